What follows belongs to an exercise in optimizing a design on an open flow for small area; a production flow would make more cautious choices.
RTL that was checked went through simulation tests only; none was proved equivalent to the original.
Runs are listed by start time; runs that overlapped did not see each other's results, and the first one shown may already differ from the original design.
The series may have gaps, and a smaller design here may also do less where the tests do not look.
No functional check of the RTL was part of runs 3 and 4.
Power is estimated from default activity; no workload was simulated.

`flow/design.v`:
```
module adder (
    input wire clk,
    input wire reset,
    input wire plus1,
    input wire plus2,
    input wire plus3,
    input wire minus1,
    input wire minus2,
    input wire minus3,
    output reg [10:0] score
);
    wire reset_n = ~reset;
    localparam DEBOUNCE_TIME = 500;   
    reg [8:0] debounce_counter_plus1;
    reg debounce_plus1;
    reg plus1_stable;
    always @(posedge clk or negedge reset) begin
        if (!reset) begin
            debounce_counter_plus1 <= 0;
            debounce_plus1 <= 0;
            plus1_stable <= 0;
        end else begin
            if (plus1 == 1'b0) begin
                if (debounce_counter_plus1 < DEBOUNCE_TIME) begin
                    debounce_counter_plus1 <= debounce_counter_plus1 + 1;
                end else begin
                    debounce_plus1 <= 1;
                    plus1_stable <= 1;
                end
            end else begin
                debounce_counter_plus1 <= 0;
                debounce_plus1 <= 0;
                plus1_stable <= 0;
            end
        end
    end
    reg [8:0] debounce_counter_plus2;
    reg debounce_plus2;
    reg plus2_stable;
    always @(posedge clk or negedge reset) begin
        if (!reset) begin
            debounce_counter_plus2 <= 0;
            debounce_plus2 <= 0;
            plus2_stable <= 0;
        end else begin
            if (plus2 == 1'b0) begin
                if (debounce_counter_plus2 < DEBOUNCE_TIME) begin
                    debounce_counter_plus2 <= debounce_counter_plus2 + 1;
                end else begin
                    debounce_plus2 <= 1;
                    plus2_stable <= 1;
                end
            end else begin
                debounce_counter_plus2 <= 0;
                debounce_plus2 <= 0;
                plus2_stable <= 0;
            end
        end
    end
    reg [8:0] debounce_counter_plus3;
    reg debounce_plus3;
    reg plus3_stable;
    always @(posedge clk or negedge reset) begin
        if (!reset) begin
            debounce_counter_plus3 <= 0;
            debounce_plus3 <= 0;
            plus3_stable <= 0;
        end else begin
            if (plus3 == 1'b0) begin
                if (debounce_counter_plus3 < DEBOUNCE_TIME) begin
                    debounce_counter_plus3 <= debounce_counter_plus3 + 1;
                end else begin
                    debounce_plus3 <= 1;
                    plus3_stable <= 1;
                end
            end else begin
                debounce_counter_plus3 <= 0;
                debounce_plus3 <= 0;
                plus3_stable <= 0;
            end
        end
    end
    reg [8:0] debounce_counter_minus1;
    reg debounce_minus1;
    reg minus1_stable;
    always @(posedge clk or negedge reset) begin
        if (!reset) begin
            debounce_counter_minus1 <= 0;
            debounce_minus1 <= 0;
            minus1_stable <= 0;
        end else begin
            if (minus1 == 1'b0) begin
                if (debounce_counter_minus1 < DEBOUNCE_TIME) begin
                    debounce_counter_minus1 <= debounce_counter_minus1 + 1;
                end else begin
                    debounce_minus1 <= 1;
                    minus1_stable <= 1;
                end
            end else begin
                debounce_counter_minus1 <= 0;
                debounce_minus1 <= 0;
                minus1_stable <= 0;
            end
        end
    end
    reg [8:0] debounce_counter_minus2;
    reg debounce_minus2;
    reg minus2_stable;
    always @(posedge clk or negedge reset) begin
        if (!reset) begin
            debounce_counter_minus2 <= 0;
            debounce_minus2 <= 0;
            minus2_stable <= 0;
        end else begin
            if (minus2 == 1'b0) begin
                if (debounce_counter_minus2 < DEBOUNCE_TIME) begin
                    debounce_counter_minus2 <= debounce_counter_minus2 + 1;
                end else begin
                    debounce_minus2 <= 1;
                    minus2_stable <= 1;
                end
            end else begin
                debounce_counter_minus2 <= 0;
                debounce_minus2 <= 0;
                minus2_stable <= 0;
            end
        end
    end
    reg [8:0] debounce_counter_minus3;
    reg debounce_minus3;
    reg minus3_stable;
    always @(posedge clk or negedge reset) begin
        if (!reset) begin
            debounce_counter_minus3 <= 0;
            debounce_minus3 <= 0;
            minus3_stable <= 0;
        end else begin
            if (minus3 == 1'b0) begin
                if (debounce_counter_minus3 < DEBOUNCE_TIME) begin
                    debounce_counter_minus3 <= debounce_counter_minus3 + 1;
                end else begin
                    debounce_minus3 <= 1;
                    minus3_stable <= 1;
                end
            end else begin
                debounce_counter_minus3 <= 0;
                debounce_minus3 <= 0;
                minus3_stable <= 0;
            end
        end
    end
    reg plus1_reg, plus2_reg, plus3_reg, minus1_reg, minus2_reg, minus3_reg;
    reg plus1_last, plus2_last, plus3_last, minus1_last, minus2_last, minus3_last;
    always @(posedge clk or negedge reset) begin
        if (!reset) begin
            plus1_reg <= 0;
            plus2_reg <= 0;
            plus3_reg <= 0;
            minus1_reg <= 0;
            minus2_reg <= 0;
            minus3_reg <= 0;
            plus1_last <= 0;
            plus2_last <= 0;
            plus3_last <= 0;
            minus1_last <= 0;
            minus2_last <= 0;
            minus3_last <= 0;
        end else begin
            plus1_last <= plus1_stable;
            plus2_last <= plus2_stable;
            plus3_last <= plus3_stable;
            minus1_last <= minus1_stable;
            minus2_last <= minus2_stable;
            minus3_last <= minus3_stable;
            plus1_reg <= (plus1_stable & ~plus1_last);   
            plus2_reg <= (plus2_stable & ~plus2_last);   
            plus3_reg <= (plus3_stable & ~plus3_last);   
            minus1_reg <= (minus1_stable & ~minus1_last);   
            minus2_reg <= (minus2_stable & ~minus2_last);   
            minus3_reg <= (minus3_stable & ~minus3_last);   
        end
    end
    always @(posedge clk or negedge reset) begin
        if (!reset) begin
            score <= 0;   
        end else begin
            if (plus1_reg) begin
                score <= score + 1;
            end
            if (plus2_reg) begin
                score <= score + 2;
            end
            if (plus3_reg) begin
                score <= score + 3;
            end
            if (minus1_reg) begin
                score <= score - 1;
            end
            if (minus2_reg) begin
                score <= score - 2;
            end
            if (minus3_reg) begin
                score <= score - 3;
            end
        end
    end
endmodule
module DecimalToASCII(
    input [10:0] decimal,
    output reg [7:0] ascii_0, ascii_1, ascii_2
);
always @* begin
		  ascii_0 = decimal % 10 + 48;
		  ascii_1 = (decimal / 10) % 10 + 48;
		  ascii_2 = (decimal / 100) % 10 + 48;
end
endmodule
module timer(clk,pause,min,sec,reset,period);
input clk,pause,reset;
output reg [10:0] min,sec;
output reg [10:0] period;
localparam TICK_MAX = 99;
reg [6:0] tick;
reg clkt,p,stop;
reg pause_last;
wire reset_n=~reset;
wire clkt_rise = (tick == TICK_MAX) && !clkt;
wire pause_rise = pause && !pause_last;
always @(posedge clk or posedge reset_n)
begin
	 if (reset_n) begin
        tick <= 0;
        clkt <= 0;
    end else begin
        tick <= tick + 1;
        if (tick == TICK_MAX) begin	 
            clkt <= ~clkt;
            tick <= 0;
        end
    end
end
always @(posedge clk or posedge reset_n) begin
    if (reset_n) begin
        pause_last <= 1'b1;
        p <= 1'b0;
    end else begin
        pause_last <= pause;
        if (pause_rise) p <= ~p;
    end
end
always @(posedge clk or posedge reset_n) begin
    if (reset_n) begin
        min <= 10;
        sec <= 0;
        period <= 1;
        stop <= 0;
    end else if (clkt_rise) begin
        if (!p^!stop) begin
            stop <= 0;
            if (min > 0 || sec > 0) begin
                if (sec == 0) begin
                    if (min > 0) begin
                        min <= min - 1;
                        sec <= 59;
                    end
                end else begin
                    sec <= sec - 1;
                end
            end else if (period<4) begin period<=period + 1; min<=10; sec<=0; stop<=1;  end
        end
    end
end
endmodule
module datapath(plus1_H,plus2_H,plus3_H,minus1_H,minus2_H,minus3_H,plus1_G,plus2_G,plus3_G,minus1_G,minus2_G,minus3_G,reset,pause,clk,ascii_0_H, ascii_1_H, ascii_2_H,ascii_0_G, ascii_1_G, ascii_2_G,ascii_0_min, ascii_1_min,ascii_0_sec, ascii_1_sec,ascii_0_period);
    input clk,reset,plus1_H,plus2_H,plus3_H,minus1_H,minus2_H,minus3_H,plus1_G,plus2_G,plus3_G,minus1_G,minus2_G,minus3_G;
    input pause;
	 output  [7:0] ascii_0_G, ascii_1_G, ascii_2_G;
    output  [7:0] ascii_0_H, ascii_1_H, ascii_2_H;
	 output  [7:0] ascii_0_min, ascii_1_min;
	 output  [7:0] ascii_0_sec, ascii_1_sec;
	 output  [7:0] ascii_0_period;
    wire [10:0] score_H,score_G;
	 wire [10:0] min,sec,period;
    adder HOME(clk,reset,plus1_H,plus2_H,plus3_H,minus1_H,minus2_H,minus3_H,score_H);
    adder GUEST(clk,reset,plus1_G,plus2_G,plus3_G,minus1_G,minus2_G,minus3_G,score_G);
    timer timer(.clk(clk),.pause(pause),.reset(reset),.min(min),.sec(sec),.period(period));
    DecimalToASCII dectoAsc_H (.decimal(score_H),.ascii_0(ascii_0_H),.ascii_1(ascii_1_H),.ascii_2(ascii_2_H));
    DecimalToASCII dectoAsc_G (.decimal(score_G),.ascii_0(ascii_0_G),.ascii_1(ascii_1_G),.ascii_2(ascii_2_G));
	 DecimalToASCII dectoAsc_min (.decimal(min),.ascii_0(ascii_0_min),.ascii_1(ascii_1_min),.ascii_2());
	 DecimalToASCII dectoAsc_sec (.decimal(sec),.ascii_0(ascii_0_sec),.ascii_1(ascii_1_sec),.ascii_2());
	 DecimalToASCII dectoAsc_period (.decimal(period),.ascii_0(ascii_0_period),.ascii_1(),.ascii_2());
endmodule
module ps2scan(
	input clk,
	input reset,
	input ps2k_clk,
	input ps2k_data,
	output[7:0] ps2_byte,
	output ps2_state
);
reg[7:0] ps2_byte_r;
reg[7:0] temp_data;
reg[3:0] num;
wire parity_check;
reg parity_good;
reg start_good;
reg stop_good;
reg ps2k_clk_s1, ps2k_clk_s2, ps2k_clk_s3;
reg ps2k_data_s1, ps2k_data_s2;
always @ (posedge clk or negedge reset) begin
	if(!reset) begin
			ps2k_clk_s1 <= 1'b1;
			ps2k_clk_s2 <= 1'b1;
			ps2k_clk_s3 <= 1'b1;
			ps2k_data_s1 <= 1'b1;
			ps2k_data_s2 <= 1'b1;
		end
	else begin
			ps2k_clk_s1 <= ps2k_clk;
			ps2k_clk_s2 <= ps2k_clk_s1;
			ps2k_clk_s3 <= ps2k_clk_s2;
			ps2k_data_s1 <= ps2k_data;
			ps2k_data_s2 <= ps2k_data_s1;
		end
end
wire ps2k_fall = ps2k_clk_s3 & ~ps2k_clk_s2;
wire ps2d = ps2k_data_s2;
assign parity_check = ~^temp_data;
wire newcode_rise = ps2k_fall && (num == 4'd10) && ps2d;
always @ (posedge clk or negedge reset) begin
	if(!reset) begin
			num <= 4'd0;
			temp_data <= 8'd0;
			parity_good <= 1'b0;
			start_good <= 1'b0;
			stop_good <= 1'b0;
		end
		else if (ps2k_fall) begin
				case (num)
					4'd0:	begin
								start_good <= ~ps2d;
								if (~ps2d) begin
									num <= num+1'b1;
								end
							end
					4'd1:	begin
								num <= num+1'b1;
								temp_data[0] <= ps2d;	 
							end
					4'd2:	begin
								num <= num+1'b1;
								temp_data[1] <= ps2d;	 
							end
					4'd3:	begin
								num <= num+1'b1;
								temp_data[2] <= ps2d;	 
							end
					4'd4:	begin
								num <= num+1'b1;
								temp_data[3] <= ps2d;	 
							end
					4'd5:	begin
								num <= num+1'b1;
								temp_data[4] <= ps2d;	 
							end
					4'd6:	begin
								num <= num+1'b1;
								temp_data[5] <= ps2d;	 
							end
					4'd7:	begin
								num <= num+1'b1;
								temp_data[6] <= ps2d;	 
							end
					4'd8:	begin
								num <= num+1'b1;
								temp_data[7] <= ps2d;	 
							end
					4'd9:	begin
								num <= num+1'b1;
								parity_good <= parity_check == ps2d;
							end
					4'd10: begin
								stop_good <= ps2d;
								if (ps2d) begin
									num <= 4'd0;
								end
							end
					default: ;
					endcase
				end
end
reg key_f0;
reg key_e0;
reg ps2_state_r;
always @ (posedge clk or negedge reset) begin
	if(!reset) begin
			key_f0 <= 1'b0;
			key_e0 <= 1'b0;
			ps2_state_r <= 1'b0;
			ps2_byte_r <= 8'h00;
		end
	else if (newcode_rise) begin
			if(temp_data == 8'hf0) key_f0 <= 1'b1;
			else if (temp_data == 8'he0) key_e0 <= 1'b1;
			else begin
					if(!key_f0 && !key_e0) begin
							ps2_byte_r <= temp_data;
							ps2_state_r <= 1'b1;
						end
					else begin
							ps2_state_r <= 1'b0;
							key_f0 <= 1'b0;
							key_e0 <= 1'b0;
							ps2_byte_r<=8'hf0;
						end
				end
		end
end
assign ps2_byte=ps2_byte_r;  
assign ps2_state = ps2_state_r;
endmodule
module receive(
	input state,
	input [7:0] code,
	output reg pause,
	output reg plus1_G,
	output reg plus2_G,
	output reg plus3_G,
	output reg plus1_H,
	output reg plus2_H,
	output reg plus3_H,
	output reg minus1_G,
	output reg minus2_G,
	output reg minus3_G,
	output reg minus1_H,
	output reg minus2_H,
	output reg minus3_H
	);
	parameter space=8'h29,
				 A=8'h1c, 
				 S=8'h1b, 
				 D=8'h23, 
				 J=8'h3b, 
				 K=8'h42, 
				 L=8'h4b, 
				 X=8'h22, 
				 C=8'h21, 
				 V=8'h2a,  
				 B=8'h32,  
				 N=8'h31,  
				 M=8'h3a;  
	always@(*) begin
		case(code) 
			A: begin
						pause=0;
						plus1_G=1;
						plus2_G=1;
						plus3_G=1;
						plus1_H=0;
						plus2_H=1;
						plus3_H=1;
						minus1_G=1;
						minus2_G=1;
						minus3_G=1;
						minus1_H=1;
						minus2_H=1;
						minus3_H=1;
					end
			S: begin
						pause=0;
						plus1_G=1;
						plus2_G=1;
						plus3_G=1;
						plus1_H=1;
						plus2_H=0;
						plus3_H=1;
						minus1_G=1;
						minus2_G=1;
						minus3_G=1;
						minus1_H=1;
						minus2_H=1;
						minus3_H=1;
					end
			D: begin
						pause=0;
						plus1_G=1;
						plus2_G=1;
						plus3_G=1;
						plus1_H=1;
						plus2_H=1;
						plus3_H=0;
						minus1_G=1;
						minus2_G=1;
						minus3_G=1;
						minus1_H=1;
						minus2_H=1;
						minus3_H=1;
					end
			J: begin
						pause=1;
						plus1_G=0;
						plus2_G=1;
						plus3_G=1;
						plus1_H=1;
						plus2_H=1;
						plus3_H=1;
						minus1_G=1;
						minus2_G=1;
						minus3_G=1;
						minus1_H=1;
						minus2_H=1;
						minus3_H=1;
					end
			K: begin
						pause=0;
						plus1_G=1;
						plus2_G=0;
						plus3_G=1;
						plus1_H=1;
						plus2_H=1;
						plus3_H=1;
						minus1_G=1;
						minus2_G=1;
						minus3_G=1;
						minus1_H=1;
						minus2_H=1;
						minus3_H=1;
					end
			L: begin
						pause=0;
						plus1_G=1;
						plus2_G=1;
						plus3_G=0;
						plus1_H=1;
						plus2_H=1;
						plus3_H=1;
						minus1_G=1;
						minus2_G=1;
						minus3_G=1;
						minus1_H=1;
						minus2_H=1;
						minus3_H=1;
					end
				X: begin
						pause=0;
						plus1_G=1;
						plus2_G=1;
						plus3_G=1;
						plus1_H=1;
						plus2_H=1;
						plus3_H=1;
						minus1_G=1;
						minus2_G=1;
						minus3_G=1;
						minus1_H=0;
						minus2_H=1;
						minus3_H=1;
					end
			C: begin
						pause=0;
						plus1_G=1;
						plus2_G=1;
						plus3_G=1;
						plus1_H=1;
						plus2_H=1;
						plus3_H=1;
						minus1_G=1;
						minus2_G=1;
						minus3_G=1;
						minus1_H=1;
						minus2_H=0;
						minus3_H=1;
					end
			V: begin
						pause=0;
						plus1_G=1;
						plus2_G=1;
						plus3_G=1;
						plus1_H=1;
						plus2_H=1;
						plus3_H=1;
						minus1_G=1;
						minus2_G=1;
						minus3_G=1;
						minus1_H=1;
						minus2_H=1;
						minus3_H=0;
					end
			B: begin
						pause=0;
						plus1_G=1;
						plus2_G=1;
						plus3_G=1;
						plus1_H=1;
						plus2_H=1;
						plus3_H=1;
						minus1_G=0;
						minus2_G=1;
						minus3_G=1;
						minus1_H=1;
						minus2_H=1;
						minus3_H=1;
					end
			N: begin
						pause=0;
						plus1_G=1;
						plus2_G=1;
						plus3_G=1;
						plus1_H=1;
						plus2_H=1;
						plus3_H=1;
						minus1_G=1;
						minus2_G=0;
						minus3_G=1;
						minus1_H=1;
						minus2_H=1;
						minus3_H=1;
					end
			M :begin
						pause=0;
						plus1_G=1;
						plus2_G=1;
						plus3_G=1;
						plus1_H=1;
						plus2_H=1;
						plus3_H=1;
						minus1_G=1;
						minus2_G=1;
						minus3_G=0;
						minus1_H=1;
						minus2_H=1;
						minus3_H=1;
					end	
			space: begin
						pause=0;
						plus1_G=1;
						plus2_G=1;
						plus3_G=1;
						plus1_H=1;
						plus2_H=1;
						plus3_H=1;
						minus1_G=1;
						minus2_G=1;
						minus3_G=1;
						minus1_H=1;
						minus2_H=1;
						minus3_H=1;
					end
			default:  begin
						pause=1;
						plus1_G=1;
						plus2_G=1;
						plus3_G=1;
						plus1_H=1;
						plus2_H=1;
						plus3_H=1;
						minus1_G=1;
						minus2_G=1;
						minus3_G=1;
						minus1_H=1;
						minus2_H=1;
						minus3_H=1;
					end
			endcase
	end
endmodule
module ps2_key(
	input clk,
	input reset,
	input ps2k_clk,
	input ps2k_data,
	output  pause,
	output plus1_G,
	output  plus2_G,
	output  plus3_G,
	output plus1_H,
	output  plus2_H,
	output  plus3_H,
	output minus1_G,
	output  minus2_G,
	output  minus3_G,
	output minus1_H,
	output  minus2_H,
	output  minus3_H	);
wire[7:0] ps2_byte;	 
wire ps2_state;		 
ps2scan			ps2scan(	.clk(clk),
								.reset(reset),
								.ps2k_clk(ps2k_clk),
								.ps2k_data(ps2k_data),
								.ps2_byte(ps2_byte),
								.ps2_state(ps2_state)
								);
receive			digits(	 
								.state(ps2_state),
								.code(ps2_byte),
								.plus1_G(plus1_G),
								.plus2_G(plus2_G),
								.plus3_G(plus3_G),
								.plus1_H(plus1_H),
								.plus2_H(plus2_H),
								.plus3_H(plus3_H),
								.minus1_G(minus1_G),
								.minus2_G(minus2_G),
								.minus3_G(minus3_G),
								.minus1_H(minus1_H),
								.minus2_H(minus2_H),
								.minus3_H(minus3_H),
								.pause(pause)
								);
endmodule
module lcd(clk, reset, rs, rw, en,dat,ascii_0_G,ascii_1_G,ascii_2_G,ascii_0_H,ascii_1_H,ascii_2_H,ascii_0_min,ascii_1_min,ascii_0_sec,ascii_1_sec,ascii_0_period);
 input clk;
 input reset;
 input  [7:0] ascii_0_G, ascii_1_G, ascii_2_G;
 input  [7:0] ascii_0_H, ascii_1_H, ascii_2_H;
 input  [7:0] ascii_0_min, ascii_1_min;
 input  [7:0] ascii_0_sec, ascii_1_sec;
 input  [7:0] ascii_0_period;
 output [7:0] dat;
 output  rs,rw,en;
 reg [7:0] g0,g1,g2,h0,h1,h2,m0,m1,s0,s1,p;
 reg [7:0] dat;
 reg rs;
 localparam LCD_DIV = 4'd8;
 reg  [3:0] counter;
 reg [4:0] next;
 wire [4:0] current = next;
 reg clkr;
 parameter  set0=4'h0; 
 parameter  set1=4'h1; 
 parameter  set2=4'h2; 
 parameter  set3=4'h3; 
 parameter  dat0=4'h4; 
 parameter  dat1=4'h5; 
 parameter  dat2=4'h6; 
 parameter  dat3=4'h7; 
 parameter  set4=4'h8; 
 parameter  dat4=4'h9; 
 parameter  dat5=4'hA; 
 parameter  dat6=4'hB; 
 parameter  dat7=4'hC; 
 parameter  dat8=4'hD; 
 parameter  set5=4'hE; 
 parameter  dat9=5'hF; 
 parameter  dat10=5'h10; 
 parameter  dat11=5'h11;
 parameter  dat12=5'h12;
 parameter  dat13=5'h13; 
 parameter  dat14=5'h14;  
 parameter  dat15=5'h15;
 parameter  dat16=5'h16;
 parameter  dat17=5'h17; 
 parameter  dat18=5'h18; 
 parameter  dat19=5'h19;
 parameter  dat20=5'h1A; 
 parameter  dat21=5'h1B; 
 parameter  dat22=5'h1C;
 parameter  dat23=5'h1D;
 parameter  dat24=5'h1F;
 parameter  nul=4'hE;   
wire clkr_tog = (counter == LCD_DIV - 4'd1);
wire clkr_rise = clkr_tog && !clkr;
wire clkr_fall = clkr_tog && clkr;
always @(posedge clk or negedge reset)
 begin
  if (!reset) begin
   counter <= 0;
   clkr <= 0;
  end else if (clkr_tog) begin
   clkr <= ~clkr;
   counter <= 0;
  end else begin
   counter <= counter + 4'd1;
  end
end
always @(posedge clk)
begin
 if (clkr_rise) begin
 g0 <= ascii_0_G;
 g1 <= ascii_1_G;
 g2 <= ascii_2_G;
 h0 <= ascii_0_H;
 h1 <= ascii_1_H;
 h2 <= ascii_2_H;
 s0 <= ascii_0_sec;
 s1 <= ascii_1_sec;
 m0 <= ascii_0_min;
 m1 <= ascii_1_min;
 p  <= ascii_0_period;
 end
end
always @(posedge clk or negedge reset)
begin
 if (!reset) begin
  next <= set0;
  rs <= 0;
  dat <= 8'h00;
 end else if (clkr_fall) begin
  case(current) 
    set0:   begin  rs<=0; dat<=8'h38; next<=set1; end 
    set1:   begin  rs<=0; dat<=8'h0c; next<=set2; end 
    set2:   begin  rs<=0; dat<=8'h6; next<=set3; end 
    set3:   begin  rs<=0; dat<=8'h1; next<=dat0; end 
    dat0:   begin  rs<=1; dat<="H"; next<=dat1; end 
    dat1:   begin  rs<=1; dat<="O"; next<=dat2; end 
    dat2:   begin  rs<=1; dat<="M"; next<=dat3; end 
    dat3:   begin  rs<=1; dat<="E"; next<=set4; end
    set4:   begin  rs<=0; dat<=8'h8b; next<=dat4; end 
    dat4:   begin  rs<=1; dat<="G"; next<=dat5; end 
    dat5:   begin  rs<=1; dat<="U"; next<=dat6; end 
    dat6:   begin  rs<=1; dat<="E"; next<=dat7; end 
    dat7:   begin  rs<=1; dat<="S"; next<=dat8; end 
    dat8:   begin  rs<=1; dat<="T"; next<=set5; end 
	 set5:   begin  rs<=0; dat<=8'hc0; next<=dat9; end 
    dat9:   begin  rs<=1; dat<=h2; next<=dat10; end 
	 dat10:   begin  rs<=1; dat<=h1; next<=dat11; end
	 dat11:   begin  rs<=1; dat<=h0; next<=dat12; end
	 dat12:   begin  rs<=1; dat<=" "; next<=dat13; end
	 dat13:   begin  rs<=1; dat<=p; next<=dat14; end 
	 dat14:   begin  rs<=1; dat<="-"; next<=dat15; end
	 dat15:   begin  rs<=1; dat<=m1; next<=dat16; end
	 dat16:   begin  rs<=1; dat<=m0; next<=dat17; end
	 dat17:   begin  rs<=1; dat<=":"; next<=dat18; end
	 dat18:   begin  rs<=1; dat<=s1; next<=dat19; end
	 dat19:   begin  rs<=1; dat<=s0; next<=dat20; end
	 dat20:   begin  rs<=1; dat<=" "; next<=dat21; end
	 dat21:   begin  rs<=1; dat<=" "; next<=dat22; end
	 dat22:   begin  rs<=1; dat<=g2; next<=dat23; end
	 dat23:   begin  rs<=1; dat<=g1; next<=dat24; end
	 dat24:   begin  rs<=1; dat<=g0; next<=nul;  end
   default:   next<=set0;
    endcase
 end
end
assign en=clkr;
assign rw=0;
endmodule
module top(clk, rs, rw, en,dat,ps2k_clk,ps2k_data,reset);
 input clk,reset; 
 input ps2k_clk,ps2k_data; 
 output [7:0] dat; 
 output  rs,rw,en; 
	 wire plus1_H,plus2_H,plus3_H,minus1_H,minus2_H,minus3_H,plus1_G,plus2_G,plus3_G,minus1_G,minus2_G,minus3_G;
    wire pause;
    wire [9:0] decimal;
	 wire  [7:0] ascii_0_G, ascii_1_G, ascii_2_G;
    wire  [7:0] ascii_0_H, ascii_1_H, ascii_2_H;
	 wire  [7:0] ascii_0_min, ascii_1_min;
	 wire  [7:0] ascii_0_sec, ascii_1_sec;
	 wire [7:0] ascii_0_period;
	 datapath d(plus1_H,plus2_H,plus3_H,minus1_H,minus2_H,minus3_H,
	 plus1_G,plus2_G,plus3_G,minus1_G,minus2_G,minus3_G,reset,pause,
	 clk,ascii_0_H, ascii_1_H, ascii_2_H,ascii_0_G, ascii_1_G, 
	 ascii_2_G,ascii_0_min, ascii_1_min,ascii_0_sec, ascii_1_sec,ascii_0_period);
	 ps2_key p(clk,reset,ps2k_clk,ps2k_data,pause,plus1_G,plus2_G,plus3_G,plus1_H,plus2_H,plus3_H,minus1_G,
	minus2_G,minus3_G,minus1_H,minus2_H,minus3_H	);
	lcd l(clk, reset, rs, rw, en,dat,
	ascii_0_G,ascii_1_G,ascii_2_G,ascii_0_H,
	ascii_1_H,ascii_2_H,ascii_0_min,ascii_1_min,
	ascii_0_sec,ascii_1_sec,ascii_0_period);
endmodule
```
`flow/run.sh`:
```
#!/bin/bash
# synth_recipe.tcl (not shown) runs the flow's synth.tcl, then flattens the netlist and writes it again
# the make line also repeats each setting of config.mk as NAME=value (left out here)
make -C /OpenROAD-flow-scripts/flow DESIGN_CONFIG=/design/flow/config.mk WORK_HOME=/design/flow/orfs CLKGATE_MAP_FILE= SYNTH_SCRIPT=/design/flow/synth_recipe.tcl finish
```
`flow/config.mk`:
```
export PLATFORM = sky130hd
export DESIGN_NAME = top
export DESIGN_NICKNAME = top
export VERILOG_FILES = /design/flow/design.v
export SDC_FILE = /design/flow/constraint.sdc
export NUM_CORES = 4
export LEC_CHECK = 0
export CAP_MARGIN = 20
export CORE_MARGIN = 2
export CORE_UTILIZATION = 40
export SLEW_MARGIN = 20
```
`flow/constraint.sdc`:
```
create_clock -name core_clock -period 10.0 [get_ports {clk}]
set_input_delay 2.0000 -clock core_clock [delete_from_list [all_inputs] [get_ports {clk}]]
set_output_delay 2.0000 -clock core_clock [all_outputs]
set_load 0.01 [all_outputs]
```
==> impl_metrics.py, run 1 <==
metrics = {
    "layout": {
        "filler_cell_count": 7691,
        "regArea_sq_um": 9060,
        "syn2layout_area_growth_pct": 6.703,
        "nets": 3800,
        "final_area_sq_um": 33080,
        "multi_input_area_sq_um": 20430,
        "drive_gt1_share_pct": 7.585,
        "insertedDiodeCount": 0,
    },
    "logic_synthesis": {
        "synth-edff-count": 88,
        "netlist_instances": 3831,
        "async_reset_ff_share_pct": 74.42,
        "synth_cell_type_count": 145,
        "synth.most_common_cell": "nor2_1",
        "synth.ff_latch_count": 344,
        "synth_area_per_cell_sq_um": 8.093,
        "ys_top_cells_by_area": "dfrtp_1, edfxtp_1, nor2_1, a21oi_1, xnor2_1",
        "synth_top_area_share_pct": 19.93,
        "yosysSeqAreaShare_pct": 29.22,
        "synthTopCellsByCount": "nor2_1, nand2_1, a21oi_1",
        "synth.net_count": 3932,
        "yosysWarnings": 6,
        "synth_flop_cell": "dfrtp_1",
        "synth_largest_area_cell": "dfrtp_1",
        "syn_area_sq_um": 31010,
    },
    "route": {
        "vias": 28511,
        "wl_per_cell_um": 16.97,
        "wl_um": 80970,
        "drc_errors": 0,
        "vias_per_cell": 5.976,
        "drt.antenna.violating_nets": 0,
        "first_pass_iters": 6,
        "first_iter_violations": 2593,
    },
    "grt": {
        "grt_use_met3_pct": 2.428,
        "grt_pass1_wl_um": 134300,
        "grt_max_degree": 144,
        "grtUsageMet1_pct": 28.55,
        "gr-total-overflow": 0,
        "grt.met2_usage_pct": 31.82,
        "antenna_found_initial": 0,
        "top_usage_layer": "met2",
        "grt_usage_pct": 19.94,
        "grt_pass1_vias": 25909,
    },
    "timing": {
        "slew_violations": 0,
        "setup_tns_ns": 0,
        "skew_ns": 0.02564,
        "setup-violations-final": 0,
        "post-route-min-period_ns": 8.243,
        "worst_pin_slew_ns": 1.064,
        "slew_headroom_pct": 29.04,
        "max_freq_mhz": 121.3,
        "post-route-period-util_pct": 82.43,
        "fin_ws_ns": 1.757,
        "rsz0062_at_grt": "false",
        "hold_viol": 0,
    },
    "placement": {
        "place.gp.congestion": 0.9213,
        "numPortBuffers": 13,
        "dpl_worst_slack_ns": 1.938,
        "placed_cell_area_sq_um": 31630,
        "dp.final_hpwl_um": 57600,
    },
    "floorplan": {
        "boundaryPins": 15,
        "core_sq_um": 77080,
        "rows": 102,
        "die-height_um": 282.4,
        "dieArea_sq_um": 79760,
        "initial_core_util_pct": 40.22,
        "die_w_um": 282.4,
    },
    "cts": {
        "cts.sinks": 344,
        "cts_root_buf": "clkbuf_16",
        "hold_buffers": 0,
        "clock_latency_ns": 0.61,
        "cts_buffers": 43,
        "cts_max_level": 2,
        "post_cts_resize_count": 0,
        "ctsLongestPathBuffers": 3,
        "post_cts_buffers": 0,
        "path_clk_slew_ns": 0.06,
        "cts_tree": "built",
    },
    "worst_setup_path": {
        "criticalPathCategory": "reg -> reg",
        "end_kind": "flop",
        "crit_required_ns": 10.33,
        "crit_arrival_ns": 8.58,
        "start_kind": "flop",
        "cp_max_fo": 25,
    },
    "min_path": {
        "min_path_type": "reg -> reg",
    },
    "flow_run": {
        "max_cap_viol_count": 0,
    },
    "outcome": {
        "outcome": "complete, no violations",
    },
}
==> worst max-delay path, cell delays in order, from the launching register on <==
cell	delay, ns
dfrtp_1	0.65
nor2_1	0.44
inv_1	0.15
ha_1	0.51
nand3b_1	0.20
o22ai_1	0.10
or2_2	0.34
a21oi_1	0.44
inv_1	0.21
ha_1	0.22
nand2b_1	0.17
ha_1	0.28
o21ai_0	0.34
nor2b_1	0.58
o21ai_0	0.24
a2111oi_0	0.80
and3_1	0.31
o221ai_4	0.14
o21bai_4	0.30
xnor2_2	0.20
ha_1	0.23
nor2_1	0.05
mux2_1	0.30
a31o_2	0.26
nor4_2	0.25
o221ai_2	0.14
xnor2_1	0.13
==> cell type report <==
class / instances / area share [%]
timing repair buffer: 30 / 0.8320
clock inverter: 26 / 0.8850
sequential: 344 / 27.38
tap: 1040 / 3.933
clock buffer: 51 / 3.494
multi-input combinational: 3130 / 61.75
inverter: 150 / 1.721
==> cells in the final DEF, fill, tap and decap left out, drive strengths merged, types with 36 or more instances in the layout <==
master,instances
a211oi,64
a21o,47
a21oi,280
a31oi,69
and2,36
and3,59
clkbuf,51
dfrtp,247
edfxtp,88
ha,97
inv,149
mux2i,53
nand2,316
nand2b,72
nand3,141
nand4,62
nor2,414
nor2b,50
nor3,140
o211ai,48
o21ai,238
or3,43
xnor2,148
xor2,83
==> metrics by stage <==
step,std cells,hold WS (ns),utilization [%]
4_1_cts,4771,0.3570,42.91
2_1_floorplan,3831,0.3452,-
5_1_grt,4771,0.3622,42.92
3_5_place_dp,4694,0.3489,41.04
3_3_place_gp,4694,0.3456,41.04
6_report,4771,0.3555,42.92
==> layer usage <==
| layer | vias to the layer above | routed length (um) |
|---|---|---|
| li1 | 14032 | - |
| met1 | 13551 | 38240 |
| met2 | 827 | 37080 |
| met3 | 101 | 4140 |
| met4 | 0 | 1508 |
| met5 | - | 0 |
==> kinds of logic (layout without fill, tap and decap cells) <==
group           Yosys count  after routing  share of synthesized area [%]
other cells               1              1                        0.01209
buf+inv                 357            257                          4.963
compound gates         1172           1172                          26.48
xor+xnor                231            231                          6.598
fa+ha+maj               129            129                          4.955
simple gates           1510           1510                          24.74
flops                   344            344                          29.22
mux                      87             87                          3.022
==> worst paths after layout <==
path	start	slack (ns)	depth (start not counted)	end
setup / recovery	d.timer.min[9]$_DFFE_PN0P_	1.76	26	l.m1[7]$_DFFE_PP_
hold / removal	p.ps2scan.ps2k_data_s1$_DFF_PN1_	0.36	0	p.ps2scan.ps2k_data_s2$_DFF_PN1_
setup reg to reg	d.timer.min[9]$_DFFE_PN0P_	1.76	26	l.m1[7]$_DFFE_PP_
hold reg to reg	p.ps2scan.ps2k_data_s1$_DFF_PN1_	0.36	0	p.ps2scan.ps2k_data_s2$_DFF_PN1_
max in group asynchronous	reset	7.17	2	d.timer.period[5]$_DFFE_PN0P_
min in group asynchronous	reset	1.47	1	d.HOME.debounce_counter_plus3[3]$_DFFE_PN0P_
Power of run 1 is not shown: the default activity estimate is doubtful for this run.
==> run 2, diff against run 1 <==
==> flow/design.v (replaced) <==
module adder(
	input clk,
	input reset,
	input upd,
	input [2:0] delta,
	output reg [3:0] d0, d1, d2,
	output reg [1:0] d3
);
wire [3:0] n0, n1, n2;
wire [1:0] n3;
bcd_step step(.d0(d0), .d1(d1), .d2(d2), .d3(d3), .delta(delta),
	.n0(n0), .n1(n1), .n2(n2), .n3(n3));
always @(posedge clk or negedge reset)
	if (!reset) begin
		d0 <= 4'd0; d1 <= 4'd0; d2 <= 4'd0; d3 <= 2'd0;
	end else if (upd) begin
		d0 <= n0; d1 <= n1; d2 <= n2; d3 <= n3;
	end
endmodule
module bcd_step(
	input [3:0] d0, d1, d2,
	input [1:0] d3,
	input [2:0] delta,
	output reg [3:0] n0, n1, n2,
	output reg [1:0] n3
);
	reg [4:0] t;
	reg up, dn;
	reg [3:0] r0, r1, r2;
	reg [2:0] r3;
	always @(*) begin
		t = {1'b0, d0} + {{2{delta[2]}}, delta};
		dn = t[4];
		up = !t[4] && t[3] && (t[2] || t[1]);
		if (up) r0 = t[3:0] - 4'd10;
		else if (dn) r0 = t[3:0] + 4'd10;
		else r0 = t[3:0];
		r1 = d1;
		if (up) begin
			if (d1 == 4'd9) r1 = 4'd0; else begin r1 = d1 + 4'd1; up = 1'b0; end
		end else if (dn) begin
			if (d1 == 4'd0) r1 = 4'd9; else begin r1 = d1 - 4'd1; dn = 1'b0; end
		end
		r2 = d2;
		if (up) begin
			if (d2 == 4'd9) r2 = 4'd0; else begin r2 = d2 + 4'd1; up = 1'b0; end
		end else if (dn) begin
			if (d2 == 4'd0) r2 = 4'd9; else begin r2 = d2 - 4'd1; dn = 1'b0; end
		end
		r3 = {1'b0, d3};
		if (up) r3 = r3 + 3'd1;
		else if (dn) r3 = r3 - 3'd1;
		if (dn && d3 == 2'd0) begin
			n3 = 2'd2; n2 = 4'd0; n1 = 4'd4; n0 = r0 - 4'd2;
		end else if (r3 == 3'd2 && r2 == 4'd0 && ((r1 == 4'd4 && r0 >= 4'd8) || r1 == 4'd5)) begin
			n3 = 2'd0; n2 = 4'd0; n1 = 4'd0; n0 = (r0 >= 4'd8) ? r0 - 4'd8 : r0 + 4'd2;
		end else begin
			n3 = r3[1:0]; n2 = r2; n1 = r1; n0 = r0;
		end
	end
endmodule
module timer(
	input clk,
	input reset,
	input tick,
	input p,
	output reg [3:0] s0,
	output reg [2:0] s1,
	output reg [3:0] m0,
	output reg m1,
	output reg [2:0] period
);
reg stop;
wire zero = !m1 && m0 == 4'd0 && s1 == 3'd0 && s0 == 4'd0;
always @(posedge clk or negedge reset)
	if (!reset) begin
		s0 <= 4'd0; s1 <= 3'd0; m0 <= 4'd0; m1 <= 1'b1;
		period <= 3'd1;
		stop <= 1'b0;
	end else if (tick && (p ^ stop)) begin
		stop <= 1'b0;
		if (!zero) begin
			if (s0 != 4'd0) s0 <= s0 - 4'd1;
			else begin
				s0 <= 4'd9;
				if (s1 != 3'd0) s1 <= s1 - 3'd1;
				else begin
					s1 <= 3'd5;
					if (m0 != 4'd0) m0 <= m0 - 4'd1;
					else begin
						m0 <= 4'd9;
						m1 <= 1'b0;
					end
				end
			end
		end else if (period != 3'd4) begin
			period <= period + 3'd1;
			m1 <= 1'b1; m0 <= 4'd0; s1 <= 3'd0; s0 <= 4'd0;
			stop <= 1'b1;
		end
	end
endmodule
module datapath(
	input clk,
	input reset,
	input fire,
	input [3:0] key,
	input p,
	input tick,
	output [3:0] h0, h1, h2, g0, g1, g2,
	output [3:0] s0,
	output [2:0] s1,
	output [3:0] m0,
	output m1,
	output [2:0] period
);
	wire [1:0] h3, g3;
	adder HOME(.clk(clk), .reset(reset), .upd(fire && !key[3]), .delta(key[2:0]),
		.d0(h0), .d1(h1), .d2(h2), .d3(h3));
	adder GUEST(.clk(clk), .reset(reset), .upd(fire && key[3]), .delta(key[2:0]),
		.d0(g0), .d1(g1), .d2(g2), .d3(g3));
	timer timer(.clk(clk), .reset(reset), .tick(tick), .p(p),
		.s0(s0), .s1(s1), .m0(m0), .m1(m1), .period(period));
endmodule
module ps2scan(
	input clk,
	input reset,
	input ps2k_clk,
	input ps2k_data,
	output newcode,
	output [7:0] code
);
reg cs1, cs2, cs3;
reg ds1, ds2;
always @(posedge clk or negedge reset)
	if (!reset) {cs1, cs2, cs3} <= 3'b111;
	else        {cs1, cs2, cs3} <= {ps2k_clk, cs1, cs2};
always @(posedge clk) begin
	ds1 <= ps2k_data;
	ds2 <= ds1;
end
wire fall = cs3 & ~cs2;
wire d = ds2;
reg [3:0] num;
reg [7:0] sr;
always @(posedge clk or negedge reset)
	if (!reset) num <= 4'd0;
	else if (fall) begin
		if (num == 4'd0) begin
			if (!d) num <= 4'd1;
		end else if (num == 4'd10) begin
			if (d) num <= 4'd0;
		end else
			num <= num + 4'd1;
	end
always @(posedge clk)
	if (fall && num != 4'd0 && num <= 4'd8) sr <= {d, sr[7:1]};
assign newcode = fall && (num == 4'd10) && d;
assign code = sr;
endmodule
module receive(
	input [7:0] code,
	output reg [3:0] cls
);
	always @(*) begin
		case (code)
			8'h1c: cls = 4'b0001;  
			8'h1b: cls = 4'b0010;  
			8'h23: cls = 4'b0011;  
			8'h22: cls = 4'b0111;  
			8'h21: cls = 4'b0110;  
			8'h2a: cls = 4'b0101;  
			8'h3b: cls = 4'b1001;  
			8'h42: cls = 4'b1010;  
			8'h4b: cls = 4'b1011;  
			8'h32: cls = 4'b1111;  
			8'h31: cls = 4'b1110;  
			8'h3a: cls = 4'b1101;  
			8'h29: cls = 4'b1000;  
			default: cls = 4'b0000;
		endcase
	end
endmodule
module ps2_key(
	input clk,
	input reset,
	input ps2k_clk,
	input ps2k_data,
	output reg p,
	output reg fire,
	output reg [3:0] key
);
wire newcode;
wire [7:0] code;
ps2scan ps2scan(.clk(clk), .reset(reset), .ps2k_clk(ps2k_clk),
	.ps2k_data(ps2k_data), .newcode(newcode), .code(code));
wire [3:0] enc;
receive digits(.code(code), .cls(enc));
reg flag;
reg [3:0] cls;
wire prefix = (code == 8'hf0) || (code == 8'he0);
wire [3:0] ncls = flag ? 4'b0000 : enc;
wire wr = newcode && !prefix;
wire chg = wr && (ncls != cls);
always @(posedge clk or negedge reset)
	if (!reset) begin
		flag <= 1'b0;
		cls <= 4'b0000;
	end else if (newcode) begin
		if (prefix) flag <= 1'b1;
		else begin
			flag <= 1'b0;
			cls <= ncls;
		end
	end
wire active = cls[2:0] != 3'b000;
wire pause = active ? (cls == 4'b1001) : !cls[3];
reg pause_last;
always @(posedge clk or negedge reset)
	if (!reset) begin
		pause_last <= 1'b1;
		p <= 1'b0;
	end else begin
		pause_last <= pause;
		if (pause && !pause_last) p <= ~p;
	end
reg [8:0] cnt;
wire hit = (cnt == 9'd500);
always @(posedge clk)
	if (chg || !active) cnt <= 9'd0;
	else if (cnt != 9'd501) cnt <= cnt + 9'd1;
reg f1;
always @(posedge clk or negedge reset)
	if (!reset) begin
		f1 <= 1'b0;
		fire <= 1'b0;
	end else begin
		f1 <= active && hit;
		fire <= f1;
	end
always @(posedge clk)
	if (active && hit) key <= cls;
endmodule
module lcd(
	input clk,
	input reset,
	input rise,
	input fall,
	input [3:0] h2, h1, h0, g2, g1, g0,
	input [3:0] s0,
	input [2:0] s1,
	input [3:0] m0,
	input m1,
	input [2:0] period,
	output rs,
	output [7:0] dat
);
reg [4:0] state;
reg [3:0] snap, dig;
always @(posedge clk or negedge reset)
	if (!reset) state <= 5'd0;
	else if (fall) state <= (state == 5'd31) ? 5'd15 : state + 5'd1;
reg [3:0] sel;
always @(*) begin
	case (state)
		5'd15: sel = h2;
		5'd16: sel = h1;
		5'd17: sel = h0;
		5'd19: sel = {1'b0, period};
		5'd21: sel = {3'b000, m1};
		5'd22: sel = m0;
		5'd24: sel = {1'b0, s1};
		5'd25: sel = s0;
		5'd28: sel = g2;
		5'd29: sel = g1;
		5'd30: sel = g0;
		default: sel = g0;
	endcase
end
always @(posedge clk) begin
	if (rise) snap <= sel;
	if (fall) dig <= snap;
end
reg [8:0] b;
always @(*) begin
	case (state)
		5'd0:  b = 9'h000;
		5'd1:  b = 9'h038;
		5'd2:  b = 9'h00c;
		5'd3:  b = 9'h006;
		5'd4:  b = 9'h001;
		5'd5:  b = {1'b1, "H"};
		5'd6:  b = {1'b1, "O"};
		5'd7:  b = {1'b1, "M"};
		5'd8:  b = {1'b1, "E"};
		5'd9:  b = 9'h08b;
		5'd10: b = {1'b1, "G"};
		5'd11: b = {1'b1, "U"};
		5'd12: b = {1'b1, "E"};
		5'd13: b = {1'b1, "S"};
		5'd14: b = {1'b1, "T"};
		5'd15: b = 9'h0c0;
		5'd19: b = {1'b1, " "};
		5'd21: b = {1'b1, "-"};
		5'd24: b = {1'b1, ":"};
		5'd27: b = {1'b1, " "};
		5'd28: b = {1'b1, " "};
		default: b = {1'b1, 4'h3, dig};
	endcase
end
assign rs = b[8];
assign dat = b[7:0];
endmodule
module top(clk, rs, rw, en, dat, ps2k_clk, ps2k_data, reset);
 input clk, reset;
 input ps2k_clk, ps2k_data;
 output [7:0] dat;
 output rs, rw, en;
 reg [2:0] ph;
 reg clkr;
 reg [4:0] u;
 always @(posedge clk or negedge reset)
  if (!reset) begin
   ph <= 3'd0; clkr <= 1'b0; u <= 5'd0;
  end else begin
   ph <= ph + 3'd1;
   if (ph == 3'd7) begin
    clkr <= ~clkr;
    u <= (u == 5'd24) ? 5'd0 : u + 5'd1;
   end
  end
 wire tick = (u == 5'd12) && (ph == 3'd3);
 wire rise = (ph == 3'd7) && !clkr;
 wire fall = (ph == 3'd7) && clkr;
 wire p, fire;
 wire [3:0] key;
 ps2_key k(.clk(clk), .reset(reset), .ps2k_clk(ps2k_clk), .ps2k_data(ps2k_data),
  .p(p), .fire(fire), .key(key));
 wire [3:0] h0, h1, h2, g0, g1, g2, s0, m0;
 wire [2:0] s1, period;
 wire m1;
 datapath d(.clk(clk), .reset(reset), .fire(fire), .key(key), .p(p), .tick(tick),
  .h0(h0), .h1(h1), .h2(h2), .g0(g0), .g1(g1), .g2(g2),
  .s0(s0), .s1(s1), .m0(m0), .m1(m1), .period(period));
 lcd l(.clk(clk), .reset(reset), .rise(rise), .fall(fall),
  .h2(h2), .h1(h1), .h0(h0), .g2(g2), .g1(g1), .g0(g0),
  .s0(s0), .s1(s1), .m0(m0), .m1(m1), .period(period),
  .rs(rs), .dat(dat));
 assign en = clkr;
 assign rw = 1'b0;
endmodule
==> impl_metrics.py, run 2 <==
metrics = {
    "logic_synthesis": {
        "synthAdderAreaFrac_pct": 7.256,
        "synth_largest_area_cell": "dfrtp_1",
        "yosysWarnings": 8,
        "synth.most_common_cell": "nand2_1",
        "async_reset_ff_share_pct": 70.48,
        "synth_flop_cell": "dfrtp_1",
        "synth_top_area_share_pct": 23.38,
        "synth.ff_latch_count": 105,
        "synth_area_per_cell_sq_um": 8.511,
        "ys_top_cells_by_area": "dfrtp_1, edfxtp_1, ha_1, nand2_1, o21ai_0",
        "yosysSeqAreaShare_pct": 36.83,
        "synth_top_family_by_area": "simple AND/OR/NAND/NOR gates",
        "yosys.area_share.simple_pct": 23.23,
        "synth-edff-count": 20,
        "synthTopCellsByCount": "nand2_1, nor2_1, dfrtp_1",
        "synth.mux.area_fraction_pct": 3.422,
        "synth_xor_area_share_pct": 5.089,
        "synth.net_count": 900,
        "synth_compound_area_share_pct": 19.50,
        "netlist_instances": 855,
        "syn_area_sq_um": 7277,
        "synth_cell_type_count": 84,
    },
    "route": {
        "first_iter_violations": 335,
        "vias": 6012,
        "first_pass_iters": 5,
        "wl_per_cell_um": 15.48,
        "drc_errors": 0,
        "wl_um": 16650,
        "drt.antenna.violating_nets": 0,
        "vias_per_cell": 5.593,
    },
    "layout": {
        "drive_gt1_share_pct": 6.383,
        "nets": 886,
        "final_area_sq_um": 7854,
        "largest_reg_flops": 9,
        "filler_cell_count": 1774,
        "syn2layout_area_growth_pct": 7.926,
        "reg_top3": "k.cnt: 9 flops, k.ps2scan.sr: 8 flops",
        "regMostFlops": "k.cnt",
        "insertedDiodeCount": 0,
        "final_common_cell": "nand2_1",
        "finalNonFillerCells": 1075,
        "final_core_util_pct": 43.87,
        "layout_common_cells": "nand2_1, nor2_1, dfrtp_1, o21ai_0, inv_1",
        "multi_input_area_sq_um": 4260,
        "regArea_sq_um": 2680,
    },
    "power": {
        "p_leak_nw": 3.188,
        "ir_drop_uv": 70.65,
        "power.density_nw_per_um2": 114.6,
    },
    "placement": {
        "dp.final_hpwl_um": 12140,
        "numPortBuffers": 13,
        "place.gp.congestion": 0.8842,
        "placedCellCount": 1059,
        "placed_cell_area_sq_um": 7550,
    },
    "floorplan": {
        "boundaryPins": 15,
        "initial_core_util_pct": 40.65,
        "die-height_um": 138.9,
        "dieArea_sq_um": 19290,
        "rows": 49,
        "die_w_um": 138.9,
        "core_sq_um": 17900,
    },
    "cts": {
        "path_clk_slew_ns": 0.08,
        "ctsLongestPathBuffers": 2,
        "cts_tree": "built",
        "post_cts_resize_count": 0,
        "cts.sinks": 105,
        "cts_max_level": 3,
        "post_cts_buffers": 0,
        "cts_buffers": 9,
        "cts_root_buf": "clkbuf_16",
        "clock_latency_ns": 0.36,
        "hold_buffers": 0,
    },
    "worst_setup_path": {
        "cp_max_fo": 21,
        "crit_required_ns": 8.00,
        "criticalPathCategory": "reg -> out",
        "critPathMaxStageDelay_ns": 0.79,
        "start_kind": "flop",
        "end_kind": "output port",
        "critPathSlowestCell": "dfrtp_1",
        "crit_chain": "clkinv_1 > o21ai_0 > a21oi_1 > nor4_1 > mux2_2 > clkdlybuf4s50_1",
        "crit_arrival_ns": 3.44,
    },
    "timing": {
        "holdWs_ns": 0.3359,
        "setup_tns_ns": 0,
        "slew_violations": 0,
        "post-route-period-util_pct": 54.43,
        "worst_pin_slew_ns": 0.9049,
        "slew_headroom_pct": 39.68,
        "setup-violations-final": 0,
        "rsz0062_at_grt": "false",
        "skew_ns": 0.008904,
        "hold_viol": 0,
        "max_freq_mhz": 183.7,
        "post-route-min-period_ns": 5.443,
    },
    "grt": {
        "grt_max_degree": 68,
        "grt_pass1_vias": 5692,
        "grt_usage_pct": 17.92,
        "gr-total-overflow": 0,
        "antenna_found_initial": 0,
        "grt_pass1_wl_um": 28460,
    },
    "flow_run": {
        "max_cap_viol_count": 0,
    },
    "min_path": {
        "min_path_type": "reg -> reg",
    },
    "outcome": {
        "outcome": "complete, no violations",
    },
}
run 2: changes by cell type after synthesis, moves of 93 or more:
cell	before	now
xnor2_1	145	24
a21oi_1	269	33
nand2_1	313	109
clkbuf_1	126	33
o21ai_0	202	67
nor2_1	407	77
dfrtp_1	247	68
nor3_1	134	23
nand3_1	140	28
run 2: worst max-delay path: cells and delay by family (launching register included):
family	cells	cell delay, ns
and+or+nand+nor	1	0.69
AOI/OAI and AO/OA	2	0.27
DFF	1	0.79
buffers and inverters	2	0.92
muxes	1	0.41
run 2: power by group:
part | switching [mW] | total, mW | internal (mW)
logic | 0.0270 | 0.0530 | 0.0260
registers | 0.0292 | 0.484 | 0.454
clock network | 0.167 | 0.363 | 0.196
run 2: cell type report:
type | instances | share of cell area (%)
multi-input cells | 662 | 54.25
flip-flops and latches | 105 | 34.12
well taps | 229 | 3.648
clock buffers | 9 | 2.868
inverters | 48 | 2.294
repair buffers | 15 | 1.816
clock inverters | 7 | 1.004
run 2: kinds of logic after synthesis:
logic type	after synthesis
AND/OR/NAND/NOR	342
AO/OA/AOI/OAI	216
flip-flops	105
buffers and inverters	88
adder cells (fa/ha/maj)	41
XOR/XNOR	39
multiplexers	23
other	1
run 2: metrics by stage:
| stage | setup slack [ns] | power (mW) |
|---|---|---|
| 5_1_grt | 4.296 | 0.9471 |
| 3_5_place_dp | 4.964 | 0.5459 |
| 3_3_place_gp | 4.996 | 0.5447 |
| 2_1_floorplan | 5.736 | 0.5258 |
| 6_report | 4.557 | 0.9000 |
| 4_1_cts | 4.578 | 0.9173 |
run 2: final timing paths:
kind / from / end / slack [ns] / depth (start not counted)
worst max-delay path: l.state[3]$_DFFE_PN0P_ / dat[0] / 4.56 / 6
worst min-delay path: k.ps2scan.ds1$_DFF_P_ / k.ps2scan.ds2$_DFF_P_ / 0.34 / 0
worst max register to register: d.HOME.d0[0]$_DFFE_PN0P_ / d.HOME.d0[2]$_DFFE_PN0P_ / 6.02 / 13
worst min register to register: k.ps2scan.ds1$_DFF_P_ / k.ps2scan.ds2$_DFF_P_ / 0.34 / 0
max in group asynchronous: reset / d.timer.s0[0]$_DFFE_PN0P_ / 7.47 / 2
min in group asynchronous: reset / l.state[4]$_DFFE_PN0P_ / 1.45 / 1
run 2: routing by layer:
layer / up-vias / wire length (um) / GRT usage [%]
met1: 2834 / 8135 / 24.58
met5: - / 0 / 0
met3: 26 / 477 / 3.246
met4: 0 / 387 / 6.539
li1: 3040 / - / -
met2: 112 / 7646 / 28.44
==> run 3, diff against run 2 <==
--- a/flow/design.v
+++ b/flow/design.v
@@ -3,17 +3,26 @@
 	input reset,
 	input upd,
+	input team,
 	input [2:0] delta,
-	output reg [3:0] d0, d1, d2,
-	output reg [1:0] d3
+	output reg [3:0] h0, h1, h2,
+	output reg [3:0] g0, g1, g2
 );
+reg [1:0] h3, g3;
 wire [3:0] n0, n1, n2;
 wire [1:0] n3;
-bcd_step step(.d0(d0), .d1(d1), .d2(d2), .d3(d3), .delta(delta),
+bcd_step step(.d0(team ? g0 : h0), .d1(team ? g1 : h1), .d2(team ? g2 : h2),
+	.d3(team ? g3 : h3), .delta(delta),
 	.n0(n0), .n1(n1), .n2(n2), .n3(n3));
 always @(posedge clk or negedge reset)
 	if (!reset) begin
-		d0 <= 4'd0; d1 <= 4'd0; d2 <= 4'd0; d3 <= 2'd0;
-	end else if (upd) begin
-		d0 <= n0; d1 <= n1; d2 <= n2; d3 <= n3;
+		h0 <= 4'd0; h1 <= 4'd0; h2 <= 4'd0; h3 <= 2'd0;
+	end else if (upd && !team) begin
+		h0 <= n0; h1 <= n1; h2 <= n2; h3 <= n3;
+	end
+always @(posedge clk or negedge reset)
+	if (!reset) begin
+		g0 <= 4'd0; g1 <= 4'd0; g2 <= 4'd0; g3 <= 2'd0;
+	end else if (upd && team) begin
+		g0 <= n0; g1 <= n1; g2 <= n2; g3 <= n3;
 	end
 endmodule
@@ -115,9 +124,6 @@
 	output [2:0] period
 );
-	wire [1:0] h3, g3;
-	adder HOME(.clk(clk), .reset(reset), .upd(fire && !key[3]), .delta(key[2:0]),
-		.d0(h0), .d1(h1), .d2(h2), .d3(h3));
-	adder GUEST(.clk(clk), .reset(reset), .upd(fire && key[3]), .delta(key[2:0]),
-		.d0(g0), .d1(g1), .d2(g2), .d3(g3));
+	adder scores(.clk(clk), .reset(reset), .upd(fire), .team(key[3]), .delta(key[2:0]),
+		.h0(h0), .h1(h1), .h2(h2), .g0(g0), .g1(g1), .g2(g2));
 	timer timer(.clk(clk), .reset(reset), .tick(tick), .p(p),
 		.s0(s0), .s1(s1), .m0(m0), .m1(m1), .period(period));
@@ -188,6 +194,6 @@
 	input ps2k_data,
 	output reg p,
-	output reg fire,
-	output reg [3:0] key
+	output fire,
+	output [3:0] key
 );
 wire newcode;
@@ -225,25 +231,17 @@
 		if (pause && !pause_last) p <= ~p;
 	end
+localparam [8:0] CNT0 = 9'h1DC;
 reg [8:0] cnt;
-wire hit = (cnt == 9'd500);
-always @(posedge clk)
-	if (chg || !active) cnt <= 9'd0;
-	else if (cnt != 9'd501) cnt <= cnt + 9'd1;
-reg f1;
-always @(posedge clk or negedge reset)
-	if (!reset) begin
-		f1 <= 1'b0;
-		fire <= 1'b0;
-	end else begin
-		f1 <= active && hit;
-		fire <= f1;
-	end
+wire hit = (cnt == 9'h0FF);
 always @(posedge clk)
-	if (active && hit) key <= cls;
+	if (chg || !active) cnt <= CNT0;
+	else cnt <= {cnt[7:0], ~(cnt[8] ^ cnt[4]) | hit};
+assign fire = active && hit;
+assign key = cls;
 endmodule
 module lcd(
 	input clk,
 	input reset,
-	input rise,
+	input sample,
 	input fall,
 	input [3:0] h2, h1, h0, g2, g1, g0,
@@ -279,5 +277,5 @@
 end
 always @(posedge clk) begin
-	if (rise) snap <= sel;
+	if (sample) snap <= sel;
 	if (fall) dig <= snap;
 end
@@ -331,5 +329,5 @@
   end
  wire tick = (u == 5'd12) && (ph == 3'd3);
- wire rise = (ph == 3'd7) && !clkr;
+ wire sample = (ph == 3'd5) && !clkr;
  wire fall = (ph == 3'd7) && clkr;
  wire p, fire;
@@ -343,5 +341,5 @@
   .h0(h0), .h1(h1), .h2(h2), .g0(g0), .g1(g1), .g2(g2),
   .s0(s0), .s1(s1), .m0(m0), .m1(m1), .period(period));
- lcd l(.clk(clk), .reset(reset), .rise(rise), .fall(fall),
+ lcd l(.clk(clk), .reset(reset), .sample(sample), .fall(fall),
   .h2(h2), .h1(h1), .h0(h0), .g2(g2), .g1(g1), .g0(g0),
   .s0(s0), .s1(s1), .m0(m0), .m1(m1), .period(period),
--- a/flow/config.mk
+++ b/flow/config.mk
@@ -6,6 +6,8 @@
 export NUM_CORES = 4
 export LEC_CHECK = 0
+export ABC_AREA = 1
 export CAP_MARGIN = 20
 export CORE_MARGIN = 2
 export CORE_UTILIZATION = 40
+export CTS_BUF_LIST = sky130_fd_sc_hd__clkbuf_8
 export SLEW_MARGIN = 20
==> impl_metrics.py, run 3 <==
metrics = {
    "placement": {
        "dp.final_hpwl_um": 10720,
        "place.gp.congestion": 0.8590,
        "numPortBuffers": 13,
        "dpl_worst_slack_ns": 5.576,
    },
    "grt": {
        "grt_usage_pct": 18.23,
        "grt_max_degree": 73,
        "grtUsageMet1_pct": 24.53,
        "grt_pass1_vias": 5141,
        "grt_pass1_wl_um": 24340,
        "gr-total-overflow": 0,
        "grt_use_met3_pct": 3.813,
        "grt.met2_usage_pct": 29.75,
        "top_usage_layer": "met2",
        "antenna_found_initial": 0,
    },
    "cts": {
        "post_cts_buffers": 0,
        "cts_tree": "built",
        "hold_buffers": 0,
        "cts_root_buf": "clkbuf_8",
        "cts_buffers": 9,
        "cts_max_level": 3,
        "path_clk_slew_ns": 0.10,
        "cts.sinks": 99,
        "ctsLongestPathBuffers": 2,
        "clock_latency_ns": 0.39,
        "post_cts_resize_count": 0,
    },
    "floorplan": {
        "initial_core_util_pct": 41.32,
        "core_sq_um": 15310,
        "die-height_um": 129.8,
        "boundaryPins": 15,
        "rows": 45,
        "die_w_um": 129.8,
        "dieArea_sq_um": 16840,
    },
    "layout": {
        "regMostFlops": "k.cnt",
        "syn2layout_area_growth_pct": 7.968,
        "reg_top3": "k.cnt: 9 flops, k.ps2scan.sr: 8 flops",
        "final_core_util_pct": 44.62,
        "largest_reg_flops": 9,
        "nets": 926,
        "multi_input_area_sq_um": 3218,
        "regArea_sq_um": 2510,
        "filler_cell_count": 1602,
        "layout_common_cells": "nand2_1, inv_1, nor2_1, dfrtp_1, nand3_1",
        "insertedDiodeCount": 0,
        "final_common_cell": "nand2_1",
        "drive_gt1_share_pct": 5.593,
    },
    "timing": {
        "rsz0062_at_grt": "false",
        "post-route-period-util_pct": 48.98,
        "skew_ns": 0.01523,
        "setup-violations-final": 0,
        "setup_tns_ns": 0,
        "slew_headroom_pct": 39.13,
        "post-route-min-period_ns": 4.898,
        "slew_violations": 0,
        "max_freq_mhz": 204.2,
        "worst_pin_slew_ns": 0.9131,
        "hold_viol": 0,
        "fin_ws_ns": 5.102,
    },
    "route": {
        "drt.antenna.violating_nets": 0,
        "vias": 5435,
        "drc_errors": 0,
        "first_iter_violations": 312,
        "wl_um": 14190,
        "vias_per_cell": 4.919,
        "wl_per_cell_um": 12.84,
        "first_pass_iters": 5,
    },
    "worst_setup_path": {
        "cp_num_buf_inv": 5,
        "cp_max_fo": 5,
        "crit_arrival_ns": 2.90,
        "crit_chain": "inv_1 > ha_1 > inv_1 > nor2_1 > inv_1 > nor2_1 > nor2_1 > o311ai_0 > nor3_1 > nand3_1 > inv_1 > nand2_1 > nand4_1 > clkdlybuf4s50_1",
        "path_common_cell": "inv_1",
        "critPathTopFamily": "buffers and inverters",
        "critPathSlowestCell": "clkdlybuf4s50_1",
        "critPathMaxStageDelay_ns": 0.54,
        "criticalPathCategory": "reg -> out",
        "end_kind": "output port",
        "start_kind": "flop",
        "crit_required_ns": 8.00,
    },
    "logic_synthesis": {
        "synth.most_common_cell": "nand2_1",
        "synth-edff-count": 16,
        "synth_area_per_cell_sq_um": 7.216,
        "synth_cell_type_count": 48,
        "ys_top_cells_by_area": "dfrtp_1, nand2_1, inv_1, edfxtp_1, ha_1",
        "async_reset_ff_share_pct": 72.73,
        "synth_flop_cell": "dfrtp_1",
        "syn_area_sq_um": 6329,
        "synth_largest_area_cell": "dfrtp_1",
        "synthTopCellsByCount": "nand2_1, inv_1, nor2_1",
        "synth_top_area_share_pct": 26.10,
        "yosysWarnings": 8,
        "yosysSeqAreaShare_pct": 39.66,
        "netlist_instances": 877,
        "synth.ff_latch_count": 99,
        "synth.net_count": 914,
    },
    "flow_run": {
        "max_cap_viol_count": 0,
    },
    "power": {
        "power_mw": 0.7602,
        "p_leak_nw": 3.311,
        "ir_drop_uv": 71.82,
        "power.density_nw_per_um2": 111.3,
    },
    "outcome": {
        "outcome": "complete, no violations",
    },
    "min_path": {
        "min_path_type": "reg -> reg",
    },
}
[run 3: cell type report]
class / instances / share of cell area [%]
Timing Repair Buffer: 16 / 2.197
Multi-Input combinational cell: 627 / 47.10
Clock inverter: 7 / 0.8240
Sequential cell: 99 / 36.73
Inverter: 136 / 7.471
Tap cell: 211 / 3.864
Clock buffer: 9 / 1.813
[run 3: path summary, 6_finish.rpt]
| check | start | cells past startpoint | end | slack [ns] |
|---|---|---|---|---|
| hold / removal | k.ps2scan.ds1$_DFF_P_ | 0 | k.ps2scan.ds2$_DFF_P_ | 0.33 |
| max in group asynchronous | reset | 1 | d.scores.h1[2]$_DFFE_PN0P_ | 7.67 |
| hold reg to reg | k.ps2scan.ds1$_DFF_P_ | 0 | k.ps2scan.ds2$_DFF_P_ | 0.33 |
| setup / recovery | l.state[0]$_DFFE_PN0P_ | 14 | dat[3] | 5.10 |
| setup reg to reg | k.cls[3]$_DFFE_PN0P_ | 22 | d.scores.h0[3]$_DFFE_PN0P_ | 5.78 |
| min in group asynchronous | reset | 1 | u[3]$_DFFE_PN0N_ | 1.73 |
[run 3: worst reg2reg max path, delay by kind of cell (launching register included)]
family	cells	cell delay, ns
buf+inv	4	0.90
fa+ha+maj	2	0.70
simple gates	14	1.77
flops	1	0.37
compound gates	1	0.13
xor+xnor	1	0.25
[run 3: logic make-up (layout without fill, tap and decap cells)]
logic type / after synthesis / count (layout) / synth area share, %
other: 1 / 1 / 0.05926
AO/OA/AOI/OAI: 111 / 111 / 10.06
buffers and inverters: 151 / 168 / 9.490
XOR/XNOR: 14 / 14 / 1.937
AND/OR/NAND/NOR: 468 / 468 / 32.15
flip-flops: 99 / 99 / 39.66
adder cells (fa/ha/maj): 33 / 33 / 6.643
[run 3: per-layer routing]
metal  part of all wire [%]  vias to the layer above
met1                     49                     2463
met5                      0                        -
met3                    3.4                       19
met2                     46                       92
met4                    1.8                        0
li1                       -                     2861
[run 3: report_power, final]
part | switching (mW) | internal [mW] | leakage [nW]
sequential | 0.0137 | 0.429 | 1.16
clock | 0.154 | 0.0945 | 0.0963
combinational | 0.0475 | 0.0212 | 2.05
total | 0.215 | 0.545 | 3.31
[run 3: metrics by stage]
stage | instance area (sq um) | std cells | hold WS (ns)
3_3_place_gp | 6653 | 1089 | 0.3152
3_5_place_dp | 6653 | 1089 | 0.3171
2_1_floorplan | 6329 | 877 | 0.3096
5_1_grt | 6833 | 1105 | 0.3531
4_1_cts | 6833 | 1105 | 0.3401
6_report | 6833 | 1105 | 0.3346
==> run 4, diff against run 3 <==
==> flow/flow/run.sh (new file) <==
#!/bin/bash
# Layout flow: the standard ORFS flow (standard.sh) with
#  - an area-oriented ABC script for the standard synthesis's logic mapping
#    (registers are mapped before ABC runs, so they are the standard ones),
#  - small port buffers, and a clock tree without dummy loads.
# Each tool's output goes to a log file of its own in this folder.
set -euo pipefail
S=$PWD/scripts
rm -rf "$S"
cp -r "$FLOW_HOME/scripts" "$S"
cp flow/abc_area.script "$S/abc_area.script"
CTS="-sink_clustering_enable -repair_clock_nets -dont_use_dummy_load -buf_list sky130_fd_sc_hd__clkbuf_8"
bash standard.sh SCRIPTS_DIR="$S" ABC_AREA=1 synth > synth.log 2>&1
bash standard.sh SCRIPTS_DIR="$S" ABC_AREA=1 \
  BUFFER_PORTS_ARGS="-buffer_cell sky130_fd_sc_hd__buf_1" \
  CTS_ARGS="$CTS" finish > layout.log 2>&1
==> flow/flow/abc_area.script (new file) <==
strash
&get -n
&deepsyn -T 60
&put
dch -f
amap
topo
==> flow/standard.sh (new file) <==
#!/bin/bash
# synth_recipe.tcl (not shown) runs the flow's synth.tcl, then flattens the netlist and writes it again
# the make line also repeats each setting of config.mk as NAME=value (left out here)
make -C /OpenROAD-flow-scripts/flow DESIGN_CONFIG=/design/flow/config.mk WORK_HOME=/design/flow/orfs CLKGATE_MAP_FILE= SYNTH_SCRIPT=/design/flow/synth_recipe.tcl "${@:-finish}"
--- a/flow/config.mk
+++ b/flow/config.mk
@@ -6,8 +6,6 @@
 export NUM_CORES = 4
 export LEC_CHECK = 0
-export ABC_AREA = 1
 export CAP_MARGIN = 20
 export CORE_MARGIN = 2
 export CORE_UTILIZATION = 40
-export CTS_BUF_LIST = sky130_fd_sc_hd__clkbuf_8
 export SLEW_MARGIN = 20
removed: flow/run.sh
==> impl_metrics.py, run 4 <==
metrics = {
    "grt": {
        "grt_pass1_wl_um": 20420,
        "grt_pass1_vias": 4334,
        "grt_max_degree": 73,
        "gr-total-overflow": 0,
        "grt_usage_pct": 17.93,
        "antenna_found_initial": 0,
    },
    "worst_setup_path": {
        "path_common_cell": "clkinv_1",
        "critPathTopFamily": "compound AO/OA/AOI/OAI gates",
        "crit_chain": "clkinv_1 > o22a_1 > ha_1 > clkinv_1 > fa_1 > nor2_1 > o21a_1 > nor2_1 > o21ai_0 > nor3_1 > clkinv_1 > nor2_1 > clkinv_1 > nor2_1 > a221oi_1 > or2_0 > a2111oi_0 > nand2_1 > clkinv_1 > a21oi_1 > a21oi_1 > a31oi_1 > o21ai_0",
        "cp_num_buf_inv": 5,
        "crit_arrival_ns": 6.14,
        "cp_max_fo": 20,
        "critPathMaxStageDelay_ns": 0.66,
        "crit_required_ns": 10.27,
        "end_kind": "flop",
        "critPathSlowestCell": "dfrtp_1",
        "criticalPathCategory": "reg -> reg",
        "start_kind": "flop",
    },
    "route": {
        "wl_per_cell_um": 15.20,
        "wl_um": 12240,
        "drt.antenna.violating_nets": 0,
        "first_iter_violations": 338,
        "first_pass_iters": 5,
        "vias_per_cell": 5.569,
        "drc_errors": 0,
        "vias": 4483,
    },
    "layout": {
        "layout_common_cells": "nor2_1, clkinv_1, dfrtp_1, o21ai_0, o22ai_1",
        "nets": 667,
        "insertedDiodeCount": 0,
        "regMostFlops": "k.cnt",
        "largest_reg_flops": 9,
        "finalNonFillerCells": 805,
        "final_common_cell": "nor2_1",
        "drive_gt1_share_pct": 2.703,
        "syn2layout_area_growth_pct": 7.417,
        "regArea_sq_um": 2510,
        "reg_top3": "k.cnt: 9 flops, k.ps2scan.sr: 8 flops",
        "multi_input_area_sq_um": 2489,
        "filler_cell_count": 1295,
    },
    "cts": {
        "post_cts_buffers": 0,
        "path_clk_slew_ns": 0.10,
        "ctsLongestPathBuffers": 2,
        "cts_tree": "built",
        "cts_max_level": 3,
        "cts_buffers": 9,
        "clock_latency_ns": 0.38,
        "cts.sinks": 99,
        "cts_root_buf": "clkbuf_8",
        "post_cts_resize_count": 0,
        "hold_buffers": 0,
    },
    "logic_synthesis": {
        "synth-edff-count": 16,
        "synthTopCellsByCount": "nor2_1, clkinv_1, dfrtp_1",
        "synth_xor_area_share_pct": 0,
        "synth.net_count": 643,
        "synth_area_per_cell_sq_um": 8.810,
        "async_reset_ff_share_pct": 72.73,
        "synthAdderAreaFrac_pct": 7.628,
        "netlist_instances": 607,
        "synth_top_family_by_area": "compound AO/OA/AOI/OAI gates",
        "synth_cell_type_count": 44,
        "ys_top_cells_by_area": "dfrtp_1, edfxtp_1, ha_1, nor2_1, clkinv_1",
        "yosys.area_share.simple_pct": 16.07,
        "synth.ff_latch_count": 99,
        "synth.mux.area_fraction_pct": 0,
        "synth_largest_area_cell": "dfrtp_1",
        "synth_top_area_share_pct": 30.88,
        "syn_area_sq_um": 5348,
        "yosysSeqAreaShare_pct": 46.93,
        "synth.most_common_cell": "nor2_1",
        "synth_compound_area_share_pct": 22.77,
        "yosysWarnings": 8,
        "synth_flop_cell": "dfrtp_1",
    },
    "power": {
        "power_mw": 0.8804,
        "p_leak_nw": 2.271,
        "ir_drop_uv": 121.3,
        "power.density_nw_per_um2": 153.3,
    },
    "timing": {
        "post-route-min-period_ns": 5.869,
        "post-route-period-util_pct": 58.69,
        "setup-violations-final": 0,
        "hold_viol": 0,
        "rsz0062_at_grt": "false",
        "worst_pin_slew_ns": 0.9395,
        "setup_tns_ns": 0,
        "slew_headroom_pct": 37.36,
        "skew_ns": 0.02984,
        "max_freq_mhz": 170.4,
        "slew_violations": 0,
    },
    "placement": {
        "dp.final_hpwl_um": 9032,
        "numPortBuffers": 13,
        "place.gp.congestion": 0.8983,
        "placedCellCount": 796,
    },
    "outcome": {
        "outcome": "complete, no violations",
    },
    "floorplan": {
        "rows": 42,
        "core_sq_um": 13140,
        "dieArea_sq_um": 14310,
        "boundaryPins": 15,
        "initial_core_util_pct": 40.70,
        "die-height_um": 119.6,
        "die_w_um": 119.6,
    },
    "flow_run": {
        "max_cap_viol_count": 0,
    },
    "min_path": {
        "min_path_type": "reg -> reg",
    },
}
[run 4: power by group]
part / internal, mW / switching (mW) / total [mW]
clock network: 0.0809 / 0.124 / 0.205
logic: 0.0783 / 0.139 / 0.217
registers: 0.435 / 0.0236 / 0.458
[run 4: layout make-up]
class,count,area share [%]
repair buffers,14,1.046
well taps,176,3.834
clock buffers,9,2.156
inverters,91,5.946
multi-input cells,416,43.32
flip-flops and latches,99,43.69
[run 4: kinds of logic after synthesis]
family                   Yosys count
AND/OR/NAND/NOR                  195
other                              1
flip-flops                        99
buffers and inverters             92
adder cells (fa/ha/maj)           32
AO/OA/AOI/OAI                    188
[run 4: metrics by stage]
| step | area (sq um) | util [%] | setup WS (ns) | hold slack [ns] |
|---|---|---|---|---|
| 2_1_floorplan | 5348 | - | 5.146 | 0.3096 |
| 3_3_place_gp | 5620 | 42.78 | 4.441 | 0.3169 |
| 6_report | 5744 | 43.72 | 4.131 | 0.3356 |
| 5_1_grt | 5744 | 43.72 | 3.606 | 0.3535 |
| 4_1_cts | 5744 | 43.72 | 4.236 | 0.3399 |
| 3_5_place_dp | 5620 | 42.78 | 4.296 | 0.3150 |
[run 4: final timing paths]
| path | start | endpoint | slack [ns] | depth (start not counted) |
|---|---|---|---|---|
| setup / recovery | k.cls[3]$_DFFE_PN0P_ | d.scores.g0[3]$_DFFE_PN0P_ | 4.13 | 23 |
| min in group asynchronous | reset | d.scores.g3[0]$_DFFE_PN0P_ | 1.75 | 1 |
| max in group asynchronous | reset | d.scores.h0[0]$_DFFE_PN0P_ | 7.62 | 1 |
| hold / removal | k.ps2scan.ds1$_DFF_P_ | k.ps2scan.ds2$_DFF_P_ | 0.34 | 0 |
| setup reg to reg | k.cls[3]$_DFFE_PN0P_ | d.scores.g0[3]$_DFFE_PN0P_ | 4.13 | 23 |
| hold reg to reg | k.ps2scan.ds1$_DFF_P_ | k.ps2scan.ds2$_DFF_P_ | 0.34 | 0 |
[run 4: routing by layer]
layer / vias to the layer above / routed length (um) / global-route usage [%]
li1: 2213 / - / -
met4: 0 / 266 / 6.838
met3: 22 / 647 / 5.228
met1: 2141 / 5639 / 23.67
met2: 107 / 5683 / 27.89
met5: - / 0 / 0
[run 4: worst register-to-register path: cells and delay by family, from the launching register on]
| family | cells | cell delay, ns |
|---|---|---|
| buf+inv | 5 | 1.13 |
| simple gates | 7 | 1.57 |
| flops | 1 | 0.66 |
| compound gates | 9 | 2.01 |
| fa+ha+maj | 2 | 0.38 |
==> run 5, diff against run 4 <==
--- a/flow/design.v
+++ b/flow/design.v
@@ -8,62 +8,61 @@
 	output reg [3:0] g0, g1, g2
 );
-reg [1:0] h3, g3;
+reg ht, gt;
 wire [3:0] n0, n1, n2;
-wire [1:0] n3;
-bcd_step step(.d0(team ? g0 : h0), .d1(team ? g1 : h1), .d2(team ? g2 : h2),
-	.d3(team ? g3 : h3), .delta(delta),
-	.n0(n0), .n1(n1), .n2(n2), .n3(n3));
+wire nt;
+bcd_step step(.d0(team ? g0 : h0), .d1(team ? g1 : h1), .h(team ? g2 : h2),
+	.t(team ? gt : ht), .delta(delta),
+	.n0(n0), .n1(n1), .nh(n2), .nt(nt));
 always @(posedge clk or negedge reset)
 	if (!reset) begin
-		h0 <= 4'd0; h1 <= 4'd0; h2 <= 4'd0; h3 <= 2'd0;
+		h0 <= 4'd0; h1 <= 4'd0; h2 <= 4'd0; ht <= 1'b0;
 	end else if (upd && !team) begin
-		h0 <= n0; h1 <= n1; h2 <= n2; h3 <= n3;
+		h0 <= n0; h1 <= n1; h2 <= n2; ht <= nt;
 	end
 always @(posedge clk or negedge reset)
 	if (!reset) begin
-		g0 <= 4'd0; g1 <= 4'd0; g2 <= 4'd0; g3 <= 2'd0;
+		g0 <= 4'd0; g1 <= 4'd0; g2 <= 4'd0; gt <= 1'b0;
 	end else if (upd && team) begin
-		g0 <= n0; g1 <= n1; g2 <= n2; g3 <= n3;
+		g0 <= n0; g1 <= n1; g2 <= n2; gt <= nt;
 	end
 endmodule
 module bcd_step(
-	input [3:0] d0, d1, d2,
-	input [1:0] d3,
+	input [3:0] d0, d1, h,
+	input t,
 	input [2:0] delta,
-	output reg [3:0] n0, n1, n2,
-	output reg [1:0] n3
+	output reg [3:0] n0, n1, nh,
+	output reg nt
 );
-	reg [4:0] t;
-	reg up, dn;
-	reg [3:0] r0, r1, r2;
-	reg [2:0] r3;
+	reg [4:0] t5;
+	reg up, dn, c1;
+	reg [3:0] r0;
 	always @(*) begin
-		t = {1'b0, d0} + {{2{delta[2]}}, delta};
-		dn = t[4];
-		up = !t[4] && t[3] && (t[2] || t[1]);
-		if (up) r0 = t[3:0] - 4'd10;
-		else if (dn) r0 = t[3:0] + 4'd10;
-		else r0 = t[3:0];
-		r1 = d1;
+		t5 = {1'b0, d0} + {{2{delta[2]}}, delta};
+		dn = t5[4];
+		up = !t5[4] && t5[3] && (t5[2] || t5[1]);
+		if (up) r0 = t5[3:0] - 4'd10;
+		else if (dn) r0 = t5[3:0] + 4'd10;
+		else r0 = t5[3:0];
+		n0 = r0;
+		n1 = d1; c1 = 1'b0;
 		if (up) begin
-			if (d1 == 4'd9) r1 = 4'd0; else begin r1 = d1 + 4'd1; up = 1'b0; end
+			if (d1 == 4'd9) begin n1 = 4'd0; c1 = 1'b1; end else n1 = d1 + 4'd1;
 		end else if (dn) begin
-			if (d1 == 4'd0) r1 = 4'd9; else begin r1 = d1 - 4'd1; dn = 1'b0; end
+			if (d1 == 4'd0) begin n1 = 4'd9; c1 = 1'b1; end else n1 = d1 - 4'd1;
 		end
-		r2 = d2;
-		if (up) begin
-			if (d2 == 4'd9) r2 = 4'd0; else begin r2 = d2 + 4'd1; up = 1'b0; end
-		end else if (dn) begin
-			if (d2 == 4'd0) r2 = 4'd9; else begin r2 = d2 - 4'd1; dn = 1'b0; end
+		nh = h; nt = t;
+		if (c1 && !delta[2]) begin
+			if (h == 4'd9) begin
+				if (t) nh = 4'd10; else begin nh = 4'd0; nt = 1'b1; end
+			end else nh = h + 4'd1;
+		end else if (c1 && delta[2]) begin
+			if (h == 4'd0) begin nh = 4'd9; nt = 1'b0; end
+			else if (h == 4'd10) nh = 4'd9;
+			else nh = h - 4'd1;
 		end
-		r3 = {1'b0, d3};
-		if (up) r3 = r3 + 3'd1;
-		else if (dn) r3 = r3 - 3'd1;
-		if (dn && d3 == 2'd0) begin
-			n3 = 2'd2; n2 = 4'd0; n1 = 4'd4; n0 = r0 - 4'd2;
-		end else if (r3 == 3'd2 && r2 == 4'd0 && ((r1 == 4'd4 && r0 >= 4'd8) || r1 == 4'd5)) begin
-			n3 = 2'd0; n2 = 4'd0; n1 = 4'd0; n0 = (r0 >= 4'd8) ? r0 - 4'd8 : r0 + 4'd2;
-		end else begin
-			n3 = r3[1:0]; n2 = r2; n1 = r1; n0 = r0;
+		if (dn && c1 && h == 4'd0 && !t) begin
+			nt = 1'b1; nh = 4'd10; n1 = 4'd4; n0 = r0 - 4'd2;
+		end else if (h == 4'd10 && ((n1 == 4'd4 && r0 >= 4'd8) || n1 == 4'd5)) begin
+			nt = 1'b0; nh = 4'd0; n1 = 4'd0; n0 = (r0 >= 4'd8) ? r0 - 4'd8 : r0 + 4'd2;
 		end
 	end
@@ -76,14 +75,13 @@
 	output reg [3:0] s0,
 	output reg [2:0] s1,
-	output reg [3:0] m0,
-	output reg m1,
-	output reg [2:0] period
+	output reg [3:0] min,
+	output reg pa, pb
 );
 reg stop;
-wire zero = !m1 && m0 == 4'd0 && s1 == 3'd0 && s0 == 4'd0;
+wire zero = min == 4'd0 && s1 == 3'd0 && s0 == 4'd0;
 always @(posedge clk or negedge reset)
 	if (!reset) begin
-		s0 <= 4'd0; s1 <= 3'd0; m0 <= 4'd0; m1 <= 1'b1;
-		period <= 3'd1;
+		s0 <= 4'd0; s1 <= 3'd0; min <= 4'd10;
+		pa <= 1'b1; pb <= 1'b0;
 		stop <= 1'b0;
 	end else if (tick && (p ^ stop)) begin
@@ -96,14 +94,11 @@
 				else begin
 					s1 <= 3'd5;
-					if (m0 != 4'd0) m0 <= m0 - 4'd1;
-					else begin
-						m0 <= 4'd9;
-						m1 <= 1'b0;
-					end
+					min <= min - 4'd1;
 				end
 			end
-		end else if (period != 3'd4) begin
-			period <= period + 3'd1;
-			m1 <= 1'b1; m0 <= 4'd0; s1 <= 3'd0; s0 <= 4'd0;
+		end else if (pa || pb) begin
+			pa <= !pa && pb;
+			pb <= pa ^ pb;
+			min <= 4'd10;
 			stop <= 1'b1;
 		end
@@ -120,12 +115,11 @@
 	output [3:0] s0,
 	output [2:0] s1,
-	output [3:0] m0,
-	output m1,
-	output [2:0] period
+	output [3:0] min,
+	output pa, pb
 );
 	adder scores(.clk(clk), .reset(reset), .upd(fire), .team(key[3]), .delta(key[2:0]),
 		.h0(h0), .h1(h1), .h2(h2), .g0(g0), .g1(g1), .g2(g2));
 	timer timer(.clk(clk), .reset(reset), .tick(tick), .p(p),
-		.s0(s0), .s1(s1), .m0(m0), .m1(m1), .period(period));
+		.s0(s0), .s1(s1), .min(min), .pa(pa), .pb(pb));
 endmodule
 module ps2scan(
@@ -248,7 +242,6 @@
 	input [3:0] s0,
 	input [2:0] s1,
-	input [3:0] m0,
-	input m1,
-	input [2:0] period,
+	input [3:0] min,
+	input pa, pb,
 	output rs,
 	output [7:0] dat
@@ -265,7 +258,7 @@
 		5'd16: sel = h1;
 		5'd17: sel = h0;
-		5'd19: sel = {1'b0, period};
-		5'd21: sel = {3'b000, m1};
-		5'd22: sel = m0;
+		5'd19: sel = {1'b0, !(pa || pb), pb, pa};
+		5'd21: sel = {3'b000, min[3] && min[1]};
+		5'd22: sel = min;
 		5'd24: sel = {1'b0, s1};
 		5'd25: sel = s0;
@@ -304,5 +297,5 @@
 		5'd27: b = {1'b1, " "};
 		5'd28: b = {1'b1, " "};
-		default: b = {1'b1, 4'h3, dig};
+		default: b = {1'b1, 4'h3, dig[3] && !dig[1], dig[2], dig[1] && !dig[3], dig[0]};
 	endcase
 end
@@ -335,13 +328,13 @@
  ps2_key k(.clk(clk), .reset(reset), .ps2k_clk(ps2k_clk), .ps2k_data(ps2k_data),
   .p(p), .fire(fire), .key(key));
- wire [3:0] h0, h1, h2, g0, g1, g2, s0, m0;
- wire [2:0] s1, period;
- wire m1;
+ wire [3:0] h0, h1, h2, g0, g1, g2, s0, min;
+ wire [2:0] s1;
+ wire pa, pb;
  datapath d(.clk(clk), .reset(reset), .fire(fire), .key(key), .p(p), .tick(tick),
   .h0(h0), .h1(h1), .h2(h2), .g0(g0), .g1(g1), .g2(g2),
-  .s0(s0), .s1(s1), .m0(m0), .m1(m1), .period(period));
+  .s0(s0), .s1(s1), .min(min), .pa(pa), .pb(pb));
  lcd l(.clk(clk), .reset(reset), .sample(sample), .fall(fall),
   .h2(h2), .h1(h1), .h0(h0), .g2(g2), .g1(g1), .g0(g0),
-  .s0(s0), .s1(s1), .m0(m0), .m1(m1), .period(period),
+  .s0(s0), .s1(s1), .min(min), .pa(pa), .pb(pb),
   .rs(rs), .dat(dat));
  assign en = clkr;
==> impl_metrics.py, run 5 <==
metrics = {
    "placement": {
        "placedCellCount": 795,
        "placed_cell_area_sq_um": 5470,
        "place.gp.congestion": 0.9001,
        "dpl_worst_slack_ns": 4.135,
        "dp.final_hpwl_um": 8906,
        "numPortBuffers": 13,
    },
    "timing": {
        "worst_pin_slew_ns": 0.8947,
        "rsz0062_at_grt": "false",
        "slew_violations": 0,
        "fin_ws_ns": 3.985,
        "slew_headroom_pct": 39.90,
        "post-route-period-util_pct": 60.15,
        "skew_ns": 0.02902,
        "max_freq_mhz": 166.3,
        "post-route-min-period_ns": 6.015,
        "holdWs_ns": 0.3358,
        "hold_viol": 0,
        "setup-violations-final": 0,
        "setup_tns_ns": 0,
    },
    "layout": {
        "filler_cell_count": 1272,
        "syn2layout_area_growth_pct": 7.943,
        "reg_top3": "k.cnt: 9 flops, k.ps2scan.sr: 8 flops",
        "regMostFlops": "k.cnt",
        "layout_common_cells": "clkinv_1, nor2_1, dfrtp_1, o22ai_1, nand2_1",
        "largest_reg_flops": 9,
        "final_core_util_pct": 44.33,
        "insertedDiodeCount": 0,
        "final_common_cell": "clkinv_1",
        "drive_gt1_share_pct": 3.323,
        "finalNonFillerCells": 804,
        "final_area_sq_um": 5594,
        "nets": 669,
    },
    "cts": {
        "cts_root_buf": "clkbuf_8",
        "cts.sinks": 95,
        "cts_tree": "built",
        "hold_buffers": 0,
        "cts_max_level": 3,
        "post_cts_resize_count": 0,
        "clock_latency_ns": 0.38,
        "ctsLongestPathBuffers": 2,
        "path_clk_slew_ns": 0.08,
        "cts_buffers": 9,
        "post_cts_buffers": 0,
    },
    "worst_setup_path": {
        "crit_required_ns": 10.23,
        "reg2reg_from": "k.cls[3]$_DFFE_PN0P_",
        "critPathSlowestCell": "dfrtp_1",
        "cp_max_fo": 19,
        "critPathTopFamily": "simple AND/OR/NAND/NOR gates",
        "r2r_end": "d.scores.h0[2]$_DFFE_PN0P_",
        "criticalPathCategory": "reg -> reg",
        "critPathMaxStageDelay_ns": 0.65,
        "path_common_cell": "nand2_1",
        "end_kind": "flop",
        "reg2reg_slack_ns": 3.99,
        "cp_num_buf_inv": 4,
        "rr_worst_depth": 26,
        "start_kind": "flop",
        "crit_arrival_ns": 6.24,
    },
    "route": {
        "wl_per_cell_um": 14.53,
        "first_pass_iters": 7,
        "vias": 4304,
        "first_iter_violations": 351,
        "wl_um": 11680,
        "drt.antenna.violating_nets": 0,
        "vias_per_cell": 5.353,
        "drc_errors": 0,
    },
    "grt": {
        "gr-total-overflow": 0,
        "grt_pass1_vias": 4086,
        "antenna_found_initial": 0,
        "grt_usage_pct": 17.80,
        "grt_pass1_wl_um": 19870,
        "grt_max_degree": 69,
    },
    "floorplan": {
        "initial_core_util_pct": 41.07,
        "die_w_um": 117.8,
        "core_sq_um": 12620,
        "dieArea_sq_um": 13880,
        "rows": 41,
        "die-height_um": 117.8,
        "boundaryPins": 15,
    },
    "power": {
        "power.density_nw_per_um2": 168.4,
        "ir_drop_uv": 107.0,
        "p_leak_nw": 2.201,
        "power_mw": 0.9421,
    },
    "logic_synthesis": {
        "netlist_instances": 607,
        "ys_top_cells_by_area": "dfrtp_1, edfxtp_1, clkinv_1, nor2_1, ha_1",
        "synth_flop_cell": "dfrtp_1",
        "yosysWarnings": 8,
        "synth.ff_latch_count": 95,
        "synth-edff-count": 16,
        "async_reset_ff_share_pct": 71.58,
        "synth_cell_type_count": 47,
        "synth_area_per_cell_sq_um": 8.538,
        "syn_area_sq_um": 5182,
        "synth_largest_area_cell": "dfrtp_1",
        "synthTopCellsByCount": "clkinv_1, nor2_1, dfrtp_1",
        "synth.net_count": 642,
        "synth.most_common_cell": "clkinv_1",
        "synth_top_area_share_pct": 29.45,
        "yosysSeqAreaShare_pct": 46.52,
    },
    "flow_run": {
        "max_cap_viol_count": 0,
    },
    "min_path": {
        "min_path_type": "reg -> reg",
        "whs_path_depth": 0,
        "min_to": "k.ps2scan.ds2$_DFF_P_",
        "hp-start": "k.ps2scan.ds1$_DFF_P_",
    },
    "outcome": {
        "outcome": "complete, no violations",
    },
}
## run 5: cell type report
type | count | area [sq um] | area share [%]
timing repair buffer | 17 | 80.08 | 1.431
inverter | 114 | 427.9 | 7.649
sequential | 95 | 2411 | 43.10
clock buffer | 9 | 123.9 | 2.214
multi-input combinational | 397 | 2336 | 41.76
tap | 172 | 215.2 | 3.847
## run 5: power breakdown
| group | switching [mW] | internal (mW) |
|---|---|---|
| sequential | 0.0377 | 0.439 |
| clock | 0.116 | 0.0807 |
| combinational | 0.175 | 0.0936 |
## run 5: routing by layer
metal | global-route usage [%] | part of all wire [%]
met4 | 5.873 | 1.7
met2 | 28.85 | 47
met3 | 3.924 | 4.9
met5 | 0 | 0
met1 | 23.69 | 47
## run 5: how the worst max path moves through the flow
stage	start	to	slack [ns]	cells after the start
floorplan	k.cls[3]$_DFFE_PN0P_	d.scores.h0[2]$_DFFE_PN0P_	4.97	26
global placement	k.cls[3]$_DFFE_PN0P_	d.scores.h0[2]$_DFFE_PN0P_	4.45	26
detailed placement	k.cls[3]$_DFFE_PN0P_	d.scores.h0[2]$_DFFE_PN0P_	4.13	26
CTS	k.cls[3]$_DFFE_PN0P_	d.scores.h0[2]$_DFFE_PN0P_	4.07	26
global route	k.cls[3]$_DFFE_PN0P_	d.scores.h0[2]$_DFFE_PN0P_	3.17	26
finish	k.cls[3]$_DFFE_PN0P_	d.scores.h0[2]$_DFFE_PN0P_	3.99	26
## run 5: cell families after synthesis
group | count (synthesis) | synth area share (%)
AOI/OAI and AO/OA | 163 | 19.97
DFF | 95 | 46.52
and+or+nand+nor | 202 | 17.41
buffers and inverters | 115 | 8.402
other | 1 | 0.07236
adders and majority gates | 31 | 7.629
==> run 6, diff against run 5 <==
--- a/flow/flow/run.sh
+++ b/flow/flow/run.sh
@@ -10,5 +10,5 @@
 cp -r "$FLOW_HOME/scripts" "$S"
 cp flow/abc_area.script "$S/abc_area.script"
-CTS="-sink_clustering_enable -repair_clock_nets -dont_use_dummy_load -buf_list sky130_fd_sc_hd__clkbuf_8"
+CTS="-sink_clustering_enable -repair_clock_nets -dont_use_dummy_load -buf_list sky130_fd_sc_hd__clkbuf_4 -root_buf sky130_fd_sc_hd__clkbuf_8"
 bash standard.sh SCRIPTS_DIR="$S" ABC_AREA=1 synth > synth.log 2>&1
 bash standard.sh SCRIPTS_DIR="$S" ABC_AREA=1 \
==> flow/flow/abc_area.script (replaced) <==
strash
&get -n
&deepsyn -T 20
&put
dch -f
amap
topo
==> impl_metrics.py, run 6 <==
metrics = {
    "placement": {
        "place.gp.congestion": 0.9311,
        "numPortBuffers": 13,
        "dp.final_hpwl_um": 8928,
        "placedCellCount": 785,
        "dpl_worst_slack_ns": 4.252,
    },
    "logic_synthesis": {
        "synth_cell_type_count": 47,
        "synth.most_common_cell": "clkinv_1",
        "syn_area_sq_um": 5172,
        "ys_top_cells_by_area": "dfrtp_1, edfxtp_1, clkinv_1, ha_1, nor2_1",
        "netlist_instances": 598,
        "synth_flop_cell": "dfrtp_1",
        "synth_top_area_share_pct": 29.51,
        "synth_area_per_cell_sq_um": 8.650,
        "synth_largest_area_cell": "dfrtp_1",
        "synthTopCellsByCount": "clkinv_1, nor2_1, dfrtp_1",
        "synth.net_count": 633,
        "yosysWarnings": 8,
        "yosysSeqAreaShare_pct": 46.61,
        "synth-edff-count": 16,
        "async_reset_ff_share_pct": 71.58,
        "synth.ff_latch_count": 95,
    },
    "layout": {
        "reg_top3": "k.cnt: 9 flops, k.ps2scan.sr: 8 flops",
        "final_common_cell": "clkinv_1",
        "largest_reg_flops": 9,
        "insertedDiodeCount": 0,
        "filler_cell_count": 1274,
        "regMostFlops": "k.cnt",
        "syn2layout_area_growth_pct": 7.813,
        "layout_common_cells": "clkinv_1, nor2_1, dfrtp_1, o22ai_1, a21oi_1",
        "nets": 659,
        "drive_gt1_share_pct": 3.215,
        "finalNonFillerCells": 794,
    },
    "power": {
        "p_clk_share_pct": 26.3,
        "power.switching_mw": 0.2224,
        "power.density_nw_per_um2": 138.4,
        "internal_power_mw": 0.5492,
        "switching_share_pct": 28.82,
        "power_frac_comb_pct": 14.9,
        "p_leak_nw": 2.226,
        "ir_drop_uv": 77.33,
        "power_frac_seq_pct": 58.8,
    },
    "cts": {
        "post_cts_resize_count": 0,
        "post_cts_buffers": 0,
        "ctsLongestPathBuffers": 2,
        "cts_root_buf": "clkbuf_8",
        "cts.sinks": 95,
        "hold_buffers": 0,
        "path_clk_slew_ns": 0.09,
        "cts_tree": "built",
        "clock_latency_ns": 0.37,
        "cts_max_level": 3,
        "cts_buffers": 9,
    },
    "route": {
        "drt.antenna.violating_nets": 0,
        "drc_errors": 0,
        "vias": 4327,
        "wl_per_cell_um": 15.01,
        "wl_um": 11920,
        "first_pass_iters": 5,
        "vias_per_cell": 5.450,
        "first_iter_violations": 449,
    },
    "timing": {
        "skew_ns": 0.01939,
        "worst_pin_slew_ns": 0.9235,
        "setup_tns_ns": 0,
        "slew_violations": 0,
        "post-route-min-period_ns": 5.922,
        "hold_viol": 0,
        "slew_headroom_pct": 36.84,
        "setup-violations-final": 0,
        "rsz0062_at_grt": "false",
        "post-route-period-util_pct": 59.22,
        "holdWs_ns": 0.3345,
        "max_freq_mhz": 168.9,
        "fin_ws_ns": 4.078,
    },
    "flow_run": {
        "max_cap_viol_count": 0,
    },
    "worst_setup_path": {
        "criticalPathCategory": "reg -> reg",
        "start_kind": "flop",
        "crit_required_ns": 10.23,
        "end_kind": "flop",
        "cp_max_fo": 18,
        "crit_arrival_ns": 6.15,
    },
    "floorplan": {
        "boundaryPins": 15,
        "die-height_um": 117.7,
        "rows": 41,
        "core_sq_um": 12620,
        "dieArea_sq_um": 13860,
        "initial_core_util_pct": 40.99,
        "die_w_um": 117.7,
    },
    "grt": {
        "grt_pass1_vias": 4084,
        "gr-total-overflow": 0,
        "antenna_found_initial": 0,
        "grt_pass1_wl_um": 20180,
        "grt_max_degree": 69,
        "grt_usage_pct": 18.09,
    },
    "min_path": {
        "min_path_type": "reg -> reg",
    },
    "outcome": {
        "outcome": "complete, no violations",
    },
}
run 6: cell types whose count changed in the layout (fill, tap and decap cells not counted), moves of 5 or more:
cell,change
o22ai_1,-10
a21oi_1,+11
o22a_1,+5
clkinv_1,-7
nand2_1,-5
nor2_1,-6
a2111oi_0,+6
run 6: worst max-delay path, stage by stage (launching register included):
cell and delay, ns:
dfrtp_1 0.65, clkinv_1 0.55, o22ai_1 0.34, ha_1 0.24, fa_1 0.20, nand2_1 0.07
nand2b_1 0.08, a21oi_1 0.07, o21ai_0 0.47, nor3b_1 0.41, nand2_1 0.08, nand2_1 0.11
nand3_1 0.11, nor2_1 0.24, or2_0 0.24, o21ai_0 0.13, nor2_1 0.10, a21oi_1 0.06
nor4_1 0.56, clkinv_1 0.19, nor2_1 0.21, nor2_1 0.09, a221o_1 0.37, nor2_1 0.10
a21oi_1 0.06
run 6: kinds of logic (layout without fill, tap and decap cells):
logic type               count (synthesis)  in the layout  synth area share (%)
AND/OR/NAND/NOR                        192            192                 16.67
AO/OA/AOI/OAI                          171            171                 21.09
buffers and inverters                  108            132                 7.910
flip-flops                              95             95                 46.61
adder cells (fa/ha/maj)                 31             31                 7.644
other                                    1              1               0.07250
run 6: power by group through the flow:
stage               Clock [mW]  Sequential [mW]  Combinational [mW]
global placement             0            0.460               0.112
CTS                      0.211            0.453               0.115
detailed placement           0            0.461               0.115
finish                   0.203            0.454               0.115
floorplan                    0            0.453              0.0873
global route             0.227            0.458               0.133
run 6: cell type report:
class	count	area [sq um]	area share, %
Clock buffer	9	123.9	2.221
Inverter	107	401.6	7.202
Multi-Input combinational cell	395	2352	42.18
Sequential cell	95	2411	43.24
Tap cell	172	215.2	3.859
Timing Repair Buffer	16	72.57	1.301
run 6: through the flow:
step	utilization, %	power [mW]	instance area (sq um)
2_1_floorplan	-	0.5401	5172
3_3_place_gp	43.21	0.5717	5453
3_5_place_dp	43.21	0.5761	5453
4_1_cts	44.19	0.7800	5577
5_1_grt	44.19	0.8174	5577
6_report	44.19	0.7715	5577
run 6: per-layer routing:
layer	global-route usage, %	wire (um)	vias to the layer above
li1	-	-	2157
met1	24.32	5412	2027
met2	28.45	5658	121
met3	3.198	557	22
met4	8.358	286	0
met5	0	0	-
run 6: path summary, 6_finish.rpt:
path / from / to / slack [ns] / depth (start not counted)
max: k.cls[3]$_DFFE_PN0P_ / d.scores.h0[2]$_DFFE_PN0P_ / 4.08 / 24
min: k.ps2scan.ds1$_DFF_P_ / k.ps2scan.ds2$_DFF_P_ / 0.33 / 0
max reg2reg: k.cls[3]$_DFFE_PN0P_ / d.scores.h0[2]$_DFFE_PN0P_ / 4.08 / 24
min reg2reg: k.ps2scan.ds1$_DFF_P_ / k.ps2scan.ds2$_DFF_P_ / 0.33 / 0
max in group asynchronous: reset / l.state[1]$_DFFE_PN0P_ / 7.60 / 2
min in group asynchronous: reset / k.ps2scan.num[0]$_DFFE_PN0P_ / 1.82 / 2
==> run 7, diff against run 6 <==
--- a/flow/design.v
+++ b/flow/design.v
@@ -214,15 +214,12 @@
 		end
 	end
+function pause_of;
+	input [3:0] c;
+	pause_of = (c[2:0] != 3'b000) ? (c == 4'b1001) : !c[3];
+endfunction
 wire active = cls[2:0] != 3'b000;
-wire pause = active ? (cls == 4'b1001) : !cls[3];
-reg pause_last;
 always @(posedge clk or negedge reset)
-	if (!reset) begin
-		pause_last <= 1'b1;
-		p <= 1'b0;
-	end else begin
-		pause_last <= pause;
-		if (pause && !pause_last) p <= ~p;
-	end
+	if (!reset) p <= 1'b0;
+	else if (wr && pause_of(ncls) && !pause_of(cls)) p <= ~p;
 localparam [8:0] CNT0 = 9'h1DC;
 reg [8:0] cnt;
@@ -321,5 +318,5 @@
    end
   end
- wire tick = (u == 5'd12) && (ph == 3'd3);
+ wire tick = (u == 5'd12) && (ph == 3'd2);
  wire sample = (ph == 3'd5) && !clkr;
  wire fall = (ph == 3'd7) && clkr;
==> flow/flow/run.sh (replaced) <==
#!/bin/bash
# Layout flow: the standard ORFS flow (standard.sh) with
#  - an area-oriented ABC script for the standard synthesis's logic mapping,
#    and no separate half/full-adder mapping (registers are mapped before
#    ABC runs, so they are the standard ones),
#  - small port buffers, and a clock tree without dummy loads.
# Each tool's output goes to a log file of its own in this folder.
set -euo pipefail
S=$PWD/scripts
rm -rf "$S"
cp -r "$FLOW_HOME/scripts" "$S"
cp flow/abc_area.script "$S/abc_area.script"
CTS="-sink_clustering_enable -repair_clock_nets -dont_use_dummy_load -buf_list sky130_fd_sc_hd__clkbuf_8"
bash standard.sh SCRIPTS_DIR="$S" ABC_AREA=1 ADDER_MAP_FILE= synth > synth.log 2>&1
bash standard.sh SCRIPTS_DIR="$S" ABC_AREA=1 ADDER_MAP_FILE= \
  BUFFER_PORTS_ARGS="-buffer_cell sky130_fd_sc_hd__buf_1" \
  CTS_ARGS="$CTS" finish > layout.log 2>&1
==> flow/flow/abc_area.script (replaced) <==
strash
&get -n
&deepsyn -T 90
&put
dch -f
amap
topo
==> impl_metrics.py, run 7 <==
metrics = {
    "logic_synthesis": {
        "synth_top_area_share_pct": 32.15,
        "async_reset_ff_share_pct": 71.28,
        "ys_top_cells_by_area": "dfrtp_1, edfxtp_1, nor2_1, clkinv_1, o22ai_1",
        "synth.net_count": 571,
        "synth.ff_latch_count": 94,
        "netlist_instances": 567,
        "synth.most_common_cell": "nor2_1",
        "yosysWarnings": 8,
        "syn_area_sq_um": 4748,
        "synth_largest_area_cell": "dfrtp_1",
        "yosysSeqAreaShare_pct": 50.22,
        "synth_area_per_cell_sq_um": 8.374,
        "synth_cell_type_count": 43,
        "synth-edff-count": 16,
        "synth_flop_cell": "dfrtp_1",
        "synthTopCellsByCount": "nor2_1, clkinv_1, dfrtp_1",
    },
    "timing": {
        "slew_headroom_pct": 37.34,
        "post-route-period-util_pct": 55.75,
        "worst_pin_slew_ns": 0.9278,
        "skew_ns": 0.02440,
        "setup_tns_ns": 0,
        "rsz0062_at_grt": "false",
        "hold_viol": 0,
        "max_freq_mhz": 179.4,
        "slew_violations": 0,
        "post-route-min-period_ns": 5.575,
        "setup-violations-final": 0,
    },
    "layout": {
        "insertedDiodeCount": 0,
        "filler_cell_count": 1153,
        "reg_top3": "k.cnt: 9 flops, k.ps2scan.sr: 8 flops",
        "drive_gt1_share_pct": 3.051,
        "nets": 596,
        "final_core_util_pct": 44.36,
        "final_common_cell": "nor2_1",
        "layout_common_cells": "nor2_1, clkinv_1, dfrtp_1, nand2_1, o21ai_0",
        "final_area_sq_um": 5109,
        "largest_reg_flops": 9,
        "regMostFlops": "k.cnt",
        "syn2layout_area_growth_pct": 7.589,
    },
    "route": {
        "wl_per_cell_um": 15.48,
        "drt.antenna.violating_nets": 0,
        "drc_errors": 0,
        "wl_um": 11350,
        "first_iter_violations": 347,
        "vias": 4154,
        "first_pass_iters": 16,
        "vias_per_cell": 5.667,
    },
    "min_path": {
        "min_path_type": "reg -> reg",
        "hp-start": "k.ps2scan.ds1$_DFF_P_",
        "whs_path_depth": 0,
        "min_to": "k.ps2scan.ds2$_DFF_P_",
    },
    "floorplan": {
        "dieArea_sq_um": 12760,
        "core_sq_um": 11520,
        "die-height_um": 113.0,
        "boundaryPins": 15,
        "die_w_um": 113.0,
        "initial_core_util_pct": 41.23,
        "rows": 39,
    },
    "cts": {
        "post_cts_resize_count": 0,
        "hold_buffers": 0,
        "path_clk_slew_ns": 0.09,
        "ctsLongestPathBuffers": 2,
        "cts.sinks": 94,
        "cts_tree": "built",
        "clock_latency_ns": 0.38,
        "cts_max_level": 3,
        "cts_buffers": 9,
        "cts_root_buf": "clkbuf_8",
        "post_cts_buffers": 0,
    },
    "worst_setup_path": {
        "criticalPathCategory": "reg -> out",
        "end_kind": "output port",
        "start_kind": "flop",
        "crit_start": "l.state[2]$_DFFE_PN0P_",
        "rr_worst_depth": 24,
        "cp_max_fo": 12,
        "crit_arrival_ns": 3.58,
        "reg2reg_from": "k.cls[3]$_DFFE_PN0P_",
        "reg2reg_slack_ns": 4.43,
        "r2r_end": "d.scores.g0[3]$_DFFE_PN0P_",
        "crit_required_ns": 8.00,
    },
    "flow_run": {
        "max_cap_viol_count": 0,
    },
    "power": {
        "power_mw": 0.7132,
        "power.switching_mw": 0.1919,
        "internal_power_mw": 0.5213,
        "p_clk_share_pct": 27.6,
        "power.density_nw_per_um2": 139.6,
        "p_leak_nw": 1.933,
        "power_frac_comb_pct": 12.7,
        "power_frac_seq_pct": 59.7,
        "switching_share_pct": 26.90,
        "ir_drop_uv": 67.19,
    },
    "outcome": {
        "outcome": "complete, no violations",
    },
    "placement": {
        "place.gp.congestion": 0.8975,
        "dp.final_hpwl_um": 8504,
        "numPortBuffers": 13,
        "placed_cell_area_sq_um": 4985,
    },
    "grt": {
        "grt_pass1_vias": 3864,
        "grt_max_degree": 68,
        "antenna_found_initial": 0,
        "grt_pass1_wl_um": 19380,
        "gr-total-overflow": 0,
        "grt_usage_pct": 19.20,
    },
}
run 7: changes by cell type after synthesis, moves of 7 or more:
| cell | previous run | this run |
|---|---|---|
| nor3_1 | 10 | 25 |
| nor2_1 | 95 | 108 |
| nand2_1 | 35 | 49 |
| ha_1 | 30 | 0 |
| a21oi_1 | 40 | 33 |
| clkinv_1 | 107 | 78 |
run 7: how the worst max path moves through the flow:
stage               slack (ns)  cells after the start                         end
finish                    4.42                     10                      dat[1]
global route              3.65                     24  d.scores.g0[3]$_DFFE_PN0P_
CTS                       4.49                     10                      dat[1]
detailed placement        4.49                     24  d.scores.g0[3]$_DFFE_PN0P_
global placement          4.87                     24  d.scores.g0[3]$_DFFE_PN0P_
floorplan                 5.50                     24  d.scores.h0[2]$_DFFE_PN0P_
run 7: cells by family after synthesis:
logic type | count (synthesis) | synth area share [%]
AO/OA/AOI/OAI | 166 | 22.48
buffers and inverters | 79 | 6.324
flip-flops | 94 | 50.22
other | 1 | 0.07898
AND/OR/NAND/NOR | 227 | 20.90
run 7: per-layer routing:
layer | wire, um | GRT usage, % | part of all wire [%] | vias up
li1 | - | - | - | 2069
met1 | 5316 | 26.55 | 47 | 1914
met2 | 4970 | 28.71 | 44 | 141
met3 | 618 | 3.482 | 5.4 | 30
met4 | 442 | 10.49 | 3.9 | 0
met5 | 0 | 0 | 0 | -
run 7: cell type report:
class	count	area, sq um	share of cell area [%]
Inverter	78	292.8	5.731
Tap cell	143	178.9	3.502
Timing Repair Buffer	15	65.06	1.274
Clock buffer	9	123.9	2.425
Sequential cell	94	2385	46.68
Multi-Input combinational cell	394	2063	40.39
run 7: critical path, stage by stage, from the launching register on:
cell and delay (ns):
dfrtp_1 0.62, clkinv_1 0.38, nor2_1 0.47, clkinv_1 0.22, nand2_1 0.09, a21oi_1 0.04, a2111oi_0 0.69, nor2_1 0.13
nor3_1 0.30, o32ai_1 0.12, buf_1 0.14
run 7: per-stage QoR:
stage,std cells,hold slack [ns],setup WS (ns)
after global routing,733,0.3413,3.654
after floorplan,567,0.3096,5.504
after CTS,733,0.3378,4.487
final,733,0.3336,4.425
after global placement,724,0.3125,4.866
after detailed placement,724,0.3153,4.493
run 7: power by group through the flow:
| stage | Sequential (mW) | Clock [mW] | Combinational [mW] |
|---|---|---|---|
| final | 0.426 | 0.197 | 0.0904 |
| after global routing | 0.430 | 0.221 | 0.104 |
| after CTS | 0.426 | 0.206 | 0.0917 |
| after detailed placement | 0.434 | 0 | 0.0912 |
| after global placement | 0.433 | 0 | 0.0897 |
| after floorplan | 0.429 | 0 | 0.0691 |
==> run 8, diff against run 7 <==
--- a/flow/flow/run.sh
+++ b/flow/flow/run.sh
@@ -11,5 +11,5 @@
 cp -r "$FLOW_HOME/scripts" "$S"
 cp flow/abc_area.script "$S/abc_area.script"
-CTS="-sink_clustering_enable -repair_clock_nets -dont_use_dummy_load -buf_list sky130_fd_sc_hd__clkbuf_8"
+CTS="-sink_clustering_enable -repair_clock_nets -dont_use_dummy_load -buf_list sky130_fd_sc_hd__clkbuf_8 -sink_clustering_size 30 -sink_clustering_max_diameter 300 -sink_clustering_levels 1"
 bash standard.sh SCRIPTS_DIR="$S" ABC_AREA=1 ADDER_MAP_FILE= synth > synth.log 2>&1
 bash standard.sh SCRIPTS_DIR="$S" ABC_AREA=1 ADDER_MAP_FILE= \
==> flow/flow/abc_area.script (replaced) <==
strash
&get -n
&deepsyn -T 30
&put
dch -f
amap
topo
==> impl_metrics.py, run 8 <==
metrics = {
    "cts": {
        "path_clk_slew_ns": 0.09,
        "post_cts_resize_count": 0,
        "cts_tree": "built",
        "cts_max_level": 3,
        "ctsLongestPathBuffers": 2,
        "clock_latency_ns": 0.38,
        "post_cts_buffers": 0,
        "cts_root_buf": "clkbuf_8",
        "hold_buffers": 0,
        "cts.sinks": 94,
        "cts_buffers": 9,
    },
    "route": {
        "drc_errors": 0,
        "first_iter_violations": 347,
        "first_pass_iters": 16,
        "wl_um": 11350,
        "wl_per_cell_um": 15.48,
        "vias_per_cell": 5.667,
        "vias": 4154,
        "drt.antenna.violating_nets": 0,
    },
    "floorplan": {
        "die_w_um": 113.0,
        "rows": 39,
        "core_sq_um": 11520,
        "boundaryPins": 15,
        "initial_core_util_pct": 41.23,
        "dieArea_sq_um": 12760,
        "die-height_um": 113.0,
    },
    "layout": {
        "regMostFlops": "k.cnt",
        "final_common_cell": "nor2_1",
        "insertedDiodeCount": 0,
        "reg_top3": "k.cnt: 9 flops, k.ps2scan.sr: 8 flops",
        "drive_gt1_share_pct": 3.051,
        "largest_reg_flops": 9,
        "finalNonFillerCells": 733,
        "layout_common_cells": "nor2_1, clkinv_1, dfrtp_1, nand2_1, o21ai_0",
        "nets": 596,
        "final_core_util_pct": 44.36,
        "filler_cell_count": 1153,
        "syn2layout_area_growth_pct": 7.589,
    },
    "timing": {
        "post-route-period-util_pct": 55.75,
        "worst_pin_slew_ns": 0.9278,
        "slew_violations": 0,
        "skew_ns": 0.02440,
        "post-route-min-period_ns": 5.575,
        "slew_headroom_pct": 37.34,
        "max_freq_mhz": 179.4,
        "setup_tns_ns": 0,
        "setup-violations-final": 0,
        "fin_ws_ns": 4.425,
        "hold_viol": 0,
        "rsz0062_at_grt": "false",
    },
    "logic_synthesis": {
        "yosysWarnings": 8,
        "yosysSeqAreaShare_pct": 50.22,
        "synth_top_area_share_pct": 32.15,
        "synth.ff_latch_count": 94,
        "synth_area_per_cell_sq_um": 8.374,
        "netlist_instances": 567,
        "synth.most_common_cell": "nor2_1",
        "synth_cell_type_count": 43,
        "synth.net_count": 571,
        "synth_flop_cell": "dfrtp_1",
        "syn_area_sq_um": 4748,
        "async_reset_ff_share_pct": 71.28,
        "synthTopCellsByCount": "nor2_1, clkinv_1, dfrtp_1",
        "synth_largest_area_cell": "dfrtp_1",
        "synth-edff-count": 16,
        "ys_top_cells_by_area": "dfrtp_1, edfxtp_1, nor2_1, clkinv_1, o22ai_1",
    },
    "placement": {
        "place.gp.congestion": 0.8975,
        "dpl_worst_slack_ns": 4.493,
        "placedCellCount": 724,
        "dp.final_hpwl_um": 8504,
        "numPortBuffers": 13,
    },
    "grt": {
        "grt_pass1_wl_um": 19380,
        "grt_max_degree": 68,
        "top_usage_layer": "met2",
        "gr-total-overflow": 0,
        "grt_usage_pct": 19.20,
        "antenna_found_initial": 0,
        "grtUsageMet1_pct": 26.55,
        "grt_use_met3_pct": 3.482,
        "grt.met2_usage_pct": 28.71,
        "grt_pass1_vias": 3864,
    },
    "power": {
        "power.density_nw_per_um2": 139.6,
        "ir_drop_uv": 67.19,
        "p_leak_nw": 1.933,
        "power_mw": 0.7132,
    },
    "worst_setup_path": {
        "crit_arrival_ns": 3.58,
        "criticalPathCategory": "reg -> out",
        "cp_max_fo": 12,
        "reg2reg_slack_ns": 4.43,
        "start_kind": "flop",
        "end_kind": "output port",
        "crit_required_ns": 8.00,
    },
    "min_path": {
        "min_path_type": "reg -> reg",
    },
    "flow_run": {
        "max_cap_viol_count": 0,
    },
    "outcome": {
        "outcome": "complete, no violations",
    },
}
[run 8: cell counts in the layout (fill, tap and decap cells not counted)]
No cell type changed its count.
[run 8: per-layer routing]
metal | up-vias | routed length [um]
li1 | 2069 | -
met1 | 1914 | 5316
met2 | 141 | 4970
met3 | 30 | 618
met4 | 0 | 442
met5 | - | 0
[run 8: through the flow]
stage	hold slack (ns)	area (sq um)
final	0.3336	5109
after global routing	0.3413	5109
after CTS	0.3378	5109
after detailed placement	0.3153	4985
after global placement	0.3125	4985
after floorplan	0.3096	4748
[run 8: area by class of cell]
cell class	instances	area, sq um	area share, %
flip-flops and latches	94	2385	46.68
multi-input cells	394	2063	40.39
inverters	78	292.8	5.731
well taps	143	178.9	3.502
clock buffers	9	123.9	2.425
repair buffers	15	65.06	1.274
[run 8: cell families (layout without fill, tap and decap cells)]
logic type | Yosys count | after routing | share of synthesized area, %
flip-flops | 94 | 94 | 50.22
AND/OR/NAND/NOR | 227 | 227 | 20.90
AO/OA/AOI/OAI | 166 | 166 | 22.48
other | 1 | 1 | 0.07898
buffers and inverters | 79 | 102 | 6.324
[run 8: final timing paths]
path / start / to / depth (start not counted)
setup / recovery: l.state[2]$_DFFE_PN0P_ / dat[1] / 10
hold / removal: k.ps2scan.ds1$_DFF_P_ / k.ps2scan.ds2$_DFF_P_ / 0
setup reg to reg: k.cls[3]$_DFFE_PN0P_ / d.scores.g0[3]$_DFFE_PN0P_ / 24
hold reg to reg: k.ps2scan.ds1$_DFF_P_ / k.ps2scan.ds2$_DFF_P_ / 0
max in group asynchronous: reset / d.scores.gt$_DFFE_PN0P_ / 2
min in group asynchronous: reset / d.scores.h0[3]$_DFFE_PN0P_ / 2
[run 8: report_power, final]
group	internal (mW)	total (mW)	switching [mW]	leakage, nW
clock	0.0807	0.197	0.116	0.0647
combinational	0.0319	0.0904	0.0585	0.746
sequential	0.409	0.426	0.0170	1.12
total	0.521	0.713	0.192	1.93
[run 8: worst max-delay path, stage by stage (launching register included)]
cell and delay, ns:
dfrtp_1 0.62, clkinv_1 0.38, nor2_1 0.47, clkinv_1 0.22
nand2_1 0.09, a21oi_1 0.04, a2111oi_0 0.69, nor2_1 0.13
nor3_1 0.30, o32ai_1 0.12, buf_1 0.14
==> run 9, diff against run 8 <==
--- a/flow/design.v
+++ b/flow/design.v
@@ -142,20 +142,17 @@
 wire fall = cs3 & ~cs2;
 wire d = ds2;
-reg [3:0] num;
-reg [7:0] sr;
+reg busy;
+reg [9:0] sr;
 always @(posedge clk or negedge reset)
-	if (!reset) num <= 4'd0;
+	if (!reset) busy <= 1'b0;
 	else if (fall) begin
-		if (num == 4'd0) begin
-			if (!d) num <= 4'd1;
-		end else if (num == 4'd10) begin
-			if (d) num <= 4'd0;
-		end else
-			num <= num + 4'd1;
+		if (!busy) busy <= !d;
+		else if (sr[0] && d) busy <= 1'b0;
 	end
 always @(posedge clk)
-	if (fall && num != 4'd0 && num <= 4'd8) sr <= {d, sr[7:1]};
-assign newcode = fall && (num == 4'd10) && d;
-assign code = sr;
+	if (!busy) sr <= 10'b10_0000_0000;
+	else if (fall && !sr[0]) sr <= {d, sr[9:1]};
+assign newcode = fall && busy && sr[0] && d;
+assign code = sr[8:1];
 endmodule
 module receive(
@@ -315,8 +312,8 @@
    if (ph == 3'd7) begin
     clkr <= ~clkr;
-    u <= (u == 5'd24) ? 5'd0 : u + 5'd1;
+    u <= (u == 5'd20) ? 5'd0 : {u[3:0], ~(u[4] ^ u[2])};
    end
   end
- wire tick = (u == 5'd12) && (ph == 3'd2);
+ wire tick = (u == 5'd5) && (ph == 3'd2);
  wire sample = (ph == 3'd5) && !clkr;
  wire fall = (ph == 3'd7) && clkr;
--- a/flow/flow/run.sh
+++ b/flow/flow/run.sh
@@ -11,5 +11,5 @@
 cp -r "$FLOW_HOME/scripts" "$S"
 cp flow/abc_area.script "$S/abc_area.script"
-CTS="-sink_clustering_enable -repair_clock_nets -dont_use_dummy_load -buf_list sky130_fd_sc_hd__clkbuf_8 -sink_clustering_size 30 -sink_clustering_max_diameter 300 -sink_clustering_levels 1"
+CTS="-sink_clustering_enable -repair_clock_nets -dont_use_dummy_load -buf_list sky130_fd_sc_hd__clkbuf_8"
 bash standard.sh SCRIPTS_DIR="$S" ABC_AREA=1 ADDER_MAP_FILE= synth > synth.log 2>&1
 bash standard.sh SCRIPTS_DIR="$S" ABC_AREA=1 ADDER_MAP_FILE= \
==> flow/flow/abc_area.script (replaced) <==
strash
&get -n
&deepsyn -T 90
&put
dch -f
amap
topo
==> impl_metrics.py, run 9 <==
metrics = {
    "outcome": {
        "outcome": "complete, no violations",
    },
    "logic_synthesis": {
        "ys_top_cells_by_area": "dfrtp_1, nor2_1, dfxtp_1, clkinv_1, o22ai_1",
        "synthTopCellsByCount": "nor2_1, clkinv_1, dfrtp_1",
        "async_reset_ff_share_pct": 68.82,
        "synth.most_common_cell": "nor2_1",
        "synth_area_per_cell_sq_um": 8.251,
        "netlist_instances": 560,
        "syn_area_sq_um": 4621,
        "yosysSeqAreaShare_pct": 49.12,
        "synth-edff-count": 8,
        "yosysWarnings": 8,
        "synth_cell_type_count": 45,
        "synth.ff_latch_count": 93,
        "synth.net_count": 564,
        "synth_largest_area_cell": "dfrtp_1",
        "synth_top_area_share_pct": 31.41,
        "synth_flop_cell": "dfrtp_1",
    },
    "floorplan": {
        "core_sq_um": 11370,
        "die-height_um": 111.5,
        "boundaryPins": 15,
        "die_w_um": 111.5,
        "initial_core_util_pct": 40.64,
        "dieArea_sq_um": 12430,
        "rows": 39,
    },
    "power": {
        "p_clk_share_pct": 23.2,
        "power_mw": 0.8400,
        "power_frac_comb_pct": 22.1,
        "p_leak_nw": 1.887,
        "power.density_nw_per_um2": 168.6,
        "power_frac_seq_pct": 54.7,
        "ir_drop_uv": 114.0,
        "internal_power_mw": 0.5712,
        "switching_share_pct": 32.00,
        "power.switching_mw": 0.2688,
    },
    "route": {
        "first_pass_iters": 5,
        "wl_um": 11130,
        "drc_errors": 0,
        "first_iter_violations": 361,
        "vias": 4039,
        "vias_per_cell": 5.563,
        "drt.antenna.violating_nets": 0,
        "wl_per_cell_um": 15.33,
    },
    "worst_setup_path": {
        "crit_arrival_ns": 6.18,
        "reg2reg_from": "k.cls[3]$_DFFE_PN0P_",
        "crit_required_ns": 10.20,
        "end_kind": "flop",
        "rr_worst_depth": 29,
        "criticalPathCategory": "reg -> reg",
        "path_common_cell": "o21ai_0",
        "critPathMaxStageDelay_ns": 0.68,
        "cp_max_fo": 18,
        "critPathSlowestCell": "dfrtp_1",
        "r2r_end": "d.scores.g0[3]$_DFFE_PN0P_",
        "start_kind": "flop",
        "reg2reg_slack_ns": 4.02,
    },
    "layout": {
        "reg_top3": "k.ps2scan.sr: 10 flops, k.cnt: 9 flops",
        "final_common_cell": "nor2_1",
        "layout_common_cells": "nor2_1, clkinv_1, dfrtp_1, o22ai_1, nand2_1",
        "final_core_util_pct": 43.81,
        "syn2layout_area_growth_pct": 7.799,
        "largest_reg_flops": 10,
        "final_area_sq_um": 4981,
        "regMostFlops": "k.ps2scan.sr",
        "nets": 589,
        "insertedDiodeCount": 0,
        "drive_gt1_share_pct": 3.087,
    },
    "min_path": {
        "min_path_type": "reg -> reg",
        "whs_path_depth": 0,
        "hp-start": "k.ps2scan.ds1$_DFF_P_",
        "min_to": "k.ps2scan.ds2$_DFF_P_",
    },
    "cts": {
        "cts.sinks": 93,
        "cts_tree": "built",
        "path_clk_slew_ns": 0.09,
        "clock_latency_ns": 0.37,
        "post_cts_buffers": 0,
        "cts_root_buf": "clkbuf_8",
        "cts_buffers": 9,
        "ctsLongestPathBuffers": 2,
        "post_cts_resize_count": 0,
        "hold_buffers": 0,
        "cts_max_level": 3,
    },
    "grt": {
        "grt_pass1_vias": 3767,
        "antenna_found_initial": 0,
        "grt_usage_pct": 18.19,
        "grt_max_degree": 65,
        "gr-total-overflow": 0,
        "grt_pass1_wl_um": 18350,
    },
    "timing": {
        "setup_tns_ns": 0,
        "setup-violations-final": 0,
        "post-route-min-period_ns": 5.978,
        "skew_ns": 0.03288,
        "worst_pin_slew_ns": 0.8217,
        "post-route-period-util_pct": 59.78,
        "rsz0062_at_grt": "false",
        "max_freq_mhz": 167.3,
        "slew_violations": 0,
        "slew_headroom_pct": 45.22,
        "hold_viol": 0,
    },
    "placement": {
        "placed_cell_area_sq_um": 4857,
        "numPortBuffers": 13,
        "dp.final_hpwl_um": 8393,
        "place.gp.congestion": 0.9604,
    },
    "flow_run": {
        "max_cap_viol_count": 0,
    },
}
==> run 9: cell count changes after synthesis, sizes merged, moves of 6 or more <==
| cell | delta |
|---|---|
| o21ai | -7 |
| dfxtp | +10 |
| clkinv | +7 |
| nand3 | -6 |
| nor3 | -8 |
| nor2 | +6 |
| edfxtp | -8 |
| o22ai | +12 |
| nand2 | -11 |
==> run 9: power by group through the flow <==
stage | Combinational (mW) | Clock, mW | Sequential [mW]
final | 0.185 | 0.195 | 0.459
after global routing | 0.213 | 0.217 | 0.467
after CTS | 0.185 | 0.204 | 0.459
after detailed placement | 0.184 | 0 | 0.466
after global placement | 0.183 | 0 | 0.465
after floorplan | 0.145 | 0 | 0.457
==> run 9: worst max-delay path, delay by kind of cell, from the launching register on <==
kind | cells | cell delay (ns)
AO/OA/AOI/OAI | 15 | 2.48
buffers and inverters | 4 | 0.98
AND/OR/NAND/NOR | 10 | 1.66
flip-flops | 1 | 0.68
==> run 9: worst max-delay path by stage <==
stage / end / depth (start not counted) / slack, ns / from
after floorplan: d.scores.h0[3]$_DFFE_PN0P_ / 29 / 5.08 / k.cls[3]$_DFFE_PN0P_
after global placement: d.scores.h0[3]$_DFFE_PN0P_ / 29 / 4.40 / k.cls[3]$_DFFE_PN0P_
after detailed placement: d.scores.h0[3]$_DFFE_PN0P_ / 29 / 4.18 / k.cls[3]$_DFFE_PN0P_
after CTS: d.scores.g0[3]$_DFFE_PN0P_ / 29 / 4.10 / k.cls[3]$_DFFE_PN0P_
after global routing: d.scores.h0[3]$_DFFE_PN0P_ / 29 / 3.17 / k.cls[3]$_DFFE_PN0P_
final: d.scores.g0[3]$_DFFE_PN0P_ / 29 / 4.02 / k.cls[3]$_DFFE_PN0P_
==> run 9: stage by stage <==
| stage | worst slack [ns] | hold slack [ns] | cells |
|---|---|---|---|
| 2_1_floorplan | 5.080 | 0.3096 | 560 |
| 3_3_place_gp | 4.404 | 0.3212 | 717 |
| 3_5_place_dp | 4.179 | 0.3243 | 717 |
| 4_1_cts | 4.101 | 0.3478 | 726 |
| 5_1_grt | 3.167 | 0.3547 | 726 |
| 6_report | 4.022 | 0.3395 | 726 |
==> run 9: layout make-up <==
type | count | area (sq um)
Fill cell | 1128 | 6389
Sequential cell | 93 | 2270
Multi-Input combinational cell | 381 | 2024
Inverter | 85 | 319.1
Tap cell | 143 | 178.9
Clock buffer | 9 | 123.9
Timing Repair Buffer | 15 | 65.06
==> run 9: per-layer routing <==
| metal | up-vias | share of wire, % | wire, um | GRT usage [%] |
|---|---|---|---|---|
| li1 | 2026 | - | - | - |
| met1 | 1868 | 47 | 5272 | 25.38 |
| met2 | 124 | 45 | 5044 | 28.41 |
| met3 | 21 | 4.8 | 533 | 3.375 |
| met4 | 0 | 2.5 | 278 | 6.749 |
| met5 | - | 0 | 0 | 0 |
==> run 9: logic make-up after synthesis <==
family / count (synthesis) / synth area share, %
buffers and inverters: 86 / 7.068
other: 1 / 0.08116
AO/OA/AOI/OAI: 176 / 24.83
flip-flops: 93 / 49.12
AND/OR/NAND/NOR: 204 / 18.90
==> run 10, diff against run 9 <==
--- a/flow/config.mk
+++ b/flow/config.mk
@@ -8,4 +8,4 @@
 export CAP_MARGIN = 20
 export CORE_MARGIN = 2
-export CORE_UTILIZATION = 40
+export CORE_UTILIZATION = 60
 export SLEW_MARGIN = 20
==> impl_metrics.py, run 10 <==
metrics = {
    "worst_setup_path": {
        "criticalPathCategory": "reg -> reg",
        "crit_required_ns": 10.19,
        "cp_max_fo": 18,
        "end_kind": "flop",
        "crit_arrival_ns": 6.18,
        "critPathSlowestCell": "dfrtp_1",
        "start_kind": "flop",
        "path_common_cell": "o21ai_0",
        "critPathMaxStageDelay_ns": 0.66,
    },
    "logic_synthesis": {
        "syn_area_sq_um": 4621,
        "synth_top_area_share_pct": 31.41,
        "yosysWarnings": 8,
        "ys_top_cells_by_area": "dfrtp_1, nor2_1, dfxtp_1, clkinv_1, o22ai_1",
        "yosysSeqAreaShare_pct": 49.12,
        "async_reset_ff_share_pct": 68.82,
        "synth_largest_area_cell": "dfrtp_1",
        "synth-edff-count": 8,
        "netlist_instances": 560,
        "synth.most_common_cell": "nor2_1",
        "synth.ff_latch_count": 93,
        "synth_area_per_cell_sq_um": 8.251,
        "synth.net_count": 564,
        "synth_flop_cell": "dfrtp_1",
        "synthTopCellsByCount": "nor2_1, clkinv_1, dfrtp_1",
        "synth_cell_type_count": 45,
    },
    "route": {
        "wl_per_cell_um": 15.53,
        "drc_errors": 0,
        "vias_per_cell": 6.091,
        "dr_wl_met3_um": 586,
        "drt-met1-wl_um": 4779,
        "first_iter_violations": 328,
        "met2_length_um": 4910,
        "drt.antenna.violating_nets": 0,
        "first_pass_iters": 5,
        "vias": 4148,
        "routed.top_layer": "met4",
        "wl_um": 10580,
    },
    "cts": {
        "clock_latency_ns": 0.36,
        "cts_tree": "built",
        "hold_buffers": 0,
        "ctsLongestPathBuffers": 2,
        "cts_buffers": 9,
        "post_cts_buffers": 0,
        "path_clk_slew_ns": 0.07,
        "post_cts_resize_count": 0,
        "cts_max_level": 3,
        "cts_root_buf": "clkbuf_8",
        "cts.sinks": 93,
    },
    "floorplan": {
        "rows": 31,
        "dieArea_sq_um": 8419,
        "boundaryPins": 15,
        "initial_core_util_pct": 62.70,
        "core_sq_um": 7370,
        "die_w_um": 91.76,
        "die-height_um": 91.76,
    },
    "layout": {
        "syn2layout_area_growth_pct": 6.445,
        "reg_top3": "k.ps2scan.sr: 10 flops, k.cnt: 9 flops",
        "layout_common_cells": "nor2_1, clkinv_1, dfrtp_1, o22ai_1, nand2_1",
        "regMostFlops": "k.ps2scan.sr",
        "nets": 588,
        "insertedDiodeCount": 0,
        "final_common_cell": "nor2_1",
        "drive_gt1_share_pct": 2.921,
        "largest_reg_flops": 10,
    },
    "timing": {
        "rsz0062_at_grt": "false",
        "worst_pin_slew_ns": 0.7754,
        "post-route-period-util_pct": 59.95,
        "slew_violations": 0,
        "max_freq_mhz": 166.8,
        "fin_ws_ns": 4.005,
        "setup_tns_ns": 0,
        "skew_ns": 0.02787,
        "slew_headroom_pct": 46.97,
        "setup-violations-final": 0,
        "post-route-min-period_ns": 5.995,
        "hold_viol": 0,
    },
    "grt": {
        "grt_usage_pct": 26.78,
        "gr-total-overflow": 0,
        "antenna_found_initial": 0,
        "grt_pass1_wl_um": 18110,
        "grt_max_degree": 65,
        "grt_pass1_vias": 3874,
    },
    "placement": {
        "numPortBuffers": 13,
        "place.gp.congestion": 0.8916,
        "dp.final_hpwl_um": 8030,
        "dpl_worst_slack_ns": 4.083,
    },
    "power": {
        "power.density_nw_per_um2": 170.2,
        "ir_drop_uv": 143.1,
        "power_mw": 0.8371,
        "p_leak_nw": 1.882,
    },
    "flow_run": {
        "max_cap_viol_count": 0,
    },
    "min_path": {
        "min_path_type": "reg -> reg",
    },
    "outcome": {
        "outcome": "complete, no violations",
    },
}
[run 10: cell counts after synthesis]
No cell type changed its count.
[run 10: logic make-up after synthesis]
group	after synthesis	synth area share, %
and+or+nand+nor	204	18.90
DFF	93	49.12
AOI/OAI and AO/OA	176	24.83
buffers and inverters	86	7.068
other	1	0.08116
[run 10: area by class of cell]
class	instances	area, sq um
clock buffer	9	123.9
fill	605	2451
inverter	85	319.1
multi-input combinational	381	2024
sequential	93	2270
tap	99	123.9
timing repair buffer	14	57.56
[run 10: final timing paths]
| kind | to | slack, ns | startpoint | cells past startpoint |
|---|---|---|---|---|
| setup / recovery | d.scores.g0[3]$_DFFE_PN0P_ | 4.01 | k.cls[3]$_DFFE_PN0P_ | 29 |
| hold / removal | k.ps2scan.ds2$_DFF_P_ | 0.34 | k.ps2scan.ds1$_DFF_P_ | 0 |
| setup reg to reg | d.scores.g0[3]$_DFFE_PN0P_ | 4.01 | k.cls[3]$_DFFE_PN0P_ | 29 |
| hold reg to reg | k.ps2scan.ds2$_DFF_P_ | 0.34 | k.ps2scan.ds1$_DFF_P_ | 0 |
| max in group asynchronous | k.flag$_DFFE_PN0P_ | 7.64 | reset | 2 |
| min in group asynchronous | l.state[0]$_DFFE_PN0P_ | 1.82 | reset | 2 |
[run 10: layer usage]
layer,GRT usage (%),vias up
met2,41.67,162
met4,12.56,0
met5,0,-
met3,3.862,28
li1,-,2038
met1,37.26,1920
[run 10: metrics by stage]
stage	hold slack, ns	util [%]	instances	area [sq um]
2_1_floorplan	0.3096	-	560	4621
6_report	0.3409	66.74	681	4918
3_5_place_dp	0.3281	65.06	672	4795
5_1_grt	0.3642	66.74	681	4918
3_3_place_gp	0.3221	65.06	672	4795
4_1_cts	0.3459	66.74	681	4918
[run 10: worst max-delay path, delay by kind of cell (launching register included)]
family / cells / cell delay [ns]
DFF: 1 / 0.66
buffers and inverters: 4 / 0.99
and+or+nand+nor: 10 / 1.70
AOI/OAI and AO/OA: 15 / 2.51
[run 10: power by group]
group | total [mW] | leakage, nW | switching, mW | internal, mW
registers | 0.459 | 1.08 | 0.0331 | 0.426
clock network | 0.193 | 0.0647 | 0.112 | 0.0808
logic | 0.185 | 0.737 | 0.121 | 0.0646
total | 0.837 | 1.88 | 0.266 | 0.571
==> run 11, diff against run 10 <==
--- a/flow/config.mk
+++ b/flow/config.mk
@@ -8,4 +8,4 @@
 export CAP_MARGIN = 20
 export CORE_MARGIN = 2
-export CORE_UTILIZATION = 60
+export CORE_UTILIZATION = 75
 export SLEW_MARGIN = 20
==> impl_metrics.py, run 11 <==
metrics = {
    "logic_synthesis": {
        "synth_largest_area_cell": "dfrtp_1",
        "synth-edff-count": 8,
        "netlist_instances": 560,
        "synthTopCellsByCount": "nor2_1, clkinv_1, dfrtp_1",
        "yosysWarnings": 8,
        "ys_top_cells_by_area": "dfrtp_1, nor2_1, dfxtp_1, clkinv_1, o22ai_1",
        "synth_top_area_share_pct": 31.41,
        "async_reset_ff_share_pct": 68.82,
        "yosysSeqAreaShare_pct": 49.12,
        "synth.net_count": 564,
        "synth_flop_cell": "dfrtp_1",
        "synth_area_per_cell_sq_um": 8.251,
        "synth.most_common_cell": "nor2_1",
        "synth.ff_latch_count": 93,
        "syn_area_sq_um": 4621,
        "synth_cell_type_count": 45,
    },
    "placement": {
        "dpl_worst_slack_ns": 3.979,
        "dp.final_hpwl_um": 8612,
        "placedCellCount": 648,
        "placed_cell_area_sq_um": 4765,
        "place.gp.congestion": 0.9311,
        "numPortBuffers": 13,
    },
    "worst_setup_path": {
        "cp_max_fo": 18,
        "critPathSlowestCell": "dfrtp_1",
        "crit_arrival_ns": 6.58,
        "reg2reg_from": "k.cls[3]$_DFFE_PN0P_",
        "start_kind": "flop",
        "r2r_end": "d.scores.h0[3]$_DFFE_PN0P_",
        "end_kind": "flop",
        "crit_required_ns": 10.16,
        "reg2reg_slack_ns": 3.58,
        "criticalPathCategory": "reg -> reg",
        "critPathMaxStageDelay_ns": 0.71,
        "rr_worst_depth": 29,
        "path_common_cell": "o21ai_0",
    },
    "timing": {
        "post-route-min-period_ns": 6.418,
        "max_freq_mhz": 155.8,
        "holdWs_ns": 0.3370,
        "rsz0062_at_grt": "false",
        "setup_tns_ns": 0,
        "worst_pin_slew_ns": 0.8000,
        "slew_violations": 0,
        "fin_ws_ns": 3.582,
        "hold_viol": 0,
        "skew_ns": 0.02324,
        "slew_headroom_pct": 45.29,
        "setup-violations-final": 0,
        "post-route-period-util_pct": 64.18,
    },
    "min_path": {
        "whs_path_depth": 0,
        "min_to": "k.ps2scan.ds2$_DFF_P_",
        "min_path_type": "reg -> reg",
        "hp-start": "k.ps2scan.ds1$_DFF_P_",
    },
    "power": {
        "power.density_nw_per_um2": 174.1,
        "power_mw": 0.8510,
        "ir_drop_uv": 185.8,
        "p_leak_nw": 1.882,
    },
    "grt": {
        "grt_pass1_vias": 4131,
        "antenna_found_initial": 0,
        "gr-total-overflow": 0,
        "grt_usage_pct": 37.26,
        "grt_max_degree": 63,
        "grt_pass1_wl_um": 19080,
    },
    "cts": {
        "ctsLongestPathBuffers": 2,
        "clock_latency_ns": 0.36,
        "cts_max_level": 3,
        "hold_buffers": 0,
        "cts_root_buf": "clkbuf_8",
        "path_clk_slew_ns": 0.07,
        "post_cts_buffers": 0,
        "cts_tree": "built",
        "cts_buffers": 9,
        "post_cts_resize_count": 0,
        "cts.sinks": 93,
    },
    "layout": {
        "largest_reg_flops": 10,
        "regMostFlops": "k.ps2scan.sr",
        "final_common_cell": "nor2_1",
        "finalNonFillerCells": 657,
        "layout_common_cells": "nor2_1, clkinv_1, dfrtp_1, o22ai_1, nand2_1",
        "syn2layout_area_growth_pct": 5.795,
        "drive_gt1_share_pct": 2.921,
        "nets": 588,
        "final_core_util_pct": 82.57,
        "filler_cell_count": 355,
        "final_area_sq_um": 4888,
        "insertedDiodeCount": 0,
        "reg_top3": "k.ps2scan.sr: 10 flops, k.cnt: 9 flops",
    },
    "route": {
        "drt.antenna.violating_nets": 0,
        "wl_um": 11870,
        "drc_errors": 0,
        "first_pass_iters": 5,
        "vias_per_cell": 6.808,
        "wl_per_cell_um": 18.07,
        "first_iter_violations": 540,
        "vias": 4473,
    },
    "floorplan": {
        "rows": 28,
        "die_w_um": 82.49,
        "dieArea_sq_um": 6805,
        "initial_core_util_pct": 78.04,
        "core_sq_um": 5921,
        "boundaryPins": 15,
        "die-height_um": 82.49,
    },
    "outcome": {
        "outcome": "complete, no violations",
    },
    "flow_run": {
        "max_cap_viol_count": 0,
    },
}
[run 11: changes by cell type in the layout (fill, tap and decap cells not counted), sizes merged]
cell / before / now
buf: 14 / 13
clkbuf: 9 / 10
[run 11: logic make-up (layout without fill, tap and decap cells)]
group	Yosys count	after routing	share of synthesized area, %
AOI/OAI and AO/OA	176	176	24.83
buffers and inverters	86	108	7.068
DFF	93	93	49.12
other	1	1	0.08116
and+or+nand+nor	204	204	18.90
[run 11: layer usage]
metal	vias to the layer above	wire, um	global-route usage, %	share of wire, %
li1	2031	-	-	-
met2	310	5632	59.76	47
met4	0	491	19.02	4.1
met3	61	996	7.935	8.4
met1	2071	4748	47.93	40
met5	-	0	0	0
[run 11: cell type report]
| type | instances | area, sq um | share of cell area (%) |
|---|---|---|---|
| flip-flops and latches | 93 | 2270 | 46.43 |
| multi-input cells | 381 | 2024 | 41.41 |
| inverters | 85 | 319.1 | 6.527 |
| clock buffers | 9 | 123.9 | 2.534 |
| well taps | 75 | 93.84 | 1.920 |
| repair buffers | 14 | 57.56 | 1.177 |
[run 11: how the worst max path moves through the flow]
stage	from	end	slack, ns	cells after the start
4_1_cts	k.cls[3]$_DFFE_PN0P_	d.scores.h0[3]$_DFFE_PN0P_	3.89	29
3_3_place_gp	k.cls[3]$_DFFE_PN0P_	d.scores.h0[3]$_DFFE_PN0P_	4.47	29
3_5_place_dp	k.cls[3]$_DFFE_PN0P_	d.scores.h0[3]$_DFFE_PN0P_	3.98	29
2_1_floorplan	k.cls[3]$_DFFE_PN0P_	d.scores.h0[3]$_DFFE_PN0P_	5.08	29
6_report	k.cls[3]$_DFFE_PN0P_	d.scores.h0[3]$_DFFE_PN0P_	3.58	29
5_1_grt	k.cls[3]$_DFFE_PN0P_	d.scores.h0[3]$_DFFE_PN0P_	2.91	29
[run 11: worst max-delay path, delay by kind of cell, from the launching register on]
family	cells	cell delay (ns)
DFF	1	0.71
buffers and inverters	4	1.07
and+or+nand+nor	10	1.85
AOI/OAI and AO/OA	15	2.61
[run 11: power breakdown]
part           internal, mW  switching, mW  total [mW]
clock network        0.0808          0.111       0.192
logic                0.0647          0.132       0.196
registers             0.426         0.0367       0.463
==> run 12, diff against run 11 <==
--- a/flow/design.v
+++ b/flow/design.v
@@ -78,5 +78,5 @@
 	output reg pa, pb
 );
-reg stop;
+wire stop = min[3] && min[1] && !(pa && !pb);
 wire zero = min == 4'd0 && s1 == 3'd0 && s0 == 4'd0;
 always @(posedge clk or negedge reset)
@@ -84,7 +84,5 @@
 		s0 <= 4'd0; s1 <= 3'd0; min <= 4'd10;
 		pa <= 1'b1; pb <= 1'b0;
-		stop <= 1'b0;
 	end else if (tick && (p ^ stop)) begin
-		stop <= 1'b0;
 		if (!zero) begin
 			if (s0 != 4'd0) s0 <= s0 - 4'd1;
@@ -101,5 +99,4 @@
 			pb <= pa ^ pb;
 			min <= 4'd10;
-			stop <= 1'b1;
 		end
 	end
==> flow/flow/abc_area.script (replaced) <==
strash
&get -n
&deepsyn -T 150
&put
dch -f
amap
topo
--- a/flow/config.mk
+++ b/flow/config.mk
@@ -8,4 +8,4 @@
 export CAP_MARGIN = 20
 export CORE_MARGIN = 2
-export CORE_UTILIZATION = 75
+export CORE_UTILIZATION = 40
 export SLEW_MARGIN = 20
==> impl_metrics.py, run 12 <==
metrics = {
    "outcome": {
        "outcome": "complete, no violations",
    },
    "logic_synthesis": {
        "syn_area_sq_um": 4588,
        "synth_cell_type_count": 44,
        "yosysSeqAreaShare_pct": 48.92,
        "synth_largest_area_cell": "dfrtp_1",
        "synth.most_common_cell": "nor2_1",
        "yosysWarnings": 8,
        "synth_area_per_cell_sq_um": 8.149,
        "async_reset_ff_share_pct": 68.48,
        "synthTopCellsByCount": "nor2_1, clkinv_1, dfrtp_1",
        "ys_top_cells_by_area": "dfrtp_1, nor2_1, dfxtp_1, clkinv_1, edfxtp_1",
        "synth_flop_cell": "dfrtp_1",
        "synth_top_area_share_pct": 31.09,
        "synth.net_count": 567,
        "netlist_instances": 563,
        "synth.ff_latch_count": 92,
        "synth-edff-count": 8,
    },
    "placement": {
        "numPortBuffers": 13,
        "place.gp.congestion": 0.8721,
        "placedCellCount": 721,
        "dpl_worst_slack_ns": 3.970,
        "dp.final_hpwl_um": 8392,
        "placed_cell_area_sq_um": 4832,
    },
    "floorplan": {
        "rows": 39,
        "die_w_um": 111.1,
        "initial_core_util_pct": 40.53,
        "dieArea_sq_um": 12340,
        "boundaryPins": 15,
        "core_sq_um": 11320,
        "die-height_um": 111.1,
    },
    "power": {
        "power_frac_seq_pct": 54.6,
        "switching_share_pct": 32.13,
        "power_mw": 0.8307,
        "power.switching_mw": 0.2669,
        "p_leak_nw": 1.910,
        "internal_power_mw": 0.5638,
        "p_clk_share_pct": 23.7,
        "power.density_nw_per_um2": 167.6,
        "power_frac_comb_pct": 21.7,
        "ir_drop_uv": 103.3,
    },
    "layout": {
        "regArea_sq_um": 2245,
        "nets": 593,
        "reg_top3": "k.ps2scan.sr: 10 flops, k.cnt: 9 flops",
        "finalNonFillerCells": 730,
        "regMostFlops": "k.ps2scan.sr",
        "syn2layout_area_growth_pct": 8.017,
        "final_core_util_pct": 43.78,
        "final_common_cell": "nor2_1",
        "largest_reg_flops": 10,
        "insertedDiodeCount": 0,
        "layout_common_cells": "nor2_1, clkinv_1, dfrtp_1, nand2_1, o21ai_0",
        "multi_input_area_sq_um": 2043,
        "filler_cell_count": 1131,
        "drive_gt1_share_pct": 3.237,
        "final_area_sq_um": 4956,
    },
    "cts": {
        "cts_root_buf": "clkbuf_8",
        "cts_tree": "built",
        "cts.sinks": 92,
        "clock_latency_ns": 0.37,
        "ctsLongestPathBuffers": 2,
        "cts_max_level": 3,
        "post_cts_resize_count": 0,
        "cts_buffers": 9,
        "hold_buffers": 0,
        "post_cts_buffers": 0,
        "path_clk_slew_ns": 0.09,
    },
    "timing": {
        "slew_headroom_pct": 32.51,
        "fin_ws_ns": 3.823,
        "post-route-min-period_ns": 6.177,
        "hold_viol": 0,
        "rsz0062_at_grt": "false",
        "setup_tns_ns": 0,
        "post-route-period-util_pct": 61.77,
        "worst_pin_slew_ns": 1.002,
        "slew_violations": 0,
        "max_freq_mhz": 161.9,
        "skew_ns": 0.02659,
        "holdWs_ns": 0.3319,
        "setup-violations-final": 0,
    },
    "worst_setup_path": {
        "critPathTopFamily": "compound AO/OA/AOI/OAI gates",
        "crit_arrival_ns": 6.42,
        "end_kind": "flop",
        "start_kind": "flop",
        "reg2reg_slack_ns": 3.82,
        "rr_worst_depth": 32,
        "crit_required_ns": 10.24,
        "critPathSlowestCell": "dfrtp_1",
        "criticalPathCategory": "reg -> reg",
        "reg2reg_from": "k.cls[3]$_DFFE_PN0P_",
        "cp_max_fo": 20,
        "r2r_end": "d.scores.h2[3]$_DFFE_PN0P_",
        "cp_num_buf_inv": 4,
        "critPathMaxStageDelay_ns": 0.74,
        "path_common_cell": "nor2_1",
    },
    "route": {
        "wl_per_cell_um": 15.18,
        "drc_errors": 0,
        "vias_per_cell": 5.570,
        "vias": 4066,
        "drt.antenna.violating_nets": 0,
        "first_pass_iters": 4,
        "wl_um": 11080,
        "first_iter_violations": 306,
    },
    "grt": {
        "grt_pass1_wl_um": 18670,
        "grt_max_degree": 64,
        "gr-total-overflow": 0,
        "grt_usage_pct": 18.74,
        "antenna_found_initial": 0,
        "grt_pass1_vias": 3892,
    },
    "min_path": {
        "whs_path_depth": 0,
        "min_path_type": "reg -> reg",
        "min_to": "k.ps2scan.ds2$_DFF_P_",
        "hp-start": "k.ps2scan.ds1$_DFF_P_",
    },
    "flow_run": {
        "max_cap_viol_count": 0,
    },
}
[run 12: changes by cell type after synthesis, moves of 5 or more]
cell / before / now
clkinv_1: 85 / 78
o21ai_0: 31 / 41
o22ai_1: 49 / 37
nand2_1: 38 / 53
or2_0: 10 / 16
nor2b_1: 9 / 4
nor4_1: 0 / 6
a21oi_1: 31 / 26
[run 12: area by class of cell]
type                            count  share of cell area, %
Sequential cell                    92                  45.29
Multi-Input combinational cell    392                  41.23
Inverter                           78                  5.908
Tap cell                          143                  3.610
Clock buffer                        9                  2.499
Timing Repair Buffer               16                  1.464
[run 12: cell families after synthesis]
kind of cell | share of synthesized area (%)
flops | 48.92
other cells | 0.08173
simple gates | 21.93
compound gates | 22.52
buf+inv | 6.545
[run 12: layer usage]
layer / vias up / track usage [%] / wire, um
met4: 0 / 9.053 / 345
met1: 1877 / 24.85 / 5214
met3: 25 / 3.773 / 517
met2: 122 / 29.45 / 5004
met5: - / 0 / 0
li1: 2042 / - / -
[run 12: worst max-delay path by stage]
stage	cells past startpoint	slack [ns]	end	startpoint
6_report	32	3.82	d.scores.h2[3]$_DFFE_PN0P_	k.cls[3]$_DFFE_PN0P_
2_1_floorplan	32	4.93	d.scores.h2[3]$_DFFE_PN0P_	k.cls[3]$_DFFE_PN0P_
5_1_grt	32	3.13	d.scores.h2[3]$_DFFE_PN0P_	k.cls[3]$_DFFE_PN0P_
4_1_cts	32	3.92	d.scores.h2[3]$_DFFE_PN0P_	k.cls[3]$_DFFE_PN0P_
3_3_place_gp	32	4.37	d.scores.h2[3]$_DFFE_PN0P_	k.cls[3]$_DFFE_PN0P_
3_5_place_dp	32	3.97	d.scores.h2[3]$_DFFE_PN0P_	k.cls[3]$_DFFE_PN0P_
[run 12: power by group through the flow]
stage               Sequential (mW)  Combinational [mW]  Clock, mW
floorplan                     0.452               0.134          0
global placement              0.461               0.173          0
detailed placement            0.461               0.178          0
CTS                           0.453               0.179      0.203
global route                  0.461               0.205      0.214
finish                        0.454               0.180      0.197
==> run 13, diff against run 12 <==
--- a/flow/flow/run.sh
+++ b/flow/flow/run.sh
@@ -11,5 +11,5 @@
 cp -r "$FLOW_HOME/scripts" "$S"
 cp flow/abc_area.script "$S/abc_area.script"
-CTS="-sink_clustering_enable -repair_clock_nets -dont_use_dummy_load -buf_list sky130_fd_sc_hd__clkbuf_8"
+CTS="-sink_clustering_enable -repair_clock_nets -dont_use_dummy_load -buf_list sky130_fd_sc_hd__clkbuf_16 -sink_buffer_max_cap_derate 1.0"
 bash standard.sh SCRIPTS_DIR="$S" ABC_AREA=1 ADDER_MAP_FILE= synth > synth.log 2>&1
 bash standard.sh SCRIPTS_DIR="$S" ABC_AREA=1 ADDER_MAP_FILE= \
==> flow/flow/abc_area.script (replaced) <==
strash
&get -n
&deepsyn -T 30
&put
dch -f
amap
topo
==> impl_metrics.py, run 13 <==
metrics = {
    "timing": {
        "worst_pin_slew_ns": 1.003,
        "post-route-period-util_pct": 61.49,
        "max_freq_mhz": 162.6,
        "setup_tns_ns": 0,
        "slew_violations": 0,
        "post-route-min-period_ns": 6.149,
        "skew_ns": 0.01813,
        "slew_headroom_pct": 32.41,
        "rsz0062_at_grt": "false",
        "hold_viol": 0,
        "fin_ws_ns": 3.851,
        "setup-violations-final": 0,
    },
    "logic_synthesis": {
        "syn_area_sq_um": 4588,
        "synth.most_common_cell": "nor2_1",
        "yosysSeqAreaShare_pct": 48.92,
        "ys_top_cells_by_area": "dfrtp_1, nor2_1, dfxtp_1, clkinv_1, edfxtp_1",
        "synth.ff_latch_count": 92,
        "synth-edff-count": 8,
        "synth_cell_type_count": 44,
        "async_reset_ff_share_pct": 68.48,
        "synthTopCellsByCount": "nor2_1, clkinv_1, dfrtp_1",
        "netlist_instances": 563,
        "synth_area_per_cell_sq_um": 8.149,
        "synth.net_count": 567,
        "synth_largest_area_cell": "dfrtp_1",
        "yosysWarnings": 8,
        "synth_flop_cell": "dfrtp_1",
        "synth_top_area_share_pct": 31.09,
    },
    "floorplan": {
        "dieArea_sq_um": 12340,
        "boundaryPins": 15,
        "core_sq_um": 11320,
        "die_w_um": 111.1,
        "rows": 39,
        "die-height_um": 111.1,
        "initial_core_util_pct": 40.53,
    },
    "layout": {
        "insertedDiodeCount": 0,
        "largest_reg_flops": 10,
        "drive_gt1_share_pct": 3.237,
        "nets": 593,
        "syn2layout_area_growth_pct": 10.23,
        "reg_top3": "k.ps2scan.sr: 10 flops, k.cnt: 9 flops",
        "final_common_cell": "nor2_1",
        "layout_common_cells": "nor2_1, clkinv_1, dfrtp_1, nand2_1, o21ai_0",
        "regMostFlops": "k.ps2scan.sr",
        "finalNonFillerCells": 730,
    },
    "placement": {
        "numPortBuffers": 13,
        "dpl_worst_slack_ns": 3.970,
        "dp.final_hpwl_um": 8392,
        "placedCellCount": 721,
        "place.gp.congestion": 0.8721,
    },
    "route": {
        "wl_um": 11140,
        "first_pass_iters": 5,
        "wl_per_cell_um": 15.26,
        "drc_errors": 0,
        "first_iter_violations": 303,
        "vias_per_cell": 5.604,
        "vias": 4091,
        "drt.antenna.violating_nets": 0,
    },
    "cts": {
        "post_cts_resize_count": 0,
        "hold_buffers": 0,
        "cts.sinks": 92,
        "ctsLongestPathBuffers": 2,
        "cts_tree": "built",
        "cts_root_buf": "clkbuf_16",
        "cts_max_level": 3,
        "cts_buffers": 9,
        "clock_latency_ns": 0.34,
        "path_clk_slew_ns": 0.06,
        "post_cts_buffers": 0,
    },
    "power": {
        "power.switching_mw": 0.2781,
        "power.density_nw_per_um2": 181.9,
        "switching_share_pct": 30.22,
        "power_frac_seq_pct": 49.4,
        "p_clk_share_pct": 30.9,
        "power_frac_comb_pct": 19.6,
        "ir_drop_uv": 132.1,
        "p_leak_nw": 1.956,
        "internal_power_mw": 0.6420,
    },
    "grt": {
        "grt_usage_pct": 18.75,
        "grt_max_degree": 64,
        "antenna_found_initial": 0,
        "gr-total-overflow": 0,
        "grt_pass1_vias": 3904,
        "grt_pass1_wl_um": 18800,
    },
    "outcome": {
        "outcome": "complete, no violations",
    },
    "min_path": {
        "min_path_type": "reg -> reg",
        "whs_path_depth": 0,
    },
    "worst_setup_path": {
        "path_common_cell": "nor2_1",
        "end_kind": "flop",
        "criticalPathCategory": "reg -> reg",
        "start_kind": "flop",
        "critPathMaxStageDelay_ns": 0.72,
        "critPathSlowestCell": "dfrtp_1",
        "crit_arrival_ns": 6.37,
        "crit_required_ns": 10.22,
        "cp_max_fo": 20,
        "rr_worst_depth": 32,
    },
    "flow_run": {
        "max_cap_viol_count": 0,
    },
}
[run 13: area by class of cell]
cell class	instances	area, sq um
Timing Repair Buffer	16	72.57
Clock buffer	9	225.2
Tap cell	143	178.9
Inverter	78	292.8
Fill cell	1118	6264
Multi-Input combinational cell	392	2043
Sequential cell	92	2245
[run 13: logic make-up after synthesis]
family	share of synthesized area (%)
AO/OA/AOI/OAI	22.52
AND/OR/NAND/NOR	21.93
other	0.08173
buffers and inverters	6.545
flip-flops	48.92
[run 13: path summary, 6_finish.rpt]
| path | from | slack (ns) | endpoint |
|---|---|---|---|
| setup / recovery | k.cls[3]$_DFFE_PN0P_ | 3.85 | d.scores.h2[3]$_DFFE_PN0P_ |
| hold / removal | k.ps2scan.ds1$_DFF_P_ | 0.33 | k.ps2scan.ds2$_DFF_P_ |
| setup reg to reg | k.cls[3]$_DFFE_PN0P_ | 3.85 | d.scores.h2[3]$_DFFE_PN0P_ |
| hold reg to reg | k.ps2scan.ds1$_DFF_P_ | 0.33 | k.ps2scan.ds2$_DFF_P_ |
| max in group asynchronous | reset | 7.64 | l.state[0]$_DFFE_PN0P_ |
| min in group asynchronous | reset | 1.81 | d.timer.s0[2]$_DFFE_PN0P_ |
[run 13: stage by stage]
| stage | power [mW] | hold slack, ns | utilization [%] | instance area [sq um] |
|---|---|---|---|---|
| floorplan | 0.5863 | 0.3096 | - | 4588 |
| global placement | 0.6338 | 0.3110 | 42.68 | 4832 |
| detailed placement | 0.6387 | 0.3164 | 42.68 | 4832 |
| CTS | 0.9244 | 0.3291 | 44.67 | 5057 |
| global route | 0.9703 | 0.3550 | 44.67 | 5057 |
| finish | 0.9201 | 0.3275 | 44.67 | 5057 |
[run 13: layer usage]
| layer | wire length, um | global-route usage (%) | up-vias |
|---|---|---|---|
| met4 | 314 | 7.737 | 0 |
| met1 | 5239 | 24.71 | 1890 |
| li1 | - | - | 2049 |
| met3 | 570 | 4.155 | 26 |
| met2 | 5015 | 30.02 | 126 |
| met5 | 0 | 0 | - |
[run 13: power by group through the flow]
stage / Combinational, mW / Clock, mW / Sequential (mW)
final: 0.181 / 0.285 / 0.455
after global routing: 0.205 / 0.304 / 0.461
after CTS: 0.179 / 0.291 / 0.454
after detailed placement: 0.178 / 0 / 0.461
after global placement: 0.173 / 0 / 0.461
after floorplan: 0.134 / 0 / 0.452
[run 13: critical path: cells and delay by family, from the launching register on]
family | cells | cell delay [ns]
buffers and inverters | 4 | 0.86
AND/OR/NAND/NOR | 16 | 1.88
AO/OA/AOI/OAI | 12 | 2.56
flip-flops | 1 | 0.72
==> run 14, diff against run 13 <==
--- a/flow/design.v
+++ b/flow/design.v
@@ -307,10 +307,8 @@
   end else begin
    ph <= ph + 3'd1;
-   if (ph == 3'd7) begin
-    clkr <= ~clkr;
-    u <= (u == 5'd20) ? 5'd0 : {u[3:0], ~(u[4] ^ u[2])};
-   end
+   if (ph == 3'd7) clkr <= ~clkr;
+   u <= {u[3:0], ~(u[4] ^ u[0]) ^ (u[2] & ~u[3])};
   end
- wire tick = (u == 5'd5) && (ph == 3'd2);
+ wire tick = (u == 5'd24) && (ph == 3'd2);
  wire sample = (ph == 3'd5) && !clkr;
  wire fall = (ph == 3'd7) && clkr;
--- a/flow/flow/run.sh
+++ b/flow/flow/run.sh
@@ -11,5 +11,5 @@
 cp -r "$FLOW_HOME/scripts" "$S"
 cp flow/abc_area.script "$S/abc_area.script"
-CTS="-sink_clustering_enable -repair_clock_nets -dont_use_dummy_load -buf_list sky130_fd_sc_hd__clkbuf_16 -sink_buffer_max_cap_derate 1.0"
+CTS="-sink_clustering_enable -repair_clock_nets -dont_use_dummy_load -buf_list sky130_fd_sc_hd__clkbuf_8"
 bash standard.sh SCRIPTS_DIR="$S" ABC_AREA=1 ADDER_MAP_FILE= synth > synth.log 2>&1
 bash standard.sh SCRIPTS_DIR="$S" ABC_AREA=1 ADDER_MAP_FILE= \
==> flow/flow/abc_area.script (replaced) <==
strash
&get -n
&deepsyn -T 150
&put
dch -f
amap
topo
==> impl_metrics.py, run 14 <==
metrics = {
    "outcome": {
        "outcome": "complete, no violations",
    },
    "worst_setup_path": {
        "start_kind": "flop",
        "reg2reg_slack_ns": 4.49,
        "r2r_end": "d.scores.h0[2]$_DFFE_PN0P_",
        "reg2reg_from": "k.cls[3]$_DFFE_PN0P_",
        "critPathSlowestCell": "dfrtp_1",
        "end_kind": "flop",
        "path_common_cell": "nor2_1",
        "critPathTopFamily": "compound AO/OA/AOI/OAI gates",
        "critPathCapture": "d.scores.h0[2]$_DFFE_PN0P_",
        "criticalPathCategory": "reg -> reg",
        "rr_worst_depth": 25,
        "cp_max_fo": 18,
        "cp_num_buf_inv": 2,
        "crit_arrival_ns": 5.71,
        "critPathMaxStageDelay_ns": 0.67,
        "crit_required_ns": 10.20,
        "crit_start": "k.cls[3]$_DFFE_PN0P_",
        "cp_num_cells": 25,
    },
    "logic_synthesis": {
        "synth_cell_type_count": 45,
        "netlist_instances": 572,
        "synth_flop_cell": "dfrtp_1",
        "synth_largest_area_cell": "dfrtp_1",
        "yosysSeqAreaShare_pct": 48.14,
        "yosysWarnings": 8,
        "synthTopCellsByCount": "clkinv_1, nor2_1, dfrtp_1",
        "ys_top_cells_by_area": "dfrtp_1, dfxtp_1, clkinv_1, nor2_1, o22ai_1",
        "synth.net_count": 576,
        "synth_area_per_cell_sq_um": 8.152,
        "async_reset_ff_share_pct": 68.48,
        "synth.most_common_cell": "clkinv_1",
        "synth-edff-count": 8,
        "syn_area_sq_um": 4663,
        "synth_top_area_share_pct": 30.59,
        "synth.ff_latch_count": 92,
    },
    "route": {
        "drc_errors": 0,
        "wl_um": 11010,
        "first_iter_violations": 319,
        "drt.antenna.violating_nets": 0,
        "vias": 4180,
        "first_pass_iters": 5,
        "wl_per_cell_um": 14.94,
        "vias_per_cell": 5.672,
    },
    "timing": {
        "hold_viol": 0,
        "setup_tns_ns": 0,
        "slew_violations": 0,
        "post-route-min-period_ns": 5.510,
        "max_freq_mhz": 181.5,
        "setup-violations-final": 0,
        "holdWs_ns": 0.3336,
        "worst_pin_slew_ns": 0.8035,
        "rsz0062_at_grt": "false",
        "slew_headroom_pct": 46.43,
        "skew_ns": 0.02223,
        "post-route-period-util_pct": 55.10,
    },
    "placement": {
        "dp.final_hpwl_um": 8385,
        "place.gp.congestion": 0.9036,
        "placedCellCount": 728,
        "numPortBuffers": 13,
    },
    "min_path": {
        "min_path_type": "reg -> reg",
        "hp-start": "k.ps2scan.ds1$_DFF_P_",
    },
    "floorplan": {
        "die-height_um": 112.0,
        "boundaryPins": 15,
        "dieArea_sq_um": 12540,
        "core_sq_um": 11420,
        "rows": 39,
        "die_w_um": 112.0,
        "initial_core_util_pct": 40.84,
    },
    "cts": {
        "hold_buffers": 0,
        "cts_max_level": 3,
        "clock_latency_ns": 0.36,
        "post_cts_resize_count": 0,
        "post_cts_buffers": 0,
        "cts_tree": "built",
        "cts.sinks": 92,
        "path_clk_slew_ns": 0.09,
        "cts_root_buf": "clkbuf_8",
        "cts_buffers": 9,
        "ctsLongestPathBuffers": 2,
    },
    "grt": {
        "grt_max_degree": 64,
        "grt_pass1_wl_um": 18350,
        "grt_usage_pct": 17.95,
        "antenna_found_initial": 0,
        "grt_pass1_vias": 3772,
        "gr-total-overflow": 0,
    },
    "power": {
        "power.density_nw_per_um2": 189.2,
        "power_mw": 0.9491,
        "p_leak_nw": 1.869,
        "ir_drop_uv": 152.4,
    },
    "layout": {
        "largest_reg_flops": 10,
        "nets": 600,
        "layout_common_cells": "clkinv_1, nor2_1, dfrtp_1, o22ai_1, nand2_1",
        "filler_cell_count": 1121,
        "finalNonFillerCells": 737,
        "syn2layout_area_growth_pct": 7.566,
        "insertedDiodeCount": 0,
        "final_common_cell": "clkinv_1",
        "drive_gt1_share_pct": 2.862,
        "regMostFlops": "k.ps2scan.sr",
        "reg_top3": "k.ps2scan.sr: 10 flops, k.cnt: 9 flops",
    },
    "flow_run": {
        "max_cap_viol_count": 0,
    },
}
## run 14: layout make-up
type	instances	area [sq um]	area share (%)
Timing Repair Buffer	14	57.56	1.147
Clock buffer	9	123.9	2.469
Inverter	97	364.1	7.259
Sequential cell	92	2245	44.75
Tap cell	143	178.9	3.567
Multi-Input combinational cell	382	2047	40.81
## run 14: worst min path at each step
stage                                 end  slack [ns]  cells after the start
floorplan           k.ps2scan.ds2$_DFF_P_        0.31                      0
global placement    k.ps2scan.ds2$_DFF_P_        0.31                      0
detailed placement  k.ps2scan.ds2$_DFF_P_        0.32                      0
CTS                 k.ps2scan.ds2$_DFF_P_        0.34                      0
global route        k.ps2scan.ds2$_DFF_P_        0.35                      0
finish              k.ps2scan.ds2$_DFF_P_        0.33                      0
## run 14: metal layers
layer / track usage (%) / wire [um] / vias to the layer above
met3: 3.647 / 530 / 11
met1: 24.39 / 5116 / 1932
met4: 4.715 / 144 / 0
met5: 0 / 0 / -
met2: 29.54 / 5221 / 132
li1: - / - / 2105
## run 14: worst reg2reg max path, stage by stage, from the launching register on
cell	delay (ns)
dfrtp_1	0.67
clkinv_1	0.49
nand2_1	0.23
o22ai_1	0.11
nor2_1	0.15
a21oi_1	0.08
o21ai_0	0.54
a21oi_1	0.18
o32ai_1	0.38
nand2_1	0.11
nor2_1	0.15
nand2_1	0.09
nand2_1	0.08
nor2_1	0.05
a21oi_1	0.18
nand4_1	0.17
clkinv_1	0.13
nor2_1	0.08
nor4b_1	0.38
o21ai_0	0.33
nor2_1	0.21
nor2_1	0.07
nor2_1	0.13
nor2_1	0.06
a21oi_1	0.17
o22ai_1	0.11
## run 14: power by group
part	internal (mW)	switching, mW	total [mW]	leakage [nW]
registers	0.424	0.0389	0.463	1.08
logic	0.0966	0.197	0.293	0.728
clock network	0.0808	0.112	0.193	0.0647
total	0.601	0.348	0.949	1.87
## run 14: cells by family (layout without fill, tap and decap cells)
group	count (synthesis)	in the layout	share of synthesized area, %
buffers and inverters	98	120	7.969
AND/OR/NAND/NOR	208	208	20.04
other	1	1	0.08042
AO/OA/AOI/OAI	173	173	23.77
flip-flops	92	92	48.14
## run 14: per-stage QoR
step / worst slack [ns] / cell area, sq um / utilization, %
after floorplan: 5.451 / 4663 / -
after global placement: 4.846 / 4892 / 42.84
after detailed placement: 4.613 / 4892 / 42.84
after CTS: 4.534 / 5016 / 43.93
after global routing: 3.789 / 5016 / 43.93
final: 4.490 / 5016 / 43.93
==> run 15, diff against run 14 <==
==> flow/flow/abc_area.script (replaced) <==
strash
&get -n
&deepsyn -T 30
&put
dch -f
amap
topo
--- a/flow/config.mk
+++ b/flow/config.mk
@@ -6,6 +6,6 @@
 export NUM_CORES = 4
 export LEC_CHECK = 0
-export CAP_MARGIN = 20
+export CAP_MARGIN = 0
 export CORE_MARGIN = 2
 export CORE_UTILIZATION = 40
-export SLEW_MARGIN = 20
+export SLEW_MARGIN = 0
==> impl_metrics.py, run 15 <==
metrics = {
    "outcome": {
        "outcome": "complete, no violations",
    },
    "layout": {
        "largest_reg_flops": 10,
        "reg_top3": "k.ps2scan.sr: 10 flops, k.cnt: 9 flops",
        "filler_cell_count": 1121,
        "regMostFlops": "k.ps2scan.sr",
        "final_core_util_pct": 43.93,
        "final_common_cell": "clkinv_1",
        "nets": 600,
        "drive_gt1_share_pct": 2.862,
        "syn2layout_area_growth_pct": 7.566,
        "insertedDiodeCount": 0,
        "layout_common_cells": "clkinv_1, nor2_1, dfrtp_1, o22ai_1, nand2_1",
    },
    "grt": {
        "antenna_found_initial": 0,
        "grt_pass1_vias": 3772,
        "grt_usage_pct": 17.95,
        "grt_max_degree": 64,
        "grt_pass1_wl_um": 18350,
        "gr-total-overflow": 0,
    },
    "floorplan": {
        "rows": 39,
        "initial_core_util_pct": 40.84,
        "dieArea_sq_um": 12540,
        "die-height_um": 112.0,
        "die_w_um": 112.0,
        "core_sq_um": 11420,
        "boundaryPins": 15,
    },
    "timing": {
        "post-route-min-period_ns": 5.510,
        "max_freq_mhz": 181.5,
        "worst_pin_slew_ns": 0.8035,
        "post-route-period-util_pct": 55.10,
        "setup_tns_ns": 0,
        "rsz0062_at_grt": "false",
        "fin_ws_ns": 4.490,
        "hold_viol": 0,
        "skew_ns": 0.02223,
        "slew_headroom_pct": 46.43,
        "slew_violations": 0,
        "setup-violations-final": 0,
    },
    "worst_setup_path": {
        "end_kind": "flop",
        "cp_num_buf_inv": 2,
        "criticalPathCategory": "reg -> reg",
        "cp_max_fo": 18,
        "start_kind": "flop",
        "crit_required_ns": 10.20,
        "path_common_cell": "nor2_1",
        "critPathMaxStageDelay_ns": 0.67,
        "critPathSlowestCell": "dfrtp_1",
        "crit_arrival_ns": 5.71,
        "critPathTopFamily": "compound AO/OA/AOI/OAI gates",
    },
    "cts": {
        "clock_latency_ns": 0.36,
        "cts_tree": "built",
        "post_cts_buffers": 0,
        "cts_max_level": 3,
        "cts.sinks": 92,
        "hold_buffers": 0,
        "cts_root_buf": "clkbuf_8",
        "cts_buffers": 9,
        "post_cts_resize_count": 0,
        "ctsLongestPathBuffers": 2,
        "path_clk_slew_ns": 0.09,
    },
    "route": {
        "first_iter_violations": 319,
        "wl_um": 11010,
        "vias_per_cell": 5.672,
        "drc_errors": 0,
        "drt.antenna.violating_nets": 0,
        "first_pass_iters": 5,
        "vias": 4180,
        "wl_per_cell_um": 14.94,
    },
    "flow_run": {
        "max_cap_viol_count": 0,
    },
    "power": {
        "p_leak_nw": 1.869,
        "ir_drop_uv": 152.4,
        "power_mw": 0.9491,
        "power.density_nw_per_um2": 189.2,
    },
    "logic_synthesis": {
        "synth.ff_latch_count": 92,
        "synth_largest_area_cell": "dfrtp_1",
        "syn_area_sq_um": 4663,
        "synth.net_count": 576,
        "synth_area_per_cell_sq_um": 8.152,
        "synthTopCellsByCount": "clkinv_1, nor2_1, dfrtp_1",
        "netlist_instances": 572,
        "synth.most_common_cell": "clkinv_1",
        "ys_top_cells_by_area": "dfrtp_1, dfxtp_1, clkinv_1, nor2_1, o22ai_1",
        "yosysWarnings": 8,
        "synth_flop_cell": "dfrtp_1",
        "synth_top_area_share_pct": 30.59,
        "async_reset_ff_share_pct": 68.48,
        "synth_cell_type_count": 45,
        "synth-edff-count": 8,
        "yosysSeqAreaShare_pct": 48.14,
    },
    "placement": {
        "numPortBuffers": 13,
        "place.gp.congestion": 0.9036,
        "dpl_worst_slack_ns": 4.613,
        "dp.final_hpwl_um": 8385,
    },
    "min_path": {
        "min_path_type": "reg -> reg",
    },
}
run 15: worst reg2reg max path: stages, from the launching register on:
cell      delay (ns)
dfrtp_1         0.67
clkinv_1        0.49
nand2_1         0.23
o22ai_1         0.11
nor2_1          0.15
a21oi_1         0.08
o21ai_0         0.54
a21oi_1         0.18
o32ai_1         0.38
nand2_1         0.11
nor2_1          0.15
nand2_1         0.09
nand2_1         0.08
nor2_1          0.05
a21oi_1         0.18
nand4_1         0.17
clkinv_1        0.13
nor2_1          0.08
nor4b_1         0.38
o21ai_0         0.33
nor2_1          0.21
nor2_1          0.07
nor2_1          0.13
nor2_1          0.06
a21oi_1         0.17
o22ai_1         0.11
run 15: area by class of cell:
type                    count  area (sq um)  share of cell area [%]
clock buffers               9         123.9                   2.469
inverters                  97         364.1                   7.259
flip-flops and latches     92          2245                   44.75
multi-input cells         382          2047                   40.81
repair buffers             14         57.56                   1.147
well taps                 143         178.9                   3.567
run 15: cells by family after synthesis:
| kind of cell | synth area share, % |
|---|---|
| and+or+nand+nor | 20.04 |
| AOI/OAI and AO/OA | 23.77 |
| buffers and inverters | 7.969 |
| DFF | 48.14 |
| other | 0.08042 |
run 15: per-layer routing:
layer	vias up	routed length, um	share of wire (%)	track usage, %
met2	132	5221	47	29.54
met1	1932	5116	46	24.39
met4	0	144	1.3	4.715
met5	-	0	0	0
met3	11	530	4.8	3.647
li1	2105	-	-	-
run 15: through the flow:
stage                     hold WS, ns  std cells  instance area (sq um)
after global placement         0.3143        728                   4892
final                          0.3336        737                   5016
after floorplan                0.3096        572                   4663
after global routing           0.3514        737                   5016
after detailed placement       0.3189        728                   4892
after CTS                      0.3393        737                   5016
run 15: power by group:
group	switching, mW	leakage, nW	internal (mW)	total (mW)
registers	0.0389	1.08	0.424	0.463
logic	0.197	0.728	0.0966	0.293
clock network	0.112	0.0647	0.0808	0.193
run 15: path summary, 6_finish.rpt:
path,endpoint,slack (ns),depth (start not counted),from
max,d.scores.h0[2]$_DFFE_PN0P_,4.49,25,k.cls[3]$_DFFE_PN0P_
min,k.ps2scan.ds2$_DFF_P_,0.33,0,k.ps2scan.ds1$_DFF_P_
max reg2reg,d.scores.h0[2]$_DFFE_PN0P_,4.49,25,k.cls[3]$_DFFE_PN0P_
min reg2reg,k.ps2scan.ds2$_DFF_P_,0.33,0,k.ps2scan.ds1$_DFF_P_
max in group asynchronous,d.timer.s1[2]$_DFFE_PN0P_,7.65,2,reset
min in group asynchronous,d.scores.g2[0]$_DFFE_PN0P_,1.80,2,reset
==> run 16, diff against run 15 <==
--- a/flow/design.v
+++ b/flow/design.v
@@ -131,6 +131,7 @@
 reg ds1, ds2;
 always @(posedge clk or negedge reset)
-	if (!reset) {cs1, cs2, cs3} <= 3'b111;
-	else        {cs1, cs2, cs3} <= {ps2k_clk, cs1, cs2};
+	if (!reset) {cs1, cs2} <= 2'b11;
+	else        {cs1, cs2} <= {ps2k_clk, cs1};
+always @(posedge clk) cs3 <= cs2;
 always @(posedge clk) begin
 	ds1 <= ps2k_data;
@@ -307,8 +308,10 @@
   end else begin
    ph <= ph + 3'd1;
-   if (ph == 3'd7) clkr <= ~clkr;
-   u <= {u[3:0], ~(u[4] ^ u[0]) ^ (u[2] & ~u[3])};
+   if (ph == 3'd7) begin
+    clkr <= ~clkr;
+    u <= (u == 5'd20) ? 5'd0 : {u[3:0], ~(u[4] ^ u[2])};
+   end
   end
- wire tick = (u == 5'd24) && (ph == 3'd2);
+ wire tick = (u == 5'd5) && (ph == 3'd2);
  wire sample = (ph == 3'd5) && !clkr;
  wire fall = (ph == 3'd7) && clkr;
==> flow/flow/run.sh (replaced) <==
#!/bin/bash
# Layout flow: the standard ORFS flow (standard.sh) with
#  - an area-oriented logic mapping in the standard synthesis: ABC runs with
#    several seeds and the smallest result is kept (abc_best.tcl), and there
#    is no separate half/full-adder mapping (registers are mapped before ABC
#    runs, so they are the standard ones),
#  - small port buffers, and a clock tree without dummy loads.
# Each tool's output goes to a log file of its own in this folder.
set -euo pipefail
S=$PWD/scripts
rm -rf "$S"
cp -r "$FLOW_HOME/scripts" "$S"
cp flow/abc_best.tcl "$S/abc_best.tcl"
python3 - "$S/synth.tcl" <<'PY'
import sys
p = sys.argv[1]
s = open(p).read()
old = "  log_cmd abc {*}$abc_args\n"
assert s.count(old) == 1
s = s.replace(old, "  source $::env(SCRIPTS_DIR)/abc_best.tcl\n")
open(p, "w").write(s)
PY
CTS="-sink_clustering_enable -repair_clock_nets -dont_use_dummy_load -buf_list sky130_fd_sc_hd__clkbuf_8"
bash standard.sh SCRIPTS_DIR="$S" ABC_AREA=1 ADDER_MAP_FILE= synth > synth.log 2>&1
bash standard.sh SCRIPTS_DIR="$S" ABC_AREA=1 ADDER_MAP_FILE= \
  BUFFER_PORTS_ARGS="-buffer_cell sky130_fd_sc_hd__buf_1" \
  CTS_ARGS="$CTS" finish > layout.log 2>&1
==> flow/flow/abc_best.tcl (new file) <==
# Logic mapping: run ABC several times with an area-oriented script and
# different random seeds, and keep the mapping with the smallest cell area.
# Registers are mapped before this step and are left as they are.
design -save pre_abc
set best_area 1e18
set best_seed -1
foreach seed {1 2 3 4 5} {
  design -load pre_abc
  set script $::env(OBJECTS_DIR)/abc_seed$seed.script
  set f [open $script w]
  puts $f "strash\n&get -n\n&deepsyn -T 40 -S $seed\n&put\ndch -f\namap\ntopo"
  close $f
  set args $abc_args
  lset args [expr {[lsearch -exact $args -script] + 1}] $script
  log_cmd abc {*}$args
  tee -q -o $::env(OBJECTS_DIR)/abc_seed$seed.stat stat {*}$lib_args
  set fh [open $::env(OBJECTS_DIR)/abc_seed$seed.stat r]
  set area 1e18
  foreach line [split [read $fh] "\n"] {
    if {[regexp {Chip area for (?:top )?module '\\top': ([0-9.]+)} $line -> a]} { set area $a }
  }
  close $fh
  puts "abc seed $seed: area $area"
  if {$area < $best_area} {
    set best_area $area
    set best_seed $seed
    design -save best_abc
  }
}
design -load best_abc
puts "abc: kept seed $best_seed, area $best_area"
--- a/flow/config.mk
+++ b/flow/config.mk
@@ -6,6 +6,6 @@
 export NUM_CORES = 4
 export LEC_CHECK = 0
-export CAP_MARGIN = 0
+export CAP_MARGIN = 20
 export CORE_MARGIN = 2
 export CORE_UTILIZATION = 40
-export SLEW_MARGIN = 0
+export SLEW_MARGIN = 20
removed: flow/flow/abc_area.script
==> impl_metrics.py, run 16 <==
metrics = {
    "outcome": {
        "outcome": "complete, no violations",
    },
    "logic_synthesis": {
        "synth_largest_area_cell": "dfrtp_1",
        "synth_area_per_cell_sq_um": 8.136,
        "synth_flop_cell": "dfrtp_1",
        "syn_area_sq_um": 4564,
        "ys_top_cells_by_area": "dfrtp_1, dfxtp_1, o22ai_1, nor2_1, clkinv_1",
        "synth.net_count": 565,
        "netlist_instances": 561,
        "synth_top_area_share_pct": 31.25,
        "async_reset_ff_share_pct": 67.39,
        "yosysSeqAreaShare_pct": 49.04,
        "synthTopCellsByCount": "nor2_1, clkinv_1, o22ai_1",
        "yosysWarnings": 8,
        "synth-edff-count": 8,
        "synth.ff_latch_count": 92,
        "synth.most_common_cell": "nor2_1",
        "synth_cell_type_count": 43,
    },
    "layout": {
        "drive_gt1_share_pct": 3.077,
        "layout_common_cells": "nor2_1, clkinv_1, o22ai_1, dfrtp_1, nand2_1",
        "reg_top3": "k.ps2scan.sr: 10 flops, k.cnt: 9 flops",
        "nets": 591,
        "filler_cell_count": 1136,
        "largest_reg_flops": 10,
        "regMostFlops": "k.ps2scan.sr",
        "insertedDiodeCount": 0,
        "syn2layout_area_growth_pct": 8.059,
        "final_area_sq_um": 4932,
        "regArea_sq_um": 2238,
        "multi_input_area_sq_um": 1966,
        "final_common_cell": "nor2_1",
    },
    "cts": {
        "cts.sinks": 92,
        "ctsLongestPathBuffers": 2,
        "post_cts_resize_count": 0,
        "cts_root_buf": "clkbuf_8",
        "cts_buffers": 9,
        "cts_max_level": 3,
        "path_clk_slew_ns": 0.09,
        "post_cts_buffers": 0,
        "hold_buffers": 0,
        "cts_tree": "built",
        "clock_latency_ns": 0.37,
    },
    "timing": {
        "post-route-min-period_ns": 5.467,
        "slew_headroom_pct": 44.89,
        "worst_pin_slew_ns": 0.8196,
        "post-route-period-util_pct": 54.67,
        "setup_tns_ns": 0,
        "hold_viol": 0,
        "rsz0062_at_grt": "false",
        "setup-violations-final": 0,
        "max_freq_mhz": 182.9,
        "slew_violations": 0,
        "skew_ns": 0.02703,
    },
    "worst_setup_path": {
        "critPathMaxStageDelay_ns": 0.71,
        "critPathSlowestCell": "dfrtp_1",
        "crit_arrival_ns": 5.69,
        "reg2reg_from": "k.cls[3]$_DFFE_PN0P_",
        "criticalPathCategory": "reg -> reg",
        "reg2reg_slack_ns": 4.53,
        "crit_chain": "clkinv_1 > o221ai_1 > o21ai_0 > nor2_1 > a21oi_1 > nor2_1 > a21oi_1 > a22oi_1 > o211ai_1 > o21ai_0 > nand2_1 > nor2_1 > o221ai_1 > clkinv_1 > nand3_1 > or3_1 > o21ai_0 > nor3_1 > o31a_1 > o2111a_1 > nor3_1 > o22ai_1",
        "r2r_end": "d.scores.h2[1]$_DFFE_PN0P_",
        "rr_worst_depth": 22,
        "crit_required_ns": 10.22,
        "cp_max_fo": 18,
        "end_kind": "flop",
        "start_kind": "flop",
    },
    "floorplan": {
        "boundaryPins": 15,
        "die_w_um": 110.8,
        "die-height_um": 110.8,
        "core_sq_um": 11270,
        "rows": 39,
        "initial_core_util_pct": 40.49,
        "dieArea_sq_um": 12280,
    },
    "power": {
        "power.density_nw_per_um2": 163.5,
        "power.switching_mw": 0.2496,
        "p_clk_share_pct": 24.3,
        "p_leak_nw": 1.875,
        "internal_power_mw": 0.5568,
        "ir_drop_uv": 124.2,
        "power_frac_seq_pct": 56.3,
        "power_mw": 0.8065,
        "switching_share_pct": 30.95,
        "power_frac_comb_pct": 19.3,
    },
    "grt": {
        "grt_pass1_vias": 3975,
        "grt_pass1_wl_um": 18970,
        "grt_max_degree": 63,
        "gr-total-overflow": 0,
        "antenna_found_initial": 0,
        "grt_usage_pct": 18.92,
    },
    "route": {
        "routed.top_layer": "met4",
        "wl_um": 10990,
        "drc_errors": 0,
        "first_iter_violations": 336,
        "dr_wl_met3_um": 493,
        "drt.antenna.violating_nets": 0,
        "vias": 4107,
        "drt-met1-wl_um": 5180,
        "first_pass_iters": 5,
        "met2_length_um": 5032,
        "vias_per_cell": 5.641,
        "wl_per_cell_um": 15.09,
    },
    "placement": {
        "dp.final_hpwl_um": 8247,
        "place.gp.congestion": 0.9169,
        "numPortBuffers": 13,
        "placed_cell_area_sq_um": 4808,
    },
    "flow_run": {
        "max_cap_viol_count": 0,
    },
    "min_path": {
        "whs_path_depth": 0,
        "min_path_type": "reg -> reg",
        "min_to": "k.ps2scan.ds2$_DFF_P_",
        "hp-start": "k.ps2scan.ds1$_DFF_P_",
    },
}
-- run 16: worst max-delay path: cells and delay by family, from the launching register on --
kind,cells,cell delay [ns]
AO/OA/AOI/OAI,12,2.47
flip-flops,1,0.71
buffers and inverters,2,0.69
AND/OR/NAND/NOR,8,1.46
-- run 16: routing by layer --
metal / GRT usage [%] / up-vias
li1: - / 2045
met1: 25.33 / 1921
met2: 29.90 / 117
met3: 3.773 / 24
met4: 8.333 / 0
met5: 0 / -
-- run 16: worst max-delay path by stage --
| stage | startpoint | slack (ns) | depth (start not counted) | to |
|---|---|---|---|---|
| final | k.cls[3]$_DFFE_PN0P_ | 4.53 | 22 | d.scores.h2[1]$_DFFE_PN0P_ |
| after global routing | k.cls[3]$_DFFE_PN0P_ | 4.01 | 24 | d.scores.h2[1]$_DFFE_PN0P_ |
| after CTS | k.cls[3]$_DFFE_PN0P_ | 4.60 | 22 | d.scores.h2[1]$_DFFE_PN0P_ |
| after detailed placement | k.cls[3]$_DFFE_PN0P_ | 4.61 | 22 | d.scores.h2[1]$_DFFE_PN0P_ |
| after global placement | k.cls[3]$_DFFE_PN0P_ | 4.93 | 24 | d.scores.g2[1]$_DFFE_PN0P_ |
| after floorplan | k.cls[3]$_DFFE_PN0P_ | 5.46 | 24 | d.scores.h2[1]$_DFFE_PN0P_ |
-- run 16: cells by family after synthesis --
| family | Yosys count | share of synthesized area (%) |
|---|---|---|
| compound gates | 179 | 24.81 |
| buf+inv | 95 | 7.895 |
| other cells | 1 | 0.08216 |
| simple gates | 194 | 18.17 |
| flops | 92 | 49.04 |
-- run 16: stage by stage --
stage               std cells  worst slack (ns)  hold WS (ns)  util (%)
global route              728             4.006        0.3561     43.76
global placement          719             4.935        0.3169     42.66
detailed placement        719             4.612        0.3178     42.66
floorplan                 561             5.455        0.3096         -
CTS                       728             4.604        0.3407     43.76
finish                    728             4.533        0.3376     43.76
-- run 16: layout make-up --
| class | count | share of cell area (%) |
|---|---|---|
| Multi-Input combinational cell | 374 | 39.85 |
| Sequential cell | 92 | 45.38 |
| Inverter | 94 | 7.154 |
| Tap cell | 143 | 3.628 |
| Timing Repair Buffer | 16 | 1.471 |
| Clock buffer | 9 | 2.511 |
-- run 16: power groups by stage --
stage	combinational, mW	clock (mW)	sequential (mW)
3_5_place_dp	0.155	0	0.460
4_1_cts	0.157	0.200	0.453
3_3_place_gp	0.153	0	0.459
6_report	0.156	0.196	0.454
5_1_grt	0.184	0.218	0.460
2_1_floorplan	0.124	0	0.451
==> run 17, diff against run 16 <==
--- a/flow/design.v
+++ b/flow/design.v
@@ -128,16 +128,13 @@
 	output [7:0] code
 );
-reg cs1, cs2, cs3;
-reg ds1, ds2;
+reg cs1, cs2;
+reg ds1;
 always @(posedge clk or negedge reset)
 	if (!reset) {cs1, cs2} <= 2'b11;
 	else        {cs1, cs2} <= {ps2k_clk, cs1};
-always @(posedge clk) cs3 <= cs2;
-always @(posedge clk) begin
+always @(posedge clk)
 	ds1 <= ps2k_data;
-	ds2 <= ds1;
-end
-wire fall = cs3 & ~cs2;
-wire d = ds2;
+wire fall = cs2 & ~cs1;
+wire d = ds1;
 reg busy;
 reg [9:0] sr;
@@ -313,6 +310,6 @@
    end
   end
- wire tick = (u == 5'd5) && (ph == 3'd2);
- wire sample = (ph == 3'd5) && !clkr;
+ wire tick = (u == 5'd5) && (ph == 3'd1);
+ wire sample = (ph == 3'd4) && !clkr;
  wire fall = (ph == 3'd7) && clkr;
  wire p, fire;
--- a/flow/flow/abc_best.tcl
+++ b/flow/flow/abc_best.tcl
@@ -5,9 +5,9 @@
 set best_area 1e18
 set best_seed -1
-foreach seed {1 2 3 4 5} {
+foreach seed {1 2 3 4 5 6 7 8} {
   design -load pre_abc
   set script $::env(OBJECTS_DIR)/abc_seed$seed.script
   set f [open $script w]
-  puts $f "strash\n&get -n\n&deepsyn -T 40 -S $seed\n&put\ndch -f\namap\ntopo"
+  puts $f "strash\n&get -n\n&deepsyn -T 30 -S $seed\n&put\ndch -f\namap\ntopo"
   close $f
   set args $abc_args
==> impl_metrics.py, run 17 <==
metrics = {
    "floorplan": {
        "core_sq_um": 10980,
        "die-height_um": 110.8,
        "initial_core_util_pct": 41.52,
        "boundaryPins": 15,
        "dieArea_sq_um": 12270,
        "die_w_um": 110.8,
        "rows": 38,
    },
    "grt": {
        "grt_pass1_wl_um": 18970,
        "grt_pass1_vias": 3910,
        "grt_usage_pct": 19.03,
        "antenna_found_initial": 0,
        "gr-total-overflow": 0,
        "grt_max_degree": 63,
    },
    "power": {
        "p_leak_nw": 1.860,
        "power.density_nw_per_um2": 188.6,
        "ir_drop_uv": 156.5,
    },
    "timing": {
        "slew_violations": 0,
        "setup-violations-final": 0,
        "setup_tns_ns": 0,
        "hold_viol": 0,
        "max_freq_mhz": 161.9,
        "skew_ns": 0.02906,
        "post-route-min-period_ns": 6.178,
        "post-route-period-util_pct": 61.78,
        "rsz0062_at_grt": "false",
        "slew_headroom_pct": 32.35,
        "worst_pin_slew_ns": 1.004,
    },
    "cts": {
        "cts_root_buf": "clkbuf_8",
        "cts_max_level": 3,
        "ctsLongestPathBuffers": 2,
        "cts_buffers": 9,
        "post_cts_resize_count": 0,
        "cts.sinks": 90,
        "post_cts_buffers": 0,
        "path_clk_slew_ns": 0.08,
        "hold_buffers": 0,
        "cts_tree": "built",
        "clock_latency_ns": 0.38,
    },
    "route": {
        "first_iter_violations": 309,
        "vias_per_cell": 5.784,
        "wl_per_cell_um": 15.27,
        "wl_um": 10980,
        "drc_errors": 0,
        "drt.antenna.violating_nets": 0,
        "first_pass_iters": 6,
        "vias": 4159,
    },
    "logic_synthesis": {
        "synthTopCellsByCount": "clkinv_1, nor2_1, dfrtp_1",
        "synth_top_area_share_pct": 31.28,
        "synth.ff_latch_count": 90,
        "async_reset_ff_share_pct": 68.89,
        "yosysWarnings": 8,
        "netlist_instances": 557,
        "synth_area_per_cell_sq_um": 8.188,
        "synth_cell_type_count": 41,
        "synth_largest_area_cell": "dfrtp_1",
        "synth_flop_cell": "dfrtp_1",
        "yosysSeqAreaShare_pct": 48.20,
        "syn_area_sq_um": 4561,
        "synth-edff-count": 8,
        "ys_top_cells_by_area": "dfrtp_1, dfxtp_1, clkinv_1, o22ai_1, nor2_1",
        "synth.most_common_cell": "clkinv_1",
        "synth.net_count": 561,
    },
    "layout": {
        "syn2layout_area_growth_pct": 7.654,
        "nets": 585,
        "regMostFlops": "k.ps2scan.sr",
        "largest_reg_flops": 10,
        "finalNonFillerCells": 719,
        "layout_common_cells": "clkinv_1, nor2_1, dfrtp_1, o22ai_1, nand2_1",
        "final_common_cell": "clkinv_1",
        "reg_top3": "k.ps2scan.sr: 10 flops, k.cnt: 9 flops",
        "filler_cell_count": 1077,
        "insertedDiodeCount": 0,
        "drive_gt1_share_pct": 2.763,
    },
    "placement": {
        "dp.final_hpwl_um": 8179,
        "place.gp.congestion": 0.9032,
        "numPortBuffers": 13,
        "placedCellCount": 710,
    },
    "flow_run": {
        "max_cap_viol_count": 0,
    },
    "worst_setup_path": {
        "crit_required_ns": 10.23,
        "critPathSlowestCell": "dfrtp_1",
        "criticalPathCategory": "reg -> reg",
        "end_kind": "flop",
        "crit_arrival_ns": 6.40,
        "critPathMaxStageDelay_ns": 0.69,
        "cp_max_fo": 20,
        "start_kind": "flop",
        "path_common_cell": "nor2_1",
    },
    "outcome": {
        "outcome": "complete, no violations",
    },
    "min_path": {
        "min_path_type": "reg -> reg",
    },
}
run 17: cell type report:
class | count | area, sq um | share of cell area [%]
clock buffers | 9 | 123.9 | 2.523
inverters | 94 | 352.8 | 7.187
multi-input cells | 372 | 2002 | 40.77
flip-flops and latches | 90 | 2198 | 44.78
well taps | 140 | 175.2 | 3.568
repair buffers | 14 | 57.56 | 1.172
run 17: worst paths after layout:
path	startpoint	end	slack (ns)	cells after the start
max in group asynchronous	reset	u[2]$_DFFE_PN0N_	7.71	2
min in group asynchronous	reset	d.scores.g1[1]$_DFFE_PN0P_	1.78	2
hold / removal	k.ps2scan.cs1$_DFF_PN1_	k.ps2scan.cs2$_DFF_PN1_	0.37	0
hold reg to reg	k.ps2scan.cs1$_DFF_PN1_	k.ps2scan.cs2$_DFF_PN1_	0.37	0
setup / recovery	k.cls[3]$_DFFE_PN0P_	d.scores.h0[2]$_DFFE_PN0P_	3.82	29
setup reg to reg	k.cls[3]$_DFFE_PN0P_	d.scores.h0[2]$_DFFE_PN0P_	3.82	29
run 17: metrics by stage:
stage / instance area, sq um / util, % / setup slack, ns / hold slack, ns / power [mW]
final: 4910 / 44.70 / 3.822 / 0.3668 / 0.9258
after global routing: 4910 / 44.70 / 2.917 / 0.3734 / 1.003
after CTS: 4910 / 44.70 / 3.850 / 0.3699 / 0.9324
after detailed placement: 4786 / 43.57 / 3.867 / 0.3579 / 0.7358
after global placement: 4786 / 43.57 / 4.273 / 0.3538 / 0.7275
after floorplan: 4561 / - / 4.950 / 0.3506 / 0.6657
run 17: kinds of logic after synthesis:
kind of cell | count (synthesis) | share of synthesized area [%]
AO/OA/AOI/OAI | 178 | 24.69
flip-flops | 90 | 48.20
AND/OR/NAND/NOR | 193 | 19.12
buffers and inverters | 95 | 7.901
other | 1 | 0.08223
run 17: critical path, delay by kind of cell (launching register included):
| kind | cells | cell delay [ns] |
|---|---|---|
| buffers and inverters | 4 | 0.95 |
| AND/OR/NAND/NOR | 12 | 1.97 |
| flip-flops | 1 | 0.69 |
| AO/OA/AOI/OAI | 13 | 2.44 |
run 17: metal layers:
metal,global-route usage (%),share of wire (%),vias to the layer above
li1,-,-,2039
met1,26.73,47,1937
met2,28.34,45,161
met3,4.265,6.1,22
met4,8.083,2.3,0
met5,0,0,-
run 17: report_power, final:
part	switching [mW]	internal [mW]
combinational	0.182	0.0962
clock	0.115	0.0807
sequential	0.0373	0.415
==> run 18, diff against run 17 <==
--- a/flow/design.v
+++ b/flow/design.v
@@ -237,22 +237,23 @@
 );
 reg [4:0] state;
+localparam [4:0] S0 = 5'd10, S15 = 5'd25, S31 = 5'd9;
 reg [3:0] snap, dig;
 always @(posedge clk or negedge reset)
-	if (!reset) state <= 5'd0;
-	else if (fall) state <= (state == 5'd31) ? 5'd15 : state + 5'd1;
+	if (!reset) state <= S0;
+	else if (fall) state <= (state == S31) ? S15 : state + 5'd1;
 reg [3:0] sel;
 always @(*) begin
 	case (state)
-		5'd15: sel = h2;
-		5'd16: sel = h1;
-		5'd17: sel = h0;
-		5'd19: sel = {1'b0, !(pa || pb), pb, pa};
-		5'd21: sel = {3'b000, min[3] && min[1]};
-		5'd22: sel = min;
-		5'd24: sel = {1'b0, s1};
-		5'd25: sel = s0;
-		5'd28: sel = g2;
-		5'd29: sel = g1;
-		5'd30: sel = g0;
+		5'd25: sel = h2;
+		5'd26: sel = h1;
+		5'd27: sel = h0;
+		5'd29: sel = {1'b0, !(pa || pb), pb, pa};
+		5'd31: sel = {3'b000, min[3] && min[1]};
+		5'd0: sel = min;
+		5'd2: sel = {1'b0, s1};
+		5'd3: sel = s0;
+		5'd6: sel = g2;
+		5'd7: sel = g1;
+		5'd8: sel = g0;
 		default: sel = g0;
 	endcase
@@ -265,25 +266,25 @@
 always @(*) begin
 	case (state)
-		5'd0:  b = 9'h000;
-		5'd1:  b = 9'h038;
-		5'd2:  b = 9'h00c;
-		5'd3:  b = 9'h006;
-		5'd4:  b = 9'h001;
-		5'd5:  b = {1'b1, "H"};
-		5'd6:  b = {1'b1, "O"};
-		5'd7:  b = {1'b1, "M"};
-		5'd8:  b = {1'b1, "E"};
-		5'd9:  b = 9'h08b;
-		5'd10: b = {1'b1, "G"};
-		5'd11: b = {1'b1, "U"};
-		5'd12: b = {1'b1, "E"};
-		5'd13: b = {1'b1, "S"};
-		5'd14: b = {1'b1, "T"};
-		5'd15: b = 9'h0c0;
-		5'd19: b = {1'b1, " "};
-		5'd21: b = {1'b1, "-"};
-		5'd24: b = {1'b1, ":"};
-		5'd27: b = {1'b1, " "};
-		5'd28: b = {1'b1, " "};
+		5'd10:  b = 9'h000;
+		5'd11:  b = 9'h038;
+		5'd12:  b = 9'h00c;
+		5'd13:  b = 9'h006;
+		5'd14:  b = 9'h001;
+		5'd15:  b = {1'b1, "H"};
+		5'd16:  b = {1'b1, "O"};
+		5'd17:  b = {1'b1, "M"};
+		5'd18:  b = {1'b1, "E"};
+		5'd19:  b = 9'h08b;
+		5'd20: b = {1'b1, "G"};
+		5'd21: b = {1'b1, "U"};
+		5'd22: b = {1'b1, "E"};
+		5'd23: b = {1'b1, "S"};
+		5'd24: b = {1'b1, "T"};
+		5'd25: b = 9'h0c0;
+		5'd29: b = {1'b1, " "};
+		5'd31: b = {1'b1, "-"};
+		5'd2: b = {1'b1, ":"};
+		5'd5: b = {1'b1, " "};
+		5'd6: b = {1'b1, " "};
 		default: b = {1'b1, 4'h3, dig[3] && !dig[1], dig[2], dig[1] && !dig[3], dig[0]};
 	endcase
--- a/flow/flow/abc_best.tcl
+++ b/flow/flow/abc_best.tcl
@@ -9,5 +9,5 @@
   set script $::env(OBJECTS_DIR)/abc_seed$seed.script
   set f [open $script w]
-  puts $f "strash\n&get -n\n&deepsyn -T 30 -S $seed\n&put\ndch -f\namap\ntopo"
+  puts $f "strash\n&get -n\n&deepsyn -T 40 -S $seed\n&put\ndch -f\namap\ntopo"
   close $f
   set args $abc_args
==> impl_metrics.py, run 18 <==
metrics = {
    "outcome": {
        "outcome": "complete, no violations",
    },
    "layout": {
        "final_common_cell": "nor2_1",
        "drive_gt1_share_pct": 3.316,
        "final_area_sq_um": 4891,
        "layout_common_cells": "nor2_1, clkinv_1, dfrtp_1, o22ai_1, nand2_1",
        "insertedDiodeCount": 0,
        "largest_reg_flops": 10,
        "nets": 579,
        "syn2layout_area_growth_pct": 7.805,
        "regMostFlops": "k.ps2scan.sr",
        "reg_top3": "k.ps2scan.sr: 10 flops, k.cnt: 9 flops",
    },
    "cts": {
        "clock_latency_ns": 0.37,
        "cts.sinks": 90,
        "path_clk_slew_ns": 0.09,
        "post_cts_buffers": 0,
        "cts_root_buf": "clkbuf_8",
        "hold_buffers": 0,
        "post_cts_resize_count": 0,
        "ctsLongestPathBuffers": 2,
        "cts_max_level": 3,
        "cts_tree": "built",
        "cts_buffers": 9,
    },
    "logic_synthesis": {
        "synth_xor_area_share_pct": 0,
        "synthTopCellsByCount": "nor2_1, clkinv_1, dfrtp_1",
        "synth.mux.area_fraction_pct": 0,
        "yosysSeqAreaShare_pct": 48.51,
        "synth_area_per_cell_sq_um": 8.234,
        "yosysWarnings": 8,
        "yosys.area_share.simple_pct": 19.14,
        "synth_largest_area_cell": "dfrtp_1",
        "synth.most_common_cell": "nor2_1",
        "netlist_instances": 551,
        "synth-edff-count": 8,
        "synth_flop_cell": "dfrtp_1",
        "synth_cell_type_count": 42,
        "synth.ff_latch_count": 90,
        "synth_compound_area_share_pct": 25.15,
        "async_reset_ff_share_pct": 68.89,
        "syn_area_sq_um": 4537,
        "synthAdderAreaFrac_pct": 0,
        "synth.net_count": 555,
        "ys_top_cells_by_area": "dfrtp_1, dfxtp_1, nor2_1, clkinv_1, o22ai_1",
        "synth_top_area_share_pct": 30.34,
        "synth_top_family_by_area": "compound AO/OA/AOI/OAI gates",
    },
    "min_path": {
        "min_path_type": "reg -> reg",
    },
    "grt": {
        "gr-total-overflow": 0,
        "grt_max_degree": 38,
        "grt_pass1_wl_um": 19070,
        "grt_pass1_vias": 3896,
        "antenna_found_initial": 0,
        "grt_usage_pct": 18.98,
    },
    "worst_setup_path": {
        "reg2reg_from": "k.cls[3]$_DFFE_PN0P_",
        "reg2reg_slack_ns": 3.99,
        "crit_required_ns": 10.27,
        "criticalPathCategory": "reg -> reg",
        "end_kind": "flop",
        "r2r_end": "d.scores.h2[3]$_DFFE_PN0P_",
        "critPathCapture": "d.scores.h2[3]$_DFFE_PN0P_",
        "crit_arrival_ns": 6.29,
        "crit_start": "k.cls[3]$_DFFE_PN0P_",
        "start_kind": "flop",
        "cp_max_fo": 17,
        "rr_worst_depth": 27,
    },
    "timing": {
        "max_freq_mhz": 166.3,
        "fin_ws_ns": 3.988,
        "post-route-min-period_ns": 6.012,
        "setup_tns_ns": 0,
        "holdWs_ns": 0.3696,
        "worst_pin_slew_ns": 0.9178,
        "hold_viol": 0,
        "rsz0062_at_grt": "false",
        "post-route-period-util_pct": 60.12,
        "slew_violations": 0,
        "slew_headroom_pct": 38.17,
        "skew_ns": 0.02440,
        "setup-violations-final": 0,
    },
    "floorplan": {
        "boundaryPins": 15,
        "die_w_um": 110.5,
        "core_sq_um": 10940,
        "dieArea_sq_um": 12210,
        "initial_core_util_pct": 41.49,
        "die-height_um": 110.5,
        "rows": 38,
    },
    "route": {
        "first_iter_violations": 309,
        "first_pass_iters": 6,
        "vias_per_cell": 5.738,
        "drc_errors": 0,
        "drt.antenna.violating_nets": 0,
        "wl_per_cell_um": 15.95,
        "wl_um": 11370,
        "vias": 4091,
    },
    "power": {
        "power.density_nw_per_um2": 186.2,
        "ir_drop_uv": 143.9,
        "power_mw": 0.9106,
        "p_leak_nw": 1.827,
    },
    "flow_run": {
        "max_cap_viol_count": 0,
    },
    "placement": {
        "numPortBuffers": 13,
        "dpl_worst_slack_ns": 4.204,
        "place.gp.congestion": 0.9269,
        "dp.final_hpwl_um": 8486,
        "placed_cell_area_sq_um": 4767,
    },
}
[run 18: cell types whose count changed in the layout (fill, tap and decap cells not counted), sizes merged, moves of 4 or more]
cell and change:
nand3 -6, nor2 +7, o22ai -10, nor4 +4, clkinv -10, nand2 +6
[run 18: area by class of cell]
class	count	area, sq um
clock buffer	9	123.9
fill	1114	6045
inverter	84	315.3
multi-input combinational	376	2018
sequential	90	2201
tap	140	175.2
timing repair buffer	14	57.56
[run 18: per-stage QoR]
stage	util, %	cells
6_report	44.73	713
5_1_grt	44.73	713
4_1_cts	44.73	713
3_5_place_dp	43.59	704
3_3_place_gp	43.55	704
2_1_floorplan	-	551
[run 18: worst min path at each step]
| stage | start | endpoint | cells after the start |
|---|---|---|---|
| final | k.ps2scan.cs1$_DFF_PN1_ | k.ps2scan.cs2$_DFF_PN1_ | 0 |
| after global routing | k.ps2scan.cs1$_DFF_PN1_ | k.ps2scan.cs2$_DFF_PN1_ | 0 |
| after CTS | k.ps2scan.cs1$_DFF_PN1_ | k.ps2scan.cs2$_DFF_PN1_ | 0 |
| after detailed placement | k.ps2scan.cs1$_DFF_PN1_ | k.ps2scan.cs2$_DFF_PN1_ | 0 |
| after global placement | k.ps2scan.cs1$_DFF_PN1_ | k.ps2scan.cs2$_DFF_PN1_ | 0 |
| after floorplan | k.ps2scan.cs1$_DFF_PN1_ | k.ps2scan.cs2$_DFF_PN1_ | 0 |
[run 18: critical path, cell delays in order, from the launching register on]
cell and delay (ns):
dfrtp_1 0.71, clkinv_1 0.58, o22ai_1 0.45, a21oi_1 0.13, nand2_1 0.08, o21ai_0 0.10, or2_0 0.25, nor2_1 0.18
o21ai_0 0.15, o21ai_0 0.27, o21ai_0 0.19, nor3_1 0.36, clkinv_1 0.15, o21ai_0 0.24, nor2_1 0.09, nand2_1 0.09
nand2_1 0.07, o21ai_0 0.26, a22oi_1 0.21, nand4_1 0.18, clkinv_1 0.09, o21ai_0 0.20, a21oi_1 0.21, o21a_1 0.24
o21a_1 0.12, nor2_1 0.12, nor2_1 0.06, a21oi_1 0.12
[run 18: cells by family (layout without fill, tap and decap cells)]
kind of cell           count (synthesis)  in the layout
and+or+nand+nor                      198            198
other                                  1              1
AOI/OAI and AO/OA                    177            177
buffers and inverters                 85            107
DFF                                   90             90
[run 18: report_power, final]
part | internal (mW) | switching, mW
clock | 0.0808 | 0.115
sequential | 0.414 | 0.0363
combinational | 0.0927 | 0.172
total | 0.587 | 0.323
[run 18: per-layer routing]
layer / share of wire (%) / vias to the layer above / GRT usage [%]
met2: 46 / 143 / 31.04
met5: 0 / - / 0
met4: 1.4 / 0 / 4.917
met1: 45 / 1910 / 25.39
li1: - / 2021 / -
met3: 6.8 / 17 / 4.555

## static timing again, ports no longer ideal
Ports are ideal in the flow. The routed layouts listed here were re-timed in OpenROAD.
Step 1: set_driving_cell puts a clkbuf_16 on clk and a buf_2 on each other input, an assumption about the parent block.
Step 2 times the ports against the registers' clock, not the clock port: input delays grow and output delays shrink by t, the midpoint of the rising clock arrivals with the driver on.
a / b / c = ideal / step 1 / step 2; a / b = the first two.
| run | shift t [ns] | setup WS [ns] | worst hold slack (ns) |
|---|---|---|---|
| run 1 | 0.652 | 1.757 / 1.757 / 1.757 | 0.356 / 0.356 / 0.356 |
| run 2 | 0.398 | 4.557 / 4.515 / 4.913 | 0.336 / 0.336 / 0.336 |
| run 3 | 0.419 | 5.102 / 5.065 / 5.484 | 0.335 / 0.335 / 0.335 |
| run 4 | 0.404 | 4.131 / 4.131 / 4.131 | 0.336 / 0.336 / 0.336 |
| run 5 | 0.398 | 3.985 / 3.985 / 3.985 | 0.336 / 0.336 / 0.336 |
| run 6 | 0.403 | 4.078 / 4.078 / 4.078 | 0.335 / 0.335 / 0.335 |
| run 7 | 0.398 | 4.425 / 4.392 / 4.428 | 0.334 / 0.334 / 0.334 |
| run 8 | 0.398 | 4.425 / 4.392 / 4.428 | 0.334 / 0.334 / 0.334 |
| run 9 | 0.382 | 4.022 / 4.022 / 4.022 | 0.340 / 0.340 / 0.340 |
| run 10 | 0.375 | 4.005 / 4.005 / 4.005 | 0.341 / 0.341 / 0.341 |
| run 11 | 0.370 | 3.582 / 3.582 / 3.582 | 0.337 / 0.337 / 0.337 |
| run 12 | 0.395 | 3.823 / 3.823 / 3.823 | 0.332 / 0.332 / 0.332 |
| run 13 | 0.373 | 3.851 / 3.851 / 3.851 | 0.328 / 0.328 / 0.328 |
| run 14 | 0.378 | 4.490 / 4.490 / 4.490 | 0.334 / 0.334 / 0.334 |
| run 15 | 0.378 | 4.490 / 4.490 / 4.490 | 0.334 / 0.334 / 0.334 |
| run 16 | 0.392 | 4.533 / 4.533 / 4.533 | 0.338 / 0.338 / 0.338 |
| run 17 | 0.400 | 3.822 / 3.822 / 3.822 | 0.367 / 0.367 / 0.367 |
| run 18 | 0.390 | 3.988 / 3.988 / 3.988 | 0.370 / 0.370 / 0.370 |
After both steps setup and hold are still met in every run listed.
